Context: an optimization exercise on an open-source flow, tuned for small area. The choices shown serve that exercise and are no tape-out recipe.
At most, simulation tests tie the RTL to the original design; equivalence was not proved.
Runs are listed by start time; runs that overlapped did not see each other's results, and the first one shown may already differ from the original design.
Not every run is shown, and edits may drop behaviour that the tests do not exercise.
For runs 1, 16 and 17, only the layout was checked, not whether the RTL still works.
Power is estimated from default activity; no workload was simulated.

==> design/flow/config.mk <==
export PLATFORM = sky130hd
export DESIGN_NAME = rcp
export DESIGN_NICKNAME = rcp
export VERILOG_FILES = /design/flow/design.v
export SDC_FILE = /design/flow/constraint.sdc
export NUM_CORES = 4
export LEC_CHECK = 0
export CAP_MARGIN = 20
export CORE_MARGIN = 2
export CORE_UTILIZATION = 40
export SLEW_MARGIN = 20
==> design/flow/constraint.sdc <==
create_clock -name core_clock -period 8.0 [get_ports {clk}]
set_input_delay 1.6000 -clock core_clock [delete_from_list [all_inputs] [get_ports {clk}]]
set_output_delay 1.6000 -clock core_clock [all_outputs]
set_load 0.01 [all_outputs]
==> design/flow/design.v <==
module small_fifo
  #(parameter WIDTH = 72,
    parameter MAX_DEPTH_BITS = 3,
    parameter PROG_FULL_THRESHOLD = 2**MAX_DEPTH_BITS - 1)
   (
    input      [WIDTH-1:0] din,
    input                  wr_en,
    input                  rd_en,
    output reg [WIDTH-1:0] dout,
    output                 full,
    output                 nearly_full,
    output                 prog_full,
    output                 empty,
    input                  reset,
    input                  clk
    );
   localparam MAX_DEPTH = 2 ** MAX_DEPTH_BITS;
   reg [WIDTH-1:0]          queue [MAX_DEPTH-1:0];
   reg [MAX_DEPTH_BITS-1:0] rd_ptr;
   reg [MAX_DEPTH_BITS-1:0] wr_ptr;
   reg [MAX_DEPTH_BITS:0]   depth;
   always @(posedge clk) begin
      if (wr_en)
        queue[wr_ptr] <= din;
      if (rd_en)
        dout <= queue[rd_ptr];
   end
   always @(posedge clk) begin
      if (reset) begin
         rd_ptr <= 'h0;
         wr_ptr <= 'h0;
         depth  <= 'h0;
      end
      else begin
         if (wr_en) wr_ptr <= wr_ptr + 'h1;
         if (rd_en) rd_ptr <= rd_ptr + 'h1;
         if (wr_en & ~rd_en)
           depth <= depth + 'h1;
         else if (~wr_en & rd_en)
           depth <= depth - 'h1;
      end
   end
   assign full        = depth == MAX_DEPTH;
   assign prog_full   = depth >= PROG_FULL_THRESHOLD;
   assign nearly_full = depth >= MAX_DEPTH-1;
   assign empty       = depth == 'h0;
endmodule  
module generic_regs
  #(parameter UDP_REG_SRC_WIDTH   = 2,
    parameter TAG                 = 0,
    parameter REG_ADDR_WIDTH      = 5,
    parameter NUM_COUNTERS        = 0,
    parameter NUM_SOFTWARE_REGS   = 1,
    parameter NUM_HARDWARE_REGS   = 1,
    parameter COUNTER_INPUT_WIDTH = 1)
   (
    input                                  reg_req_in,
    input                                  reg_ack_in,
    input                                  reg_rd_wr_L_in,
    input      [23-1:0]   reg_addr_in,
    input      [32-1:0]  reg_data_in,
    input      [UDP_REG_SRC_WIDTH-1:0]     reg_src_in,
    output reg                             reg_req_out,
    output reg                             reg_ack_out,
    output reg                             reg_rd_wr_L_out,
    output reg [23-1:0]   reg_addr_out,
    output reg [32-1:0]  reg_data_out,
    output reg [UDP_REG_SRC_WIDTH-1:0]     reg_src_out,
    input  [NUM_COUNTERS*COUNTER_INPUT_WIDTH-1:0] counter_updates,
    input  [NUM_COUNTERS-1:0]                     counter_decrement,
    output [NUM_SOFTWARE_REGS*32-1:0] software_regs,
    input  [NUM_HARDWARE_REGS*32-1:0] hardware_regs,
    input                                  clk,
    input                                  reset);
   localparam NUM_REGS_USED = NUM_SOFTWARE_REGS + NUM_HARDWARE_REGS;
   reg  [NUM_SOFTWARE_REGS*32-1:0] sw_reg;
   reg  [32-1:0] rd_data;
   wire [REG_ADDR_WIDTH-1:0]       addr;
   wire [23-REG_ADDR_WIDTH-1:0] tag_addr;
   wire                            addr_good;
   wire                            tag_hit;
   integer                         i;
   assign addr      = reg_addr_in[REG_ADDR_WIDTH-1:0];
   assign tag_addr  = reg_addr_in[23-1:REG_ADDR_WIDTH];
   assign addr_good = (addr < NUM_REGS_USED);
   assign tag_hit   = (tag_addr == TAG);
   assign software_regs = sw_reg;
   always @(*) begin
      rd_data = 32'hdead_beef;
      for (i = 0; i < NUM_SOFTWARE_REGS; i = i + 1)
        if (addr == i)
          rd_data = sw_reg[i*32 +: 32];
      for (i = 0; i < NUM_HARDWARE_REGS; i = i + 1)
        if (addr == NUM_SOFTWARE_REGS + i)
          rd_data = hardware_regs[i*32 +: 32];
   end
   always @(posedge clk) begin
      reg_rd_wr_L_out <= reg_rd_wr_L_in;
      reg_addr_out    <= reg_addr_in;
      reg_src_out     <= reg_src_in;
      if (reset) begin
         reg_req_out  <= 1'b0;
         reg_ack_out  <= 1'b0;
         reg_data_out <= 'h0;
         sw_reg       <= 'h0;
      end
      else begin
         if (reg_req_in && tag_hit) begin
            if (addr_good) begin
               reg_data_out <= rd_data;
               if (!reg_rd_wr_L_in)
                 for (i = 0; i < NUM_SOFTWARE_REGS; i = i + 1)
                   if (addr == i)
                     sw_reg[i*32 +: 32] <= reg_data_in;
            end
            else
              reg_data_out <= 32'hdead_beef;
            reg_ack_out <= 1'b1;
         end
         else begin
            reg_ack_out  <= reg_ack_in;
            reg_data_out <= reg_data_in;
         end
         reg_req_out <= reg_req_in;
      end
   end
endmodule  
  module rcp_parser_control
    #(parameter DATA_WIDTH = 64,
      parameter CTRL_WIDTH = DATA_WIDTH/8
      )
   ( 
    input  [CTRL_WIDTH-1:0]            in_ctrl,
    input                              in_wr,
    output reg                         word_RCP_FRATE,
    output reg                         word_RCP_RTT,
    output reg                         word_RCP_FIRST,
    output reg                         word_RCP_THIRD,
    input                              reset,
    input                              clk
   );
   function integer log2;
      input integer number;
      begin
         log2=0;
         while(2**log2<number) begin
            log2=log2+1;
         end
      end
   endfunction  
   localparam HDRS             = 1;
   localparam WORD_1           = 2;
   localparam WORD_2           = 4;
   localparam WORD_3           = 8;
   localparam WORD_4           = 16;
   localparam WORD_5           = 32;
   localparam WAIT_EOP         = 64;
   reg [6:0]                            state, state_next;
   always @(*) begin
      state_next = state;
      word_RCP_FRATE = 0;
      word_RCP_RTT = 0;
      word_RCP_FIRST = 0;
      word_RCP_THIRD = 0;
      case(state)
        HDRS: begin
	   if(in_ctrl==8'hFF && in_wr) begin
	      word_RCP_FIRST = 1;
	      state_next = HDRS;
	   end
           if(in_ctrl==0 && in_wr) begin
              state_next     = WORD_1;
           end
        end
        WORD_1: begin
           if(in_wr) begin
              state_next = WORD_2;
           end
	   else
	     state_next = WORD_1;
	end
        WORD_2: begin
           if(in_wr) begin
              word_RCP_THIRD = 1;
              state_next = WORD_3;
           end
	   else
	     state_next = WORD_2;
	end
        WORD_3: begin
           if(in_wr) begin
	      state_next = WORD_4;
           end
	   else
	     state_next = WORD_3;
	end
        WORD_4: begin
           if(in_wr) begin
              word_RCP_FRATE = 1;
	      state_next = WORD_5;
           end
	   else
	     state_next = WORD_4;
	end
	WORD_5: begin
	   if(in_wr) begin
	      word_RCP_RTT = 1;
	      state_next = WAIT_EOP;
	   end
	   else
	     state_next = WORD_5;
	end
        WAIT_EOP: begin
           if(in_ctrl!=0 & in_wr) begin
              state_next = HDRS;
           end
	   else
	     state_next = WAIT_EOP;
	end
      endcase  
   end  
   always@(posedge clk) begin
      if(reset) begin
         state <= HDRS;
      end
      else begin
         state <= state_next;
      end
   end
endmodule  
module rcp_parser #(parameter DATA_WIDTH = 64,
		    CTRL_WIDTH = 8		    
      )
   ( 
    input  [DATA_WIDTH-1:0]            in_data,
    input  [CTRL_WIDTH-1:0]            in_ctrl,
    input                              word_RCP_FRATE,
    input                              word_RCP_RTT,
    input                              word_RCP_FIRST,
    input                              word_RCP_THIRD,
    output reg                         is_rcp,
    output reg [15:0]                  rcp_out_port,
    output reg [31:0]                  rcp_frate,
    output reg [15:0]                  rcp_rtt,
    output reg [7:0]                   rcp_proto,
    output reg [15:0]                  rcp_packet_length,
    output reg                         rcp_out_port_vld,
    output reg                         rcp_frate_vld,
    output reg                         rcp_rtt_vld,
    output reg                         rcp_proto_vld,
    output reg                         rcp_packet_length_vld,
    input                              reset,
    input                              clk
   );
    localparam RCP_TYPE = 8'hFE;
   always @(posedge clk) begin
      if(reset) begin
         rcp_rtt <= 0;
         rcp_proto <= 0;
	 is_rcp <= 0;
	 rcp_packet_length <= 0;
         rcp_out_port <= 0;
         rcp_frate <= 0;
         rcp_out_port_vld <= 0;
         rcp_frate_vld <= 0;
         rcp_rtt_vld <= 0;
         rcp_proto_vld <= 0;
         rcp_packet_length_vld <= 0;
      end
      else begin
	 if (word_RCP_FRATE) begin
	    rcp_frate <= in_data[47:16];
	    rcp_frate_vld <= 1;	    
	 end
	 else
	   rcp_frate_vld <= 0;
	 if (word_RCP_RTT)begin
	    rcp_rtt   <= in_data[47:32];
            rcp_proto <= in_data[31:24];
	    rcp_rtt_vld <= 1;
	    rcp_proto_vld <= 1;	    
	 end
	 else begin
	    rcp_rtt_vld <= 0;
	    rcp_proto_vld <= 0;	    
	 end
	 if(word_RCP_FIRST) begin
	    rcp_packet_length <= in_data[15:0];
	    rcp_out_port <= in_data[63:48];
	    rcp_out_port_vld <= 1;
	 end
	 else
	   rcp_packet_length_vld <= 0;
	 if(word_RCP_THIRD) begin
	    rcp_packet_length_vld <= 1;
	    if (in_data[7:0] == RCP_TYPE)
	      is_rcp <= 1;
	 end
         if(in_ctrl == 8'h01)
           is_rcp <= 0;       
      end  
   end  
endmodule  
module rcp_acc (
		input                        is_rcp,
		input [15:0] 		     rcp_out_port,		
		input [15:0] 		     rcp_rtt,
		input [7:0] 		     rcp_proto,
		input [15:0] 		     rcp_packet_length,
		input                        rcp_out_port_vld,
		input                        rcp_rtt_vld,
		input                        rcp_proto_vld,
		input                        rcp_packet_length_vld,
		output reg  [32-1:0] mac_0_rtt_L,
		output reg  [32-1:0] mac_0_rtt_H,
		output reg  [32-1:0] mac_0_num_byte_L,
		output reg  [32-1:0] mac_0_num_byte_H,
		output reg  [32-1:0] mac_0_num_rcp,
		output reg  [32-1:0] mac_1_rtt_L,
		output reg  [32-1:0] mac_1_rtt_H,
		output reg  [32-1:0] mac_1_num_byte_L,
		output reg  [32-1:0] mac_1_num_byte_H,
		output reg  [32-1:0] mac_1_num_rcp,
		output reg  [32-1:0] mac_2_rtt_L,
		output reg  [32-1:0] mac_2_rtt_H,
		output reg  [32-1:0] mac_2_num_byte_L,
		output reg  [32-1:0] mac_2_num_byte_H,
		output reg  [32-1:0] mac_2_num_rcp,
		output reg  [32-1:0] mac_3_rtt_L,
		output reg  [32-1:0] mac_3_rtt_H,
		output reg  [32-1:0] mac_3_num_byte_L,
		output reg  [32-1:0] mac_3_num_byte_H,
		output reg  [32-1:0] mac_3_num_rcp,
		input                       reset,
		input                       clk);
   reg [2*32-1:0]	    temp_mac_0_rtt;
   reg [2*32-1:0]	    temp_mac_0_length;
   reg [32-1:0]	    temp_mac_0_is_rcp;
   reg [2*32-1:0] 	    temp_mac_1_rtt;
   reg [2*32-1:0] 	    temp_mac_1_length;
   reg [32-1:0] 	    temp_mac_1_is_rcp;   
   reg [2*32-1:0] 	    temp_mac_2_rtt;
   reg [2*32-1:0] 	    temp_mac_2_length;
   reg [32-1:0] 	    temp_mac_2_is_rcp;   
   reg [2*32-1:0] 	    temp_mac_3_rtt;
   reg [2*32-1:0]	    temp_mac_3_length;
   reg [32-1:0]	    temp_mac_3_is_rcp;
   reg 					    rcp_packet_length_vld_delay_1;
   reg 					    rcp_packet_length_vld_delay_2;
   reg 					    rcp_packet_length_vld_delay_3;
   always @(posedge clk) begin
      if (reset)
	rcp_packet_length_vld_delay_1 <= 0;
      else
	rcp_packet_length_vld_delay_1 <= rcp_packet_length_vld;      
   end
   always @(posedge clk) begin
      if (reset)
	rcp_packet_length_vld_delay_2 <= 0;
      else
	rcp_packet_length_vld_delay_2 <= rcp_packet_length_vld_delay_1;      
   end
   always @(posedge clk) begin
      if (reset)
	rcp_packet_length_vld_delay_3 <= 0;
      else
	rcp_packet_length_vld_delay_3 <= rcp_packet_length_vld_delay_2;      
   end
   always @(posedge clk)
     begin
	if (reset) begin
	   temp_mac_0_rtt <= 0;
	   temp_mac_0_length<= 0;
	   temp_mac_0_is_rcp <= 0;
	end
	else if (is_rcp & (rcp_out_port== 16'h0001))begin
	   if(rcp_rtt_vld) begin
	     temp_mac_0_rtt <= temp_mac_0_rtt + rcp_rtt;
	      temp_mac_0_is_rcp <= temp_mac_0_is_rcp + 1;
	   end
	   if(rcp_packet_length_vld_delay_3)
	     temp_mac_0_length <= temp_mac_0_length + rcp_packet_length;
	end  
     end  
   always @(*)
     begin
	mac_0_rtt_L        <= temp_mac_0_rtt[32-1:0];
	mac_0_rtt_H        <= temp_mac_0_rtt[2*32-1:32];
	mac_0_num_byte_L   <= temp_mac_0_length[32-1:0];
	mac_0_num_byte_H   <= temp_mac_0_length[2*32-1:32];
	mac_0_num_rcp      <= temp_mac_0_is_rcp[32-1:0];
     end
   always @(posedge clk)
     begin
	if (reset) begin
	   temp_mac_1_rtt <= 0;
	   temp_mac_1_length<= 0;
	   temp_mac_1_is_rcp <= 0;
	end
	else if (is_rcp & (rcp_out_port == 16'h0004))begin
	   if(rcp_rtt_vld) begin
	      temp_mac_1_rtt <= temp_mac_1_rtt + rcp_rtt;
	      temp_mac_1_is_rcp <= temp_mac_1_is_rcp + 1;
	   end
	   if(rcp_packet_length_vld_delay_3)
	     temp_mac_1_length <= temp_mac_1_length + rcp_packet_length;
	end  
     end  
   always @(*)
     begin
	mac_1_rtt_L        <= temp_mac_1_rtt[32-1:0];
	mac_1_rtt_H        <= temp_mac_1_rtt[2*32-1:32];
	mac_1_num_byte_L   <= temp_mac_1_length[32-1:0];
	mac_1_num_byte_H   <= temp_mac_1_length[2*32-1:32];
	mac_1_num_rcp      <= temp_mac_1_is_rcp[32-1:0];
     end
   always @(posedge clk)
     begin
	if (reset) begin
	   temp_mac_2_rtt <= 0;
	   temp_mac_2_length<= 0;
	   temp_mac_2_is_rcp <= 0;
	end
	else if (is_rcp & (rcp_out_port == 16'h0010))begin
	   if(rcp_rtt_vld) begin
	     temp_mac_2_rtt <= temp_mac_2_rtt + rcp_rtt;
	      temp_mac_2_is_rcp <= temp_mac_2_is_rcp + 1;
	   end
	   if(rcp_packet_length_vld_delay_3)
	     temp_mac_2_length <= temp_mac_2_length + rcp_packet_length;
	end  
     end  
   always @(*)
     begin
	mac_2_rtt_L        <= temp_mac_2_rtt[32-1:0];
	mac_2_rtt_H        <= temp_mac_2_rtt[2*32-1:32];
	mac_2_num_byte_L   <= temp_mac_2_length[32-1:0];
	mac_2_num_byte_H   <= temp_mac_2_length[2*32-1:32];
	mac_2_num_rcp      <= temp_mac_2_is_rcp[32-1:0];
     end
   always @(posedge clk)
     begin
	if (reset) begin
	   temp_mac_3_rtt <= 0;
	   temp_mac_3_length<= 0;
	   temp_mac_3_is_rcp <= 0;
	end
	else if (is_rcp & (rcp_out_port == 16'h0040))begin
	   if(rcp_rtt_vld) begin
	     temp_mac_3_rtt <= temp_mac_3_rtt + rcp_rtt;
	      temp_mac_3_is_rcp <= temp_mac_3_is_rcp + 1;
	   end
	   if(rcp_packet_length_vld_delay_3)
	     temp_mac_3_length <= temp_mac_3_length + rcp_packet_length;
	end  
     end  
   always @(*)
     begin
	mac_3_rtt_L        <= temp_mac_3_rtt[32-1:0];
	mac_3_rtt_H        <= temp_mac_3_rtt[2*32-1:32];
	mac_3_num_byte_L   <= temp_mac_3_length[32-1:0];
	mac_3_num_byte_H   <= temp_mac_3_length[2*32-1:32];
	mac_3_num_rcp      <= temp_mac_3_is_rcp[32-1:0];
     end
endmodule  
 module rcp
    #(parameter DATA_WIDTH = 64,
      parameter CTRL_WIDTH=DATA_WIDTH/8,
      parameter UDP_REG_SRC_WIDTH = 2)
   ( 
    output   [DATA_WIDTH-1:0]        out_data,
    output   [CTRL_WIDTH-1:0]        out_ctrl,
    output reg                          out_wr,
    input                               out_rdy,
    input  [DATA_WIDTH-1:0]            in_data,
    input  [CTRL_WIDTH-1:0]            in_ctrl,
    input                              in_wr,
    output                             in_rdy,
    input                              reg_req_in,
    input                              reg_ack_in,
    input                              reg_rd_wr_L_in,
    input  [23-1:0]   reg_addr_in,
    input  [32-1:0]  reg_data_in,
    input  [UDP_REG_SRC_WIDTH-1:0]     reg_src_in,
    output                             reg_req_out,
    output                             reg_ack_out,
    output                             reg_rd_wr_L_out,
    output  [23-1:0]  reg_addr_out,
    output  [32-1:0] reg_data_out,
    output  [UDP_REG_SRC_WIDTH-1:0]    reg_src_out,
    input                              clk,
    input                              reset);
   wire                         is_rcp;
   wire [15:0] 			rcp_out_port;
   wire [31:0] 			rcp_frate;
   wire [15:0] 			rcp_rtt;
   wire [7:0] 			rcp_proto;
   wire [15:0] 			rcp_packet_length;
   wire                         rcp_out_port_vld;
   wire                         rcp_frate_vld;
   wire                         rcp_rtt_vld;
   wire                         rcp_proto_vld;
   wire                         rcp_packet_length_vld;
   wire 			word_RCP_FRATE;
   wire 			word_RCP_RTT;
   wire 			word_RCP_FIRST;
   wire 			word_RCP_THIRD;
   wire 			fifo_wr;
   wire 			fifo_rd;
   wire 			rcp_data_full;
   wire 			rcp_data_nearly_full;
   wire 			rcp_data_empty;
   wire [32-1:0] 			rcp_rate_0;
   wire [32-1:0]      rcp_rate_1;
   wire [32-1:0]      rcp_rate_2;
   wire [32-1:0]      rcp_rate_3;
   reg [DATA_WIDTH -1 :0] mid_data;
   wire [32-1:0] mac_0_rtt_L;
   wire [32-1:0] mac_0_rtt_H;
   wire [32-1:0] mac_0_num_byte_L;
   wire [32-1:0] mac_0_num_byte_H;
   wire [32-1:0] mac_0_num_rcp;
   wire [32-1:0] mac_1_rtt_L;
   wire [32-1:0] mac_1_rtt_H;
   wire [32-1:0] mac_1_num_byte_L;
   wire [32-1:0] mac_1_num_byte_H;
   wire [32-1:0] mac_1_num_rcp;
   wire [32-1:0] mac_2_rtt_L;
   wire [32-1:0] mac_2_rtt_H;
   wire [32-1:0] mac_2_num_byte_L;
   wire [32-1:0] mac_2_num_byte_H;
   wire [32-1:0] mac_2_num_rcp;
   wire [32-1:0] mac_3_rtt_L;
   wire [32-1:0] mac_3_rtt_H;
   wire [32-1:0] mac_3_num_byte_L;
   wire [32-1:0] mac_3_num_byte_H;
   wire [32-1:0] mac_3_num_rcp;
   reg [31:0] 			   num_words_in;
   reg [31:0] 			   num_words_out;
   reg [31:0] 			   num_packets_in;
   reg [31:0] 			   num_packets_out;
   always @(posedge clk)begin
      if (reset)
	num_words_in <= 32'b0;
      else if(in_wr == 1'b1)
	num_words_in <= num_words_in +1;
   end
   always @(posedge clk)begin
      if (reset)
	num_words_out <= 32'b0;
      else if(out_wr == 1'b1)
	num_words_out <= num_words_out +1;
   end
   always @(posedge clk)begin
      if (reset)
	num_packets_in <= 32'b0;
      else if(in_ctrl == 8'hFF & in_wr)
	num_packets_in <= num_packets_in +1;
   end
   always @(posedge clk)begin
      if (reset)
	num_packets_out <= 32'b0;
      else if(out_ctrl == 8'hFF & out_wr)
	num_packets_out <= num_packets_out +1;
   end
   small_fifo
     #(.WIDTH    (DATA_WIDTH+CTRL_WIDTH),
       .MAX_DEPTH_BITS (3))rcp_fifo_data
       (
	.din         ({mid_data, in_ctrl}),        
	.wr_en       (fifo_wr),                   
	.rd_en       (fifo_rd),                   
	.dout         ({out_data,out_ctrl}),      
	.full         (rcp_data_full),
	.nearly_full  (rcp_data_nearly_full),
	.empty        (rcp_data_empty),
	.reset        (reset),
	.clk          (clk)
	);
   assign     fifo_wr = in_wr;
   assign     fifo_rd = out_rdy & !rcp_data_empty;
   assign     in_rdy = !rcp_data_nearly_full;
   always @(posedge clk) begin
      if(fifo_rd)
	out_wr <= 1;
      else
	out_wr <= 0;
   end
  always @(*)begin
	if (is_rcp & word_RCP_FRATE) begin
		if((rcp_out_port == 16'h 0001) & (in_data[47:16] > rcp_rate_0))
			mid_data = {in_data[63:48],rcp_rate_0,in_data[15:0]};
		else if ((rcp_out_port == 16'h 0004) & (in_data[47:16] > rcp_rate_1))
			mid_data = {in_data[63:48],rcp_rate_1,in_data[15:0]};
		else if ((rcp_out_port == 16'h 0010) & (in_data[47:16] > rcp_rate_2))
			mid_data = {in_data[63:48],rcp_rate_2,in_data[15:0]};
		else if ((rcp_out_port == 16'h 0040) & (in_data[47:16] > rcp_rate_3))
			mid_data = {in_data[63:48],rcp_rate_3,in_data[15:0]};
		else
			mid_data = in_data;
	end
	else
		mid_data = in_data;
  end
   rcp_parser_control
     #(.DATA_WIDTH  (DATA_WIDTH),
       .CTRL_WIDTH  (CTRL_WIDTH)
       )rcp_parser_control
       ( 
	.in_ctrl          (in_ctrl),
	.in_wr            (in_wr),
	.word_RCP_FRATE   (word_RCP_FRATE),
	.word_RCP_RTT     (word_RCP_RTT),
	.word_RCP_FIRST   (word_RCP_FIRST),
	.word_RCP_THIRD   (word_RCP_THIRD),
	.reset            (reset),
	.clk              (clk)
	);   
   rcp_parser #(.DATA_WIDTH  (DATA_WIDTH),
		.CTRL_WIDTH  (CTRL_WIDTH)		    
		) rcp_parser
     ( 
      .in_data             (in_data),
      .in_ctrl             (in_ctrl),
      .word_RCP_FRATE         (word_RCP_FRATE),
      .word_RCP_RTT           (word_RCP_RTT),
      .word_RCP_FIRST         (word_RCP_FIRST),
      .word_RCP_THIRD         (word_RCP_THIRD),
      .is_rcp                 (is_rcp),
      .rcp_out_port           (rcp_out_port),
      .rcp_frate              (rcp_frate),
      .rcp_rtt                (rcp_rtt),
      .rcp_proto              (rcp_proto),
      .rcp_packet_length      (rcp_packet_length),
      .rcp_out_port_vld       (rcp_out_port_vld),
      .rcp_frate_vld          (rcp_frate_vld),
      .rcp_rtt_vld            (rcp_rtt_vld),
      .rcp_proto_vld          (rcp_proto_vld),
      .rcp_packet_length_vld  (rcp_packet_length_vld),
      .reset                  (reset),
      .clk                    (clk)
      );
   rcp_acc 
     rcp_acc(
	     .is_rcp                (is_rcp),
	     .rcp_out_port          (rcp_out_port),		
	     .rcp_rtt               (rcp_rtt),
	     .rcp_proto             (rcp_proto),
	     .rcp_packet_length     (rcp_packet_length),
	     .rcp_out_port_vld      (rcp_out_port_vld),
	     .rcp_rtt_vld           (rcp_rtt_vld),
	     .rcp_proto_vld         (rcp_proto_vld),
	     .rcp_packet_length_vld (rcp_packet_length_vld),
	     .mac_0_rtt_L           (mac_0_rtt_L),
	     .mac_0_rtt_H           (mac_0_rtt_H),
	     .mac_0_num_byte_L      (mac_0_num_byte_L),
	     .mac_0_num_byte_H      (mac_0_num_byte_H),
	     .mac_0_num_rcp         (mac_0_num_rcp),
	     .mac_1_rtt_L           (mac_1_rtt_L),
	     .mac_1_rtt_H           (mac_1_rtt_H),
	     .mac_1_num_byte_L      (mac_1_num_byte_L),
	     .mac_1_num_byte_H      (mac_1_num_byte_H),
	     .mac_1_num_rcp         (mac_1_num_rcp),
	     .mac_2_rtt_L           (mac_2_rtt_L),
	     .mac_2_rtt_H           (mac_2_rtt_H),
	     .mac_2_num_byte_L      (mac_2_num_byte_L),
	     .mac_2_num_byte_H      (mac_2_num_byte_H),
	     .mac_2_num_rcp         (mac_2_num_rcp),
	     .mac_3_rtt_L           (mac_3_rtt_L),
	     .mac_3_rtt_H           (mac_3_rtt_H),
	     .mac_3_num_byte_L      (mac_3_num_byte_L),
	     .mac_3_num_byte_H      (mac_3_num_byte_H),
	     .mac_3_num_rcp         (mac_3_num_rcp),
	     .reset                 (reset),
	     .clk                   (clk));
   generic_regs
     #( 
	.UDP_REG_SRC_WIDTH    (UDP_REG_SRC_WIDTH),
	.TAG                  (1032),
	.REG_ADDR_WIDTH       (6),  
	.NUM_COUNTERS         (0),
	.NUM_SOFTWARE_REGS    (4),
	.NUM_HARDWARE_REGS    (20),
	.COUNTER_INPUT_WIDTH  (0)
	) generic_regs
       (
	.reg_req_in      (reg_req_in),
	.reg_ack_in      (reg_ack_in),
	.reg_rd_wr_L_in  (reg_rd_wr_L_in),
	.reg_addr_in     (reg_addr_in),
	.reg_data_in     (reg_data_in),
	.reg_src_in      (reg_src_in),
	.reg_req_out     (reg_req_out),
	.reg_ack_out     (reg_ack_out),
	.reg_rd_wr_L_out (reg_rd_wr_L_out),
	.reg_addr_out    (reg_addr_out),
	.reg_data_out    (reg_data_out),
	.reg_src_out     (reg_src_out),
	.counter_updates  (),    
	.counter_decrement(),  
	.software_regs    ({rcp_rate_3, rcp_rate_2, rcp_rate_1, rcp_rate_0}),  
	.hardware_regs  ({
			  mac_3_num_byte_L, mac_3_num_byte_H,  mac_3_num_rcp, mac_3_rtt_L, mac_3_rtt_H,
			  mac_2_num_byte_L, mac_2_num_byte_H,  mac_2_num_rcp, mac_2_rtt_L, mac_2_rtt_H,
			  mac_1_num_byte_L, mac_1_num_byte_H,  mac_1_num_rcp, mac_1_rtt_L, mac_1_rtt_H,
			  mac_0_num_byte_L, mac_0_num_byte_H,  mac_0_num_rcp, mac_0_rtt_L, mac_0_rtt_H }),
	.clk           (clk),
	.reset         (reset));
endmodule  
==> design/flow/run.sh <==
#!/bin/bash
# synth_recipe.tcl (not shown) runs the flow's synth.tcl, then flattens the netlist and writes it again
# the make line also repeats each setting of config.mk as NAME=value (left out here)
make -C /OpenROAD-flow-scripts/flow DESIGN_CONFIG=/design/flow/config.mk WORK_HOME=/design/flow/orfs CLKGATE_MAP_FILE= SYNTH_SCRIPT=/design/flow/synth_recipe.tcl finish
==> results of run 1 <==
==> final cells by class <==
cell class              instances  area (sq um)
diodes                         15         37.54
clock buffers                 243          4845
clock inverters                76          1007
fillers                     17650        101800
inverters                     234         880.8
multi-input cells            5479         36510
flip-flops and latches       1548         37490
well taps                    2511          3142
repair buffers                405          3824
==> cells by family after synthesis <==
kind of cell	Yosys count
AND/OR/NAND/NOR	2780
multiplexers	358
AO/OA/AOI/OAI	1639
adder cells (fa/ha/maj)	274
XOR/XNOR	428
buffers and inverters	628
flip-flops	1548
==> power by group through the flow <==
stage / registers, W / logic, W / clock network (W)
after CTS: 0.00873 / 0.00218 / 0.00826
after detailed placement: 0.00890 / 0.00217 / 0
after floorplan: 0.00886 / 0.00129 / 0
final: 0.00872 / 0.00218 / 0.00817
after global placement: 0.00889 / 0.00216 / 0
after global routing: 0.00875 / 0.00232 / 0.00859
==> metrics by stage <==
step                      hold WS, ns  worst slack, ns
final                          0.4477            1.552
after global routing           0.4691            1.720
after CTS                      0.4538            1.905
after detailed placement       0.4278            1.018
after global placement         0.4392           0.9957
after floorplan                0.4138           0.1769
==> routing by layer <==
| metal | vias to the layer above | GRT usage, % | share of wire [%] |
|---|---|---|---|
| li1 | 28560 | - | - |
| met1 | 31790 | 41.03 | 39 |
| met2 | 3439 | 47.09 | 43 |
| met3 | 882 | 7.817 | 9.6 |
| met4 | 26 | 21.12 | 7.8 |
| met5 | - | 0 | 0.052 |
==> Yosys cell counts (13+ instances only) <==
library cell | instances | area [sq um]
a21o_1 | 59 | 442.9
o21a_1 | 38 | 285.3
mux4_2 | 153 | 3446
a211oi_1 | 68 | 510.5
o41ai_1 | 29 | 254.0
nand3_1 | 204 | 1021
nor3_1 | 146 | 730.7
buf_1 | 27 | 101.4
nand2b_1 | 33 | 206.5
ha_1 | 265 | 3316
a31oi_1 | 22 | 137.6
o221ai_1 | 47 | 411.6
or3_1 | 126 | 788.3
o211ai_1 | 38 | 285.3
edfxtp_1 | 648 | 19460
o31ai_1 | 31 | 232.7
xor2_1 | 183 | 1603
a221oi_1 | 59 | 516.8
nand4_1 | 137 | 857.1
and4_1 | 36 | 315.3
o2111ai_1 | 14 | 122.6
mux2i_1 | 62 | 620.6
a22oi_1 | 38 | 285.3
nor2b_1 | 64 | 400.4
nor4b_1 | 22 | 192.7
inv_1 | 231 | 867.1
o21bai_1 | 13 | 97.59
xnor2_1 | 245 | 2146
nand2_1 | 923 | 3465
o311ai_0 | 23 | 201.4
nand3b_1 | 13 | 97.59
dfxtp_1 | 900 | 18020
nor3b_1 | 17 | 127.6
or4_1 | 31 | 232.7
or2_2 | 36 | 225.2
nor4_1 | 88 | 550.5
o21ai_0 | 271 | 1356
a21oi_1 | 611 | 3058
nor2_1 | 741 | 2781
a2111oi_0 | 18 | 157.7
and2_1 | 33 | 206.5
clkbuf_1 | 365 | 1370
and3_1 | 94 | 588.1
o22ai_1 | 172 | 1076
mux2_2 | 143 | 1610
==> worst max-delay path by stage <==
stage                                                    end  slack, ns  cells after the start
CTS                 generic_regs.reg_data_out[15]$_SDFF_PP0_       1.90                     10
floorplan                rcp_fifo_data.queue[4][0]$_DFFE_PP_       0.18                      4
global placement    generic_regs.reg_data_out[15]$_SDFF_PP0_        1.0                     10
finish              generic_regs.reg_data_out[15]$_SDFF_PP0_       1.55                     10
detailed placement  generic_regs.reg_data_out[15]$_SDFF_PP0_       1.02                     10
global route        generic_regs.reg_data_out[15]$_SDFF_PP0_       1.72                     10
==> results.toml, run 1 <==
[run_status]
status = "complete, no violations"

[critical_path]
worstReg2RegStart = "rcp_parser.rcp_out_port[15]$_SDFFE_PP0P_"
crit_family = "compound AO/OA/AOI/OAI gates"
reg2reg_to = "rcp_fifo_data.queue[7][44]$_DFFE_PP_"
slowest_stage = "or4b_2"
cp_cell_sequence = "clkdlybuf4s50_1 -> or4b_2 -> nor2_1 -> a222oi_1 -> nand4_1 -> a221oi_1 -> a2111oi_0 -> o21ai_0 -> o221ai_1 -> a31oi_1"
required_ns = 8.65
crit_path_end_kind = "flip-flop"
crit_path_start_kind = "input port"
rrSetupSlack_ns = 3.09
worstPathBufferInverterCount = 1
worstSetupPathType = "input port to flip-flop"
crit_fanout = 14
ff2ff_path_depth = 10
crit_arrival_ns = 7.10
cpPeakStageDelay_ns = 0.96
crit_path_start = "reg_addr_in[3]"

[logic_synthesis]
synth_nets = 8065
synthSimpleGateAreaFrac_pct = 17.30
seq_area_frac_synth_pct = 49.21
synth-compound-area-share_pct = 13.42
synthAdderAreaFrac_pct = 4.591
ys.flop_type = "dfxtp_1"
async_flop_share_pct = 0
synth_top_family_by_area = "simple AND/OR/NAND/NOR gates"
synth_xor_area_share_pct = 4.923
synth_cell_types = 89
synthMuxAreaShare_pct = 7.455
netlist_instances = 7655
syn_area_per_cell_sq_um = 9.948
ys_warn_count = 6
syn_area_sq_um = 76150
ys_ff_latch = 1548
synth_edf_count = 648

[global_route]
grt_pass1_wl_microns = 444000
grt_start_max_net_pins = 192
gr-usage-all-layers_pct = 31.76
gr-total-overflow = 0
grt_pass1_vias = 59580
antenna_found_initial = 34

[floorplan]
die_y_microns = 440.3
start_util_pct = 40.17
die_w_microns = 440.3
rows = 160
io_pins = 270
coreArea_sq_um = 189600
die_area_sq_um = 193900

[sta]
relSlewSlack_pct = 19.62
slew_violations = 0
finalSetupViolCount = 0
finClkSkew_ns = 0.06784
min_period_over_period_pct = 80.60
fin_setup_tns_ns = 0
rsz0062_at_grt = "no"
hold_viol = 0
tightest_slew_ns = 1.201
min_period_ns = 6.448
timing.fmax_ghz = 0.1551

[clock_tree]
root_buffer = "clkbuf_16"
insertion_delay_ns = 0.88
htreeDepth = 4
ctsHoldBuffers = 0
cts_sinks = 1548
clkTransAtPathRegs_ns = 0.06
cts_tree = "built"
cts_buffers = 170
post-cts-setup-buffer-count = 0
clk_path_buf_depth = 3
ctsResizeCount = 0

[cells_and_area]
final_cells = 10510
layout-drive-gt1-share_pct = 10.18
layout_commonest_cell = "nand2_1"
largest_reg_flops = 576
fin_area_sq_um = 87740
finish.utilization_pct = 46.28
area_delta_synth_final_pct = 15.22
final_cell_mix = "nand2_1 (920), dfxtp_1 (897), nor2_1 (732)"
fin_nets = 8248

[min_path]
holdPathEnd = "rcp_acc.rcp_packet_length_vld_delay_3$_SDFF_PP0_"
hold-path-cell-count = 1
hp-start = "rcp_acc.rcp_packet_length_vld_delay_2$_SDFF_PP0_"
hold_class = "flip-flop to flip-flop"

[detailed_routing]
num_vias = 64700
routed_wirelength_microns = 315100
ant_nets = 0
post_drt_wl_per_cell_microns = 29.98
first_iter_violations = 8535
via_per_inst = 6.156
drc = 0
drtPass1Iterations = 8

[place]
place_inst = 10170
portBuffers = 269
hpwl_microns = 232600
dpl_cell_area_sq_um = 81810
gp_congestion = 1.144

[power]
power.leakage_nw = 29.64
p_int_w = 0.01429
clkPwrFrac_pct = 42.8
p_seq_share_pct = 45.7
vdd_ir_drop_max_mv = 0.1805
switchingPower_w = 0.004775
power_frac_comb_pct = 11.4
switching_share_pct = 25.04
total_power_w = 0.01907
power_density_nw_per_um2 = 217.3

[job]
maxCapViolCount = 0
==> inputs of run 2 (changes only) <==
==> design/flow/design.v (replaced) <==
module small_fifo
  #(parameter WIDTH = 72,
    parameter DEPTH = 7)
   (
    input      [WIDTH-1:0] din,
    input                  wr_en,
    input                  out_rdy,
    output     [WIDTH-1:0] dout,
    output reg             out_wr,
    output                 in_rdy,
    input                  reset,
    input                  clk
    );
   reg [WIDTH-1:0] slot [0:DEPTH-1];
   reg [DEPTH-1:0] last;    
   reg [DEPTH-1:0] wptr;    
   reg [2:0]       depth;
   wire             rd_en    = out_rdy & (depth != 3'd0);
   wire [DEPTH-1:0] rptr     = {last[DEPTH-2:0], last[DEPTH-1]};
   wire [DEPTH-1:0] last_nxt = rd_en ? rptr :
                               reset ? {1'b1, {(DEPTH-1){1'b0}}} : last;
   assign in_rdy = ~&depth;
   always @(posedge clk) begin
      out_wr <= rd_en;
      last   <= last_nxt;
      if (reset) begin
         wptr  <= {last_nxt[DEPTH-2:0], last_nxt[DEPTH-1]};
         depth <= 3'd0;
      end
      else begin
         if (wr_en)
           wptr <= {wptr[DEPTH-2:0], wptr[DEPTH-1]};
         depth <= depth + {2'b0, wr_en} - {2'b0, rd_en};
      end
   end
   genvar i;
   generate
      for (i = 0; i < DEPTH; i = i + 1) begin : g_slot
         always @(posedge clk)
           if (wr_en & wptr[i])
             slot[i] <= din;
      end
   endgenerate
   reg [WIDTH-1:0] sel;
   integer k;
   always @(*) begin
      sel = {WIDTH{1'b0}};
      for (k = 0; k < DEPTH; k = k + 1)
        sel = sel | ({WIDTH{last[k]}} & slot[k]);
   end
   assign dout = sel;
endmodule  
module generic_regs
  #(parameter UDP_REG_SRC_WIDTH = 2,
    parameter TAG               = 0,
    parameter REG_ADDR_WIDTH    = 6,
    parameter NUM_SOFTWARE_REGS = 4,
    parameter NUM_HARDWARE_REGS = 20)
   (
    input                                  reg_req_in,
    input                                  reg_ack_in,
    input                                  reg_rd_wr_L_in,
    input      [23-1:0]   reg_addr_in,
    input      [32-1:0]  reg_data_in,
    input      [UDP_REG_SRC_WIDTH-1:0]     reg_src_in,
    output reg                             reg_req_out,
    output reg                             reg_ack_out,
    output reg                             reg_rd_wr_L_out,
    output reg [23-1:0]   reg_addr_out,
    output reg [32-1:0]  reg_data_out,
    output reg [UDP_REG_SRC_WIDTH-1:0]     reg_src_out,
    output [NUM_SOFTWARE_REGS*32-1:0] software_regs,
    input  [NUM_HARDWARE_REGS*32-1:0] hardware_regs,
    input                                  clk,
    input                                  reset);
   localparam DW = 32;
   localparam NR = NUM_SOFTWARE_REGS + NUM_HARDWARE_REGS;
   reg  [NUM_SOFTWARE_REGS*DW-1:0] sw_reg;
   wire [NR*DW-1:0] all_regs = {hardware_regs, sw_reg};
   wire [REG_ADDR_WIDTH-1:0] addr = reg_addr_in[REG_ADDR_WIDTH-1:0];
   wire hit  = reg_req_in &
               (reg_addr_in[23-1:REG_ADDR_WIDTH] == TAG);
   wire good = addr < NR;
   wire pass = ~reset & ~hit;
   wire dead = ~reset & hit & ~good;
   reg  [NR-1:0] sel;
   integer i;
   always @(*)
     for (i = 0; i < NR; i = i + 1)
       sel[i] = ~reset & hit & (addr == i);
   reg [DW-1:0] rd_data;
   always @(*) begin
      rd_data = ({DW{pass}} & reg_data_in) | ({DW{dead}} & 32'hdead_beef);
      for (i = 0; i < NR; i = i + 1)
        rd_data = rd_data | ({DW{sel[i]}} & all_regs[i*DW +: DW]);
   end
   assign software_regs = sw_reg;
   always @(posedge clk) begin
      reg_rd_wr_L_out <= reg_rd_wr_L_in;
      reg_addr_out    <= reg_addr_in;
      reg_src_out     <= reg_src_in;
      reg_req_out     <= ~reset & reg_req_in;
      reg_ack_out     <= ~reset & (hit | reg_ack_in);
      reg_data_out    <= rd_data;
   end
   genvar j;
   generate
      for (j = 0; j < NUM_SOFTWARE_REGS; j = j + 1) begin : g_sw
         always @(posedge clk)
           if (reset)
             sw_reg[j*DW +: DW] <= {DW{1'b0}};
           else if (sel[j] & ~reg_rd_wr_L_in)
             sw_reg[j*DW +: DW] <= reg_data_in;
      end
   endgenerate
endmodule  
module rcp_parser_control
   (
    input  [7:0] in_ctrl,
    input        in_wr,
    output       word_RCP_FRATE,
    output       word_RCP_RTT,
    output       word_RCP_FIRST,
    output       word_RCP_THIRD,
    input        reset,
    input        clk
   );
   localparam HDRS = 3'd0, WORD_1 = 3'd1, WORD_2 = 3'd2, WORD_3 = 3'd3,
              WORD_4 = 3'd4, WORD_5 = 3'd5, WAIT_EOP = 3'd6;
   reg [2:0] state;
   wire ctrl_zero = in_ctrl == 8'h00;
   assign word_RCP_FIRST = in_wr & (state == HDRS) & (in_ctrl == 8'hff);
   assign word_RCP_THIRD = in_wr & (state == WORD_2);
   assign word_RCP_FRATE = in_wr & (state == WORD_4);
   assign word_RCP_RTT   = in_wr & (state == WORD_5);
   always @(posedge clk) begin
      if (reset)
        state <= HDRS;
      else if (in_wr)
        case (state)
          HDRS:     if (ctrl_zero)  state <= WORD_1;
          WAIT_EOP: if (!ctrl_zero) state <= HDRS;
          default:  state <= state + 3'd1;
        endcase
   end
endmodule  
module rcp_parser
   (
    input  [63:0]     in_data,
    input  [7:0]      in_ctrl,
    input             word_RCP_RTT,
    input             word_RCP_FIRST,
    input             word_RCP_THIRD,
    output reg        is_rcp,
    output reg [3:0]  port_sel,            
    output reg [15:0] rcp_rtt,
    output reg [15:0] rcp_packet_length,
    output reg        rcp_rtt_vld,
    output            rcp_length_add,      
    input             reset,
    input             clk
   );
   localparam RCP_TYPE = 8'hFE;
   reg [3:0] third_dly;
   assign rcp_length_add = third_dly[3];
   wire [15:0] port = in_data[63:48];
   always @(posedge clk) begin
      if (word_RCP_RTT)
        rcp_rtt <= in_data[47:32];
      if (word_RCP_FIRST)
        rcp_packet_length <= in_data[15:0];
      if (reset) begin
         is_rcp      <= 1'b0;
         port_sel    <= 4'b0;
         rcp_rtt_vld <= 1'b0;
         third_dly   <= 4'b0;
      end
      else begin
         rcp_rtt_vld <= word_RCP_RTT;
         third_dly   <= {third_dly[2:0], word_RCP_THIRD};
         if (word_RCP_FIRST)
           port_sel <= {port == 16'h0040, port == 16'h0010,
                        port == 16'h0004, port == 16'h0001};
         if (in_ctrl == 8'h01)
           is_rcp <= 1'b0;
         else if (word_RCP_THIRD & (in_data[7:0] == RCP_TYPE))
           is_rcp <= 1'b1;
      end
   end
endmodule  
module rcp_acc
   (
    input         is_rcp,
    input  [3:0]  port_sel,
    input  [15:0] rcp_rtt,
    input  [15:0] rcp_packet_length,
    input         rcp_rtt_vld,
    input         rcp_length_add,
    output [4*160-1:0] stats,
    input         reset,
    input         clk
   );
   genvar p;
   generate
      for (p = 0; p < 4; p = p + 1) begin : g_port
         wire        upd_rtt = rcp_rtt_vld & is_rcp & port_sel[p];
         wire        upd_len = rcp_length_add & is_rcp & port_sel[p];
         wire [63:0] rtt_sum, len_sum;
         wire [31:0] num_rcp;
         rcp_acc_sum #(.W(64), .XW(16)) u_rtt
           (.x(rcp_rtt & {16{upd_rtt}}), .q(rtt_sum), .reset(reset), .clk(clk));
         rcp_acc_sum #(.W(64), .XW(16)) u_len
           (.x(rcp_packet_length & {16{upd_len}}), .q(len_sum), .reset(reset), .clk(clk));
         rcp_acc_sum #(.W(32), .XW(1)) u_num
           (.x(upd_rtt), .q(num_rcp), .reset(reset), .clk(clk));
         assign stats[p*160 +: 160] = {rtt_sum, num_rcp, len_sum};
      end
   endgenerate
endmodule  
module rcp_acc_sum
  #(parameter W  = 64,
    parameter XW = 16,
    parameter BLK = 16)
   (
    input      [XW-1:0] x,
    output reg [W-1:0]  q,
    input               reset,
    input               clk
   );
   wire [W:0]   c;
   wire [W-1:0] s;
   assign c[0] = 1'b0;
   genvar i;
   generate
      for (i = 0; i < W; i = i + 1) begin : g_bit
         if (i < XW) begin : g_fa
            assign s[i]   = q[i] ^ x[i] ^ c[i];
            assign c[i+1] = (q[i] & x[i]) | (c[i] & (q[i] ^ x[i]));
         end
         else begin : g_inc
            assign s[i] = q[i] ^ c[i];
            if (i + 1 < W && (i + 1 - XW) % BLK == 0) begin : g_skip
               assign c[i+1] = c[XW] & (&q[i:XW]);
            end
            else begin : g_ha
               assign c[i+1] = q[i] & c[i];
            end
         end
      end
   endgenerate
   always @(posedge clk)
     q <= reset ? {W{1'b0}} : s;
endmodule  
module rcp
    #(parameter DATA_WIDTH = 64,
      parameter CTRL_WIDTH=DATA_WIDTH/8,
      parameter UDP_REG_SRC_WIDTH = 2)
   ( 
    output   [DATA_WIDTH-1:0]        out_data,
    output   [CTRL_WIDTH-1:0]        out_ctrl,
    output                              out_wr,
    input                               out_rdy,
    input  [DATA_WIDTH-1:0]            in_data,
    input  [CTRL_WIDTH-1:0]            in_ctrl,
    input                              in_wr,
    output                             in_rdy,
    input                              reg_req_in,
    input                              reg_ack_in,
    input                              reg_rd_wr_L_in,
    input  [23-1:0]   reg_addr_in,
    input  [32-1:0]  reg_data_in,
    input  [UDP_REG_SRC_WIDTH-1:0]     reg_src_in,
    output                             reg_req_out,
    output                             reg_ack_out,
    output                             reg_rd_wr_L_out,
    output  [23-1:0]  reg_addr_out,
    output  [32-1:0] reg_data_out,
    output  [UDP_REG_SRC_WIDTH-1:0]    reg_src_out,
    input                              clk,
    input                              reset);
   wire        word_RCP_FRATE, word_RCP_RTT, word_RCP_FIRST, word_RCP_THIRD;
   wire        is_rcp;
   wire [3:0]  port_sel;
   wire [15:0] rcp_rtt, rcp_packet_length;
   wire        rcp_rtt_vld, rcp_length_add;
   wire [127:0] rates;
   wire [639:0] stats;
   reg  [31:0] rate_sel;
   integer p;
   always @(*) begin
      rate_sel = 32'b0;
      for (p = 0; p < 4; p = p + 1)
        rate_sel = rate_sel | ({32{port_sel[p]}} & rates[p*32 +: 32]);
   end
   wire stamp = is_rcp & word_RCP_FRATE & (|port_sel) &
                (in_data[47:16] > rate_sel);
   wire [DATA_WIDTH-1:0] mid_data =
        {in_data[63:48], stamp ? rate_sel : in_data[47:16], in_data[15:0]};
   small_fifo #(.WIDTH(DATA_WIDTH+CTRL_WIDTH), .DEPTH(7)) rcp_fifo_data
     (.din     ({mid_data, in_ctrl}),
      .wr_en   (in_wr),
      .out_rdy (out_rdy),
      .dout    ({out_data, out_ctrl}),
      .out_wr  (out_wr),
      .in_rdy  (in_rdy),
      .reset   (reset),
      .clk     (clk));
   rcp_parser_control rcp_parser_control
     (.in_ctrl        (in_ctrl),
      .in_wr          (in_wr),
      .word_RCP_FRATE (word_RCP_FRATE),
      .word_RCP_RTT   (word_RCP_RTT),
      .word_RCP_FIRST (word_RCP_FIRST),
      .word_RCP_THIRD (word_RCP_THIRD),
      .reset          (reset),
      .clk            (clk));
   rcp_parser rcp_parser
     (.in_data           (in_data),
      .in_ctrl           (in_ctrl),
      .word_RCP_RTT      (word_RCP_RTT),
      .word_RCP_FIRST    (word_RCP_FIRST),
      .word_RCP_THIRD    (word_RCP_THIRD),
      .is_rcp            (is_rcp),
      .port_sel          (port_sel),
      .rcp_rtt           (rcp_rtt),
      .rcp_packet_length (rcp_packet_length),
      .rcp_rtt_vld       (rcp_rtt_vld),
      .rcp_length_add    (rcp_length_add),
      .reset             (reset),
      .clk               (clk));
   rcp_acc rcp_acc
     (.is_rcp            (is_rcp),
      .port_sel          (port_sel),
      .rcp_rtt           (rcp_rtt),
      .rcp_packet_length (rcp_packet_length),
      .rcp_rtt_vld       (rcp_rtt_vld),
      .rcp_length_add    (rcp_length_add),
      .stats             (stats),
      .reset             (reset),
      .clk               (clk));
   wire [639:0] hw_regs;
   genvar g;
   generate
      for (g = 0; g < 4; g = g + 1) begin : g_hw
         wire [159:0] s = stats[g*160 +: 160];    
         assign hw_regs[g*160 +: 160] =
           {s[31:0], s[63:32], s[95:64], s[127:96], s[159:128]};
      end
   endgenerate
   generic_regs
     #(.UDP_REG_SRC_WIDTH (UDP_REG_SRC_WIDTH),
       .TAG               (1032),
       .REG_ADDR_WIDTH    (6),
       .NUM_SOFTWARE_REGS (4),
       .NUM_HARDWARE_REGS (20)) generic_regs
       (.reg_req_in      (reg_req_in),
        .reg_ack_in      (reg_ack_in),
        .reg_rd_wr_L_in  (reg_rd_wr_L_in),
        .reg_addr_in     (reg_addr_in),
        .reg_data_in     (reg_data_in),
        .reg_src_in      (reg_src_in),
        .reg_req_out     (reg_req_out),
        .reg_ack_out     (reg_ack_out),
        .reg_rd_wr_L_out (reg_rd_wr_L_out),
        .reg_addr_out    (reg_addr_out),
        .reg_data_out    (reg_data_out),
        .reg_src_out     (reg_src_out),
        .software_regs   (rates),
        .hardware_regs   (hw_regs),
        .clk             (clk),
        .reset           (reset));
endmodule  
==> results.toml, run 2 <==
[clock_tree]
cts_tree = "built"
insertion_delay_ns = 0.84
clk_path_buf_depth = 3
clkTransAtPathRegs_ns = 0.06
cts_buffers = 155
htreeDepth = 4
root_buffer = "clkbuf_16"
ctsHoldBuffers = 0
cts_sinks = 1395

[cells_and_area]
layout-drive-gt1-share_pct = 22.19
largest_register = "rcp_fifo_data.slot"
fin_nets = 6211
final_cells = 7578
regArea_sq_um = 33390
largest_reg_flops = 504
layout_commonest_cell = "dfxtp_1"
final_cell_mix = "dfxtp_1 (842), nor2b_1 (552), edfxtp_1 (543)"
fill_cells = 12940
area_delta_synth_final_pct = 27.53
multi_input_area_sq_um = 32170

[sta]
slew_violations = 0
hold_viol = 0
rsz0062_at_grt = "yes"
timing.fmax_ghz = 0.1082
finalSetupViolCount = 204
min_period_over_period_pct = 115.6
finClkSkew_ns = 0.07097
tightest_slew_ns = 1.334
fin_setup_tns_ns = -129.91
relSlewSlack_pct = 11.10
setup_ws_ns = -1.245
min_period_ns = 9.245

[floorplan]
die_w_microns = 395.0
die_area_sq_um = 156100
io_pins = 270
coreArea_sq_um = 151900
start_util_pct = 40.26
rows = 143
die_y_microns = 395.0

[logic_synthesis]
yosysTopAreaCell = "dfxtp_1"
synth_most_common_cell = "dfxtp_1"
syn_area_sq_um = 61160
synth_edf_count = 543
synth_nets = 5881
ys_ff_latch = 1395
netlist_instances = 5098
synth.area.top_cells = "dfxtp_1 (28%), edfxtp_1 (27%), ha_1 (11%)"
async_flop_share_pct = 0
ys.flop_type = "dfxtp_1"
synthTopCellsByCount = "dfxtp_1 (852), nor2b_1 (612), edfxtp_1 (543), ha_1 (526), nand2_1 (315)"
synth_top_area_share_pct = 27.89
syn_area_per_cell_sq_um = 12.00
ys_warn_count = 8
seq_area_frac_synth_pct = 54.55
synth_cell_types = 68

[critical_path]
cpPeakStageDelay_ns = 0.42
worstPathBufferInverterCount = 2
crit_path_start_kind = "flip-flop"
slowest_stage = "fa_2"
crit_path_end_kind = "flip-flop"
worstSetupPathType = "flip-flop to flip-flop"
crit_fanout = 2
crit_arrival_ns = 9.91
crit_family = "adder cells"
required_ns = 8.67

[global_route]
antenna_found_initial = 11
grt_start_max_net_pins = 214
gr-total-overflow = 0
grt_pass1_vias = 44080
grt_pass1_wl_microns = 326800
gr-usage-all-layers_pct = 29.09

[place]
hpwl_microns = 167500
portBuffers = 269
place_inst = 7279
gp_congestion = 1.052

[detailed_routing]
first_iter_violations = 5373
via_per_inst = 5.940
ant_nets = 0
drc = 0
post_drt_wl_per_cell_microns = 30.55
routed_wirelength_microns = 231500
drtPass1Iterations = 10
num_vias = 45020

[power]
vdd_ir_drop_max_mv = 0.2096
power.leakage_nw = 28.01
power_density_nw_per_um2 = 215.3

[run_status]
so_faults = "negative setup slack"
status = "failed layout checks"

[min_path]
hold_class = "flip-flop to flip-flop"

[job]
maxCapViolCount = 0
[run 2: changes by cell type in the layout (fill, tap and decap cells not counted), moves of 248 or more]
cell,change
o21ai_0,-256
nor2_1,-655
nor2b_1,+488
ha_4,+363
a22oi_1,+248
nand2_1,-606
a21oi_1,-485
[run 2: repair_timing]
action	CTS	global route
setup buffers	14	14
gates resized for setup	62	99
pin swaps	13	8
cloned	1	0
setup endpoints to repair	198	226
[run 2: routing by layer]
layer  vias to the layer above  routed length [microns]  GRT usage [%]
met4                        10                    16700          18.24
met1                     22380                    91330          37.62
met5                         -                       70              0
li1                      19610                        -              -
met2                      2386                   102100          44.18
met3                       631                    21280          6.467
[run 2: through the flow]
step                area [sq um]  total power (W)  utilization, %  setup WS, ns  hold WS (ns)
floorplan                  66120         0.008709               -        -1.074        0.4138
detailed placement         71760         0.009787           47.24        -1.240        0.4285
global placement           71750         0.009766           47.24        -1.197        0.4372
global route               77990          0.01733           51.34        -1.466        0.4638
finish                     78000          0.01679           51.35        -1.245        0.4476
CTS                        77410          0.01691           50.96        -1.237        0.4544
[run 2: worst register-to-register path, delay by kind of cell (launching register included)]
family | cells | cell delay [ns]
fa+ha+maj | 31 | 7.79
simple gates | 6 | 0.74
flops | 1 | 0.32
xor+xnor | 1 | 0.14
buf+inv | 2 | 0.08
[run 2: worst paths after layout]
check	depth (start not counted)	endpoint	startpoint	slack, ns
max	40	rcp_acc.g_port[3].u_len.q[63]$_SDFF_PP0_	rcp_parser.third_dly[3]$_SDFF_PP0_	-1.24
min	1	rcp_parser.third_dly[1]$_SDFF_PP0_	rcp_parser.third_dly[0]$_SDFF_PP0_	0.45
max reg2reg	40	rcp_acc.g_port[3].u_len.q[63]$_SDFF_PP0_	rcp_parser.third_dly[3]$_SDFF_PP0_	-1.24
min reg2reg	1	rcp_parser.third_dly[1]$_SDFF_PP0_	rcp_parser.third_dly[0]$_SDFF_PP0_	0.45
[run 2: area by class of cell]
| class | count | area share [%] |
|---|---|---|
| Clock inverter | 77 | 1.177 |
| Antenna cell | 5 | 0.01604 |
| Clock buffer | 195 | 5.423 |
| Multi-Input combinational cell | 3315 | 41.25 |
| Inverter | 72 | 0.3465 |
| Tap cell | 2030 | 3.256 |
| Timing Repair Buffer | 489 | 5.726 |
| Sequential cell | 1395 | 42.81 |
[run 2: cell families after synthesis]
logic type	Yosys count	synth area share, %
fa+ha+maj	647	14.72
xor+xnor	34	0.4869
flops	1395	54.55
compound gates	799	10.18
simple gates	1790	16.77
mux	45	0.7508
buf+inv	388	2.549
[run 2: power by group]
part / internal, W / switching [W] / total (W)
clock: 0.00403 / 0.00313 / 0.00716
sequential: 0.00763 / 0.000139 / 0.00777
combinational: 0.000758 / 0.00111 / 0.00187
==> inputs of run 3 (changes only) <==
--- a/design/flow/design.v
+++ b/design/flow/design.v
@@ -157,4 +157,4 @@
     output reg [15:0] rcp_packet_length,
-    output reg        rcp_rtt_vld,
-    output            rcp_length_add,      
+    output reg [3:0]  upd_rtt,             
+    output reg [3:0]  upd_len,             
     input             reset,
@@ -163,5 +163,10 @@
    localparam RCP_TYPE = 8'hFE;
-   reg [3:0] third_dly;
-   assign rcp_length_add = third_dly[3];
    wire [15:0] port = in_data[63:48];
+   wire is_rcp_nxt = ~reset & (in_ctrl != 8'h01) &
+                     (is_rcp | (word_RCP_THIRD & (in_data[7:0] == RCP_TYPE)));
+   wire [3:0] port_nxt =
+        reset          ? 4'b0 :
+        word_RCP_FIRST ? {port == 16'h0040, port == 16'h0010,
+                          port == 16'h0004, port == 16'h0001} : port_sel;
+   reg [2:0] third_dly;
    always @(posedge clk) begin
@@ -171,19 +176,7 @@
         rcp_packet_length <= in_data[15:0];
-      if (reset) begin
-         is_rcp      <= 1'b0;
-         port_sel    <= 4'b0;
-         rcp_rtt_vld <= 1'b0;
-         third_dly   <= 4'b0;
-      end
-      else begin
-         rcp_rtt_vld <= word_RCP_RTT;
-         third_dly   <= {third_dly[2:0], word_RCP_THIRD};
-         if (word_RCP_FIRST)
-           port_sel <= {port == 16'h0040, port == 16'h0010,
-                        port == 16'h0004, port == 16'h0001};
-         if (in_ctrl == 8'h01)
-           is_rcp <= 1'b0;
-         else if (word_RCP_THIRD & (in_data[7:0] == RCP_TYPE))
-           is_rcp <= 1'b1;
-      end
+      is_rcp   <= is_rcp_nxt;
+      port_sel <= port_nxt;
+      upd_rtt  <= {4{~reset & word_RCP_RTT & is_rcp_nxt}} & port_nxt;
+      upd_len  <= {4{~reset & third_dly[2] & is_rcp_nxt}} & port_nxt;
+      third_dly <= reset ? 3'b0 : {third_dly[1:0], word_RCP_THIRD};
    end
@@ -192,8 +185,6 @@
    (
-    input         is_rcp,
-    input  [3:0]  port_sel,
+    input  [3:0]  upd_rtt_all,         
+    input  [3:0]  upd_len_all,         
     input  [15:0] rcp_rtt,
     input  [15:0] rcp_packet_length,
-    input         rcp_rtt_vld,
-    input         rcp_length_add,
     output [4*160-1:0] stats,
@@ -205,4 +196,4 @@
       for (p = 0; p < 4; p = p + 1) begin : g_port
-         wire        upd_rtt = rcp_rtt_vld & is_rcp & port_sel[p];
-         wire        upd_len = rcp_length_add & is_rcp & port_sel[p];
+         wire        upd_rtt = upd_rtt_all[p];
+         wire        upd_len = upd_len_all[p];
          wire [63:0] rtt_sum, len_sum;
@@ -213,3 +204,3 @@
            (.x(rcp_packet_length & {16{upd_len}}), .q(len_sum), .reset(reset), .clk(clk));
-         rcp_acc_sum #(.W(32), .XW(1)) u_num
+         rcp_acc_sum #(.W(32), .XW(1), .BLK(32)) u_num
            (.x(upd_rtt), .q(num_rcp), .reset(reset), .clk(clk));
@@ -222,3 +213,3 @@
     parameter XW = 16,
-    parameter BLK = 16)
+    parameter BLK = 8)
    (
@@ -236,4 +227,5 @@
          if (i < XW) begin : g_fa
-            assign s[i]   = q[i] ^ x[i] ^ c[i];
-            assign c[i+1] = (q[i] & x[i]) | (c[i] & (q[i] ^ x[i]));
+            if (i == 0) begin : g_add
+               assign {c[XW], s[XW-1:0]} = {1'b0, q[XW-1:0]} + {1'b0, x};
+            end
          end
@@ -284,3 +276,3 @@
    wire [15:0] rcp_rtt, rcp_packet_length;
-   wire        rcp_rtt_vld, rcp_length_add;
+   wire [3:0]  upd_rtt, upd_len;
    wire [127:0] rates;
@@ -326,4 +318,4 @@
       .rcp_packet_length (rcp_packet_length),
-      .rcp_rtt_vld       (rcp_rtt_vld),
-      .rcp_length_add    (rcp_length_add),
+      .upd_rtt           (upd_rtt),
+      .upd_len           (upd_len),
       .reset             (reset),
@@ -331,8 +323,6 @@
    rcp_acc rcp_acc
-     (.is_rcp            (is_rcp),
-      .port_sel          (port_sel),
+     (.upd_rtt_all       (upd_rtt),
+      .upd_len_all       (upd_len),
       .rcp_rtt           (rcp_rtt),
       .rcp_packet_length (rcp_packet_length),
-      .rcp_rtt_vld       (rcp_rtt_vld),
-      .rcp_length_add    (rcp_length_add),
       .stats             (stats),
==> results.toml, run 3 <==
[job]
maxCapViolCount = 0

[critical_path]
crit_path_start_kind = "flip-flop"
slowest_stage = "dfxtp_1"
worstSetupPathType = "flip-flop to flip-flop"
crit_path_end_kind = "flip-flop"
crit_fanout = 17
cpPeakStageDelay_ns = 0.47
crit_arrival_ns = 7.41
required_ns = 8.63
cp_common_cell = "ha_1"

[logic_synthesis]
syn_area_sq_um = 62380
synth_nets = 6265
netlist_instances = 5494
ys.flop_type = "dfxtp_1"
synthTopCellsByCount = "dfxtp_1 (858), ha_1 (626), edfxtp_1 (543), nor2b_1 (509), nand2_1 (356)"
synth_most_common_cell = "dfxtp_1"
async_flop_share_pct = 0
ys_warn_count = 8
ys_ff_latch = 1401
synth_cell_types = 76
synth_top_area_share_pct = 27.54
seq_area_frac_synth_pct = 53.68
synth.area.top_cells = "dfxtp_1 (28%), edfxtp_1 (26%), ha_1 (13%)"
syn_area_per_cell_sq_um = 11.35
synth_edf_count = 543
yosysTopAreaCell = "dfxtp_1"

[sta]
rsz0062_at_grt = "no"
min_period_ns = 6.779
slew_violations = 0
fin_setup_tns_ns = 0
relSlewSlack_pct = 17.24
hold_ws_ns = 0.4399
setup_ws_ns = 1.221
finalSetupViolCount = 0
timing.fmax_ghz = 0.1475
finClkSkew_ns = 0.04685
tightest_slew_ns = 1.241
hold_viol = 0
min_period_over_period_pct = 84.74

[cells_and_area]
fin_nets = 6497
largest_reg_flops = 504
largest_register = "rcp_fifo_data.slot"
layout_commonest_cell = "dfxtp_1"
finish.utilization_pct = 47.14
final_cell_mix = "dfxtp_1 (851), ha_1 (626), edfxtp_1 (543)"
fill_cells = 14010
final_cells = 7904
area_delta_synth_final_pct = 16.68
layout-drive-gt1-share_pct = 7.107

[floorplan]
die_y_microns = 398.9
die_w_microns = 398.9
io_pins = 270
start_util_pct = 40.40
coreArea_sq_um = 154400
rows = 144
die_area_sq_um = 159100

[detailed_routing]
drtPass1Iterations = 9
via_per_inst = 5.845
ant_nets = 0
routed_wirelength_microns = 216300
drc = 0
post_drt_wl_per_cell_microns = 27.37
num_vias = 46200
first_iter_violations = 5237

[clock_tree]
post-cts-setup-buffer-count = 0
root_buffer = "clkbuf_16"
cts_tree = "built"
cts_buffers = 153
clkTransAtPathRegs_ns = 0.06
htreeDepth = 4
insertion_delay_ns = 0.81
ctsResizeCount = 0
ctsHoldBuffers = 0
cts_sinks = 1401
clk_path_buf_depth = 3

[place]
place_inst = 7612
place_ws_ns = 1.322
hpwl_microns = 155500
portBuffers = 269
gp_congestion = 0.9975

[power]
vdd_ir_drop_max_mv = 0.1959
power.leakage_nw = 29.20
power_density_nw_per_um2 = 234.7

[global_route]
grt_pass1_vias = 44090
gr-total-overflow = 0
grt_pass1_wl_microns = 308400
antenna_found_initial = 17
grt_start_max_net_pins = 122
gr-usage-all-layers_pct = 26.58

[min_path]
hold_class = "flip-flop to flip-flop"

[run_status]
status = "complete, no violations"
## run 3: cell count changes in the layout (fill, tap and decap cells not counted), moves of 72 or more
cell     before  now
ha_1        158  626
nand3_1     203  131
xnor2_1      10   85
buf_4       191   92
fa_2        120    0
a21oi_1     125  216
ha_4        363    0
nor2_1       77  291
## run 3: area by class of cell
class                   instances  area [sq um]  area share (%)
clock inverters                77          1124           1.544
well taps                    2044          2557           3.514
flip-flops and latches       1401         33510           46.04
inverters                      99         371.6          0.5105
clock buffers                 205          4265           5.860
multi-input cells            3706         27510           37.80
repair buffers                365          3430           4.712
diodes                          7         17.52         0.02407
## run 3: critical path: cells and delay by family, from the launching register on
kind          cells  cell delay [ns]
fa+ha+maj        31             6.04
flops             1             0.47
simple gates      1             0.12
## run 3: layer usage
layer | GRT usage [%] | up-vias | share of wire [%]
met5 | 0 | - | 0.032
met4 | 13.46 | 10 | 5.5
met3 | 4.739 | 459 | 8.4
met2 | 41.75 | 2143 | 45
met1 | 35.14 | 22660 | 41
li1 | - | 20920 | -
## run 3: worst paths after layout
check                                      from                                        to  slack (ns)  cells past startpoint
min          rcp_parser.third_dly[1]$_SDFF_PP0_        rcp_parser.third_dly[2]$_SDFF_PP0_        0.44                      1
max reg2reg       rcp_parser.upd_rtt[3]$_DFF_P_  rcp_acc.g_port[3].u_num.q[30]$_SDFF_PP0_        1.22                     32
max               rcp_parser.upd_rtt[3]$_DFF_P_  rcp_acc.g_port[3].u_num.q[30]$_SDFF_PP0_        1.22                     32
min reg2reg  rcp_parser.third_dly[1]$_SDFF_PP0_        rcp_parser.third_dly[2]$_SDFF_PP0_        0.44                      1
## run 3: kinds of logic (layout without fill, tap and decap cells)
group / after synthesis / in the layout / share of synthesized area, %
simple gates: 1802 / 1802 / 15.26
buf+inv: 387 / 746 / 2.519
compound gates: 1078 / 1078 / 12.90
other cells: 0 / 7 / 0
flops: 1401 / 1401 / 53.68
mux: 52 / 52 / 0.8404
xor+xnor: 139 / 139 / 1.952
fa+ha+maj: 635 / 635 / 12.85
## run 3: report_power, final
group / leakage (nW) / switching, W / internal [W]
Clock: 2.61 / 0.00311 / 0.00436
Combinational: 14.6 / 0.00105 / 0.000753
Sequential: 12.0 / 0.000155 / 0.00766
## run 3: through the flow
stage	total power [W]	cell area [sq um]
2_1_floorplan	0.008713	62380
3_3_place_gp	0.009773	67320
3_5_place_dp	0.009785	67330
4_1_cts	0.01721	72720
5_1_grt	0.01760	72770
6_report	0.01709	72790
==> inputs of run 4 (changes only) <==
--- a/design/flow/config.mk
+++ b/design/flow/config.mk
@@ -10,2 +10,4 @@
 export CORE_UTILIZATION = 40
+export CTS_BUF_LIST = sky130_fd_sc_hd__clkbuf_8
+export CTS_CLUSTER_SIZE = 20
 export SLEW_MARGIN = 20
==> results.toml, run 4 <==
[logic_synthesis]
syn_area_sq_um = 62380
synth_top_area_share_pct = 27.54
ys_warn_count = 8
ys_ff_latch = 1401
synth.area.top_cells = "dfxtp_1 (28%), edfxtp_1 (26%), ha_1 (13%)"
syn_area_per_cell_sq_um = 11.35
ys.flop_type = "dfxtp_1"
synthTopCellsByCount = "dfxtp_1 (858), ha_1 (626), edfxtp_1 (543), nor2b_1 (509), nand2_1 (356)"
synth_most_common_cell = "dfxtp_1"
synth_nets = 6265
async_flop_share_pct = 0
netlist_instances = 5494
synth_edf_count = 543
synth_cell_types = 76
seq_area_frac_synth_pct = 53.68
yosysTopAreaCell = "dfxtp_1"

[power]
switching_share_pct = 26.79
power_frac_comb_pct = 11.2
power_density_nw_per_um2 = 223.8
p_seq_share_pct = 48.3
total_power_w = 0.01616
clkPwrFrac_pct = 40.5
power.leakage_nw = 29.36
switchingPower_w = 0.004329
vdd_ir_drop_max_mv = 0.1504
p_int_w = 0.01183

[global_route]
gr-usage-all-layers_pct = 26.72
grt_pass1_wl_microns = 310200
grt_start_max_net_pins = 122
grt_pass1_vias = 44670
gr-total-overflow = 0
antenna_found_initial = 17

[detailed_routing]
drc = 0
ant_nets = 0
num_vias = 46880
via_per_inst = 5.825
first_iter_violations = 5144
routed_wirelength_microns = 218000
post_drt_wl_per_cell_microns = 27.08
drtPass1Iterations = 8

[sta]
slew_violations = 0
tightest_slew_ns = 1.307
min_period_ns = 6.778
rsz0062_at_grt = "no"
finClkSkew_ns = 0.06630
hold_viol = 0
relSlewSlack_pct = 12.89
timing.fmax_ghz = 0.1475
finalSetupViolCount = 0
min_period_over_period_pct = 84.72
fin_setup_tns_ns = 0

[critical_path]
slowest_stage = "dfxtp_1"
crit_arrival_ns = 7.62
required_ns = 8.84
cp_common_cell = "ha_1"
crit_path_end_kind = "flip-flop"
worstSetupPathType = "flip-flop to flip-flop"
crit_path_start_kind = "flip-flop"
crit_fanout = 17
cpPeakStageDelay_ns = 0.30

[clock_tree]
clkTransAtPathRegs_ns = 0.06
ctsHoldBuffers = 0
root_buffer = "clkbuf_8"
ctsResizeCount = 0
cts_tree = "built"
cts_buffers = 230
htreeDepth = 4
clk_path_buf_depth = 3
cts_sinks = 1401
insertion_delay_ns = 1.00
post-cts-setup-buffer-count = 0

[floorplan]
die_area_sq_um = 159100
rows = 144
coreArea_sq_um = 154400
die_w_microns = 398.9
start_util_pct = 40.40
io_pins = 270
die_y_microns = 398.9

[cells_and_area]
finish.utilization_pct = 46.77
area_delta_synth_final_pct = 15.76
layout-drive-gt1-share_pct = 8.354
fin_nets = 6573
largest_register = "rcp_fifo_data.slot"
largest_reg_flops = 504
layout_commonest_cell = "dfxtp_1"
final_cell_mix = "dfxtp_1 (851), ha_1 (626), edfxtp_1 (543)"

[place]
hpwl_microns = 155500
gp_congestion = 0.9975
portBuffers = 269

[job]
maxCapViolCount = 0

[run_status]
status = "complete, no violations"

[min_path]
hold_class = "flip-flop to flip-flop"
==> run 4: cell counts after synthesis <==
No cell type changed its count.
==> run 4: per-layer routing <==
| layer | vias up | part of all wire [%] | global-route usage, % |
|---|---|---|---|
| li1 | 21130 | - | - |
| met1 | 23000 | 41 | 35.32 |
| met2 | 2282 | 44 | 41.51 |
| met3 | 472 | 8.2 | 4.796 |
| met4 | 6 | 6.0 | 14.44 |
| met5 | - | 0.016 | 0 |
==> run 4: logic make-up after synthesis <==
group	share of synthesized area [%]
muxes	0.8404
AOI/OAI and AO/OA	12.90
buffers and inverters	2.519
DFF	53.68
adders and majority gates	12.85
and+or+nand+nor	15.26
xor gates and xnor gates	1.952
==> run 4: layout make-up <==
class                           count  area [sq um]
Fill cell                       14150         82200
Sequential cell                  1401         33510
Multi-Input combinational cell   3706         27510
Clock buffer                      282          3881
Timing Repair Buffer              364          3422
Tap cell                         2044          2557
Clock inverter                    145         942.2
Inverter                           99         371.6
Antenna cell                        8         20.02
==> run 4: worst paths after layout <==
path	slack, ns	cells after the start	startpoint	end
max	1.22	33	rcp_parser.upd_rtt[2]$_DFF_P_	rcp_acc.g_port[2].u_num.q[30]$_SDFF_PP0_
max reg2reg	1.22	33	rcp_parser.upd_rtt[2]$_DFF_P_	rcp_acc.g_port[2].u_num.q[30]$_SDFF_PP0_
min	0.44	1	rcp_parser.third_dly[1]$_SDFF_PP0_	rcp_parser.third_dly[2]$_SDFF_PP0_
min reg2reg	0.44	1	rcp_parser.third_dly[1]$_SDFF_PP0_	rcp_parser.third_dly[2]$_SDFF_PP0_
==> run 4: per-stage QoR <==
stage	setup WS, ns	instance area (sq um)	hold slack, ns	std cells
after floorplan	2.026	62380	0.4138	5494
after global placement	1.327	67320	0.4217	7611
after detailed placement	1.322	67330	0.4506	7612
after CTS	1.250	72160	0.4474	8039
after global routing	0.8140	72190	0.4470	8042
final	1.223	72210	0.4387	8049
==> run 4: power groups by stage <==
stage          registers (W)  logic [W]  clock network [W]
2_1_floorplan        0.00787   0.000847                  0
3_3_place_gp         0.00796    0.00181                  0
3_5_place_dp         0.00797    0.00182                  0
4_1_cts              0.00781    0.00182            0.00664
5_1_grt              0.00783    0.00192            0.00695
6_report             0.00781    0.00181            0.00654
==> run 4: critical path, delay by kind of cell (launching register included) <==
kind / cells / cell delay, ns
flip-flops: 1 / 0.30
AND/OR/NAND/NOR: 1 / 0.13
adder cells (fa/ha/maj): 31 / 6.01
buffers and inverters: 1 / 0.19
==> inputs of run 5 (changes only) <==
--- a/design/flow/config.mk
+++ b/design/flow/config.mk
@@ -10,4 +10,5 @@
 export CORE_UTILIZATION = 40
-export CTS_BUF_LIST = sky130_fd_sc_hd__clkbuf_8
-export CTS_CLUSTER_SIZE = 20
+export CTS_BUF_LIST = sky130_fd_sc_hd__clkbuf_16
+export CTS_CLUSTER_DIAMETER = 120
+export CTS_CLUSTER_SIZE = 24
 export SLEW_MARGIN = 20
==> results.toml, run 5 <==
[run_status]
status = "complete, no violations"

[detailed_routing]
ant_nets = 0
met3_length_microns = 17780
first_iter_violations = 5003
num_vias = 45440
top_layer = "met5"
drtPass1Iterations = 8
wl_met1_microns = 88430
via_per_inst = 5.877
routed_wirelength_microns = 214300
drc = 0
dr_wl_met2_microns = 95530
post_drt_wl_per_cell_microns = 27.71

[logic_synthesis]
synth_cell_types = 76
syn_area_sq_um = 62380
synth_nets = 6265
netlist_instances = 5494
synth_most_common_cell = "dfxtp_1"
ys_warn_count = 8
ys_ff_latch = 1401
seq_area_frac_synth_pct = 53.68
yosysTopAreaCell = "dfxtp_1"
ys.flop_type = "dfxtp_1"
synth_top_area_share_pct = 27.54
synth.area.top_cells = "dfxtp_1 (28%), edfxtp_1 (26%), ha_1 (13%)"
syn_area_per_cell_sq_um = 11.35
synth_edf_count = 543
async_flop_share_pct = 0
synthTopCellsByCount = "dfxtp_1 (858), ha_1 (626), edfxtp_1 (543), nor2b_1 (509), nand2_1 (356)"

[critical_path]
crit_path_start_kind = "flip-flop"
slowest_stage = "dfxtp_1"
cp_common_cell = "ha_1"
crit_fanout = 17
crit_path_end_kind = "flip-flop"
rrSetupSlack_ns = 1.23
worstSetupPathType = "flip-flop to flip-flop"
reg2reg_to = "rcp_acc.g_port[3].u_num.q[30]$_SDFF_PP0_"
worstReg2RegStart = "rcp_parser.upd_rtt[3]$_DFF_P_"
cpPeakStageDelay_ns = 0.48
ff2ff_path_depth = 32
required_ns = 8.57
crit_arrival_ns = 7.34

[clock_tree]
cts_buffers = 71
ctsResizeCount = 0
post-cts-setup-buffer-count = 0
htreeDepth = 3
cts_tree = "built"
insertion_delay_ns = 0.71
cts_sinks = 1401
clk_path_buf_depth = 3
root_buffer = "clkbuf_16"
clkTransAtPathRegs_ns = 0.10
ctsHoldBuffers = 0

[floorplan]
die_w_microns = 398.9
rows = 144
start_util_pct = 40.40
die_y_microns = 398.9
io_pins = 270
die_area_sq_um = 159100
coreArea_sq_um = 154400

[global_route]
grt_start_max_net_pins = 122
antenna_found_initial = 20
grt_pass1_wl_microns = 305100
grt_pass1_vias = 43210
gr-total-overflow = 0
gr-usage-all-layers_pct = 26.24

[sta]
finClkSkew_ns = 0.05516
timing.fmax_ghz = 0.1477
min_period_over_period_pct = 84.63
slew_violations = 0
min_period_ns = 6.771
hold_viol = 0
relSlewSlack_pct = 14.38
fin_setup_tns_ns = 0
finalSetupViolCount = 0
rsz0062_at_grt = "no"
tightest_slew_ns = 1.284

[power]
power.leakage_nw = 27.72
power_density_nw_per_um2 = 198.7
switching_share_pct = 26.37
p_int_w = 0.01017
clkPwrFrac_pct = 30.4
vdd_ir_drop_max_mv = 0.1802
switchingPower_w = 0.003643
p_seq_share_pct = 56.5
power_frac_comb_pct = 13.1

[cells_and_area]
layout-drive-gt1-share_pct = 4.613
area_delta_synth_final_pct = 11.48
final_cells = 7733
largest_register = "rcp_fifo_data.slot"
largest_reg_flops = 504
multi_input_area_sq_um = 27510
layout_commonest_cell = "dfxtp_1"
final_cell_mix = "dfxtp_1 (851), ha_1 (626), edfxtp_1 (543)"
regArea_sq_um = 33510
fin_nets = 6415
fill_cells = 14320

[place]
hpwl_microns = 155500
portBuffers = 269
gp_congestion = 0.9975
place_inst = 7612

[min_path]
holdPathEnd = "rcp_parser.third_dly[2]$_SDFF_PP0_"
hp-start = "rcp_parser.third_dly[1]$_SDFF_PP0_"
hold-path-cell-count = 1
hold_class = "flip-flop to flip-flop"

[job]
maxCapViolCount = 0
==> run 5: cell counts after synthesis <==
No cell type changed its count.
==> run 5: final cells by class <==
class,instances,area share (%)
antenna,9,0.03239
clock buffer,77,2.771
clock inverter,32,0.3149
inverter,99,0.5344
multi-input combinational,3706,39.56
sequential,1401,48.19
tap,2044,3.678
timing repair buffer,365,4.923
==> run 5: cell families after synthesis <==
logic type / count (synthesis) / synth area share, %
compound gates: 1078 / 12.90
flops: 1401 / 53.68
xor+xnor: 139 / 1.952
simple gates: 1802 / 15.26
buf+inv: 387 / 2.519
mux: 52 / 0.8404
fa+ha+maj: 635 / 12.85
==> run 5: worst max-delay path by stage <==
stage	startpoint	to	slack, ns	cells after the start
floorplan	rcp_parser.upd_rtt[1]$_DFF_P_	rcp_acc.g_port[1].u_num.q[30]$_SDFF_PP0_	2.03	32
global placement	rcp_parser.upd_rtt[3]$_DFF_P_	rcp_acc.g_port[3].u_num.q[31]$_SDFF_PP0_	1.33	33
detailed placement	rcp_parser.upd_rtt[1]$_DFF_P_	rcp_acc.g_port[1].u_num.q[30]$_SDFF_PP0_	1.32	32
CTS	rcp_parser.upd_rtt[3]$_DFF_P_	rcp_acc.g_port[3].u_num.q[31]$_SDFF_PP0_	1.28	33
global route	rcp_parser.upd_rtt[3]$_DFF_P_	rcp_acc.g_port[3].u_num.q[31]$_SDFF_PP0_	0.84	33
finish	rcp_parser.upd_rtt[3]$_DFF_P_	rcp_acc.g_port[3].u_num.q[30]$_SDFF_PP0_	1.23	32
==> run 5: layer usage <==
metal  vias up  global-route usage, %
li1      20650                      -
met1     22280                  35.07
met2      2080                  41.14
met3       418                  4.016
met4        14                  13.52
met5         -                      0
==> run 5: power groups by stage <==
stage	Combinational, W	Sequential (W)	Clock, W
2_1_floorplan	0.000847	0.00787	0
3_3_place_gp	0.00181	0.00796	0
3_5_place_dp	0.00182	0.00797	0
4_1_cts	0.00182	0.00780	0.00429
5_1_grt	0.00192	0.00782	0.00452
6_report	0.00181	0.00780	0.00421
==> run 5: metrics by stage <==
stage	utilization (%)	cell area [sq um]	hold slack, ns	power, W	setup WS, ns
6_report	45.03	69540	0.4505	0.01381	1.229
5_1_grt	45.02	69510	0.4558	0.01426	0.8427
4_1_cts	45.00	69480	0.4576	0.01392	1.276
3_5_place_dp	43.61	67330	0.4506	0.009785	1.322
3_3_place_gp	43.60	67320	0.4217	0.009773	1.327
2_1_floorplan	-	62380	0.4138	0.008713	2.026
==> run 5: critical path, delay by kind of cell (launching register included) <==
kind | cells | cell delay (ns)
flops | 1 | 0.48
fa+ha+maj | 31 | 6.05
simple gates | 1 | 0.12
==> inputs of run 6 (changes only) <==
--- a/design/flow/config.mk
+++ b/design/flow/config.mk
@@ -11,4 +11,4 @@
 export CTS_BUF_LIST = sky130_fd_sc_hd__clkbuf_16
-export CTS_CLUSTER_DIAMETER = 120
-export CTS_CLUSTER_SIZE = 24
+export CTS_CLUSTER_DIAMETER = 80
+export CTS_CLUSTER_SIZE = 30
 export SLEW_MARGIN = 20
==> results.toml, run 6 <==
[cells_and_area]
layout-drive-gt1-share_pct = 5.692
layout_commonest_cell = "dfxtp_1"
largest_reg_flops = 504
fin_nets = 6429
largest_register = "rcp_fifo_data.slot"
area_delta_synth_final_pct = 12.97
final_cell_mix = "dfxtp_1 (851), ha_1 (626), edfxtp_1 (543)"
fill_cells = 14220

[critical_path]
crit_arrival_ns = 7.37
rrSetupSlack_ns = 1.21
crit_path_start_kind = "flip-flop"
worstReg2RegStart = "rcp_parser.upd_rtt[3]$_DFF_P_"
required_ns = 8.58
crit_path_end_kind = "flip-flop"
cpPeakStageDelay_ns = 0.48
slowest_stage = "dfxtp_1"
worstSetupPathType = "flip-flop to flip-flop"
ff2ff_path_depth = 32
reg2reg_to = "rcp_acc.g_port[3].u_num.q[30]$_SDFF_PP0_"
crit_end = "rcp_acc.g_port[3].u_num.q[30]$_SDFF_PP0_"
cp_common_cell = "ha_1"
crit_fanout = 17
crit_path_start = "rcp_parser.upd_rtt[3]$_DFF_P_"

[logic_synthesis]
synth_top_area_share_pct = 27.54
synth_xor_area_share_pct = 1.952
synth_edf_count = 543
synthTopCellsByCount = "dfxtp_1 (858), ha_1 (626), edfxtp_1 (543), nor2b_1 (509), nand2_1 (356)"
ys_ff_latch = 1401
synthMuxAreaShare_pct = 0.8404
synth-compound-area-share_pct = 12.90
ys_warn_count = 8
synth_top_family_by_area = "simple AND/OR/NAND/NOR gates"
synth_nets = 6265
syn_area_sq_um = 62380
synth_most_common_cell = "dfxtp_1"
seq_area_frac_synth_pct = 53.68
yosysTopAreaCell = "dfxtp_1"
syn_area_per_cell_sq_um = 11.35
async_flop_share_pct = 0
synth_cell_types = 76
synthAdderAreaFrac_pct = 12.85
ys.flop_type = "dfxtp_1"
synth.area.top_cells = "dfxtp_1 (28%), edfxtp_1 (26%), ha_1 (13%)"
synthSimpleGateAreaFrac_pct = 15.26
netlist_instances = 5494

[detailed_routing]
via_per_inst = 5.871
drtPass1Iterations = 9
ant_nets = 0
num_vias = 45670
first_iter_violations = 5049
post_drt_wl_per_cell_microns = 27.56
drc = 0
routed_wirelength_microns = 214400

[clock_tree]
cts_tree = "built"
cts_sinks = 1401
ctsResizeCount = 0
clkTransAtPathRegs_ns = 0.10
insertion_delay_ns = 0.76
cts_buffers = 82
root_buffer = "clkbuf_16"
ctsHoldBuffers = 0
clk_path_buf_depth = 3
htreeDepth = 3
post-cts-setup-buffer-count = 0

[min_path]
hold-path-cell-count = 1
hold_class = "flip-flop to flip-flop"

[place]
hpwl_microns = 155500
portBuffers = 269
gp_congestion = 0.9975

[run_status]
status = "complete, no violations"

[global_route]
grt_pass1_vias = 43360
gr-usage-all-layers_pct = 26.29
gr-total-overflow = 0
grt_start_max_net_pins = 122
grt_pass1_wl_microns = 305600
antenna_found_initial = 16

[sta]
slew_violations = 0
hold_ws_ns = 0.4659
min_period_over_period_pct = 84.86
hold_viol = 0
timing.fmax_ghz = 0.1473
finClkSkew_ns = 0.06581
min_period_ns = 6.789
finalSetupViolCount = 0
fin_setup_tns_ns = 0
rsz0062_at_grt = "no"
tightest_slew_ns = 1.342
relSlewSlack_pct = 10.54

[floorplan]
io_pins = 270
rows = 144
die_y_microns = 398.9
die_area_sq_um = 159100
die_w_microns = 398.9
coreArea_sq_um = 154400
start_util_pct = 40.40

[job]
maxCapViolCount = 0

[power]
power_density_nw_per_um2 = 208.5
power.leakage_nw = 28.08
total_power_w = 0.01469
vdd_ir_drop_max_mv = 0.1399
[run 6: cell count changes in the layout (fill, tap and decap cells not counted), moves of 3 or more]
cell / previous run / this run
clkbuf_16: 77 / 82
clkinv_16: 1 / 6
clkinv_4: 0 / 4
clkinv_8: 2 / 10
clkinvlp_4: 0 / 3
inv_1: 123 / 104
inv_12: 1 / 9
inv_16: 2 / 9
inv_6: 0 / 6
inv_8: 0 / 9
[run 6: layout make-up]
cell class | count | area [sq um] | area share [%]
antenna | 8 | 20.02 | 0.02841
clock buffer | 82 | 2052 | 2.912
clock inverter | 71 | 996.0 | 1.413
inverter | 99 | 371.6 | 0.5273
multi-input combinational | 3706 | 27510 | 39.04
sequential | 1401 | 33510 | 47.55
tap | 2044 | 2557 | 3.629
timing repair buffer | 368 | 3456 | 4.904
[run 6: worst max-delay path, delay by kind of cell (launching register included)]
family / cells / cell delay (ns)
flip-flops: 1 / 0.48
AND/OR/NAND/NOR: 1 / 0.12
adder cells (fa/ha/maj): 31 / 6.05
[run 6: kinds of logic after synthesis]
group / count (synthesis)
flops: 1401
xor+xnor: 139
simple gates: 1802
fa+ha+maj: 635
buf+inv: 387
mux: 52
compound gates: 1078
[run 6: worst min-delay path by stage]
stage / startpoint / endpoint / slack [ns]
final: rcp_parser.third_dly[1]$_SDFF_PP0_ / rcp_parser.third_dly[2]$_SDFF_PP0_ / 0.47
after global routing: rcp_parser.third_dly[1]$_SDFF_PP0_ / rcp_parser.third_dly[2]$_SDFF_PP0_ / 0.48
after CTS: rcp_parser.third_dly[0]$_SDFF_PP0_ / rcp_parser.third_dly[1]$_SDFF_PP0_ / 0.46
after detailed placement: rcp_parser.third_dly[1]$_SDFF_PP0_ / rcp_parser.third_dly[2]$_SDFF_PP0_ / 0.45
after global placement: rcp_parser.third_dly[1]$_SDFF_PP0_ / rcp_parser.third_dly[2]$_SDFF_PP0_ / 0.42
after floorplan: rcp_parser.third_dly[0]$_SDFF_PP0_ / rcp_parser.third_dly[1]$_SDFF_PP0_ / 0.41
[run 6: stage by stage]
| stage | cells | utilization (%) | setup slack (ns) | instance area [sq um] |
|---|---|---|---|---|
| after detailed placement | 7612 | 43.61 | 1.322 | 67330 |
| after floorplan | 5494 | - | 2.026 | 62380 |
| after CTS | 7765 | 45.58 | 1.270 | 70380 |
| final | 7779 | 45.64 | 1.211 | 70470 |
| after global placement | 7611 | 43.60 | 1.327 | 67320 |
| after global routing | 7771 | 45.63 | 0.8434 | 70450 |
[run 6: report_power, final]
group	internal, W	total [W]	leakage (nW)	switching (W)
clock network	0.00218	0.00509	1.48	0.00291
registers	0.00765	0.00780	12.0	0.000156
logic	0.000753	0.00180	14.6	0.00105
total	0.0106	0.0147	28.1	0.00411
[run 6: metal layers]
layer / track usage [%] / wire length, microns / vias to the layer above
li1: - / - / 20730
met1: 34.98 / 88500 / 22420
met2: 41.03 / 95420 / 2068
met3: 4.049 / 17460 / 441
met4: 14.33 / 12950 / 8
met5: 0 / 55 / -
==> inputs of run 7 (changes only) <==
==> design/flow/flow/run.sh (new file) <==
#!/bin/bash
# The standard layout (bash standard.sh, unchanged synthesis and steps),
# with one change: buffer_ports uses the smallest buffer cell, buf_1, for the
# buffer on every input and output port. The make output goes to
# standard_make.log here; ORFS writes each step's log under orfs/logs/.
set -uo pipefail
bash standard.sh "BUFFER_PORTS_ARGS=-buffer_cell sky130_fd_sc_hd__buf_1" finish \
  > standard_make.log 2>&1
status=$?
tail -n 20 standard_make.log
exit $status
==> design/flow/standard.sh (new file) <==
#!/bin/bash
# synth_recipe.tcl (not shown) runs the flow's synth.tcl, then flattens the netlist and writes it again
# the make line also repeats each setting of config.mk as NAME=value (left out here)
make -C /OpenROAD-flow-scripts/flow DESIGN_CONFIG=/design/flow/config.mk WORK_HOME=/design/flow/orfs CLKGATE_MAP_FILE= SYNTH_SCRIPT=/design/flow/synth_recipe.tcl "${@:-finish}"
--- a/design/flow/config.mk
+++ b/design/flow/config.mk
@@ -10,5 +10,4 @@
 export CORE_UTILIZATION = 40
-export CTS_BUF_LIST = sky130_fd_sc_hd__clkbuf_16
-export CTS_CLUSTER_DIAMETER = 80
-export CTS_CLUSTER_SIZE = 30
+export CTS_BUF_LIST = sky130_fd_sc_hd__clkbuf_8
+export CTS_CLUSTER_SIZE = 20
 export SLEW_MARGIN = 20
removed: design/flow/run.sh
==> results.toml, run 7 <==
[run_status]
status = "complete, no violations"

[logic_synthesis]
ys_warn_count = 8
synth_top_area_share_pct = 27.54
netlist_instances = 5494
synth.area.top_cells = "dfxtp_1 (28%), edfxtp_1 (26%), ha_1 (13%)"
syn_area_sq_um = 62380
synth_edf_count = 543
synth_cell_types = 76
synth_nets = 6265
synthTopCellsByCount = "dfxtp_1 (858), ha_1 (626), edfxtp_1 (543), nor2b_1 (509), nand2_1 (356)"
ys.flop_type = "dfxtp_1"
async_flop_share_pct = 0
ys_ff_latch = 1401
synth_most_common_cell = "dfxtp_1"
seq_area_frac_synth_pct = 53.68
syn_area_per_cell_sq_um = 11.35
yosysTopAreaCell = "dfxtp_1"

[place]
portBuffers = 269
hpwl_microns = 153500
gp_congestion = 0.9688

[sta]
finClkSkew_ns = 0.06613
relSlewSlack_pct = 19.50
slew_violations = 0
timing.fmax_ghz = 0.1461
fin_setup_tns_ns = 0
hold_viol = 0
tightest_slew_ns = 1.177
finalSetupViolCount = 0
rsz0062_at_grt = "no"
min_period_over_period_pct = 85.54
min_period_ns = 6.843

[floorplan]
coreArea_sq_um = 154400
die_w_microns = 398.9
start_util_pct = 40.40
rows = 144
io_pins = 270
die_y_microns = 398.9
die_area_sq_um = 159100

[global_route]
grt_start_max_net_pins = 213
grt_pass1_vias = 45000
grt_pass1_wl_microns = 308600
antenna_found_initial = 33
gr-total-overflow = 0
gr-usage-all-layers_pct = 26.45

[critical_path]
crit_end = "rcp_acc.g_port[1].u_num.q[31]$_SDFF_PP0_"
reg2reg_to = "rcp_acc.g_port[1].u_num.q[31]$_SDFF_PP0_"
required_ns = 8.78
rrSetupSlack_ns = 1.16
crit_fanout = 17
crit_path_start = "rcp_parser.upd_rtt[1]$_DFF_P_"
worstSetupPathType = "flip-flop to flip-flop"
crit_path_start_kind = "flip-flop"
slowest_stage = "dfxtp_1"
ff2ff_path_depth = 33
crit_path_end_kind = "flip-flop"
cp_common_cell = "ha_1"
worstReg2RegStart = "rcp_parser.upd_rtt[1]$_DFF_P_"
cpPeakStageDelay_ns = 0.45
crit_arrival_ns = 7.63

[clock_tree]
cts_buffers = 231
post-cts-setup-buffer-count = 0
cts_tree = "built"
insertion_delay_ns = 1.00
ctsHoldBuffers = 0
htreeDepth = 4
clk_path_buf_depth = 3
cts_sinks = 1401
root_buffer = "clkbuf_8"
clkTransAtPathRegs_ns = 0.07
ctsResizeCount = 0

[power]
switchingPower_w = 0.004308
p_int_w = 0.01140
total_power_w = 0.01571
power_frac_comb_pct = 9.4
clkPwrFrac_pct = 41.0
p_seq_share_pct = 49.6
switching_share_pct = 27.42
power_density_nw_per_um2 = 222.7
vdd_ir_drop_max_mv = 0.1470
power.leakage_nw = 28.58

[cells_and_area]
finish.utilization_pct = 45.68
fin_nets = 6581
layout-drive-gt1-share_pct = 8.490
layout_commonest_cell = "dfxtp_1"
area_delta_synth_final_pct = 13.07
largest_reg_flops = 504
regArea_sq_um = 33510
fill_cells = 14300
final_cell_mix = "dfxtp_1 (850), ha_1 (626), edfxtp_1 (543)"
multi_input_area_sq_um = 27500
largest_register = "rcp_fifo_data.slot"

[detailed_routing]
first_iter_violations = 5228
drc = 0
via_per_inst = 5.811
ant_nets = 0
num_vias = 46900
routed_wirelength_microns = 215700
post_drt_wl_per_cell_microns = 26.72
drtPass1Iterations = 9

[min_path]
hold_class = "flip-flop to flip-flop"

[job]
maxCapViolCount = 0
## run 7: cell count changes in the layout (fill, tap and decap cells not counted), sizes merged
| cell | delta |
|---|---|
| clkinv | +46 |
| bufinv | +6 |
| diode | +12 |
| buf | +265 |
| inv | +43 |
| clkbuf | +187 |
| clkdlybuf4s50 | -267 |
## run 7: power by group through the flow
| stage | registers (W) | logic, W | clock network [W] |
|---|---|---|---|
| 2_1_floorplan | 0.00787 | 0.000847 | 0 |
| 3_3_place_gp | 0.00793 | 0.00148 | 0 |
| 3_5_place_dp | 0.00794 | 0.00149 | 0 |
| 4_1_cts | 0.00779 | 0.00149 | 0.00655 |
| 5_1_grt | 0.00780 | 0.00160 | 0.00687 |
| 6_report | 0.00779 | 0.00148 | 0.00645 |
## run 7: critical path, delay by kind of cell, from the launching register on
kind | cells | cell delay [ns]
XOR/XNOR | 1 | 0.13
adder cells (fa/ha/maj) | 31 | 5.98
AND/OR/NAND/NOR | 1 | 0.06
flip-flops | 1 | 0.45
## run 7: final cells by class
type                    instances  area share (%)
repair buffers                371           2.560
well taps                    2044           3.626
inverters                      99          0.5269
clock inverters               166           1.559
multi-input cells            3706           38.99
clock buffers                 264           5.152
flip-flops and latches       1401           47.51
diodes                         20         0.07096
## run 7: worst min path at each step
| stage | from | end | slack [ns] | cells past startpoint |
|---|---|---|---|---|
| CTS | rcp_parser.third_dly[0]$_SDFF_PP0_ | rcp_parser.third_dly[1]$_SDFF_PP0_ | 0.46 | 1 |
| detailed placement | rcp_parser.third_dly[1]$_SDFF_PP0_ | rcp_parser.third_dly[2]$_SDFF_PP0_ | 0.44 | 1 |
| global route | rcp_parser.third_dly[0]$_SDFF_PP0_ | rcp_parser.third_dly[1]$_SDFF_PP0_ | 0.46 | 1 |
| global placement | rcp_parser.third_dly[0]$_SDFF_PP0_ | rcp_parser.third_dly[1]$_SDFF_PP0_ | 0.45 | 1 |
| floorplan | rcp_parser.third_dly[0]$_SDFF_PP0_ | rcp_parser.third_dly[1]$_SDFF_PP0_ | 0.41 | 1 |
| finish | rcp_parser.third_dly[0]$_SDFF_PP0_ | rcp_parser.third_dly[1]$_SDFF_PP0_ | 0.45 | 1 |
## run 7: cells by family (layout without fill, tap and decap cells)
family	after synthesis	after routing	synth area share, %
simple gates	1802	1802	15.26
flops	1401	1401	53.68
compound gates	1078	1078	12.90
fa+ha+maj	635	635	12.85
buf+inv	387	900	2.519
xor+xnor	139	139	1.952
mux	52	52	0.8404
other cells	0	20	0
## run 7: layer usage
metal / GRT usage, % / up-vias / wire, microns
li1: - / 21150 / -
met1: 34.59 / 23000 / 87740
met2: 40.61 / 2247 / 95940
met3: 5.918 / 485 / 19570
met4: 14.45 / 20 / 12310
met5: 0 / - / 114
## run 7: stage by stage
stage                     cell area [sq um]  hold slack [ns]  instances  setup slack [ns]
final                                 70530           0.4516       8071             1.157
after CTS                             70430           0.4550       8046             1.251
after global placement                65680           0.4468       7614             1.342
after detailed placement              65700           0.4358       7616             1.294
after global routing                  70500           0.4589       8058            0.8017
after floorplan                       62380           0.4138       5494             2.026
==> inputs of run 8 (changes only) <==
--- a/design/flow/design.v
+++ b/design/flow/design.v
@@ -213,3 +213,4 @@
     parameter XW = 16,
-    parameter BLK = 8)
+    parameter BLK = 8,
+    parameter FAN = 8)
    (
@@ -226,5 +227,9 @@
       for (i = 0; i < W; i = i + 1) begin : g_bit
-         if (i < XW) begin : g_fa
-            if (i == 0) begin : g_add
-               assign {c[XW], s[XW-1:0]} = {1'b0, q[XW-1:0]} + {1'b0, x};
+         if (i < XW) begin : g_lo
+            if (XW <= FAN || i < FAN) begin : g_fa
+               assign s[i]   = q[i] ^ x[i] ^ c[i];
+               assign c[i+1] = (q[i] & x[i]) | (c[i] & (q[i] ^ x[i]));
+            end
+            else if (i == FAN) begin : g_add
+               assign {c[XW], s[XW-1:FAN]} = {1'b0, q[XW-1:FAN]} + {1'b0, x[XW-1:FAN]} + c[FAN];
             end
==> design/flow/run.sh (new file) <==
#!/bin/bash
# synth_recipe.tcl (not shown) runs the flow's synth.tcl, then flattens the netlist and writes it again
# the make line also repeats each setting of config.mk as NAME=value (left out here)
make -C /OpenROAD-flow-scripts/flow DESIGN_CONFIG=/design/flow/config.mk WORK_HOME=/design/flow/orfs CLKGATE_MAP_FILE= SYNTH_SCRIPT=/design/flow/synth_recipe.tcl finish
--- a/design/flow/config.mk
+++ b/design/flow/config.mk
@@ -10,4 +10,5 @@
 export CORE_UTILIZATION = 40
-export CTS_BUF_LIST = sky130_fd_sc_hd__clkbuf_8
-export CTS_CLUSTER_SIZE = 20
+export CTS_BUF_LIST = sky130_fd_sc_hd__clkbuf_16
+export CTS_CLUSTER_DIAMETER = 120
+export CTS_CLUSTER_SIZE = 24
 export SLEW_MARGIN = 20
removed: design/flow/flow/run.sh
removed: design/flow/standard.sh
==> results.toml, run 8 <==
[run_status]
status = "complete, no violations"

[critical_path]
worstPathBufferInverterCount = 4
cpPeakStageDelay_ns = 0.56
worstSetupPathType = "flip-flop to flip-flop"
crit_family = "adder cells"
crit_fanout = 4
cp_common_cell = "fa_1"
crit_path_start_kind = "flip-flop"
crit_path_end_kind = "flip-flop"
required_ns = 8.59
crit_arrival_ns = 7.77
slowest_stage = "edfxtp_1"

[power]
clkPwrFrac_pct = 29.2
vdd_ir_drop_max_mv = 0.1473
power_density_nw_per_um2 = 200.5
power_frac_comb_pct = 13.4
switching_share_pct = 26.53
p_int_w = 0.009994
switchingPower_w = 0.003610
p_seq_share_pct = 57.4
power.leakage_nw = 27.35

[logic_synthesis]
synth_edf_count = 543
synthTopCellsByCount = "dfxtp_1 (858), ha_1 (562), edfxtp_1 (543), nor2b_1 (536), nand2_1 (338)"
synthAdderAreaFrac_pct = 13.91
synth_xor_area_share_pct = 1.448
ys_ff_latch = 1401
ys.flop_type = "dfxtp_1"
synth_most_common_cell = "dfxtp_1"
ys_warn_count = 8
syn_area_per_cell_sq_um = 11.89
seq_area_frac_synth_pct = 54.82
synth_top_area_share_pct = 28.12
synth_cell_types = 70
async_flop_share_pct = 0
synth.area.top_cells = "dfxtp_1 (28%), edfxtp_1 (27%), ha_1 (12%)"
synth-compound-area-share_pct = 11.60
synthMuxAreaShare_pct = 0.9464
synth_top_family_by_area = "simple AND/OR/NAND/NOR gates"
yosysTopAreaCell = "dfxtp_1"
synthSimpleGateAreaFrac_pct = 14.40
syn_area_sq_um = 61080
netlist_instances = 5137
synth_nets = 5908

[sta]
hold_viol = 0
fin_setup_tns_ns = 0
min_period_ns = 7.180
finalSetupViolCount = 0
timing.fmax_ghz = 0.1393
tightest_slew_ns = 1.265
min_period_over_period_pct = 89.75
rsz0062_at_grt = "no"
relSlewSlack_pct = 15.69
slew_violations = 0
finClkSkew_ns = 0.05493

[clock_tree]
cts_tree = "built"
ctsResizeCount = 0
root_buffer = "clkbuf_16"
insertion_delay_ns = 0.74
clkTransAtPathRegs_ns = 0.10
htreeDepth = 3
cts_sinks = 1401
ctsHoldBuffers = 0
clk_path_buf_depth = 3
post-cts-setup-buffer-count = 0
cts_buffers = 68

[cells_and_area]
fin_nets = 6055
layout_commonest_cell = "dfxtp_1"
layout-drive-gt1-share_pct = 4.663
multi_input_area_sq_um = 25970
finish.utilization_pct = 44.73
area_delta_synth_final_pct = 11.12
largest_register = "rcp_fifo_data.slot"
fill_cells = 14030
largest_reg_flops = 504
final_cell_mix = "dfxtp_1 (851), ha_1 (562), edfxtp_1 (543)"
regArea_sq_um = 33510

[detailed_routing]
via_per_inst = 5.810
post_drt_wl_per_cell_microns = 27.54
ant_nets = 0
drtPass1Iterations = 8
routed_wirelength_microns = 202600
num_vias = 42730
drc = 0
first_iter_violations = 4926

[global_route]
gr-total-overflow = 0
grt_start_max_net_pins = 109
grt_pass1_wl_microns = 290600
gr-usage-all-layers_pct = 25.38
grt_pass1_vias = 40690
antenna_found_initial = 11

[place]
hpwl_microns = 142000
gp_congestion = 0.9425
portBuffers = 269

[floorplan]
io_pins = 270
die_w_microns = 394.8
die_area_sq_um = 155800
rows = 143
die_y_microns = 394.8
start_util_pct = 40.25
coreArea_sq_um = 151700

[min_path]
hold_class = "flip-flop to flip-flop"

[job]
maxCapViolCount = 0
## run 8: changes by cell type in the layout (fill, tap and decap cells not counted), sizes merged, moves of 27 or more
cell           before  now
clkbuf            272   68
ha                626  562
nor2              311  203
nor3               82   42
clkinv             72    5
buf               363   95
clkdlybuf4s50       0  267
a22o              100  141
nor2b             509  536
fa                  9   73
## run 8: worst paths after layout
kind | startpoint | end | slack [ns] | cells past startpoint
setup / recovery | rcp_parser.rcp_packet_length[0]$_DFFE_PP_ | rcp_acc.g_port[3].u_len.q[62]$_SDFF_PP0_ | 0.82 | 30
hold / removal | rcp_parser.third_dly[1]$_SDFF_PP0_ | rcp_parser.third_dly[2]$_SDFF_PP0_ | 0.46 | 1
setup reg to reg | rcp_parser.rcp_packet_length[0]$_DFFE_PP_ | rcp_acc.g_port[3].u_len.q[62]$_SDFF_PP0_ | 0.82 | 30
hold reg to reg | rcp_parser.third_dly[1]$_SDFF_PP0_ | rcp_parser.third_dly[2]$_SDFF_PP0_ | 0.46 | 1
## run 8: area by class of cell
class,count,share of cell area [%]
inverters,131,0.7245
diodes,7,0.02581
multi-input cells,3320,38.27
flip-flops and latches,1401,49.37
clock inverters,36,0.3540
clock buffers,68,2.507
well taps,2030,3.742
repair buffers,362,5.009
## run 8: power groups by stage
stage / sequential [W] / combinational, W / clock (W)
floorplan: 0.00787 / 0.000868 / 0
global placement: 0.00796 / 0.00184 / 0
detailed placement: 0.00797 / 0.00185 / 0
CTS: 0.00781 / 0.00185 / 0.00404
global route: 0.00783 / 0.00195 / 0.00428
finish: 0.00781 / 0.00183 / 0.00397
## run 8: kinds of logic after synthesis
kind of cell | after synthesis
xor+xnor | 101
simple gates | 1594
buf+inv | 416
compound gates | 937
flops | 1401
mux | 53
fa+ha+maj | 635
## run 8: per-layer routing
metal / vias up / wire, microns / GRT usage, %
met4: 8 / 10070 / 11.16
li1: 19130 / - / -
met2: 1887 / 90770 / 39.07
met3: 369 / 15800 / 4.401
met1: 21330 / 85900 / 35.02
met5: - / 44 / 0
## run 8: through the flow
stage	hold WS (ns)	power, W	area [sq um]	worst slack [ns]	cells
finish	0.4632	0.01360	67870	0.8202	7355
global route	0.4758	0.01406	67850	0.3729	7348
CTS	0.4664	0.01370	67840	0.8278	7347
detailed placement	0.4481	0.009819	65900	0.8592	7243
global placement	0.4371	0.009806	65890	0.9351	7241
floorplan	0.4138	0.008741	61080	1.423	5137
==> inputs of run 9 (changes only) <==
==> design/flow/flow/run.sh (new file) <==
#!/bin/bash
# The standard layout (bash standard.sh, unchanged synthesis and steps),
# with one change: buffer_ports uses the smallest buffer cell, buf_1, for the
# buffer on every input and output port. The make output goes to
# standard_make.log here; ORFS writes each step's log under orfs/logs/.
set -uo pipefail
bash standard.sh "BUFFER_PORTS_ARGS=-buffer_cell sky130_fd_sc_hd__buf_1" finish \
  > standard_make.log 2>&1
status=$?
tail -n 20 standard_make.log
exit $status
==> design/flow/standard.sh (new file) <==
#!/bin/bash
# synth_recipe.tcl (not shown) runs the flow's synth.tcl, then flattens the netlist and writes it again
# the make line also repeats each setting of config.mk as NAME=value (left out here)
make -C /OpenROAD-flow-scripts/flow DESIGN_CONFIG=/design/flow/config.mk WORK_HOME=/design/flow/orfs CLKGATE_MAP_FILE= SYNTH_SCRIPT=/design/flow/synth_recipe.tcl "${@:-finish}"
removed: design/flow/run.sh
==> results.toml, run 9 <==
[run_status]
status = "complete, no violations"

[logic_synthesis]
seq_area_frac_synth_pct = 54.82
async_flop_share_pct = 0
netlist_instances = 5137
synthTopCellsByCount = "dfxtp_1 (858), ha_1 (562), edfxtp_1 (543), nor2b_1 (536), nand2_1 (338)"
synth.area.top_cells = "dfxtp_1 (28%), edfxtp_1 (27%), ha_1 (12%)"
ys.flop_type = "dfxtp_1"
synth_cell_types = 70
ys_warn_count = 8
synth_top_area_share_pct = 28.12
synth_edf_count = 543
synth_most_common_cell = "dfxtp_1"
ys_ff_latch = 1401
syn_area_sq_um = 61080
syn_area_per_cell_sq_um = 11.89
synth_nets = 5908
yosysTopAreaCell = "dfxtp_1"

[clock_tree]
root_buffer = "clkbuf_16"
post-cts-setup-buffer-count = 0
cts_tree = "built"
ctsHoldBuffers = 0
cts_sinks = 1401
clkTransAtPathRegs_ns = 0.10
cts_buffers = 69
insertion_delay_ns = 0.73
ctsResizeCount = 0
clk_path_buf_depth = 3
htreeDepth = 3

[cells_and_area]
fin_nets = 6060
largest_reg_flops = 504
final_cell_mix = "dfxtp_1 (851), ha_1 (562), edfxtp_1 (543)"
fill_cells = 14370
layout-drive-gt1-share_pct = 4.827
final_cells = 7367
largest_register = "rcp_fifo_data.slot"
area_delta_synth_final_pct = 8.498
layout_commonest_cell = "dfxtp_1"

[place]
place_inst = 7246
gp_congestion = 0.9802
portBuffers = 269
hpwl_microns = 141800

[critical_path]
slowest_stage = "edfxtp_1"
crit_path_end_kind = "flip-flop"
reg2reg_to = "rcp_acc.g_port[2].u_len.q[62]$_SDFF_PP0_"
worstReg2RegStart = "rcp_parser.rcp_packet_length[0]$_DFFE_PP_"
required_ns = 8.59
crit_end = "rcp_acc.g_port[2].u_len.q[62]$_SDFF_PP0_"
worstSetupPathType = "flip-flop to flip-flop"
rrSetupSlack_ns = 0.83
crit_path_start = "rcp_parser.rcp_packet_length[0]$_DFFE_PP_"
cp_common_cell = "fa_1"
cpPeakStageDelay_ns = 0.55
crit_arrival_ns = 7.76
crit_fanout = 4
crit_path_start_kind = "flip-flop"
ff2ff_path_depth = 30

[power]
power_density_nw_per_um2 = 200.4
vdd_ir_drop_max_mv = 0.2032
total_power_w = 0.01328
power.leakage_nw = 26.66

[sta]
hold_ws_ns = 0.4633
hold_viol = 0
fin_setup_tns_ns = 0
slew_violations = 0
timing.fmax_ghz = 0.1394
min_period_ns = 7.172
finalSetupViolCount = 0
tightest_slew_ns = 1.311
rsz0062_at_grt = "no"
min_period_over_period_pct = 89.65
finClkSkew_ns = 0.03156
relSlewSlack_pct = 12.57

[global_route]
grt_pass1_wl_microns = 289800
antenna_found_initial = 22
grt_start_max_net_pins = 236
gr-usage-all-layers_pct = 25.30
gr-total-overflow = 0
grt_pass1_vias = 40780

[floorplan]
start_util_pct = 40.25
die_area_sq_um = 155800
die_w_microns = 394.8
die_y_microns = 394.8
coreArea_sq_um = 151700
rows = 143
io_pins = 270

[detailed_routing]
via_per_inst = 5.774
routed_wirelength_microns = 201700
first_iter_violations = 4882
drtPass1Iterations = 8
num_vias = 42540
drc = 0
ant_nets = 0
post_drt_wl_per_cell_microns = 27.38

[min_path]
hold_class = "flip-flop to flip-flop"

[job]
maxCapViolCount = 0
## run 9: cell counts after synthesis
Identical to the previous run, type by type.
## run 9: layout make-up
cell class | instances | area, sq um | share of cell area (%)
Sequential cell | 1401 | 33510 | 50.56
Multi-Input combinational cell | 3320 | 25970 | 39.19
Tap cell | 2030 | 2540 | 3.833
Timing Repair Buffer | 366 | 1769 | 2.670
Clock buffer | 70 | 1752 | 2.643
Inverter | 131 | 491.7 | 0.7420
Clock inverter | 36 | 207.7 | 0.3134
Antenna cell | 13 | 32.53 | 0.04909
## run 9: logic make-up after synthesis
kind of cell / after synthesis / share of synthesized area, %
flip-flops: 1401 / 54.82
AO/OA/AOI/OAI: 937 / 11.60
AND/OR/NAND/NOR: 1594 / 14.40
adder cells (fa/ha/maj): 635 / 13.91
multiplexers: 53 / 0.9464
buffers and inverters: 416 / 2.878
XOR/XNOR: 101 / 1.448
## run 9: per-layer routing
| metal | GRT usage (%) | vias to the layer above | part of all wire (%) |
|---|---|---|---|
| met4 | 12.57 | 20 | 5.9 |
| met5 | 0 | - | 0.060 |
| met3 | 5.277 | 435 | 8.5 |
| met2 | 38.49 | 1872 | 44 |
| met1 | 34.15 | 21030 | 42 |
| li1 | - | 19190 | - |
## run 9: stage by stage
step,utilization (%),setup WS (ns),cell area (sq um)
2_1_floorplan,-,1.423,61080
3_3_place_gp,42.35,0.9358,64260
3_5_place_dp,42.35,0.8464,64260
4_1_cts,43.64,0.8285,66220
5_1_grt,43.66,0.3764,66240
6_report,43.68,0.8282,66270
## run 9: how the worst min path moves through the flow
stage | cells past startpoint | to | startpoint | slack (ns)
CTS | 1 | rcp_parser.third_dly[2]$_SDFF_PP0_ | rcp_parser.third_dly[1]$_SDFF_PP0_ | 0.46
global route | 1 | rcp_parser.third_dly[2]$_SDFF_PP0_ | rcp_parser.third_dly[1]$_SDFF_PP0_ | 0.47
finish | 1 | rcp_parser.third_dly[2]$_SDFF_PP0_ | rcp_parser.third_dly[1]$_SDFF_PP0_ | 0.46
detailed placement | 1 | rcp_parser.third_dly[2]$_SDFF_PP0_ | rcp_parser.third_dly[1]$_SDFF_PP0_ | 0.43
global placement | 1 | rcp_parser.third_dly[1]$_SDFF_PP0_ | rcp_parser.third_dly[0]$_SDFF_PP0_ | 0.43
floorplan | 1 | rcp_parser.third_dly[1]$_SDFF_PP0_ | rcp_parser.third_dly[0]$_SDFF_PP0_ | 0.41
## run 9: worst max-delay path, delay by kind of cell, from the launching register on
kind / cells / cell delay, ns
and+or+nand+nor: 5 / 0.76
DFF: 1 / 0.55
AOI/OAI and AO/OA: 4 / 0.88
buffers and inverters: 4 / 0.26
adders and majority gates: 17 / 4.59
## run 9: report_power, final
part / switching [W] / total, W / internal (W)
Sequential: 0.000150 / 0.00780 / 0.00765
Clock: 0.00238 / 0.00400 / 0.00162
Combinational: 0.00106 / 0.00149 / 0.000427
==> inputs of run 10 (changes only) <==
==> design/flow/run.sh (new file) <==
#!/bin/bash
# synth_recipe.tcl (not shown) runs the flow's synth.tcl, then flattens the netlist and writes it again
# the make line also repeats each setting of config.mk as NAME=value (left out here)
make -C /OpenROAD-flow-scripts/flow DESIGN_CONFIG=/design/flow/config.mk WORK_HOME=/design/flow/orfs CLKGATE_MAP_FILE= SYNTH_SCRIPT=/design/flow/synth_recipe.tcl finish
--- a/design/flow/config.mk
+++ b/design/flow/config.mk
@@ -7,5 +7,5 @@
 export LEC_CHECK = 0
-export CAP_MARGIN = 20
+export CAP_MARGIN = 5
 export CORE_MARGIN = 2
-export CORE_UTILIZATION = 40
+export CORE_UTILIZATION = 55
 export CTS_BUF_LIST = sky130_fd_sc_hd__clkbuf_16
@@ -13,2 +13,2 @@
 export CTS_CLUSTER_SIZE = 24
-export SLEW_MARGIN = 20
+export SLEW_MARGIN = 5
removed: design/flow/flow/run.sh
removed: design/flow/standard.sh
==> results.toml, run 10 <==
[clock_tree]
insertion_delay_ns = 0.71
cts_tree = "built"
ctsResizeCount = 0
post-cts-setup-buffer-count = 0
htreeDepth = 3
clkTransAtPathRegs_ns = 0.10
root_buffer = "clkbuf_16"
ctsHoldBuffers = 0
cts_sinks = 1401
clk_path_buf_depth = 3
cts_buffers = 68

[logic_synthesis]
ys_ff_latch = 1401
seq_area_frac_synth_pct = 54.82
yosysTopAreaCell = "dfxtp_1"
synth_edf_count = 543
synth.area.top_cells = "dfxtp_1 (28%), edfxtp_1 (27%), ha_1 (12%)"
synth_nets = 5908
synthTopCellsByCount = "dfxtp_1 (858), ha_1 (562), edfxtp_1 (543), nor2b_1 (536), nand2_1 (338)"
ys.flop_type = "dfxtp_1"
syn_area_sq_um = 61080
async_flop_share_pct = 0
synth_most_common_cell = "dfxtp_1"
synth_top_area_share_pct = 28.12
ys_warn_count = 8
netlist_instances = 5137
synth_cell_types = 70
syn_area_per_cell_sq_um = 11.89

[cells_and_area]
layout_commonest_cell = "dfxtp_1"
largest_reg_flops = 504
largest_register = "rcp_fifo_data.slot"
fin_area_sq_um = 67060
final_cell_mix = "dfxtp_1 (851), ha_1 (562), edfxtp_1 (543)"
fin_nets = 6043
layout-drive-gt1-share_pct = 4.449
area_delta_synth_final_pct = 9.800
finish.utilization_pct = 60.76

[sta]
min_period_over_period_pct = 91.34
hold_viol = 0
slew_violations = 0
setup_ws_ns = 0.6929
rsz0062_at_grt = "no"
min_period_ns = 7.307
timing.fmax_ghz = 0.1369
fin_setup_tns_ns = 0
finalSetupViolCount = 0
relSlewSlack_pct = 6.830
tightest_slew_ns = 1.394
finClkSkew_ns = 0.05738

[floorplan]
io_pins = 270
start_util_pct = 55.34
rows = 122
die_area_sq_um = 113700
die_y_microns = 337.2
coreArea_sq_um = 110400
die_w_microns = 337.2

[critical_path]
slowest_stage = "dfxtp_1"
crit_fanout = 17
crit_arrival_ns = 7.84
crit_path_start_kind = "flip-flop"
worstSetupPathType = "flip-flop to flip-flop"
cpPeakStageDelay_ns = 0.58
crit_path_end_kind = "flip-flop"
required_ns = 8.53
cp_common_cell = "fa_1"

[detailed_routing]
post_drt_wl_per_cell_microns = 28.77
num_vias = 42200
via_per_inst = 6.208
drtPass1Iterations = 7
first_iter_violations = 4777
ant_nets = 0
routed_wirelength_microns = 195600
drc = 0

[min_path]
hold_class = "flip-flop to flip-flop"

[power]
p_int_w = 0.009981
power.leakage_nw = 27.27
power_frac_comb_pct = 13.3
switching_share_pct = 25.81
power_density_nw_per_um2 = 200.6
clkPwrFrac_pct = 28.9
p_seq_share_pct = 57.8
vdd_ir_drop_max_mv = 0.1654
switchingPower_w = 0.003472

[global_route]
grt_pass1_vias = 40440
gr-total-overflow = 0
grt_pass1_wl_microns = 280100
grt_start_max_net_pins = 229
antenna_found_initial = 10
gr-usage-all-layers_pct = 34.05

[run_status]
status = "complete, no violations"

[place]
hpwl_microns = 136900
portBuffers = 269
place_ws_ns = 0.7571
gp_congestion = 0.9588
dpl_cell_area_sq_um = 65160

[job]
maxCapViolCount = 0
## run 10: cell counts after synthesis
No cell type changed its count.
## run 10: power by group through the flow
| stage | registers, W | clock network (W) | logic (W) |
|---|---|---|---|
| 5_1_grt | 0.00780 | 0.00417 | 0.00192 |
| 2_1_floorplan | 0.00787 | 0 | 0.000868 |
| 3_5_place_dp | 0.00794 | 0 | 0.00181 |
| 6_report | 0.00778 | 0.00389 | 0.00179 |
| 4_1_cts | 0.00778 | 0.00395 | 0.00181 |
| 3_3_place_gp | 0.00794 | 0 | 0.00180 |
## run 10: final cells by class
type                            count  area, sq um
Sequential cell                  1401        33510
Multi-Input combinational cell   3320        25970
Timing Repair Buffer              350         3338
Clock inverter                     35        181.4
Antenna cell                        5        12.51
Inverter                          131        491.7
Fill cell                        9072        43300
Tap cell                         1488         1862
Clock buffer                       68         1702
## run 10: through the flow
step	power, W	std cells	hold slack (ns)
after floorplan	0.008741	5137	0.4138
after detailed placement	0.009750	6689	0.4490
after global routing	0.01390	6793	0.4601
after CTS	0.01354	6792	0.4580
after global placement	0.009739	6689	0.4410
final	0.01345	6798	0.4612
## run 10: final timing paths
check | from | to | slack (ns) | depth (start not counted)
max | rcp_parser.upd_rtt[2]$_DFF_P_ | rcp_acc.g_port[2].u_rtt.q[62]$_SDFF_PP0_ | 0.69 | 30
max reg2reg | rcp_parser.upd_rtt[2]$_DFF_P_ | rcp_acc.g_port[2].u_rtt.q[62]$_SDFF_PP0_ | 0.69 | 30
min reg2reg | rcp_parser.third_dly[1]$_SDFF_PP0_ | rcp_parser.third_dly[2]$_SDFF_PP0_ | 0.46 | 1
min | rcp_parser.third_dly[1]$_SDFF_PP0_ | rcp_parser.third_dly[2]$_SDFF_PP0_ | 0.46 | 1
## run 10: per-layer routing
metal  vias up  global-route usage (%)  wire length (microns)
met5         -                       0                     69
met4        10                   20.92                  13710
met3       412                   4.463                  14830
met2      1888                   53.72                  88620
met1     20790                   44.79                  78370
li1      19110                       -                      -
## run 10: cells by family after synthesis
logic type	synth area share (%)
flops	54.82
fa+ha+maj	13.91
buf+inv	2.878
xor+xnor	1.448
mux	0.9464
simple gates	14.40
compound gates	11.60
## run 10: worst max-delay path: cells and delay by family (launching register included)
family | cells | cell delay [ns]
compound gates | 4 | 0.81
fa+ha+maj | 17 | 4.63
buf+inv | 4 | 0.27
flops | 1 | 0.58
simple gates | 5 | 0.86
==> inputs of run 11 (changes only) <==
==> design/flow/flow/run.sh (new file) <==
#!/bin/bash
# The standard layout (bash standard.sh, unchanged synthesis and steps),
# with one change: buffer_ports uses the smallest buffer cell, buf_1, for the
# buffer on every input and output port. The make output goes to
# standard_make.log here; ORFS writes each step's log under orfs/logs/.
set -uo pipefail
bash standard.sh "BUFFER_PORTS_ARGS=-buffer_cell sky130_fd_sc_hd__buf_1" finish \
  > standard_make.log 2>&1
status=$?
tail -n 20 standard_make.log
exit $status
==> design/flow/standard.sh (new file) <==
#!/bin/bash
# synth_recipe.tcl (not shown) runs the flow's synth.tcl, then flattens the netlist and writes it again
# the make line also repeats each setting of config.mk as NAME=value (left out here)
make -C /OpenROAD-flow-scripts/flow DESIGN_CONFIG=/design/flow/config.mk WORK_HOME=/design/flow/orfs CLKGATE_MAP_FILE= SYNTH_SCRIPT=/design/flow/synth_recipe.tcl "${@:-finish}"
==> design/flow/config.mk (replaced) <==
export PLATFORM = sky130hd
export DESIGN_NAME = rcp
export DESIGN_NICKNAME = rcp
export VERILOG_FILES = /design/flow/design.v
export SDC_FILE = /design/flow/constraint.sdc
export NUM_CORES = 4
export LEC_CHECK = 0
export CAP_MARGIN = 20
export CORE_MARGIN = 2
export CORE_UTILIZATION = 40
export CTS_BUF_LIST = sky130_fd_sc_hd__clkbuf_8 sky130_fd_sc_hd__clkbuf_16
export CTS_CLUSTER_DIAMETER = 120
export CTS_CLUSTER_SIZE = 24
export SLEW_MARGIN = 20
removed: design/flow/run.sh
==> results.toml, run 11 <==
[clock_tree]
cts_tree = "built"
ctsResizeCount = 0
root_buffer = "clkbuf_16"
cts_buffers = 69
clkTransAtPathRegs_ns = 0.10
post-cts-setup-buffer-count = 0
clk_path_buf_depth = 3
htreeDepth = 3
ctsHoldBuffers = 0
insertion_delay_ns = 0.73
cts_sinks = 1401

[global_route]
gr-usage-all-layers_pct = 25.30
grt_pass1_wl_microns = 289800
antenna_found_initial = 22
grt_start_max_net_pins = 236
grt_pass1_vias = 40780
gr-total-overflow = 0

[power]
total_power_w = 0.01329
power_density_nw_per_um2 = 200.5
vdd_ir_drop_max_mv = 0.2035
power.leakage_nw = 26.66

[sta]
timing.fmax_ghz = 0.1394
relSlewSlack_pct = 12.24
finalSetupViolCount = 0
tightest_slew_ns = 1.316
min_period_over_period_pct = 89.65
setup_ws_ns = 0.8284
fin_setup_tns_ns = 0
min_period_ns = 7.172
hold_viol = 0
hold_ws_ns = 0.4633
finClkSkew_ns = 0.03161
rsz0062_at_grt = "no"
slew_violations = 0

[floorplan]
die_w_microns = 394.8
die_y_microns = 394.8
coreArea_sq_um = 151700
rows = 143
start_util_pct = 40.25
io_pins = 270
die_area_sq_um = 155800

[cells_and_area]
fin_nets = 6060
area_delta_synth_final_pct = 8.514
fill_cells = 14370
largest_register = "rcp_fifo_data.slot"
layout_commonest_cell = "dfxtp_1"
final_cell_mix = "dfxtp_1 (851), ha_1 (562), edfxtp_1 (543)"
layout-drive-gt1-share_pct = 4.827
fin_area_sq_um = 66280
largest_reg_flops = 504

[detailed_routing]
via_per_inst = 5.784
post_drt_wl_per_cell_microns = 27.40
num_vias = 42610
ant_nets = 0
drtPass1Iterations = 8
drc = 0
first_iter_violations = 4882
routed_wirelength_microns = 201800

[logic_synthesis]
synth_top_area_share_pct = 28.12
syn_area_per_cell_sq_um = 11.89
yosysTopAreaCell = "dfxtp_1"
synth_most_common_cell = "dfxtp_1"
synth_edf_count = 543
netlist_instances = 5137
synth_cell_types = 70
ys_warn_count = 8
seq_area_frac_synth_pct = 54.82
ys_ff_latch = 1401
synth_nets = 5908
synth.area.top_cells = "dfxtp_1 (28%), edfxtp_1 (27%), ha_1 (12%)"
synthTopCellsByCount = "dfxtp_1 (858), ha_1 (562), edfxtp_1 (543), nor2b_1 (536), nand2_1 (338)"
syn_area_sq_um = 61080
async_flop_share_pct = 0
ys.flop_type = "dfxtp_1"

[critical_path]
crit_path_start_kind = "flip-flop"
cp_common_cell = "fa_1"
ff2ff_path_depth = 30
crit_arrival_ns = 7.76
worstSetupPathType = "flip-flop to flip-flop"
crit_fanout = 4
slowest_stage = "edfxtp_1"
crit_path_end_kind = "flip-flop"
cpPeakStageDelay_ns = 0.55
required_ns = 8.59

[job]
maxCapViolCount = 0

[place]
hpwl_microns = 141800
gp_congestion = 0.9802
portBuffers = 269
dpl_cell_area_sq_um = 64260
place_ws_ns = 0.8464

[min_path]
hold_class = "flip-flop to flip-flop"
hold-path-cell-count = 1

[run_status]
status = "complete, no violations"
run 11: cell count changes in the layout (fill, tap and decap cells not counted), moves of 2 or more:
cell,change
clkdlybuf4s50_1,-267
buf_1,+266
buf_4,+15
diode_2,+8
clkbuf_4,+3
clkbuf_16,+2
clkbuf_2,+2
run 11: kinds of logic after synthesis:
| logic type | after synthesis | synth area share [%] |
|---|---|---|
| AO/OA/AOI/OAI | 937 | 11.60 |
| AND/OR/NAND/NOR | 1594 | 14.40 |
| flip-flops | 1401 | 54.82 |
| adder cells (fa/ha/maj) | 635 | 13.91 |
| buffers and inverters | 416 | 2.878 |
| multiplexers | 53 | 0.9464 |
| XOR/XNOR | 101 | 1.448 |
run 11: stage by stage:
step | instances | util (%)
after floorplan | 5137 | -
after global placement | 7246 | 42.35
after detailed placement | 7246 | 42.35
after CTS | 7352 | 43.65
after global routing | 7355 | 43.66
final | 7367 | 43.68
run 11: area by class of cell:
type                            instances  area [sq um]  area share [%]
Multi-Input combinational cell       3320         25970           39.18
Antenna cell                           13         32.53         0.04908
Timing Repair Buffer                  366          1769           2.669
Clock buffer                           71          1765           2.664
Clock inverter                         35         203.9          0.3077
Inverter                              131         491.7          0.7419
Tap cell                             2030          2540           3.832
Sequential cell                      1401         33510           50.56
run 11: worst paths after layout:
kind                                                   from                                       end  slack [ns]
hold reg to reg          rcp_parser.third_dly[1]$_SDFF_PP0_        rcp_parser.third_dly[2]$_SDFF_PP0_        0.46
hold / removal           rcp_parser.third_dly[1]$_SDFF_PP0_        rcp_parser.third_dly[2]$_SDFF_PP0_        0.46
setup / recovery  rcp_parser.rcp_packet_length[0]$_DFFE_PP_  rcp_acc.g_port[2].u_len.q[62]$_SDFF_PP0_        0.83
setup reg to reg  rcp_parser.rcp_packet_length[0]$_DFFE_PP_  rcp_acc.g_port[2].u_len.q[62]$_SDFF_PP0_        0.83
run 11: worst max-delay path, delay by kind of cell, from the launching register on:
family	cells	cell delay (ns)
fa+ha+maj	17	4.59
compound gates	4	0.88
simple gates	5	0.76
flops	1	0.55
buf+inv	4	0.26
run 11: layer usage:
metal  track usage, %  vias up  share of wire (%)
met5                0        -              0.060
met4            12.57       20                5.9
met3            5.277      437                8.5
met2            38.49     1895                 44
met1            34.15    21080                 42
li1                 -    19190                  -
run 11: report_power, final:
part	switching [W]	internal [W]
Combinational	0.00106	0.000427
Sequential	0.000150	0.00765
Clock	0.00238	0.00163
Total	0.00359	0.00970
==> inputs of run 12 (changes only) <==
--- a/design/flow/config.mk
+++ b/design/flow/config.mk
@@ -10,5 +10,5 @@
 export CORE_UTILIZATION = 40
-export CTS_BUF_LIST = sky130_fd_sc_hd__clkbuf_8 sky130_fd_sc_hd__clkbuf_16
+export CTS_BUF_LIST = sky130_fd_sc_hd__clkbuf_16
 export CTS_CLUSTER_DIAMETER = 120
-export CTS_CLUSTER_SIZE = 24
+export CTS_CLUSTER_SIZE = 28
 export SLEW_MARGIN = 20
==> results.toml, run 12 <==
[sta]
tightest_slew_ns = 1.410
fin_setup_tns_ns = 0
min_period_over_period_pct = 89.77
timing.fmax_ghz = 0.1392
finClkSkew_ns = 0.06328
relSlewSlack_pct = 6.026
slew_violations = 0
rsz0062_at_grt = "no"
finalSetupViolCount = 0
hold_ws_ns = 0.4655
hold_viol = 0
min_period_ns = 7.181

[logic_synthesis]
synthSimpleGateAreaFrac_pct = 14.40
ys_ff_latch = 1401
async_flop_share_pct = 0
ys_warn_count = 8
ys.flop_type = "dfxtp_1"
syn_area_per_cell_sq_um = 11.89
seq_area_frac_synth_pct = 54.82
synth_cell_types = 70
synthMuxAreaShare_pct = 0.9464
synth.area.top_cells = "dfxtp_1 (28%), edfxtp_1 (27%), ha_1 (12%)"
synth_most_common_cell = "dfxtp_1"
synth_top_area_share_pct = 28.12
synthTopCellsByCount = "dfxtp_1 (858), ha_1 (562), edfxtp_1 (543), nor2b_1 (536), nand2_1 (338)"
netlist_instances = 5137
synth_xor_area_share_pct = 1.448
synth-compound-area-share_pct = 11.60
synth_top_family_by_area = "simple AND/OR/NAND/NOR gates"
synth_nets = 5908
yosysTopAreaCell = "dfxtp_1"
synth_edf_count = 543
synthAdderAreaFrac_pct = 13.91
syn_area_sq_um = 61080

[detailed_routing]
drc = 0
first_iter_violations = 5061
routed_wirelength_microns = 201200
num_vias = 42520
post_drt_wl_per_cell_microns = 27.37
via_per_inst = 5.784
drtPass1Iterations = 6
ant_nets = 0

[clock_tree]
htreeDepth = 2
cts_buffers = 57
insertion_delay_ns = 0.76
cts_sinks = 1401
post-cts-setup-buffer-count = 0
ctsHoldBuffers = 0
root_buffer = "clkbuf_16"
clkTransAtPathRegs_ns = 0.12
clk_path_buf_depth = 3
cts_tree = "built"
ctsResizeCount = 0

[critical_path]
required_ns = 8.60
worstSetupPathType = "flip-flop to flip-flop"
cpPeakStageDelay_ns = 0.51
rrSetupSlack_ns = 0.82
crit_arrival_ns = 7.78
slowest_stage = "dfxtp_1"
crit_fanout = 17
cp_common_cell = "fa_1"
crit_path_start_kind = "flip-flop"
crit_path_end_kind = "flip-flop"

[place]
hpwl_microns = 141800
portBuffers = 269
gp_congestion = 0.9802
dpl_cell_area_sq_um = 64260

[cells_and_area]
fin_area_sq_um = 65960
final_cell_mix = "dfxtp_1 (851), ha_1 (562), edfxtp_1 (543)"
finish.utilization_pct = 43.47
fill_cells = 14370
fin_nets = 6048
layout-drive-gt1-share_pct = 4.559
area_delta_synth_final_pct = 7.994
largest_register = "rcp_fifo_data.slot"
largest_reg_flops = 504
layout_commonest_cell = "dfxtp_1"

[power]
switchingPower_w = 0.003519
clkPwrFrac_pct = 28.2
power_frac_comb_pct = 11.5
total_power_w = 0.01293
vdd_ir_drop_max_mv = 0.2064
power_density_nw_per_um2 = 196.0
p_seq_share_pct = 60.3
power.leakage_nw = 26.49
switching_share_pct = 27.22
p_int_w = 0.009409

[floorplan]
rows = 143
die_area_sq_um = 155800
io_pins = 270
die_w_microns = 394.8
start_util_pct = 40.25
die_y_microns = 394.8
coreArea_sq_um = 151700

[job]
maxCapViolCount = 0

[global_route]
grt_pass1_wl_microns = 289400
gr-usage-all-layers_pct = 25.18
antenna_found_initial = 23
gr-total-overflow = 0
grt_pass1_vias = 40670
grt_start_max_net_pins = 236

[run_status]
status = "complete, no violations"

[min_path]
hold_class = "flip-flop to flip-flop"
## run 12: cell types whose count changed in the layout (fill, tap and decap cells not counted), sizes merged
cell | before | now
diode | 13 | 14
clkbuf | 76 | 62
inv | 162 | 160
## run 12: cell type report
type | instances | area, sq um | share of cell area [%]
multi-input cells | 3320 | 25970 | 39.37
clock inverters | 33 | 222.7 | 0.3377
clock buffers | 57 | 1426 | 2.163
diodes | 14 | 35.03 | 0.05311
inverters | 131 | 491.7 | 0.7455
repair buffers | 366 | 1769 | 2.682
flip-flops and latches | 1401 | 33510 | 50.80
well taps | 2030 | 2540 | 3.851
## run 12: through the flow
step / instances / worst slack (ns)
2_1_floorplan: 5137 / 1.423
3_3_place_gp: 7246 / 0.9358
3_5_place_dp: 7246 / 0.8464
4_1_cts: 7336 / 0.8114
5_1_grt: 7339 / 0.3647
6_report: 7352 / 0.8186
## run 12: worst paths after layout
check,depth (start not counted),from,endpoint
hold reg to reg,1,rcp_parser.third_dly[1]$_SDFF_PP0_,rcp_parser.third_dly[2]$_SDFF_PP0_
setup reg to reg,30,rcp_parser.upd_rtt[1]$_DFF_P_,rcp_acc.g_port[1].u_rtt.q[62]$_SDFF_PP0_
setup / recovery,30,rcp_parser.upd_rtt[1]$_DFF_P_,rcp_acc.g_port[1].u_rtt.q[62]$_SDFF_PP0_
hold / removal,1,rcp_parser.third_dly[1]$_SDFF_PP0_,rcp_parser.third_dly[2]$_SDFF_PP0_
## run 12: power groups by stage
stage	Clock [W]	Sequential (W)	Combinational, W
floorplan	0	0.00787	0.000868
global placement	0	0.00796	0.00150
detailed placement	0	0.00796	0.00151
CTS	0.00373	0.00780	0.00151
global route	0.00395	0.00782	0.00161
finish	0.00364	0.00780	0.00149
## run 12: critical path: cells and delay by family, from the launching register on
kind	cells	cell delay, ns
compound gates	4	0.87
simple gates	5	0.75
fa+ha+maj	17	4.65
flops	1	0.51
buf+inv	4	0.25
## run 12: cell families after synthesis
logic type | count (synthesis)
multiplexers | 53
buffers and inverters | 416
XOR/XNOR | 101
AND/OR/NAND/NOR | 1594
AO/OA/AOI/OAI | 937
adder cells (fa/ha/maj) | 635
flip-flops | 1401
## run 12: per-layer routing
layer / vias up / GRT usage [%] / wire [microns]
met5: - / 0 / 180
met4: 24 / 12.07 / 11190
met3: 397 / 4.513 / 17420
met2: 1901 / 38.54 / 88950
met1: 21060 / 34.45 / 83490
li1: 19140 / - / -
==> inputs of run 13 (changes only) <==
--- a/design/flow/config.mk
+++ b/design/flow/config.mk
@@ -9,6 +9,6 @@
 export CORE_MARGIN = 2
-export CORE_UTILIZATION = 40
+export CORE_UTILIZATION = 55
 export CTS_BUF_LIST = sky130_fd_sc_hd__clkbuf_16
-export CTS_CLUSTER_DIAMETER = 120
-export CTS_CLUSTER_SIZE = 28
+export CTS_CLUSTER_DIAMETER = 100
+export CTS_CLUSTER_SIZE = 30
 export SLEW_MARGIN = 20
==> results.toml, run 13 <==
[global_route]
grt_start_max_net_pins = 175
use_met1_pct = 43.73
gr-usage-all-layers_pct = 34.08
gr-total-overflow = 0
grt_pass1_vias = 40370
grtUsageMet3_pct = 5.512
top_usage_layer = "met2"
grt_pass1_wl_microns = 280500
antenna_found_initial = 15
grtUsageMet2_pct = 54.37

[clock_tree]
clk_path_buf_depth = 3
htreeDepth = 2
root_buffer = "clkbuf_16"
insertion_delay_ns = 0.74
ctsResizeCount = 0
cts_buffers = 54
ctsHoldBuffers = 0
clkTransAtPathRegs_ns = 0.12
cts_tree = "built"
cts_sinks = 1401
post-cts-setup-buffer-count = 0

[logic_synthesis]
synthTopCellsByCount = "dfxtp_1 (858), ha_1 (562), edfxtp_1 (543), nor2b_1 (536), nand2_1 (338)"
async_flop_share_pct = 0
synth-compound-area-share_pct = 11.60
synthSimpleGateAreaFrac_pct = 14.40
syn_area_per_cell_sq_um = 11.89
synth_top_area_share_pct = 28.12
synth_nets = 5908
synthMuxAreaShare_pct = 0.9464
ys.flop_type = "dfxtp_1"
synth.area.top_cells = "dfxtp_1 (28%), edfxtp_1 (27%), ha_1 (12%)"
seq_area_frac_synth_pct = 54.82
synth_xor_area_share_pct = 1.448
synth_edf_count = 543
syn_area_sq_um = 61080
synthAdderAreaFrac_pct = 13.91
synth_top_family_by_area = "simple AND/OR/NAND/NOR gates"
ys_warn_count = 8
synth_cell_types = 70
synth_most_common_cell = "dfxtp_1"
yosysTopAreaCell = "dfxtp_1"
netlist_instances = 5137
ys_ff_latch = 1401

[floorplan]
die_w_microns = 337.2
die_area_sq_um = 113700
rows = 122
start_util_pct = 55.34
io_pins = 270
coreArea_sq_um = 110400
die_y_microns = 337.2

[sta]
tightest_slew_ns = 1.305
min_period_ns = 7.223
hold_ws_ns = 0.4506
finClkSkew_ns = 0.04446
hold_viol = 0
setup_ws_ns = 0.7772
slew_violations = 0
min_period_over_period_pct = 90.29
fin_setup_tns_ns = 0
relSlewSlack_pct = 13.01
finalSetupViolCount = 0
rsz0062_at_grt = "no"
timing.fmax_ghz = 0.1385

[critical_path]
crit_path_start_kind = "flip-flop"
reg2reg_to = "rcp_acc.g_port[1].u_rtt.q[62]$_SDFF_PP0_"
slowest_stage = "dfxtp_1"
crit_arrival_ns = 7.83
required_ns = 8.60
worstReg2RegStart = "rcp_parser.upd_rtt[1]$_DFF_P_"
ff2ff_path_depth = 30
crit_fanout = 17
worstSetupPathType = "flip-flop to flip-flop"
crit_path_end_kind = "flip-flop"
rrSetupSlack_ns = 0.78
cp_common_cell = "fa_1"
cpPeakStageDelay_ns = 0.51

[cells_and_area]
layout_commonest_cell = "dfxtp_1"
regArea_sq_um = 33510
fill_cells = 9273
final_cell_mix = "dfxtp_1 (851), ha_1 (562), edfxtp_1 (543)"
fin_area_sq_um = 65160
layout-drive-gt1-share_pct = 4.396
multi_input_area_sq_um = 25970
finish.utilization_pct = 59.04
fin_nets = 6035
largest_reg_flops = 504
area_delta_synth_final_pct = 6.683
largest_register = "rcp_fifo_data.slot"

[min_path]
holdPathEnd = "rcp_parser.third_dly[2]$_SDFF_PP0_"
hold_class = "flip-flop to flip-flop"
hp-start = "rcp_parser.third_dly[1]$_SDFF_PP0_"
hold-path-cell-count = 1

[job]
maxCapViolCount = 0

[detailed_routing]
drc = 0
num_vias = 42130
drtPass1Iterations = 7
ant_nets = 0
first_iter_violations = 4441
routed_wirelength_microns = 196500
via_per_inst = 6.195
post_drt_wl_per_cell_microns = 28.89

[place]
hpwl_microns = 137400
portBuffers = 269
gp_congestion = 0.9563
dpl_cell_area_sq_um = 63500
place_ws_ns = 0.7746

[power]
vdd_ir_drop_max_mv = 0.1843
power.leakage_nw = 26.44
power_density_nw_per_um2 = 196.5

[run_status]
status = "complete, no violations"
[run 13: cell count changes in the layout (fill, tap and decap cells not counted), moves of 2 or more]
cell	previous run	this run
clkinv_2	0	2
inv_6	1	3
diode_2	14	12
buf_4	93	80
clkbuf_16	57	55
inv_1	156	158
clkinv_16	2	0
[run 13: worst max path at each step]
stage	cells past startpoint	from	slack [ns]	to
2_1_floorplan	31	rcp_parser.upd_rtt[1]$_DFF_P_	1.42	rcp_acc.g_port[1].u_rtt.q[62]$_SDFF_PP0_
3_3_place_gp	31	rcp_parser.upd_rtt[1]$_DFF_P_	0.88	rcp_acc.g_port[1].u_rtt.q[63]$_SDFF_PP0_
3_5_place_dp	30	rcp_parser.upd_rtt[1]$_DFF_P_	0.77	rcp_acc.g_port[1].u_rtt.q[62]$_SDFF_PP0_
4_1_cts	30	rcp_parser.upd_rtt[1]$_DFF_P_	0.79	rcp_acc.g_port[1].u_rtt.q[62]$_SDFF_PP0_
5_1_grt	31	rcp_parser.upd_rtt[1]$_DFF_P_	0.32	rcp_acc.g_port[1].u_rtt.q[63]$_SDFF_PP0_
6_report	30	rcp_parser.upd_rtt[1]$_DFF_P_	0.78	rcp_acc.g_port[1].u_rtt.q[62]$_SDFF_PP0_
[run 13: cells by family (layout without fill, tap and decap cells)]
logic type                 after synthesis  count (layout)
AOI/OAI and AO/OA                      937             937
muxes                                   53              53
DFF                                   1401            1401
other                                    0              12
xor gates and xnor gates               101             101
and+or+nand+nor                       1594            1594
adders and majority gates              635             635
buffers and inverters                  416             579
[run 13: final cells by class]
type | instances | share of cell area (%)
Clock inverter | 37 | 0.3360
Multi-Input combinational cell | 3320 | 39.85
Sequential cell | 1401 | 51.43
Clock buffer | 55 | 2.112
Antenna cell | 12 | 0.04609
Inverter | 131 | 0.7547
Timing Repair Buffer | 356 | 2.615
Tap cell | 1488 | 2.857
[run 13: report_power, final]
group | switching [W] | total (W) | internal [W]
registers | 0.000153 | 0.00780 | 0.00765
logic | 0.00101 | 0.00143 | 0.000426
clock network | 0.00225 | 0.00357 | 0.00131
[run 13: worst max-delay path, delay by kind of cell (launching register included)]
family	cells	cell delay (ns)
fa+ha+maj	17	4.69
compound gates	4	0.88
simple gates	5	0.74
flops	1	0.51
buf+inv	4	0.27
[run 13: routing by layer]
| metal | part of all wire [%] | up-vias |
|---|---|---|
| met5 | 0.047 | - |
| met4 | 7.3 | 14 |
| met3 | 7.7 | 436 |
| met2 | 45 | 1697 |
| met1 | 40 | 20870 |
| li1 | - | 19110 |
[run 13: metrics by stage]
step	total power [W]	cells
finish	0.01280	6800
global placement	0.009395	6692
detailed placement	0.009406	6692
floorplan	0.008741	5137
global route	0.01324	6790
CTS	0.01288	6784
==> inputs of run 14 (changes only) <==
--- a/design/flow/design.v
+++ b/design/flow/design.v
@@ -105,2 +105,3 @@
    end
+   wire [DW-1:0] sw_d = reg_data_in & {DW{~reset}};
    genvar j;
@@ -109,6 +110,4 @@
          always @(posedge clk)
-           if (reset)
-             sw_reg[j*DW +: DW] <= {DW{1'b0}};
-           else if (sel[j] & ~reg_rd_wr_L_in)
-             sw_reg[j*DW +: DW] <= reg_data_in;
+           if (reset | (sel[j] & ~reg_rd_wr_L_in))
+             sw_reg[j*DW +: DW] <= sw_d;
       end
--- a/design/flow/config.mk
+++ b/design/flow/config.mk
@@ -12,3 +12,3 @@
 export CTS_CLUSTER_DIAMETER = 100
-export CTS_CLUSTER_SIZE = 30
+export CTS_CLUSTER_SIZE = 26
 export SLEW_MARGIN = 20
==> results.toml, run 14 <==
[sta]
min_period_ns = 7.304
tightest_slew_ns = 1.230
relSlewSlack_pct = 15.88
timing.fmax_ghz = 0.1369
rsz0062_at_grt = "no"
finalSetupViolCount = 0
finClkSkew_ns = 0.02846
slew_violations = 0
min_period_over_period_pct = 91.31
fin_setup_tns_ns = 0
hold_viol = 0

[min_path]
hold_class = "flip-flop to flip-flop"

[logic_synthesis]
async_flop_share_pct = 0
ys.flop_type = "dfxtp_1"
syn_area_per_cell_sq_um = 12.52
netlist_instances = 4899
synth_cell_types = 75
ys_warn_count = 8
syn_area_sq_um = 61330
synth.area.top_cells = "edfxtp_1 (33%), dfxtp_1 (24%), ha_1 (11%)"
synth_top_area_share_pct = 32.85
seq_area_frac_synth_pct = 56.68
synth_most_common_cell = "dfxtp_1"
yosysTopAreaCell = "edfxtp_1"
ys_ff_latch = 1401
synthTopCellsByCount = "dfxtp_1 (730), edfxtp_1 (671), nor2b_1 (564), ha_1 (562), a22oi_1 (288)"
synth_edf_count = 671
synth_nets = 5670

[critical_path]
slowest_stage = "fa_1"
crit_path_start_kind = "flip-flop"
cp_common_cell = "fa_1"
crit_arrival_ns = 7.90
cpPeakStageDelay_ns = 0.45
required_ns = 8.59
worstSetupPathType = "flip-flop to flip-flop"
crit_fanout = 17
crit_path_end_kind = "flip-flop"

[floorplan]
io_pins = 270
die_area_sq_um = 114200
die_w_microns = 337.9
rows = 122
start_util_pct = 55.42
coreArea_sq_um = 110700
die_y_microns = 337.9

[clock_tree]
clk_path_buf_depth = 3
post-cts-setup-buffer-count = 0
root_buffer = "clkbuf_16"
cts_sinks = 1401
htreeDepth = 2
insertion_delay_ns = 0.74
ctsHoldBuffers = 0
ctsResizeCount = 0
cts_tree = "built"
cts_buffers = 60
clkTransAtPathRegs_ns = 0.11

[cells_and_area]
fill_cells = 9190
largest_register = "rcp_fifo_data.slot"
layout_commonest_cell = "dfxtp_1"
largest_reg_flops = 504
final_cells = 6625
area_delta_synth_final_pct = 7.897
final_cell_mix = "dfxtp_1 (723), edfxtp_1 (671), nor2b_1 (564)"
fin_nets = 5863
layout-drive-gt1-share_pct = 5.572

[global_route]
gr-usage-all-layers_pct = 36.64
grt_start_max_net_pins = 192
grt_pass1_wl_microns = 295100
grt_pass1_vias = 40090
gr-total-overflow = 0
antenna_found_initial = 14

[place]
hpwl_microns = 152900
place_inst = 6510
portBuffers = 269
gp_congestion = 1.065

[detailed_routing]
drtPass1Iterations = 9
num_vias = 42080
post_drt_wl_per_cell_microns = 31.96
drc = 0
routed_wirelength_microns = 211800
via_per_inst = 6.352
ant_nets = 0
first_iter_violations = 4769

[power]
total_power_w = 0.01324
power.leakage_nw = 26.96
power_density_nw_per_um2 = 200.1
vdd_ir_drop_max_mv = 0.1914

[run_status]
status = "complete, no violations"

[job]
maxCapViolCount = 0
## run 14: cell types whose count changed after synthesis, moves of 14 or more
cell      previous run  this run
mux2i_1             42        58
a22o_1             141        77
dfxtp_1            858       730
nor2_1             202       223
a221oi_1           141        88
a21oi_1            190        59
edfxtp_1           543       671
a22oi_1            256       288
a32oi_1              1        15
nor2b_1            536       564
nand2_1            338       124
buf_4               18         2
nor4_1               7        33
## run 14: report_power, final
part | internal, W | switching (W)
registers | 0.00781 | 0.000185
clock network | 0.00146 | 0.00228
logic | 0.000434 | 0.00107
total | 0.00970 | 0.00353
## run 14: layout make-up
| cell class | instances | area, sq um | share of cell area [%] |
|---|---|---|---|
| Antenna cell | 4 | 10.01 | 0.01513 |
| Clock buffer | 62 | 1551 | 2.344 |
| Clock inverter | 41 | 226.5 | 0.3422 |
| Inverter | 139 | 521.8 | 0.7884 |
| Multi-Input combinational cell | 3098 | 25240 | 38.15 |
| Sequential cell | 1401 | 34790 | 52.57 |
| Tap cell | 1488 | 1862 | 2.813 |
| Timing Repair Buffer | 392 | 1971 | 2.978 |
## run 14: routing by layer
metal | track usage (%) | routed length, microns | up-vias
met5 | 0 | 79 | -
met1 | 45.07 | 79670 | 20730
met3 | 7.093 | 17680 | 543
met4 | 26.37 | 18320 | 12
li1 | - | - | 18660
met2 | 57.94 | 96000 | 2138
## run 14: stage by stage
| stage | util, % | hold slack (ns) | instance area (sq um) | setup WS [ns] |
|---|---|---|---|---|
| final | 59.80 | 0.4678 | 66180 | 0.6956 |
| after global routing | 59.79 | 0.4610 | 66170 | 0.3067 |
| after CTS | 59.73 | 0.4641 | 66100 | 0.7176 |
| after detailed placement | 58.12 | 0.4311 | 64320 | 0.7410 |
| after global placement | 58.12 | 0.4455 | 64320 | 0.8179 |
| after floorplan | - | 0.4138 | 61330 | 1.527 |
## run 14: logic make-up (layout without fill, tap and decap cells)
group	count (synthesis)	in the layout	share of synthesized area, %
simple gates	1482	1482	13.85
flops	1401	1401	56.68
compound gates	807	807	10.40
fa+ha+maj	635	635	13.85
buf+inv	400	634	2.556
xor+xnor	101	101	1.442
mux	73	73	1.222
other cells	0	4	0
## run 14: worst max-delay path, delay by kind of cell, from the launching register on
kind / cells / cell delay (ns)
AO/OA/AOI/OAI: 4 / 0.89
XOR/XNOR: 1 / 0.14
adder cells (fa/ha/maj): 17 / 4.51
buffers and inverters: 5 / 0.45
flip-flops: 1 / 0.32
AND/OR/NAND/NOR: 5 / 0.84
## run 14: worst paths after layout
kind	depth (start not counted)	to	slack, ns	from
setup / recovery	32	rcp_acc.g_port[1].u_rtt.q[63]$_SDFF_PP0_	0.70	rcp_parser.upd_rtt[1]$_DFF_P_
hold / removal	1	rcp_parser.third_dly[2]$_SDFF_PP0_	0.47	rcp_parser.third_dly[1]$_SDFF_PP0_
hold reg to reg	1	rcp_parser.third_dly[2]$_SDFF_PP0_	0.47	rcp_parser.third_dly[1]$_SDFF_PP0_
setup reg to reg	32	rcp_acc.g_port[1].u_rtt.q[63]$_SDFF_PP0_	0.70	rcp_parser.upd_rtt[1]$_DFF_P_
==> inputs of run 15 (changes only) <==
--- a/design/flow/design.v
+++ b/design/flow/design.v
@@ -105,3 +105,2 @@
    end
-   wire [DW-1:0] sw_d = reg_data_in & {DW{~reset}};
    genvar j;
@@ -110,4 +109,6 @@
          always @(posedge clk)
-           if (reset | (sel[j] & ~reg_rd_wr_L_in))
-             sw_reg[j*DW +: DW] <= sw_d;
+           if (reset)
+             sw_reg[j*DW +: DW] <= {DW{1'b0}};
+           else if (sel[j] & ~reg_rd_wr_L_in)
+             sw_reg[j*DW +: DW] <= reg_data_in;
       end
==> results.toml, run 15 <==
[min_path]
hold_class = "flip-flop to flip-flop"

[floorplan]
coreArea_sq_um = 110400
rows = 122
die_y_microns = 337.2
io_pins = 270
die_w_microns = 337.2
die_area_sq_um = 113700
start_util_pct = 55.34

[global_route]
antenna_found_initial = 13
gr-total-overflow = 0
grt_start_max_net_pins = 175
grt_pass1_wl_microns = 280900
gr-usage-all-layers_pct = 34.14
grt_pass1_vias = 40560

[clock_tree]
post-cts-setup-buffer-count = 0
clk_path_buf_depth = 3
cts_sinks = 1401
cts_buffers = 60
insertion_delay_ns = 0.76
cts_tree = "built"
htreeDepth = 2
ctsResizeCount = 0
root_buffer = "clkbuf_16"
ctsHoldBuffers = 0
clkTransAtPathRegs_ns = 0.11

[sta]
setup_ws_ns = 0.7586
hold_viol = 0
timing.fmax_ghz = 0.1381
min_period_ns = 7.241
finalSetupViolCount = 0
tightest_slew_ns = 1.355
rsz0062_at_grt = "no"
slew_violations = 0
fin_setup_tns_ns = 0
finClkSkew_ns = 0.04701
relSlewSlack_pct = 9.635
min_period_over_period_pct = 90.52

[detailed_routing]
routed_wirelength_microns = 196600
dr_wl_met2_microns = 89580
post_drt_wl_per_cell_microns = 28.91
via_per_inst = 6.213
ant_nets = 0
drtPass1Iterations = 9
num_vias = 42240
met3_length_microns = 14880
wl_met1_microns = 77560
top_layer = "met5"
drc = 0
first_iter_violations = 4618

[power]
total_power_w = 0.01290
vdd_ir_drop_max_mv = 0.1924
power.leakage_nw = 26.49
power_density_nw_per_um2 = 197.6

[critical_path]
crit_fanout = 17
cp_common_cell = "fa_1"
crit_path_end_kind = "flip-flop"
required_ns = 8.61
cpPeakStageDelay_ns = 0.53
crit_family = "adder cells"
worstPathBufferInverterCount = 4
slowest_stage = "dfxtp_1"
crit_path_start_kind = "flip-flop"
crit_arrival_ns = 7.85
worstSetupPathType = "flip-flop to flip-flop"

[logic_synthesis]
synth_top_area_share_pct = 28.12
synth_edf_count = 543
syn_area_sq_um = 61080
syn_area_per_cell_sq_um = 11.89
ys_warn_count = 8
synth_cell_types = 70
netlist_instances = 5137
async_flop_share_pct = 0
ys_ff_latch = 1401
synth.area.top_cells = "dfxtp_1 (28%), edfxtp_1 (27%), ha_1 (12%)"
synth_most_common_cell = "dfxtp_1"
synth_nets = 5908
ys.flop_type = "dfxtp_1"
yosysTopAreaCell = "dfxtp_1"
seq_area_frac_synth_pct = 54.82
synthTopCellsByCount = "dfxtp_1 (858), ha_1 (562), edfxtp_1 (543), nor2b_1 (536), nand2_1 (338)"

[cells_and_area]
largest_register = "rcp_fifo_data.slot"
fin_area_sq_um = 65250
fill_cells = 9258
layout-drive-gt1-share_pct = 4.413
layout_commonest_cell = "dfxtp_1"
largest_reg_flops = 504
final_cell_mix = "dfxtp_1 (851), ha_1 (562), edfxtp_1 (543)"
fin_nets = 6041
area_delta_synth_final_pct = 6.826

[place]
dpl_cell_area_sq_um = 63500
place_ws_ns = 0.7746
gp_congestion = 0.9563
hpwl_microns = 137400
portBuffers = 269

[run_status]
status = "complete, no violations"

[job]
maxCapViolCount = 0
run 15: layout make-up:
cell class	instances	area (sq um)	area share, %
well taps	1488	1862	2.854
flip-flops and latches	1401	33510	51.36
diodes	8	20.02	0.03068
inverters	131	491.7	0.7537
clock buffers	60	1501	2.301
repair buffers	356	1704	2.612
clock inverters	35	191.4	0.2934
multi-input cells	3320	25970	39.80
run 15: final timing paths:
kind / from / end / slack (ns) / depth (start not counted)
worst min-delay path: rcp_parser.third_dly[0]$_SDFF_PP0_ / rcp_parser.third_dly[1]$_SDFF_PP0_ / 0.46 / 1
worst max-delay path: rcp_parser.upd_rtt[1]$_DFF_P_ / rcp_acc.g_port[1].u_rtt.q[62]$_SDFF_PP0_ / 0.76 / 30
worst min register to register: rcp_parser.third_dly[0]$_SDFF_PP0_ / rcp_parser.third_dly[1]$_SDFF_PP0_ / 0.46 / 1
worst max register to register: rcp_parser.upd_rtt[1]$_DFF_P_ / rcp_acc.g_port[1].u_rtt.q[62]$_SDFF_PP0_ / 0.76 / 30
run 15: routing by layer:
metal / vias to the layer above / GRT usage (%)
li1: 19140 / -
met1: 20880 / 43.48
met2: 1774 / 54.46
met3: 435 / 5.759
met4: 14 / 21.06
met5: - / 0
run 15: power breakdown:
part / leakage, nW / internal (W) / switching, W
registers: 12.0 / 0.00765 / 0.000151
logic: 13.6 / 0.000426 / 0.00100
clock network: 0.930 / 0.00141 / 0.00226
run 15: cell families after synthesis:
| logic type | Yosys count | synth area share [%] |
|---|---|---|
| AO/OA/AOI/OAI | 937 | 11.60 |
| XOR/XNOR | 101 | 1.448 |
| adder cells (fa/ha/maj) | 635 | 13.91 |
| buffers and inverters | 416 | 2.878 |
| flip-flops | 1401 | 54.82 |
| multiplexers | 53 | 0.9464 |
| AND/OR/NAND/NOR | 1594 | 14.40 |
run 15: metrics by stage:
stage,hold slack (ns),utilization [%],cells
CTS,0.4598,59.08,6787
finish,0.4588,59.12,6799
global placement,0.4366,57.54,6692
floorplan,0.4138,-,5137
global route,0.4865,59.10,6792
detailed placement,0.4388,57.54,6692
==> inputs of run 16 (changes only) <==
--- a/design/flow/design.v
+++ b/design/flow/design.v
@@ -214,3 +214,3 @@
     parameter BLK = 8,
-    parameter FAN = 8)
+    parameter FAN = 10)
    (
==> results.toml, run 16 <==
[cells_and_area]
layout_commonest_cell = "dfxtp_1"
largest_reg_flops = 504
multi_input_area_sq_um = 26700
final_cells = 6966
fin_nets = 6186
finish.utilization_pct = 59.12
final_cell_mix = "dfxtp_1 (851), nor2b_1 (547), ha_1 (546)"
fill_cells = 9461
largest_register = "rcp_fifo_data.slot"
layout-drive-gt1-share_pct = 5.983
regArea_sq_um = 33510
area_delta_synth_final_pct = 6.768

[logic_synthesis]
synth_most_common_cell = "dfxtp_1"
synthAdderAreaFrac_pct = 13.87
yosysTopAreaCell = "dfxtp_1"
syn_area_per_cell_sq_um = 11.72
ys.flop_type = "dfxtp_1"
seq_area_frac_synth_pct = 53.90
synth_xor_area_share_pct = 0.9870
syn_area_sq_um = 62120
netlist_instances = 5301
synth_top_family_by_area = "simple AND/OR/NAND/NOR gates"
synthTopCellsByCount = "dfxtp_1 (858), nor2b_1 (548), ha_1 (546), edfxtp_1 (543), nand2_1 (362)"
ys_ff_latch = 1401
synthMuxAreaShare_pct = 1.785
async_flop_share_pct = 0
synthSimpleGateAreaFrac_pct = 15.40
synth_cell_types = 82
ys_warn_count = 8
synth_nets = 6072
synth_edf_count = 543
synth.area.top_cells = "dfxtp_1 (28%), edfxtp_1 (26%), ha_1 (11%)"
synth-compound-area-share_pct = 10.67
synth_top_area_share_pct = 27.65

[detailed_routing]
num_vias = 43660
drtPass1Iterations = 9
via_per_inst = 6.267
ant_nets = 0
post_drt_wl_per_cell_microns = 29.53
drc = 0
routed_wirelength_microns = 205700
first_iter_violations = 5051

[place]
place_inst = 6849
gp_congestion = 0.9727
hpwl_microns = 145200
portBuffers = 269

[floorplan]
rows = 123
die_w_microns = 340.1
io_pins = 270
die_area_sq_um = 115600
start_util_pct = 55.37
coreArea_sq_um = 112200
die_y_microns = 340.1

[power]
total_power_w = 0.01298
clkPwrFrac_pct = 28.6
power.leakage_nw = 26.45
p_seq_share_pct = 59.9
power_frac_comb_pct = 11.5
switching_share_pct = 26.88
power_density_nw_per_um2 = 195.7
vdd_ir_drop_max_mv = 0.1918
p_int_w = 0.009489
switchingPower_w = 0.003489

[sta]
tightest_slew_ns = 1.389
min_period_ns = 7.707
timing.fmax_ghz = 0.1298
min_period_over_period_pct = 96.33
rsz0062_at_grt = "no"
relSlewSlack_pct = 7.368
finalSetupViolCount = 0
hold_viol = 0
slew_violations = 0
fin_setup_tns_ns = 0
finClkSkew_ns = 0.04107

[min_path]
holdPathEnd = "rcp_parser.third_dly[2]$_SDFF_PP0_"
hold_class = "flip-flop to flip-flop"
hold-path-cell-count = 1
hp-start = "rcp_parser.third_dly[1]$_SDFF_PP0_"

[critical_path]
crit_arrival_ns = 8.31
worstSetupPathType = "flip-flop to flip-flop"
ff2ff_path_depth = 33
required_ns = 8.60
crit_path_start_kind = "flip-flop"
slowest_stage = "fa_1"
cp_common_cell = "fa_1"
reg2reg_to = "rcp_acc.g_port[0].u_rtt.q[62]$_SDFF_PP0_"
rrSetupSlack_ns = 0.29
crit_path_end_kind = "flip-flop"
cpPeakStageDelay_ns = 0.45
worstReg2RegStart = "rcp_parser.rcp_rtt[0]$_DFFE_PP_"
crit_fanout = 4
crit_path_start = "rcp_parser.rcp_rtt[0]$_DFFE_PP_"

[clock_tree]
cts_sinks = 1401
cts_buffers = 61
clkTransAtPathRegs_ns = 0.11
ctsHoldBuffers = 0
root_buffer = "clkbuf_16"
cts_tree = "built"
insertion_delay_ns = 0.75
htreeDepth = 2
clk_path_buf_depth = 3

[global_route]
grt_pass1_vias = 41460
use_met1_pct = 45.67
gr-usage-all-layers_pct = 34.98
grtUsageMet2_pct = 53.87
grtUsageMet3_pct = 5.937
grt_pass1_wl_microns = 294500
grt_start_max_net_pins = 195
top_usage_layer = "met2"
gr-total-overflow = 0
antenna_found_initial = 27

[job]
maxCapViolCount = 0

[run_status]
status = "complete, no violations"
==> run 16: cell count changes in the layout (fill, tap and decap cells not counted), moves of 19 or more <==
cell      previous run  this run
xor2_1              33         9
and4_1               6        34
a221oi_1           141        72
nand2_1            338       362
inv_1              160       198
a21oi_1            190       164
nor2_1             201       179
nand4_1            133       220
nand3_1            114        95
buf_4               80       106
mux2_2               8        62
==> run 16: repair_timing <==
item,in CTS,in global routing
gates resized for setup,0,17
buffers inserted,0,2
setup endpoints to repair,0,47
==> run 16: metal layers <==
| metal | vias to the layer above | share of wire (%) |
|---|---|---|
| met5 | - | 0.030 |
| met2 | 2066 | 44 |
| met4 | 8 | 7.9 |
| met3 | 499 | 8.3 |
| met1 | 21440 | 39 |
| li1 | 19640 | - |
==> run 16: kinds of logic after synthesis <==
kind of cell | count (synthesis)
AND/OR/NAND/NOR | 1726
flip-flops | 1401
AO/OA/AOI/OAI | 874
adder cells (fa/ha/maj) | 635
buffers and inverters | 497
multiplexers | 98
XOR/XNOR | 70
==> run 16: worst max-delay path, delay by kind of cell (launching register included) <==
| kind | cells | cell delay [ns] |
|---|---|---|
| compound gates | 4 | 0.93 |
| flops | 1 | 0.42 |
| simple gates | 4 | 0.41 |
| fa+ha+maj | 19 | 5.22 |
| buf+inv | 6 | 0.53 |
==> run 16: layout make-up <==
type / instances / share of cell area (%)
clock inverter: 36 / 0.2830
multi-input combinational: 3403 / 40.25
timing repair buffer: 378 / 2.785
antenna: 17 / 0.06414
sequential: 1401 / 50.52
inverter: 170 / 0.9621
tap: 1500 / 2.830
clock buffer: 61 / 2.302
==> run 16: worst max-delay path by stage <==
| stage | to | slack, ns | cells after the start |
|---|---|---|---|
| 2_1_floorplan | rcp_acc.g_port[3].u_len.q[62]$_SDFF_PP0_ | 0.94 | 32 |
| 4_1_cts | rcp_acc.g_port[1].u_rtt.q[62]$_SDFF_PP0_ | 0.25 | 32 |
| 6_report | rcp_acc.g_port[0].u_rtt.q[62]$_SDFF_PP0_ | 0.29 | 33 |
| 3_3_place_gp | rcp_acc.g_port[1].u_rtt.q[63]$_SDFF_PP0_ | 0.32 | 33 |
| 3_5_place_dp | rcp_acc.g_port[1].u_rtt.q[62]$_SDFF_PP0_ | 0.26 | 32 |
| 5_1_grt | rcp_acc.g_port[0].u_rtt.q[62]$_SDFF_PP0_ | 0.002 | 33 |
==> run 16: metrics by stage <==
| stage | hold slack, ns | area [sq um] | setup slack [ns] |
|---|---|---|---|
| after floorplan | 0.4138 | 62120 | 0.9409 |
| after global placement | 0.4237 | 64470 | 0.3236 |
| after detailed placement | 0.4278 | 64480 | 0.2603 |
| after CTS | 0.4526 | 66190 | 0.2468 |
| after global routing | 0.4656 | 66290 | 0.001960 |
| final | 0.4508 | 66320 | 0.2935 |
==> run 16: power groups by stage <==
stage | registers [W] | clock network, W | logic, W
after floorplan | 0.00787 | 0 | 0.000882
after detailed placement | 0.00794 | 0 | 0.00150
final | 0.00778 | 0.00371 | 0.00149
after global routing | 0.00780 | 0.00400 | 0.00161
after global placement | 0.00793 | 0 | 0.00150
after CTS | 0.00778 | 0.00377 | 0.00151
==> inputs of run 17 (changes only) <==
--- a/design/flow/design.v
+++ b/design/flow/design.v
@@ -214,3 +214,3 @@
     parameter BLK = 8,
-    parameter FAN = 10)
+    parameter FAN = 8)
    (
@@ -247,4 +247,7 @@
    endgenerate
-   always @(posedge clk)
-     q <= reset ? {W{1'b0}} : s;
+   always @(posedge clk or posedge reset)
+     if (reset)
+       q <= {W{1'b0}};
+     else
+       q <= s;
 endmodule  
==> results.toml, run 17 <==
[run_status]
status = "complete, no violations"

[min_path]
hold_class = "flip-flop to flip-flop"
hold-path-cell-count = 1
holdPathEnd = "rcp_parser.third_dly[2]$_SDFF_PP0_"
hp-start = "rcp_parser.third_dly[1]$_SDFF_PP0_"

[global_route]
gr-usage-all-layers_pct = 35.43
grt_start_max_net_pins = 99
use_met1_pct = 51.15
grtUsageMet3_pct = 8.709
gr-total-overflow = 0
grtUsageMet2_pct = 52.61
grt_pass1_vias = 40480
top_usage_layer = "met2"
grt_pass1_wl_microns = 294600
antenna_found_initial = 25

[floorplan]
coreArea_sq_um = 110800
io_pins = 270
die_area_sq_um = 114600
die_w_microns = 338.5
die_y_microns = 338.5
start_util_pct = 55.52
rows = 122

[sta]
timing.fmax_ghz = 0.1397
tightest_slew_ns = 1.340
fin_setup_tns_ns = 0
rsz0062_at_grt = "no"
slew_violations = 0
finalSetupViolCount = 0
min_period_ns = 7.161
hold_viol = 0
min_period_over_period_pct = 89.51
relSlewSlack_pct = 9.862
finClkSkew_ns = 0.02457

[logic_synthesis]
synth.area.top_cells = "edfxtp_1 (27%), dfrtp_1 (26%), ha_1 (11%)"
synth_edf_count = 543
yosysTopAreaCell = "edfxtp_1"
ys_ff_latch = 1401
synthTopCellsByCount = "dfrtp_1 (640), ha_1 (562), edfxtp_1 (543), nand2_1 (369), a22oi_1 (286)"
synth_top_area_share_pct = 26.50
synth_nets = 5473
synth_most_common_cell = "dfrtp_1"
syn_area_sq_um = 61520
netlist_instances = 4702
synth_cell_types = 80
async_flop_share_pct = 45.68
ys_warn_count = 8
syn_area_per_cell_sq_um = 13.08
ys.flop_type = "dfrtp_1"
seq_area_frac_synth_pct = 59.63

[critical_path]
crit_arrival_ns = 7.78
ff2ff_path_depth = 29
crit_fanout = 4
worstSetupPathType = "flip-flop to flip-flop"
rrSetupSlack_ns = 0.84
worstReg2RegStart = "rcp_parser.rcp_packet_length[0]$_DFFE_PP_"
cp_common_cell = "fa_1"
crit_path_end_kind = "flip-flop"
reg2reg_to = "rcp_acc.g_port[0].u_len.q[55]$_DFF_PP0_"
required_ns = 8.62
crit_path_start_kind = "flip-flop"
slowest_stage = "fa_1"
cpPeakStageDelay_ns = 0.46

[place]
place_inst = 6310
hpwl_microns = 146000
gp_congestion = 0.9717
portBuffers = 269
dpl_cell_area_sq_um = 64350

[detailed_routing]
drtPass1Iterations = 8
routed_wirelength_microns = 205700
post_drt_wl_per_cell_microns = 31.96
num_vias = 42310
drc = 0
via_per_inst = 6.574
ant_nets = 0
first_iter_violations = 5477

[clock_tree]
cts_tree = "built"
root_buffer = "clkbuf_16"
clk_path_buf_depth = 3
ctsResizeCount = 0
clkTransAtPathRegs_ns = 0.11
cts_buffers = 60
insertion_delay_ns = 0.73
htreeDepth = 2
cts_sinks = 1401
ctsHoldBuffers = 0
post-cts-setup-buffer-count = 0

[cells_and_area]
largest_register = "rcp_fifo_data.slot"
area_delta_synth_final_pct = 7.523
layout_commonest_cell = "dfrtp_1"
finish.utilization_pct = 59.69
final_cell_mix = "dfrtp_1 (640), ha_1 (562), edfxtp_1 (543)"
fin_area_sq_um = 66150
layout-drive-gt1-share_pct = 4.982
largest_reg_flops = 504
fin_nets = 5658
final_cells = 6436

[power]
power_density_nw_per_um2 = 196.4
vdd_ir_drop_max_mv = 0.2153
power.leakage_nw = 29.94

[job]
maxCapViolCount = 0
[run 17: worst max path at each step]
stage                                               from                                       to  slack [ns]  cells after the start
4_1_cts        rcp_parser.rcp_packet_length[0]$_DFFE_PP_  rcp_acc.g_port[0].u_len.q[55]$_DFF_PP0_        0.81                     29
3_5_place_dp   rcp_parser.rcp_packet_length[0]$_DFFE_PP_  rcp_acc.g_port[0].u_len.q[55]$_DFF_PP0_        0.85                     29
2_1_floorplan                                      reset     generic_regs.reg_data_out[8]$_DFF_P_        0.82                      7
6_report       rcp_parser.rcp_packet_length[0]$_DFFE_PP_  rcp_acc.g_port[0].u_len.q[55]$_DFF_PP0_        0.84                     29
5_1_grt        rcp_parser.rcp_packet_length[0]$_DFFE_PP_  rcp_acc.g_port[0].u_len.q[63]$_DFF_PP0_        0.41                     29
3_3_place_gp   rcp_parser.rcp_packet_length[0]$_DFFE_PP_  rcp_acc.g_port[0].u_len.q[55]$_DFF_PP0_        0.98                     29
[run 17: cell families (layout without fill, tap and decap cells)]
family / Yosys count / in the layout / share of synthesized area, %
flip-flops: 1401 / 1401 / 59.63
AND/OR/NAND/NOR: 1182 / 1182 / 10.36
AO/OA/AOI/OAI: 885 / 885 / 10.75
adder cells (fa/ha/maj): 635 / 635 / 13.80
buffers and inverters: 419 / 655 / 2.727
XOR/XNOR: 102 / 102 / 1.452
multiplexers: 78 / 78 / 1.275
other: 0 / 10 / 0
[run 17: final cells by class]
cell class,instances,area [sq um]
Tap cell,1488,1862
Clock inverter,52,225.2
Sequential cell,1401,36710
Inverter,171,668.1
Timing Repair Buffer,371,1782
Antenna cell,10,25.02
Multi-Input combinational cell,2882,23350
Fill cell,9152,44670
Clock buffer,61,1526
[run 17: report_power, final]
part           internal [W]  leakage (nW)  switching [W]
Sequential          0.00769          15.8       0.000172
Combinational      0.000412          13.2        0.00102
Clock               0.00141          1.02        0.00229
Total               0.00951          29.9        0.00348
[run 17: critical path, delay by kind of cell, from the launching register on]
family,cells,cell delay (ns)
fa+ha+maj,17,4.54
compound gates,3,0.91
simple gates,4,0.75
flops,1,0.45
buf+inv,4,0.25
xor+xnor,1,0.14
[run 17: layer usage]
metal | up-vias | part of all wire, %
met5 | - | 0.034
met4 | 12 | 3.9
met3 | 356 | 11
met2 | 2117 | 44
met1 | 21640 | 41
li1 | 18190 | -
[run 17: per-stage QoR]
stage	hold WS (ns)	power, W	setup slack (ns)
floorplan	0.4138	0.008767	0.8152
global placement	0.4435	0.009452	0.9850
detailed placement	0.4241	0.009460	0.8457
CTS	0.4590	0.01306	0.8144
global route	0.4648	0.01344	0.4127
finish	0.4588	0.01299	0.8393

re-timing with driven ports:
The results above use ideal ports. As a check the final layouts listed here were re-extracted and re-timed, cells and wires unchanged.
Step 1: set_driving_cell puts a clkbuf_16 on clk and a buf_2 on each other input, an assumption about the parent block.
Step 2 also shifts input and output timing later by t, the mid clock arrival at the registers, as if the neighbouring blocks saw the same clock.
Slacks: ideal / step 1 / step 2; pairs: ideal / step 1.
| run | shift t [ns] | slack for setup (ns) | worst setup path after step 2 | worst register clock-pin slew, ns |
|---|---|---|---|---|
| run 1 | 0.935 | 1.552 / 1.611 / 0.676 | input to register | 0.07 / 0.07 |
| run 2 | 0.889 | -1.245 / -1.245 / -1.245 | register to register | 0.07 / 0.07 |
| run 3 | 0.867 | 1.221 / 1.221 / 1.221 | register to register | 0.06 / 0.06 |
| run 4 | 1.052 | 1.222 / 1.222 / 1.222 | register to register | 0.07 / 0.07 |
| run 5 | 0.754 | 1.229 / 1.230 / 1.230 | register to register | 0.11 / 0.11 |
| run 6 | 0.802 | 1.211 / 1.211 / 1.211 | register to register | 0.12 / 0.12 |
| run 7 | 1.046 | 1.157 / 1.157 / 1.157 | register to register | 0.07 / 0.07 |
| run 8 | 0.795 | 0.820 / 0.820 / 0.820 | register to register | 0.11 / 0.11 |
| run 9 | 0.786 | 0.828 / 0.828 / 0.828 | register to register | 0.11 / 0.11 |
| run 10 | 0.755 | 0.693 / 0.693 / 0.693 | register to register | 0.11 / 0.11 |
| run 11 | 0.785 | 0.828 / 0.828 / 0.828 | register to register | 0.11 / 0.11 |
| run 12 | 0.802 | 0.819 / 0.819 / 0.819 | register to register | 0.12 / 0.12 |
| run 13 | 0.794 | 0.777 / 0.777 / 0.777 | register to register | 0.12 / 0.12 |
| run 14 | 0.814 | 0.696 / 0.696 / 0.696 | register to register | 0.12 / 0.12 |
| run 15 | 0.807 | 0.759 / 0.759 / 0.759 | register to register | 0.11 / 0.11 |
| run 16 | 0.810 | 0.293 / 0.293 / 0.293 | register to register | 0.12 / 0.12 |
| run 17 | 0.802 | 0.839 / 0.839 / 0.839 | register to register | 0.11 / 0.11 |
The setup slack of run 1, which loses most, moves by +0.059 ns with the drivers and by -0.876 ns with both steps.
